This design comes from an exercise in tuning for small area, a short achievable clock period and few clock cycles on the open sky130 flow, not from production work. At most, simulation tests tie the RTL to the original design; equivalence was not proved. The runs stand in the order in which they began. Some may have run side by side, so a run need not build on the results above it, and the first need not be the original design. Not every run is shown, and edits may drop behaviour that the tests do not exercise. For runs 5, 13 and 14, only the layout was checked, not whether the RTL still works.

[flow/config.mk]
export PLATFORM = sky130hd
export DESIGN_NAME = calculator
export DESIGN_NICKNAME = calculator
export VERILOG_FILES = /design/flow/design.v
export SDC_FILE = /design/flow/constraint.sdc
export NUM_CORES = 4
export LEC_CHECK = 0
export CAP_MARGIN = 20
export CORE_MARGIN = 2
export CORE_UTILIZATION = 40
export SLEW_MARGIN = 20
[flow/run.sh]
#!/bin/bash
# synth_recipe.tcl (not shown) runs the flow's synth.tcl, then flattens the netlist and writes it again
# the make line also repeats each setting of config.mk as NAME=value (left out here)
make -C /OpenROAD-flow-scripts/flow DESIGN_CONFIG=/design/flow/config.mk WORK_HOME=/design/flow/orfs CLKGATE_MAP_FILE= SYNTH_SCRIPT=/design/flow/synth_recipe.tcl finish
[flow/design.v]
module LIFO
	#(parameter AWF=3,   
	  parameter DW=8    
	)
(
	input wire clk,
	input wire rst,
	input wire en,
	input wire wr,
	input wire [DW-1:0] dat_i,
	output wire [DW-1:0] dat_o,
	output reg [AWF:0] counter,
	output reg [1:0] error,
	output reg empty,
	output reg full
);
	reg [DW-1:0] stack_mem[1:2**AWF];
	reg [AWF:0] SP;
	always @(posedge clk) begin
		if(rst) begin
			SP <= 2**AWF;
			error <= 0;
		end 
		else if(en) begin
			error <= 0;
			if(wr==1) begin
				if(full==1) begin
					error <= 1;
				end else begin
					stack_mem[SP] <= dat_i;
					SP <= SP - 1;
				end
			end else begin
				if(empty==1) begin
					error <= 2;
				end else begin
				 	SP <= SP + 1;
				end
			end
		end
	end
	assign dat_o = stack_mem[SP+1];
	always @(*) begin
		if(SP==2**AWF) begin
			empty=1;
			full=0;
			counter=0;
		end 
		else if(SP==0) begin
			empty=0;
			full=1;
			counter=2**AWF;
		end else begin
			empty=0;
			full=0;
			counter=2**AWF - SP;
		end
	end
endmodule
module calculator 
	#( parameter MDF=3  
		) 
	(
	input wire clk,
	input wire rst,
	output reg rdy,
	input wire req_valid,
	input wire [2:0] req_instr,
	input wire [31:0] req_operand,
	output wire result_valid,
	output wire [31:0] result,
	output reg [7:0] error
);
	parameter DATA_WIDTH=32; 
	reg en;
	reg wr;
	reg [DATA_WIDTH-1:0] dat_i;
	wire [MDF:0] counter;
	wire [DATA_WIDTH-1:0] dat_o;
	wire [1:0] st_err;
	wire empty;
	wire full;
	LIFO #(MDF,DATA_WIDTH) i_stack(
		.clk(clk),
		.rst(rst),
		.en(en),
		.wr(wr),
		.dat_i(dat_i),
		.dat_o(dat_o),
		.counter(counter),
		.error(st_err),
		.empty(empty),
		.full(full)
	);
	reg [3:0] op_cnt; 	 
	reg [31:0] operand1;  
	reg [31:0] operand2;  
	reg [1:0] st_ctl;  
	reg       st_release;  
	reg [3:0] st_state;  
	localparam st0=4'b0001;   
	localparam st1=4'b0010;   
	localparam st2=4'b0100;   
	localparam st3=4'b1000;   
	always @(posedge clk) begin
		if(rst) begin
			en <= 0;
			wr <= 0;
			op_cnt <= 0;
			st_state <= st0;
		end else begin
			en <= 0;
			wr <= 0;
			case(st_state)
				st0: begin 
					if(st_ctl==1) st_state<=st1; 
					else if(st_ctl==2) st_state<=st2;
				end
				st1: begin  
					en<=1; 
					wr<=1; 
					st_state<=st3; 
				end
				st2: begin  
					wr<=0; 
					operand1<=dat_o; 
					operand2<=operand1; 
					op_cnt <= op_cnt + 1; 
					if(op_cnt <= 1) begin 
						en<=1; 
					end else begin
						en<=0; 
						st_state <= st3; 
						op_cnt <= 0;
					end
				end
				st3: begin  
					if(st_release) st_state<=st0;
				end
				default: st_state<=st0; 
			endcase
		end
	end
	reg [31:0] alg_result; 
	reg [2:0] alg_ctl; 
	reg       alg_release; 
	reg [5:0] alg_state; 
	reg [4:0]  div_cnt;   
	reg [31:0] div_rem;   
	reg [31:0] div_quo;   
	wire [32:0] div_trial = {div_rem, div_quo[31]} - {1'b0, operand2};
	localparam alg0=6'b000001;  
	localparam alg1=6'b000010;  
	localparam alg2=6'b000100;  
	localparam alg3=6'b001000;  
	localparam alg4=6'b010000;  
	localparam alg5=6'b100000;  
	always @(posedge clk) begin
		if(rst) begin
			alg_state <= alg0;
		end else begin
			case(alg_state)
				alg0: begin 
					if(alg_ctl==1) alg_state<=alg1; 
					else if(alg_ctl==2) alg_state<=alg2;
					else if(alg_ctl==3) alg_state<=alg3;
					else if(alg_ctl==4) begin
						alg_state<=alg4;
						div_cnt<=0;
						div_rem<=0;
						div_quo<=operand1;
					end
				end
				alg1: begin
					alg_result <= operand1 + operand2;
					alg_state <= alg5;
				end
				alg2: begin
					alg_result <= operand1 - operand2;
					alg_state<=alg5;
				end
				alg3: begin 
					alg_result <= operand1 * operand2;
					alg_state<=alg5;
				end
				alg4: begin
					if(div_trial[32]) begin
						div_rem <= {div_rem[30:0], div_quo[31]};
						div_quo <= {div_quo[30:0], 1'b0};
					end else begin
						div_rem <= div_trial[31:0];
						div_quo <= {div_quo[30:0], 1'b1};
					end
					div_cnt <= div_cnt + 1;
					if(div_cnt==31) begin
						alg_result <= {div_quo[30:0], ~div_trial[32]};
						alg_state<=alg5;
					end
				end
				alg5: begin
					if(alg_release) alg_state<=alg0;
				end
				default: alg_state<= alg0;
			endcase
		end
	end
	reg [3:0] op_ctl;
	reg 			op_flag;  
	reg       op_release;
	reg [31:0] dat_tmp;
	always @(posedge clk) begin
		if(rst) begin
			op_ctl <= 0;  
			op_flag <= 0; 
			rdy<=1;
		end else begin
			op_flag <= 0;  						 
			if(op_ctl==1) op_ctl<= 0;  
			if(req_valid&&rdy&&(error==0)) begin  
				rdy<= 0;  							 
				op_ctl <= req_instr+1;   
				dat_tmp<= req_operand;   
				if(req_instr==1||req_instr==2||req_instr==3||req_instr==4) op_flag<= 1; 
			end else if(op_release==1) begin
				rdy<=1;
			end
		end
	end
	reg [2:0] op_state;
	localparam  OP0=3'b001;  
	localparam  OP1=3'b010;  
	localparam  OP2=3'b100;  
	always @(posedge clk) begin
		if(rst) begin
			op_state <= OP0;
			st_release<=0;
			st_ctl<=0;
			alg_release<=0;
			alg_ctl<=0;
			op_release<=0;
		end else begin
			st_release<=0;
			alg_release<=0;
			op_release<=0;
			case(op_state)
				OP0: begin  
					if(op_ctl==1) op_state <= OP1;  
					else if(op_flag==1) op_state <= OP2;  
				end
				OP1: begin   
					if(st_state==st0) begin   
						st_ctl<=1;
						dat_i<= dat_tmp;  
					end else begin
						if(st_state==st3) begin  
							st_ctl<=0;
							st_release<=1;
							op_release<=1;
							op_state<=OP0;
						end
					end
				end
				OP2: begin  
					if(st_state==st0 && alg_state==alg0) begin   
						st_ctl<=2;   
					end else begin
						if(st_state==st3 && alg_state==alg0) begin  
							st_release<=1;  
							st_ctl<=0;     
							if(op_ctl==2) alg_ctl<=1;    
							else if(op_ctl==3) alg_ctl<=2;    
							else if(op_ctl==4) alg_ctl<=3;    
							else if(op_ctl==5) alg_ctl<=4;    
						end else begin
							if(st_state==st0 && alg_state==alg5) begin  
								st_ctl<=1;      
								dat_i<= alg_result;  
							end else begin
								if(st_state==st3) begin
									st_ctl<=0;
									st_release<=1;
									alg_ctl<=0;
									alg_release<=1;
									op_release<=1;
									op_state<=OP0;
								end
							end
						end
					end
				end
				default: begin
					op_state <= OP0;
					st_ctl<=0;
					alg_ctl<=0;
				end
			endcase
		end
	end 
	assign result = dat_o;
	assign result_valid = (op_release | rdy )&(counter>0);
	always @(*) begin
		if(counter<2&&req_valid&&req_instr!=0) error = 1; 
		else if(full&&req_valid&&req_instr==0) error = 2; 
		else if(req_valid&&req_instr>4) error = 3; 
		else error=0;
	end
endmodule
[flow/constraint.sdc]
create_clock -name core_clock -period 9.0 [get_ports {clk}]
set_input_delay 1.8000 -clock core_clock [delete_from_list [all_inputs] [get_ports {clk}]]
set_output_delay 1.8000 -clock core_clock [all_outputs]
set_load 0.01 [all_outputs]
==> results of run 1 <==
[state kept, by name, summed over array words and instances (netlist names), 2 cells and up]
name and count:
op_state 3, st_state 4, div_cnt 5, alg_ctl 3
op_ctl 4, op_cnt 4, dat_tmp 32, div_quo 32
alg_result 32, operand1 32, i_stack.SP 4, operand2 32
st_ctl 2, div_rem 32, i_stack.stack_mem 256, alg_state 6
dat_i 32
[metrics by stage]
step / area (µm²) / util (%)
3_5_place_dp: 42200 / 42.9
3_3_place_gp: 42200 / 42.8
6_report: 44100 / 44.7
2_1_floorplan: 39900 / -
4_1_cts: 44100 / 44.7
5_1_grt: 44100 / 44.7
[layer usage]
layer  share of wire [%]  vias to the layer above  GRT usage [%]
met5                   0                        -              0
met4                 4.2                        0           8.05
met3                 6.2                      202           2.94
met2                  46                      832           35.0
met1                  44                    13300           30.6
li1                    -                    11700              -
[worst max-delay path by stage]
stage / startpoint / endpoint / slack, ns / depth (start not counted)
after detailed placement: operand2[6] / alg_result[31] / 0.91 / 24
after global placement: operand2[6] / alg_result[31] / 0.95 / 24
final: operand2[3] / alg_result[31] / 0.89 / 24
after CTS: operand2[6] / alg_result[31] / 0.87 / 24
after global routing: operand2[9] / alg_result[31] / 0.53 / 25
after floorplan: rst / dat_i[0] / 1.32 / 2
[cell type report]
cell class	instances	area (µm²)	share of cell area, %
well taps	1287	1610	3.65
inverters	441	1660	3.75
flip-flops and latches	522	15300	34.7
clock inverters	39	430	0.976
diodes	1	2.50	0.00567
clock buffers	64	1430	3.25
repair buffers	151	1330	3.01
multi-input cells	2370	22300	50.6
[worst min-delay path, delay by kind of cell (launching register included)]
| kind | cells | cell delay, ns |
|---|---|---|
| DFF | 1 | 0.34 |
| and+or+nand+nor | 2 | 0.11 |
[cell usage in the layout (no fill, tap or decap), types with 30 or more instances in the layout]
cell type / n
edfxtp_1: 485
nand2_1: 469
inv_1: 440
fa_1: 410
and2_1: 290
ha_1: 203
nor2_1: 137
xnor2_1: 126
a21oi_1: 98
buf_4: 77
clkdlybuf4s50_1: 73
o21ai_0: 68
mux4_2: 64
clkbuf_16: 56
xor2_1: 49
a21o_1: 40
mux2i_1: 37
dfxtp_1: 36
mux2_2: 33
nand2b_1: 30
[cell families (layout without fill, tap and decap cells)]
kind of cell | count (synthesis) | in the layout | synth area share [%]
mux | 134 | 134 | 5.47
other cells | 1 | 7 | 0.00940
buf+inv | 611 | 695 | 5.88
simple gates | 1068 | 1068 | 13.1
fa+ha+maj | 615 | 615 | 27.0
compound gates | 370 | 370 | 6.23
xor+xnor | 177 | 177 | 3.93
flops | 522 | 522 | 38.4
==> results.txt, run 1 <==
- Die area: 0.102 mm²
- Layout cell share with drive strength beyond 1: 8.59%
- Synthesized area per cell: 11.4 µm²
- Post-DP HPWL: 79700 µm
- Hold EP: alg_state[2]
- Worst R2R Setup Slack: 0.89 ns
- Clk buf depth: 3
- Worst Reg-to-Reg Cells: 24
- Crit. End Element: flop
- Total gr overflow: 0
- # IOs: 80
- Fin cells: 4875
- Layout area overhead: 10.6%
- Clk latency of the worst-skew pair: 0.64 ns
- Number of remaining DRC errors: 0
- Max cap viols: 0
- Critical Path Fanout Max: 30
- Initial antenna violation count: 3
- Synth Cell Area: 0.0399 mm²
- Sink Count: 522
- Fin crit share: 90.1%
- Clock Tree Root: clkbuf_16
- Nets: 4193
- Post-DR wirelength/cell: 22.6 µm
- Fill cells: 9064
- Largest net degree at the start of global routing: 70
- Post-cts sizing count: 0
- Number of synthesized flops with an enable pin: 485
- Seq cells post-synth: 522
- GR Util All Layers: 21.9%
- FF-to-FF End: alg_result[31]
- Rows: 115
- Top cell type's share of synthesized area: 36.5%
- Clock tree from TritonCTS: yes
- CP bufs+invs: 4
- DR vias: 26100
- Number of port buffers: 73
- Post-Place Setup Slack: 0.905 ns
- Chip width: 320 µm
- Vias in the first global route: 26900
- Status: finished clean
- Commonest cells in the synthesized netlist: edfxtp_1 (485), nand2_1 (470), inv_1 (440)
- Seq/Total Area, Yosys: 38.4%
- Synth top area cells: edfxtp_1 (37%), fa_1 (21%), ha_1 (6.4%)
- Synth warn: 2
- Crit Path Class: reg -> reg
- Synth area leader: edfxtp_1
- Num CTS Buffers: 55
- Via density: 5.35
- Cell count after synthesis: 3498
- Post-DRT Antenna Nets: 0
- H-tree lvl count: 2
- Core ar.: 0.0986 mm²
- # Post-CTS Setup Buffers: 0
- Worst Setup Start Kind: flop
- CP peak stage delay: 1.08 ns
- Min cycle time layout: 8.11 ns
- Top FF cell, synth: edfxtp_1
- RSZ-0062 raised after global routing: false
- Worst Clk Skew: 0.0263 ns
- Cells after DPL: 4771
- CP delay by family, top: adder cells
- # setup viols final: 0
- CTS hold repair buffers: 0
- Starting density of the core: 40.5%
- Slowest CP cell: edfxtp_1
- Slew Viols, Final: 0
- Worst slew margin: 21.7%
- Iter 0 DRT Violations: 2312
- Worst hold slack: 0.492 ns
- Hold Path Class: reg -> reg
- DRT Pass-1 Iters: 5
- Final Hold Viols: 0
- Sum Neg Setup Slack: 0 ns
- WHS Path Cells: 2
- Routability cong.: 0.930
- Count leader, synth: edfxtp_1
- Final WS setup: 0.892 ns
- Worst-path clk slew: 0.07 ns
- R2r startpoint: operand2[3]
- Worst-Margin Slew: 1.17 ns
- Global-route wire length before repair: 170000 µm
- Async set-reset flop share out of synthesis: 0%
- CP required: 9.38 ns
- FMAX: 123 MHz
- Arrival @ worst endpoint: 8.49 ns
- Most used cell, CP: fa_1
- Routed wire length: 110000 µm
- Synth unique cells: 87
- Worst-path cell chain: and2_1, fa_1, inv_1, fa_1, fa_1, fa_1, inv_1, fa_1, inv_1, fa_1, inv_1, fa_1, fa_1, ha_1, a21oi_1, o21ai_0, or3_1, o22ai_1, nor2_1, a41o_1, o31a_1, a31oi_1, xnor2_1, a211o_1
- Worst Hold Launch: alg_ctl[1]
- Die Span Y: 320 µm
Testbench counts, summed over its fixed seeds: cycles 46,876.
Power of run 1 is not shown: the default activity estimate is doubtful for this run.
==> run 2: changes to the inputs <==
==> flow/design.v (replaced) <==
module LIFO
	#(parameter N=6,    
	  parameter DW=32   
	)
(
	input wire clk,
	input wire push,            
	input wire [N+2:0] dep,     
	input wire [DW-1:0] dat_i,
	output reg [DW-1:0] dat_o   
);
	reg [DW-1:0] mem [0:N-1];
	genvar i;
	generate
		for (i = 0; i < N; i = i + 1) begin : g_ent
			always @(posedge clk)
				if (push && dep[i+2]) mem[i] <= dat_i;
		end
	endgenerate
	integer j;
	always @(*) begin
		dat_o = {DW{1'b0}};
		for (j = 0; j < N; j = j + 1)
			dat_o = dat_o | ({DW{dep[j+3]}} & mem[j]);
	end
endmodule
module calculator
	(
	input wire clk,
	input wire rst,
	output reg rdy,
	input wire req_valid,
	input wire [2:0] req_instr,
	input wire [31:0] req_operand,
	output reg result_valid,
	output wire [31:0] result,
	output reg [7:0] error
);
	reg [31:0] T;       
	reg [31:0] S;       
	reg [31:0] R;       
	reg [8:0]  dep;     
	reg        bmul;    
	reg        bdiv;    
	reg [4:0]  cnt;     
	wire lt2  = dep[0] | dep[1];
	wire full = dep[8];
	wire i_push = (req_instr == 3'd0);
	wire i_add  = (req_instr == 3'd1);
	wire i_sub  = (req_instr == 3'd2);
	wire i_mul  = (req_instr == 3'd3);
	wire i_div  = (req_instr == 3'd4);
	wire i_bad  = req_instr[2] & (req_instr[1] | req_instr[0]);
	always @(*) begin
		if (req_valid && !i_push && lt2) error = 8'd1;
		else if (req_valid && i_push && full) error = 8'd2;
		else if (req_valid && i_bad) error = 8'd3;
		else error = 8'd0;
	end
	wire ok  = i_push ? !full : (!lt2 && !i_bad);
	wire acc = rdy & req_valid & ok;
	wire [31:0] pop_val;
	LIFO #(6, 32) i_stack (
		.clk(clk),
		.push(acc & i_push),
		.dep(dep),
		.dat_i(S),
		.dat_o(pop_val)
	);
	wire [31:0] sub_b = rdy ? T : R;
	wire [32:0] diff  = {1'b0, S} - {1'b0, sub_b};
	wire        borrow = diff[32];
	wire [31:0] pp0 = {32{bmul ? R[0] : 1'b1}} & S;
	wire [31:0] pp1 = {32{bmul & R[1]}} & {S[30:0], 1'b0};
	wire [31:0] pp2 = {32{bmul & R[2]}} & {S[29:0], 2'b0};
	wire [31:0] pp3 = {32{bmul & R[3]}} & {S[28:0], 3'b0};
	wire [31:0] s1 = T ^ pp0 ^ pp1;
	wire [31:0] c1 = {((T & pp0) | (T & pp1) | (pp0 & pp1)), 1'b0};
	wire [31:0] s2 = pp2 ^ pp3 ^ s1;
	wire [31:0] c2 = {((pp2 & pp3) | (pp2 & s1) | (pp3 & s1)), 1'b0};
	wire [31:0] s3 = c1 ^ s2 ^ c2;
	wire [31:0] c3 = {((c1 & s2) | (c1 & c2) | (s2 & c2)), 1'b0};
	wire [31:0] sum = s3 + c3;
	function [5:0] clz;
		input [31:0] x;
		integer k;
		begin
			clz = 6'd32;
			for (k = 0; k < 32; k = k + 1)
				if (x[k]) clz = 6'd31 - k;
		end
	endfunction
	wire [5:0] zs = clz(S);
	wire [5:0] zt = clz(T);
	wire [5:0] dz = zt - zs;
	wire       div_now = (T == 32'd0) | (zt < zs);   
	wire [31:0] t_al = T << dz[4:0];
	wire mul_last = (R[31:4] == 28'd0);
	wire div_last = (cnt == 5'd0);
	wire done = (bmul & mul_last) | (bdiv & div_last);
	always @(posedge clk) begin
		if (rst) begin
			rdy <= 1'b1;
			result_valid <= 1'b0;
			dep <= 9'd1;
			bmul <= 1'b0;
			bdiv <= 1'b0;
		end else begin
			if (acc) begin
				if (i_push) begin
					dep <= {dep[7:0], 1'b0};
					result_valid <= 1'b1;
				end else if (i_add | i_sub | (i_div & div_now)) begin
					dep <= {1'b0, dep[8:1]};
				end else begin
					rdy <= 1'b0;
					result_valid <= 1'b0;
					bmul <= i_mul;
					bdiv <= i_div;
				end
			end
			if (done) begin
				rdy <= 1'b1;
				result_valid <= 1'b1;
				bmul <= 1'b0;
				bdiv <= 1'b0;
				dep <= {1'b0, dep[8:1]};
			end
		end
	end
	always @(posedge clk) begin
		if (acc) begin
			if (i_push) begin
				T <= req_operand;
				S <= T;
			end else if (i_add) begin
				T <= sum;
				S <= pop_val;
			end else if (i_sub) begin
				T <= diff[31:0];
				S <= pop_val;
			end else if (i_mul) begin
				T <= 32'd0;
				S <= borrow ? T : S;
				R <= borrow ? S : T;
			end else begin
				T <= (T == 32'd0) ? 32'hFFFFFFFF : 32'd0;
				if (div_now) S <= pop_val;
				R <= t_al;
				cnt <= dz[4:0];
			end
		end else if (bmul) begin
			T <= sum;
			S <= mul_last ? pop_val : {S[27:0], 4'b0};
			R <= {4'b0, R[31:4]};
		end else if (bdiv) begin
			T <= {T[30:0], ~borrow};
			if (div_last) S <= pop_val;
			else if (!borrow) S <= diff[31:0];
			R <= {1'b0, R[31:1]};
			cnt <= cnt - 5'd1;
		end
	end
	assign result = T;
endmodule
==> results.txt, run 2 <==
- Status: finished clean
- # Post-CTS Setup Buffers: 0 (unchanged)
- Chip width: 244 µm (-24%)
- N_diodes: 0 (-1)
- GRT Max-Usage Layer: met2
- Crit Path Class: reg -> reg
- Met1 GRT Util: 39.3% (+8.7 points)
- Most used cell, CP: fa_1
- DR vias: 20100 (-23%)
- Layout cell share with drive strength beyond 1: 7.13% (-1.5 points)
- # IOs: 80 (unchanged)
- DRT Pass-1 Iters: 6 (+1)
- CTS hold repair buffers: 0 (unchanged)
- Crit. End Element: flop
- Critical Path Fanout Max: 29 (-3.3%)
- Post-DRT Antenna Nets: 0 (unchanged)
- Post-cts sizing count: 0 (unchanged)
- Number of port buffers: 73 (unchanged)
- Arrival @ worst endpoint: 6.66 ns (-1.83 ns)
- Synthesized area per cell: 9.48 µm² (-17%)
- Worst-Margin Slew: 1.07 ns (-0.106 ns)
- Seq/Total Area, Yosys: 39.3% (+0.90 points)
- Synth Cell Area: 0.0231 mm² (-42%)
- Worst Clk Skew: 0.0216 ns (-0.00466 ns)
- # setup viols final: 0 (unchanged)
- Via density: 6.29 (+17%)
- Synth area leader: edfxtp_1
- Clock tree from TritonCTS: yes
- Async set-reset flop share out of synthesis: 0% (unchanged)
- Post-DP HPWL: 58900 µm (-26%)
- Core ar.: 0.0574 mm² (-42%)
- CP bufs+invs: 2 (-2)
- CP required: 9.30 ns (-0.08 ns)
- FMAX: 157 MHz (+27%)
- R2r startpoint: R[1]
- Fin util: 44.7% (about the same)
- Nets: 2598 (-38%)
- Largest net degree at the start of global routing: 100 (+43%)
- Worst R2R Setup Slack: 2.64 ns (+1.75 ns)
- Met2 Track Usage GR: 41.7% (+6.6 points)
- Sink Count: 306 (-41%)
- Cell count after synthesis: 2434 (-30%)
- Vias in the first global route: 19400 (-28%)
- Die Span Y: 244 µm (-24%)
- Post-DR wirelength/cell: 26.2 µm (+16%)
- Number of remaining DRC errors: 0 (unchanged)
- Slowest CP cell: o31ai_2
- Top FF cell, synth: edfxtp_1
- GR Layer Usage met3: 4.72% (+1.8 points)
- Initial antenna violation count: 1 (-2)
- CP peak stage delay: 0.65 ns (-0.43 ns)
- Starting density of the core: 40.2% (-0.26 points)
- Worst slew margin: 28.8% (+7.1 points)
- Global-route wire length before repair: 125000 µm (-27%)
- Synth top area cells: edfxtp_1 (38%), fa_1 (7.7%), nand2_1 (5.4%)
- Fin crit share: 70.7% (-19 points)
- Rows: 88 (-23%)
- Sum Neg Setup Slack: 0 ns (unchanged)
- Clk latency of the worst-skew pair: 0.56 ns (-0.08 ns)
- Routability cong.: 1.03 (+10%)
- Worst Reg-to-Reg Cells: 18 (-25%)
- Die area: 0.0596 mm² (-42%)
- Commonest non-fill, non-tap cells in the layout: nand2_1 (333), edfxtp_1 (293), o21ai_0 (175)
- Num CTS Buffers: 36 (-35%)
- Total gr overflow: 0 (unchanged)
- Leading cell type in the layout, fill and taps excluded: nand2_1
- Slew Viols, Final: 0 (unchanged)
- Max FFs per register: 192 (-25%)
- Routed wire length: 83600 µm (-24%)
- Max cap viols: 0 (unchanged)
- Synth warn: 3 (+1)
- Iter 0 DRT Violations: 2358 (+2.0%)
- GR Util All Layers: 27.7% (+5.7 points)
- Worst Hold Launch: dep[2]
- Hold EP: dep[3]
- Clock Tree Root: clkbuf_16
- Layout area overhead: 11.2%
- Worst Setup Start Kind: flop
- WHS Path Cells: 2 (unchanged)
- H-tree lvl count: 2 (unchanged)
- Final Hold Viols: 0 (unchanged)
- Clk buf depth: 3 (unchanged)
- Worst-path cell chain: and2_1, buf_4, nand2_1, fa_1, fa_1, inv_1, fa_1, ha_1, o211ai_1, a21boi_0, o211ai_2, o31ai_2, a2111oi_4, o31ai_1, a21oi_2, xnor2_1, o211a_1, a31oi_1
- Count leader, synth: nand2_1
- Worst-path clk slew: 0.07 ns (about the same)
- CP delay by family, top: compound AO/OA/AOI/OAI gates
- Hold Path Class: reg -> reg
- Min cycle time layout: 6.36 ns (-1.75 ns)
- RSZ-0062 raised after global routing: false
- Top reg by flops: i_stack.mem
- Commonest cells in the synthesized netlist: nand2_1 (333), edfxtp_1 (293), o21ai_0 (175)
- FF-to-FF End: T[31]
- Number of synthesized flops with an enable pin: 293 (-40%)
- Seq cells post-synth: 306 (-41%)
- Synth unique cells: 77 (-11%)
- Top cell type's share of synthesized area: 38.1% (+1.6 points)
==> run 2: cell type report <==
type	count	area [µm²]
Fill cell	5447	31700
Timing Repair Buffer	126	1160
Clock inverter	23	239
Inverter	148	556
Multi-Input combinational cell	1781	12700
Clock buffer	41	920
Sequential cell	306	9060
Tap cell	765	957
==> run 2: worst max-delay path by stage <==
stage | start | to | cells past startpoint
3_3_place_gp | R[1] | T[31] | 18
2_1_floorplan | req_instr[1] | S[0] | 10
5_1_grt | R[1] | T[31] | 18
6_report | R[1] | T[31] | 18
4_1_cts | R[1] | T[31] | 18
3_5_place_dp | R[1] | T[31] | 18
==> run 2: worst reg2reg max path, stage by stage (launching register included) <==
cell	delay, ns
edfxtp_1	0.59
and2_1	0.19
buf_4	0.32
nand2_1	0.14
fa_1	0.50
fa_1	0.55
inv_1	0.05
fa_1	0.47
ha_1	0.41
o211ai_1	0.15
a21boi_0	0.64
o211ai_2	0.30
o31ai_2	0.65
a2111oi_4	0.18
o31ai_1	0.41
a21oi_2	0.11
xnor2_1	0.24
o211a_1	0.17
a31oi_1	0.04
==> run 2: per-layer routing <==
| metal | vias to the layer above | part of all wire, % |
|---|---|---|
| met4 | 0 | 4.5 |
| met1 | 9915 | 42 |
| met2 | 1107 | 44 |
| li1 | 8831 | - |
| met5 | - | 0 |
| met3 | 197 | 9.4 |
==> run 2: kinds of logic after synthesis <==
family | after synthesis | synth area share [%]
compound gates | 720 | 20.7
simple gates | 689 | 12.9
buf+inv | 352 | 5.97
flops | 306 | 39.3
fa+ha+maj | 161 | 11.6
mux | 146 | 7.21
xor+xnor | 59 | 2.24
other cells | 1 | 0.0163
==> run 2: through the flow <==
stage | cells | hold WS [ns] | setup slack (ns) | instance area [µm²]
floorplan | 2439 | 0.481 | 1.45 | 23100
global placement | 3125 | 0.509 | 2.58 | 24500
detailed placement | 3125 | 0.511 | 2.65 | 24500
CTS | 3189 | 0.524 | 2.60 | 25600
global route | 3190 | 0.564 | 2.37 | 25600
finish | 3190 | 0.535 | 2.64 | 25600
Testbench counts for the RTL of run 2, summed over its fixed seeds: cycles 7,320.
Power of run 2 is not shown: the default activity estimate is doubtful for this run.
==> run 3: changes to the inputs <==
--- a/flow/config.mk
+++ b/flow/config.mk
@@ -5,7 +5,9 @@
 export SDC_FILE = /design/flow/constraint.sdc
 export NUM_CORES = 4
 export LEC_CHECK = 0
+export ABC_CLOCK_PERIOD_IN_PS = 4500
 export CAP_MARGIN = 20
 export CORE_MARGIN = 2
 export CORE_UTILIZATION = 40
+export SETUP_SLACK_MARGIN = 4.5
 export SLEW_MARGIN = 20
==> results.txt, run 3 <==
- Synth area leader: edfxtp_1
- Clock tree from TritonCTS: yes
- Count leader, synth: nand2_1
- Worst Hold Launch: dep[2]
- Clk latency of the worst-skew pair: 0.57 ns (about the same)
- Top reg by flops: i_stack.mem
- Leading cell type in the layout, fill and taps excluded: nand2_1
- Clk buf depth: 3 (unchanged)
- GR Util All Layers: 30.4% (+2.7 points)
- Critical Path Fanout Max: 9 (-69%)
- Number of synthesized flops with an enable pin: 293 (unchanged)
- Status: finished clean
- # IOs: 80 (unchanged)
- CP peak stage delay: 0.78 ns (+0.13 ns)
- Largest net degree at the start of global routing: 61 (-39%)
- Commonest non-fill, non-tap cells in the layout: nand2_1 (304), edfxtp_1 (293), buf_4 (213)
- Top FF cell, synth: edfxtp_1
- Layout area overhead: 27.8%
- Core ar.: 0.0574 mm² (unchanged)
- Post-DRT Antenna Nets: 0 (unchanged)
- Sum Neg Setup Slack: 0 ns (unchanged)
- Routability cong.: 0.991 (-3.6%)
- Rows: 88 (unchanged)
- Final Hold Viols: 0 (unchanged)
- Synthesized area per cell: 9.48 µm² (unchanged)
- FMAX: 190 MHz (+21%)
- Commonest cells in the synthesized netlist: nand2_1 (333), edfxtp_1 (293), o21ai_0 (175)
- Worst hold slack: 0.569 ns (+0.0340 ns)
- Via density: 6.39 (+1.6%)
- Seq cells post-synth: 306 (unchanged)
- Number of port buffers: 73 (unchanged)
- Die area: 0.0596 mm² (unchanged)
- Layout cell share with drive strength beyond 1: 24.2% (+17 points)
- DRT Pass-1 Iters: 8 (+2)
- CP required: 9.39 ns (+0.09 ns)
- Async set-reset flop share out of synthesis: 0% (unchanged)
- CP bufs+invs: 3 (+1)
- Final WS setup: 3.75 ns (+1.11 ns)
- RSZ-0062 raised after global routing: true
- Worst-Margin Slew: 1.31 ns (+0.246 ns)
- Slew Viols, Final: 0 (unchanged)
- Post-DR wirelength/cell: 27.3 µm (+4.3%)
- Top cell type's share of synthesized area: 38.1% (unchanged)
- WHS Path Cells: 2 (unchanged)
- FF-to-FF End: T[31]
- DP Area: 0.0246 mm² (+0.64%)
- Starting density of the core: 40.2% (unchanged)
- Number of remaining DRC errors: 0 (unchanged)
- Total gr overflow: 0 (unchanged)
- Fill cells: 4992 (-8.4%)
- Worst-path cell chain: inv_1, fa_1, fa_1, inv_1, fa_1, ha_1, a21oi_1, a2bb2oi_2, o31ai_4, buf_6, a2111oi_4, o31ai_2, a21oi_2, xnor2_2, o211a_1, a31oi_1
- Sink Count: 306 (unchanged)
- Worst slew margin: 12.4% (-16 points)
- Num CTS Buffers: 37 (+2.8%)
- Chip width: 244 µm (unchanged)
- Clock Tree Root: clkbuf_16
- Iter 0 DRT Violations: 2874 (+22%)
- Slowest CP cell: edfxtp_1
- H-tree lvl count: 2 (unchanged)
- Routed wire length: 93500 µm (+12%)
- Arrival @ worst endpoint: 5.64 ns (-1.02 ns)
- Synth top area cells: edfxtp_1 (38%), fa_1 (7.7%), nand2_1 (5.4%)
- Register area: 0.00906 mm² (unchanged)
- Cell count after synthesis: 2434 (unchanged)
- Worst Reg-to-Reg Cells: 16 (-2)
- Synth Cell Area: 0.0231 mm² (unchanged)
- Synth unique cells: 77 (unchanged)
- Max FFs per register: 192 (unchanged)
- DR vias: 21900 (+9.0%)
- Global-route wire length before repair: 136000 µm (+9.6%)
- R2r startpoint: T[15]
- Die Span Y: 244 µm (unchanged)
- Hold Path Class: reg -> reg
- Crit Path Class: reg -> reg
- Vias in the first global route: 20900 (+7.6%)
- # setup viols final: 0 (unchanged)
- Worst Clk Skew: 0.0360 ns (+0.0144 ns)
- Max cap viols: 0 (unchanged)
- Hold EP: dep[2]
- Initial antenna violation count: 1 (unchanged)
- CP delay by family, top: adder cells
- Nets: 2829 (+8.9%)
- Fin crit share: 58.4% (-12 points)
- Worst Setup Start Kind: flop
- Area of the multi-input gates: 0.0143 mm² (+12%)
- Min cycle time layout: 5.25 ns (-1.11 ns)
- Worst R2R Setup Slack: 3.75 ns (+1.11 ns)
- Worst-path clk slew: 0.06 ns (about the same)
- Seq/Total Area, Yosys: 39.3% (unchanged)
- Crit. End Element: flop
- Most used cell, CP: fa_1
- Post-Place Setup Slack: 2.82 ns (+0.173 ns)
- Post-DP HPWL: 59800 µm (+1.5%)
- Synth warn: 3 (unchanged)
- Final Instance Area: 0.0295 mm² (+15%)
-- run 3: cell counts after synthesis --
Identical to the previous run, type by type.
-- run 3: area by class of cell --
type | count | share of cell area (%)
antenna | 1 | 0.00849
clock buffer | 42 | 3.20
clock inverter | 23 | 0.704
inverter | 148 | 1.88
multi-input combinational | 1783 | 48.6
sequential | 306 | 30.7
tap | 765 | 3.25
timing repair buffer | 354 | 11.6
-- run 3: per-stage QoR --
step	std cells	util [%]
after global placement	3124	42.9
after global routing	3421	51.4
after CTS	3378	49.6
after floorplan	2439	-
final	3422	51.4
after detailed placement	3124	42.9
-- run 3: worst max-delay path by stage --
stage,slack (ns),to,cells after the start,startpoint
6_report,3.75,T[31],16,T[15]
5_1_grt,3.64,T[29],20,bmul
4_1_cts,3.85,T[31],20,bmul
3_5_place_dp,2.82,T[29],15,bmul
3_3_place_gp,2.77,T[29],15,bmul
2_1_floorplan,4.21,S[0],10,req_instr[1]
-- run 3: cells by family (layout without fill, tap and decap cells) --
family	count (synthesis)	count (layout)	share of synthesized area, %
muxes	146	146	7.21
buffers and inverters	352	567	5.97
xor gates and xnor gates	59	59	2.24
other	1	7	0.0163
and+or+nand+nor	689	691	12.9
adders and majority gates	161	161	11.6
AOI/OAI and AO/OA	720	720	20.7
DFF	306	306	39.3
-- run 3: what timing repair did --
action / 4_1_cts / 5_1_grt
endpoints found under the setup margin: 371 / 141
resized for setup: 268 / 164
buffers inserted: 177 / 42
hold buffers: 0 / 0
gates cloned: 12 / 0
pin swaps: 157 / 124
-- run 3: worst reg2reg max path: stages, from the launching register on --
cell	delay [ns]
edfxtp_1	0.78
inv_1	0.28
fa_1	0.57
fa_1	0.57
inv_1	0.06
fa_1	0.46
ha_1	0.42
a21oi_1	0.29
a2bb2oi_2	0.21
o31ai_4	0.09
buf_6	0.15
a2111oi_4	0.41
o31ai_2	0.10
a21oi_2	0.20
xnor2_2	0.10
o211a_1	0.22
a31oi_1	0.19
-- run 3: metal layers --
| metal | global-route usage, % | vias up | routed length [µm] |
|---|---|---|---|
| met5 | 0 | - | 12 |
| met4 | 12.8 | 2 | 5010 |
| met3 | 6.53 | 314 | 10400 |
| met2 | 46.5 | 1434 | 41200 |
| met1 | 41.6 | 10800 | 36900 |
| li1 | - | 9318 | - |
Power of run 3 is not shown: the default activity estimate is doubtful for this run.
==> run 4: changes to the inputs <==
--- a/flow/config.mk
+++ b/flow/config.mk
@@ -5,7 +5,6 @@
 export SDC_FILE = /design/flow/constraint.sdc
 export NUM_CORES = 4
 export LEC_CHECK = 0
-export ABC_CLOCK_PERIOD_IN_PS = 4500
 export CAP_MARGIN = 20
 export CORE_MARGIN = 2
 export CORE_UTILIZATION = 40
==> results.txt, run 4 <==
- Status: finished clean
- Synth Cell Area: 0.0231 mm² (unchanged)
- Sum Neg Setup Slack: 0 ns (unchanged)
- Initial antenna violation count: 1 (unchanged)
- Async set-reset flop share out of synthesis: 0% (unchanged)
- Arrival @ worst endpoint: 5.64 ns (about the same)
- Fill cells: 4992 (unchanged)
- Largest family of logic cells by synthesized area: compound AO/OA/AOI/OAI gates
- # setup viols final: 0 (unchanged)
- Chip width: 244 µm (unchanged)
- Via density: 6.39 (unchanged)
- Worst Clk Skew: 0.0360 ns (unchanged)
- Synth Area in Adders: 11.6% (unchanged)
- Number of remaining DRC errors: 0 (unchanged)
- Core ar.: 0.0574 mm² (unchanged)
- Most used cell, CP: fa_1
- CP required: 9.39 ns (about the same)
- Clk latency of the worst-skew pair: 0.57 ns (about the same)
- Final WS setup: 3.75 ns (unchanged)
- RSZ-0062 raised after global routing: true
- H-tree lvl count: 2 (unchanged)
- Post-synthesis mux area share: 7.21% (unchanged)
- Worst-path cell chain: inv_1, fa_1, fa_1, inv_1, fa_1, ha_1, a21oi_1, a2bb2oi_2, o31ai_4, buf_6, a2111oi_4, o31ai_2, a21oi_2, xnor2_2, o211a_1, a31oi_1
- Worst slew margin: 12.4% (unchanged)
- Die Span Y: 244 µm (unchanged)
- DRT Pass-1 Iters: 8 (unchanged)
- Post-DP HPWL: 59800 µm (unchanged)
- Cells after DPL: 3124 (unchanged)
- Layout area overhead: 27.8% (unchanged)
- Worst-path clk slew: 0.06 ns (about the same)
- Fin crit share: 58.4% (unchanged)
- Post-DRT Antenna Nets: 0 (unchanged)
- Synth area leader: edfxtp_1
- Global-route wire length before repair: 136000 µm (unchanged)
- Final Hold Viols: 0 (unchanged)
- Clk buf depth: 3 (unchanged)
- Count leader, synth: nand2_1
- Starting density of the core: 40.2% (unchanged)
- Seq cells post-synth: 306 (unchanged)
- # IOs: 80 (unchanged)
- FMAX: 190 MHz (unchanged)
- Worst Setup Start Kind: flop
- Number of synthesized flops with an enable pin: 293 (unchanged)
- Largest net degree at the start of global routing: 61 (unchanged)
- Routed wire length: 93500 µm (unchanged)
- Synth warn: 3 (unchanged)
- Sink Count: 306 (unchanged)
- CTS hold repair buffers: 0 (unchanged)
- Crit Path Class: reg -> reg
- Worst-Margin Slew: 1.31 ns (unchanged)
- Fin cells: 3422 (unchanged)
- Cell count after synthesis: 2434 (unchanged)
- Num CTS Buffers: 37 (unchanged)
- Commonest cells in the synthesized netlist: nand2_1 (333), edfxtp_1 (293), o21ai_0 (175)
- Top cell type's share of synthesized area: 38.1% (unchanged)
- Fin util: 51.4% (unchanged)
- Slowest CP cell: edfxtp_1
- DR vias: 21900 (unchanged)
- Commonest non-fill, non-tap cells in the layout: nand2_1 (304), edfxtp_1 (293), buf_4 (213)
- Top reg by flops: i_stack.mem
- Clock tree from TritonCTS: yes
- Routability cong.: 0.991 (unchanged)
- Synthesized area per cell: 9.48 µm² (unchanged)
- Seq/Total Area, Yosys: 39.3% (unchanged)
- Synth unique cells: 77 (unchanged)
- Synth Area in Simple Gates: 12.9% (unchanged)
- Leading cell type in the layout, fill and taps excluded: nand2_1
- Crit. End Element: flop
- Critical Path Fanout Max: 9 (unchanged)
- Vias in the first global route: 20900 (unchanged)
- CP peak stage delay: 0.78 ns (about the same)
- Max cap viols: 0 (unchanged)
- GR Util All Layers: 30.4% (unchanged)
- Min cycle time layout: 5.25 ns (unchanged)
- Total gr overflow: 0 (unchanged)
- Top FF cell, synth: edfxtp_1
- Hold Path Class: reg -> reg
- Nets: 2829 (unchanged)
- Synth Area in Compound Gates: 20.7% (unchanged)
- Die area: 0.0596 mm² (unchanged)
- Iter 0 DRT Violations: 2874 (unchanged)
- Slew Viols, Final: 0 (unchanged)
- Post-DR wirelength/cell: 27.3 µm (unchanged)
- Clock Tree Root: clkbuf_16
- Synth top area cells: edfxtp_1 (38%), fa_1 (7.7%), nand2_1 (5.4%)
- Post-synthesis xor/xnor area fraction: 2.24% (unchanged)
- Max FFs per register: 192 (unchanged)
- Number of port buffers: 73 (unchanged)
- Layout cell share with drive strength beyond 1: 24.2% (unchanged)
- Rows: 88 (unchanged)
- Post-Place Setup Slack: 2.82 ns (unchanged)
==> run 4: cell counts after synthesis <==
Identical to the previous run, type by type.
==> run 4: logic make-up after synthesis <==
logic type / after synthesis
compound gates: 720
buf+inv: 352
other cells: 1
flops: 306
xor+xnor: 59
fa+ha+maj: 161
simple gates: 689
mux: 146
==> run 4: area by class of cell <==
| class | count | area [µm²] | area share, % |
|---|---|---|---|
| Antenna cell | 1 | 2.50 | 0.00849 |
| Clock buffer | 42 | 945 | 3.20 |
| Clock inverter | 23 | 208 | 0.704 |
| Inverter | 148 | 556 | 1.88 |
| Multi-Input combinational cell | 1783 | 14300 | 48.6 |
| Sequential cell | 306 | 9060 | 30.7 |
| Tap cell | 765 | 957 | 3.25 |
| Timing Repair Buffer | 354 | 3420 | 11.6 |
==> run 4: timing repair <==
item | in CTS | in global routing
pin swaps | 157 | 124
resized for setup | 268 | 164
endpoints found under the hold margin | 0 | 0
gates cloned | 12 | 0
setup buffers | 177 | 42
endpoints found under the setup margin | 371 | 141
==> run 4: worst max-delay path, delay by kind of cell (launching register included) <==
family,cells,cell delay [ns]
adder cells (fa/ha/maj),4,2.02
flip-flops,1,0.78
XOR/XNOR,1,0.10
AO/OA/AOI/OAI,8,1.71
buffers and inverters,3,0.49
==> run 4: through the flow <==
step | cell area [µm²] | hold WS, ns
finish | 29500 | 0.569
global route | 29500 | 0.584
CTS | 28500 | 0.521
detailed placement | 24600 | 0.512
global placement | 24600 | 0.509
floorplan | 23400 | 0.481
==> run 4: final timing paths <==
path              endpoint   start  slack (ns)  depth (start not counted)
setup reg to reg     T[31]   T[15]        3.75                         16
setup / recovery     T[31]   T[15]        3.75                         16
hold / removal      dep[2]  dep[2]        0.57                          2
hold reg to reg     dep[2]  dep[2]        0.57                          2
==> run 4: per-layer routing <==
| metal | wire length, µm | track usage (%) | vias to the layer above |
|---|---|---|---|
| li1 | - | - | 9318 |
| met1 | 36900 | 41.6 | 10800 |
| met2 | 41200 | 46.5 | 1434 |
| met3 | 10400 | 6.53 | 314 |
| met4 | 5010 | 12.8 | 2 |
| met5 | 12 | 0 | - |
Power of run 4 is not shown: the default activity estimate is doubtful for this run.
==> run 5: changes to the inputs <==
--- a/flow/design.v
+++ b/flow/design.v
@@ -39,6 +39,7 @@
 	reg [31:0] T;       
 	reg [31:0] S;       
 	reg [31:0] R;       
+	reg        bm1;     
 	reg [8:0]  dep;     
 	reg        bmul;    
 	reg        bdiv;    
@@ -49,7 +50,6 @@
 	wire i_add  = (req_instr == 3'd1);
 	wire i_sub  = (req_instr == 3'd2);
 	wire i_mul  = (req_instr == 3'd3);
-	wire i_div  = (req_instr == 3'd4);
 	wire i_bad  = req_instr[2] & (req_instr[1] | req_instr[0]);
 	always @(*) begin
 		if (req_valid && !i_push && lt2) error = 8'd1;
@@ -67,20 +67,24 @@
 		.dat_i(S),
 		.dat_o(pop_val)
 	);
+	wire one0 = bmul ? (R[0] ^ bm1) : 1'b1;
+	wire two0 = bmul & ((R[1] & ~R[0] & ~bm1) | (~R[1] & R[0] & bm1));
+	wire neg0 = bmul & R[1];
+	wire one1 = bmul & (R[2] ^ R[1]);
+	wire two1 = bmul & ((R[3] & ~R[2] & ~R[1]) | (~R[3] & R[2] & R[1]));
+	wire neg1 = bmul & R[3];
+	wire [31:0] S2  = {S[30:0], 1'b0};
+	wire [31:0] m0  = ({32{one0}} & S) | ({32{two0}} & S2);
+	wire [31:0] m1  = ({32{one1}} & S) | ({32{two1}} & S2);
+	wire [31:0] pp0 = m0 ^ {32{neg0}};
+	wire [31:0] pp1 = {m1[29:0], 2'b00} ^ {32{neg1}};
+	wire [31:0] cs_s = T ^ pp0 ^ pp1;
+	wire [31:0] cs_c = {(T[30:0] & pp0[30:0]) | (T[30:0] & pp1[30:0]) | (pp0[30:0] & pp1[30:0]), neg0};
+	wire [32:0] sum33 = {cs_s, neg1} + {cs_c, neg1};
+	wire [31:0] sum = sum33[32:1];
 	wire [31:0] sub_b = rdy ? T : R;
-	wire [32:0] diff  = {1'b0, S} - {1'b0, sub_b};
-	wire        borrow = diff[32];
-	wire [31:0] pp0 = {32{bmul ? R[0] : 1'b1}} & S;
-	wire [31:0] pp1 = {32{bmul & R[1]}} & {S[30:0], 1'b0};
-	wire [31:0] pp2 = {32{bmul & R[2]}} & {S[29:0], 2'b0};
-	wire [31:0] pp3 = {32{bmul & R[3]}} & {S[28:0], 3'b0};
-	wire [31:0] s1 = T ^ pp0 ^ pp1;
-	wire [31:0] c1 = {((T & pp0) | (T & pp1) | (pp0 & pp1)), 1'b0};
-	wire [31:0] s2 = pp2 ^ pp3 ^ s1;
-	wire [31:0] c2 = {((pp2 & pp3) | (pp2 & s1) | (pp3 & s1)), 1'b0};
-	wire [31:0] s3 = c1 ^ s2 ^ c2;
-	wire [31:0] c3 = {((c1 & s2) | (c1 & c2) | (s2 & c2)), 1'b0};
-	wire [31:0] sum = s3 + c3;
+	wire [32:0] d1 = {1'b0, S} - {1'b0, sub_b};
+	wire        b1 = d1[32];
 	function [5:0] clz;
 		input [31:0] x;
 		integer k;
@@ -95,7 +99,7 @@
 	wire [5:0] dz = zt - zs;
 	wire       div_now = (T == 32'd0) | (zt < zs);   
 	wire [31:0] t_al = T << dz[4:0];
-	wire mul_last = (R[31:4] == 28'd0);
+	wire mul_last = (R[31:3] == 29'd0);
 	wire div_last = (cnt == 5'd0);
 	wire done = (bmul & mul_last) | (bdiv & div_last);
 	always @(posedge clk) begin
@@ -110,13 +114,13 @@
 				if (i_push) begin
 					dep <= {dep[7:0], 1'b0};
 					result_valid <= 1'b1;
-				end else if (i_add | i_sub | (i_div & div_now)) begin
+				end else if (!i_mul && !(req_instr[2] && !div_now)) begin
 					dep <= {1'b0, dep[8:1]};
 				end else begin
 					rdy <= 1'b0;
 					result_valid <= 1'b0;
 					bmul <= i_mul;
-					bdiv <= i_div;
+					bdiv <= !i_mul;
 				end
 			end
 			if (done) begin
@@ -137,12 +141,13 @@
 				T <= sum;
 				S <= pop_val;
 			end else if (i_sub) begin
-				T <= diff[31:0];
+				T <= d1[31:0];
 				S <= pop_val;
 			end else if (i_mul) begin
 				T <= 32'd0;
-				S <= borrow ? T : S;
-				R <= borrow ? S : T;
+				S <= b1 ? T : S;
+				R <= b1 ? S : T;
+				bm1 <= 1'b0;
 			end else begin
 				T <= (T == 32'd0) ? 32'hFFFFFFFF : 32'd0;
 				if (div_now) S <= pop_val;
@@ -153,10 +158,11 @@
 			T <= sum;
 			S <= mul_last ? pop_val : {S[27:0], 4'b0};
 			R <= {4'b0, R[31:4]};
+			bm1 <= R[3];
 		end else if (bdiv) begin
-			T <= {T[30:0], ~borrow};
+			T <= {T[30:0], ~b1};
 			if (div_last) S <= pop_val;
-			else if (!borrow) S <= diff[31:0];
+			else if (!b1) S <= d1[31:0];
 			R <= {1'b0, R[31:1]};
 			cnt <= cnt - 5'd1;
 		end
--- a/flow/config.mk
+++ b/flow/config.mk
@@ -5,6 +5,7 @@
 export SDC_FILE = /design/flow/constraint.sdc
 export NUM_CORES = 4
 export LEC_CHECK = 0
+export ABC_AREA = 1
 export CAP_MARGIN = 20
 export CORE_MARGIN = 2
 export CORE_UTILIZATION = 40
==> results.txt, run 5 <==
- Status: finished clean
- Post-DP HPWL: 57900 µm (-3.2%)
- Chip width: 239 µm (-2.0%)
- Post-DR wirelength/cell: 23.7 µm (-13%)
- Met1 Wirelength: 35200 µm (-4.8%)
- Post-DRT Antenna Nets: 0 (unchanged)
- Clk buf depth: 3 (unchanged)
- Top sig layer: met4
- Top FF cell, synth: edfxtp_1
- Clock Tree Root: clkbuf_16
- Post-Place Setup Slack: 2.56 ns (-0.260 ns)
- Clk latency of the worst-skew pair: 0.57 ns (about the same)
- Final WS setup: 3.93 ns (+0.183 ns)
- DR vias: 21500 (-1.8%)
- Worst slew margin: 29.1% (+17 points)
- H-tree lvl count: 2 (unchanged)
- Arrival @ worst endpoint: 5.50 ns (-0.14 ns)
- Crit. End Element: flop
- Layout area overhead: 22.3%
- Number of remaining DRC errors: 0 (unchanged)
- Largest net degree at the start of global routing: 66 (+8.2%)
- Vias in the first global route: 20000 (-4.0%)
- # setup viols final: 0 (unchanged)
- Worst R2R Setup Slack: 3.93 ns (+0.18 ns)
- Starting density of the core: 40.3% (+0.11 points)
- Synth Cell Area: 0.0221 mm² (-4.1%)
- Async set-reset flop share out of synthesis: 0% (unchanged)
- Leading cell type in the layout, fill and taps excluded: nand2_1
- Min cycle time layout: 5.07 ns (-0.183 ns)
- Rows: 86 (-2.3%)
- Worst-Margin Slew: 1.06 ns (-0.250 ns)
- Fin crit share: 56.3% (-2.0 points)
- Num CTS Buffers: 36 (-2.7%)
- Core ar.: 0.0549 mm² (-4.3%)
- Die Span Y: 239 µm (-2.0%)
- Synth warn: 3 (unchanged)
- Worst Setup Start Kind: flop
- RSZ-0062 raised after global routing: true
- Clock tree from TritonCTS: yes
- Routability cong.: 0.964 (-2.7%)
- Seq/Total Area, Yosys: 41.1% (+1.8 points)
- Number of port buffers: 73 (unchanged)
- Final Hold Viols: 0 (unchanged)
- Crit Path Class: reg -> reg
- CTS hold repair buffers: 0 (unchanged)
- Top cell type's share of synthesized area: 39.9% (+1.8 points)
- Worst-path clk slew: 0.06 ns (about the same)
- Worst hold slack: 0.548 ns (-0.0211 ns)
- Synth area leader: edfxtp_1
- Slew Viols, Final: 0 (unchanged)
- Global-route wire length before repair: 125000 µm (-8.5%)
- Met2 routed WL: 38500 µm (-6.5%)
- # IOs: 80 (unchanged)
- GR Util All Layers: 29.1% (-1.3 points)
- Commonest cells in the synthesized netlist: nand2_1 (635), inv_1 (319), edfxtp_1 (294)
- Count leader, synth: nand2_1
- Synth top area cells: edfxtp_1 (40%), nand2_1 (11%), o21ai_0 (6.2%)
- Worst Clk Skew: 0.0312 ns (-0.00474 ns)
- Layout cell share with drive strength beyond 1: 15.3% (-8.9 points)
- Critical Path Fanout Max: 6 (-3)
- N_diodes: 0 (-1)
- Iter 0 DRT Violations: 2467 (-14%)
- Routed wl met3: 7870 µm (-24%)
- Most used cell, CP: nand2_1
- Max cap viols: 0 (unchanged)
- Sum Neg Setup Slack: 0 ns (unchanged)
- Seq cells post-synth: 307 (+0.33%)
- Initial antenna violation count: 0 (-1)
- Via density: 5.95 (-6.9%)
- Max FFs per register: 192 (unchanged)
- Cell count after synthesis: 2740 (+13%)
- Top reg by flops: i_stack.mem
- Commonest non-fill, non-tap cells in the layout: nand2_1 (608), edfxtp_1 (294), inv_1 (293)
- FMAX: 197 MHz (+3.6%)
- Nets: 3022 (+6.8%)
- CP bufs+invs: 7 (+4)
- Die area: 0.0572 mm² (-4.0%)
- CP required: 9.43 ns (+0.04 ns)
- Routed wire length: 85700 µm (-8.3%)
- Synthesized area per cell: 8.08 µm² (-15%)
- Slowest CP cell: edfxtp_1
- Synth unique cells: 61 (-21%)
- Number of synthesized flops with an enable pin: 294 (+0.34%)
- Total gr overflow: 0 (unchanged)
- CP delay by family, top: simple AND/OR/NAND/NOR gates
- DRT Pass-1 Iters: 6 (-2)
- CP peak stage delay: 0.45 ns (-0.33 ns)
- Hold Path Class: reg -> reg
- Sink Count: 307 (+0.33%)
## run 5: cell types whose count changed after synthesis, sizes merged, moves of 62 or more
cell   previous run  this run
mux2i           119        17
a21oi           157       234
o21ai           180       290
xor2             16       101
nand2           333       638
inv             148       324
nand3            44       107
a22oi            90        28
## run 5: final timing paths
path | start | to | cells past startpoint
max reg2reg | S[1] | R[24] | 45
min reg2reg | dep[1] | dep[1] | 2
max | S[1] | R[24] | 45
min | dep[1] | dep[1] | 2
## run 5: kinds of logic (layout without fill, tap and decap cells)
family	Yosys count	count (layout)	synth area share (%)
AOI/OAI and AO/OA	765	765	20.3
xor gates and xnor gates	130	130	5.15
adders and majority gates	104	104	7.00
buffers and inverters	475	636	8.19
DFF	307	307	41.1
muxes	17	17	0.769
other	1	6	0.0169
and+or+nand+nor	941	941	17.5
## run 5: timing repair
action | in CTS | in global routing
endpoints found under the setup margin | 401 | 102
gates resized for setup | 194 | 133
pin swaps | 38 | 55
buffers inserted | 81 | 39
cloned | 12 | 4
## run 5: layer usage
| layer | vias up | GRT usage, % |
|---|---|---|
| li1 | 9766 | - |
| met1 | 10300 | 39.2 |
| met2 | 1162 | 46.4 |
| met3 | 248 | 5.00 |
| met4 | 0 | 12.1 |
| met5 | - | 0 |
## run 5: cell type report
class,count,area (µm²)
fillers,5179,27800
clock inverters,23,226
inverters,331,1340
well taps,704,881
repair buffers,233,2270
multi-input cells,1963,12300
clock buffers,41,920
flip-flops and latches,307,9100
repair inverters,8,57.6
## run 5: metrics by stage
step           area (µm²)  std cells  util [%]
6_report            27100       3610      49.3
5_1_grt             27100       3610      49.3
4_1_cts             26200       3567      47.7
3_5_place_dp        23600       3410      43.0
3_3_place_gp        23600       3410      43.0
2_1_floorplan       22200       2745         -
## run 5: worst reg2reg max path: cells and delay by family, from the launching register on
| family | cells | cell delay, ns |
|---|---|---|
| and+or+nand+nor | 31 | 2.07 |
| buffers and inverters | 7 | 0.93 |
| AOI/OAI and AO/OA | 4 | 0.73 |
| adders and majority gates | 2 | 0.57 |
| DFF | 1 | 0.45 |
| xor gates and xnor gates | 1 | 0.22 |
Power of run 5 is not shown: the default activity estimate is doubtful for this run.
==> run 6: changes to the inputs <==
--- a/flow/design.v
+++ b/flow/design.v
@@ -85,17 +85,9 @@
 	wire [31:0] sub_b = rdy ? T : R;
 	wire [32:0] d1 = {1'b0, S} - {1'b0, sub_b};
 	wire        b1 = d1[32];
-	function [5:0] clz;
-		input [31:0] x;
-		integer k;
-		begin
-			clz = 6'd32;
-			for (k = 0; k < 32; k = k + 1)
-				if (x[k]) clz = 6'd31 - k;
-		end
-	endfunction
-	wire [5:0] zs = clz(S);
-	wire [5:0] zt = clz(T);
+	wire [5:0] zs, zt;
+	calc_lzc i_lzs (.x(S), .z(zs));
+	calc_lzc i_lzt (.x(T), .z(zt));
 	wire [5:0] dz = zt - zs;
 	wire       div_now = (T == 32'd0) | (zt < zs);   
 	wire [31:0] t_al = T << dz[4:0];
@@ -169,3 +161,42 @@
 	end
 	assign result = T;
 endmodule
+module calc_lzc (
+	input wire [31:0] x,
+	output wire [5:0] z
+);
+	wire [15:0] v1;
+	wire [15:0] z1;
+	genvar i;
+	generate
+		for (i = 0; i < 16; i = i + 1) begin : g1
+			assign v1[i] = x[2*i+1] | x[2*i];
+			assign z1[i] = ~x[2*i+1];
+		end
+	endgenerate
+	wire [7:0] v2;
+	wire [15:0] z2;
+	generate
+		for (i = 0; i < 8; i = i + 1) begin : g2
+			assign v2[i] = v1[2*i+1] | v1[2*i];
+			assign z2[2*i+1:2*i] = v1[2*i+1] ? {1'b0, z1[2*i+1]} : {1'b1, z1[2*i]};
+		end
+	endgenerate
+	wire [3:0] v3;
+	wire [11:0] z3;
+	generate
+		for (i = 0; i < 4; i = i + 1) begin : g3
+			assign v3[i] = v2[2*i+1] | v2[2*i];
+			assign z3[3*i+2:3*i] = v2[2*i+1] ? {1'b0, z2[4*i+3:4*i+2]} : {1'b1, z2[4*i+1:4*i]};
+		end
+	endgenerate
+	wire [1:0] v4;
+	wire [7:0] z4;
+	generate
+		for (i = 0; i < 2; i = i + 1) begin : g4
+			assign v4[i] = v3[2*i+1] | v3[2*i];
+			assign z4[4*i+3:4*i] = v3[2*i+1] ? {1'b0, z3[6*i+5:6*i+3]} : {1'b1, z3[6*i+2:6*i]};
+		end
+	endgenerate
+	assign z = v4[1] ? {2'b00, z4[7:4]} : v4[0] ? {2'b01, z4[3:0]} : 6'd32;
+endmodule
--- a/flow/config.mk
+++ b/flow/config.mk
@@ -5,7 +5,6 @@
 export SDC_FILE = /design/flow/constraint.sdc
 export NUM_CORES = 4
 export LEC_CHECK = 0
-export ABC_AREA = 1
 export CAP_MARGIN = 20
 export CORE_MARGIN = 2
 export CORE_UTILIZATION = 40
==> results.txt, run 6 <==
- Status: finished clean
- N_diodes: 0 (unchanged)
- Sink Count: 307 (unchanged)
- Clock tree from TritonCTS: yes
- Initial antenna violation count: 4 (+4)
- Commonest cells in the synthesized netlist: edfxtp_1 (294), nand2_1 (206), nor2_1 (189)
- Cell count after synthesis: 2472 (-9.8%)
- GR Layer Usage met3: 8.09% (+3.1 points)
- GR Util All Layers: 35.5% (+6.4 points)
- Synth top area cells: edfxtp_1 (38%), mux2i_1 (5.7%), a22oi_1 (4.5%)
- Worst slew margin: 18.1% (-11 points)
- Arrival @ worst endpoint: 5.16 ns (-0.34 ns)
- Seq cells post-synth: 307 (unchanged)
- Post-DP HPWL: 72900 µm (+26%)
- Count leader, synth: edfxtp_1
- Seq/Total Area, Yosys: 38.9% (-2.2 points)
- CP required: 9.33 ns (-0.10 ns)
- Top cell type's share of synthesized area: 37.8% (-2.1 points)
- DR vias: 23200 (+7.9%)
- # setup viols final: 0 (unchanged)
- Number of remaining DRC errors: 0 (unchanged)
- CP peak stage delay: 0.80 ns (+0.35 ns)
- Starting density of the core: 40.5% (+0.18 points)
- Num CTS Buffers: 35 (-2.8%)
- Largest net degree at the start of global routing: 54 (-18%)
- Synth warn: 3 (unchanged)
- Clk buf depth: 3 (unchanged)
- CP delay by family, top: compound AO/OA/AOI/OAI gates
- Global-route wire length before repair: 155000 µm (+24%)
- Worst Setup Start Kind: flop
- Clock Tree Root: clkbuf_16
- Fill cells: 5193 (+0.27%)
- Commonest non-fill, non-tap cells in the layout: edfxtp_1 (294), buf_4 (198), nand2_1 (191)
- Total gr overflow: 0 (unchanged)
- Fin crit share: 53.6% (-2.8 points)
- RSZ-0062 raised after global routing: true
- Area of the multi-input gates: 0.0150 mm² (+23%)
- Worst-path clk slew: 0.08 ns (+0.02 ns)
- Top FF cell, synth: edfxtp_1
- Synth area leader: edfxtp_1
- Nets: 2777 (-8.1%)
- Register area: 0.00910 mm² (unchanged)
- CP bufs+invs: 3 (-4)
- Number of port buffers: 73 (unchanged)
- Fin cells: 3427 (-5.1%)
- FMAX: 207 MHz (+5.2%)
- Worst-Margin Slew: 1.23 ns (+0.164 ns)
- Cells after DPL: 3175 (-6.9%)
- Chip width: 246 µm (+2.7%)
- Synth Cell Area: 0.0234 mm² (+5.6%)
- Layout cell share with drive strength beyond 1: 25.5% (+10 points)
- Iter 0 DRT Violations: 3739 (+52%)
- Max FFs per register: 192 (unchanged)
- DRT Pass-1 Iters: 8 (+2)
- Synth unique cells: 81 (+33%)
- Number of synthesized flops with an enable pin: 294 (unchanged)
- Die area: 0.0604 mm² (+5.5%)
- Max cap viols: 0 (unchanged)
- Synthesized area per cell: 9.45 µm² (+17%)
- Met1 GRT Util: 49.6% (+10 points)
- Via density: 6.76 (+14%)
- Worst-path cell chain: or4_4, nor4b_4, nor3_1, o21ai_1, a31oi_2, o21a_1, ha_4, fa_4, buf_12, buf_4, mux4_2, buf_4, mux2i_4, a21oi_2, a222oi_1, o21ai_0
- # IOs: 80 (unchanged)
- Final Hold Viols: 0 (unchanged)
- Post-DRT Antenna Nets: 0 (unchanged)
- Core ar.: 0.0577 mm² (+5.1%)
- Die Span Y: 246 µm (+2.7%)
- Slowest CP cell: fa_4
- Top reg by flops: i_stack.mem
- Hold Path Class: reg -> reg
- GRT Max-Usage Layer: met2
- Most used cell, CP: buf_4
- Sum Neg Setup Slack: 0 ns (unchanged)
- Crit. End Element: flop
- Layout area overhead: 28.3%
- Slew Viols, Final: 0 (unchanged)
- Critical Path Fanout Max: 5 (-1)
- Fin util: 52.0% (+2.7 points)
- H-tree lvl count: 2 (unchanged)
- Routed wire length: 110000 µm (+29%)
- Met2 Track Usage GR: 52.0% (+5.7 points)
- Routability cong.: 1.07 (+11%)
- Crit Path Class: reg -> reg
- Vias in the first global route: 21600 (+7.6%)
- Post-DR wirelength/cell: 32.2 µm (+36%)
- Rows: 88 (+2.3%)
- Leading cell type in the layout, fill and taps excluded: edfxtp_1
- Min cycle time layout: 4.82 ns (-0.250 ns)
- Clk latency of the worst-skew pair: 0.61 ns (+0.04 ns)
- Worst Clk Skew: 0.0617 ns (+0.0305 ns)
- Async set-reset flop share out of synthesis: 0% (unchanged)
## run 6: cell types whose count changed after synthesis, sizes merged, moves of 71 or more
cell / delta
a22oi: +112
inv: -196
mux2i: +115
nand2: -432
nand3: -79
nor2: +71
o21ai: -132
xnor2: +71
xor2: -73
## run 6: layer usage
layer	part of all wire (%)	vias up	wire, µm
met4	6.3	6	6960
met1	40	11300	43600
met3	13	420	13900
met2	42	1799	45900
li1	-	9631	-
met5	0.038	-	42
## run 6: worst register-to-register path: stages (launching register included)
cell,delay [ns]
edfxtp_1,0.45
or4_4,0.53
nor4b_4,0.31
nor3_1,0.09
o21ai_1,0.15
a31oi_2,0.17
o21a_1,0.18
ha_4,0.18
fa_4,0.80
buf_12,0.15
buf_4,0.13
mux4_2,0.35
buf_4,0.17
mux2i_4,0.19
a21oi_2,0.14
a222oi_1,0.42
o21ai_0,0.14
## run 6: cells by family (layout without fill, tap and decap cells)
family / after synthesis / count (layout) / share of synthesized area, %
AO/OA/AOI/OAI: 786 / 786 / 22.5
buffers and inverters: 341 / 522 / 5.74
AND/OR/NAND/NOR: 623 / 626 / 12.4
adder cells (fa/ha/maj): 104 / 104 / 6.63
flip-flops: 307 / 307 / 38.9
other: 1 / 6 / 0.0160
XOR/XNOR: 128 / 129 / 4.80
multiplexers: 182 / 182 / 9.03
## run 6: final timing paths
| kind | from | cells past startpoint | slack [ns] | end |
|---|---|---|---|---|
| worst min-delay path | dep[2] | 2 | 0.54 | dep[2] |
| worst min register to register | dep[2] | 2 | 0.54 | dep[2] |
| worst max-delay path | S[5] | 16 | 4.18 | R[12] |
| worst max register to register | S[5] | 16 | 4.18 | R[12] |
## run 6: cell type report
cell class,count,area share (%)
Timing Repair Buffer,329,10.7
Clock inverter,23,1.04
Sequential cell,307,30.3
Inverter,129,1.64
Tap cell,765,3.19
Multi-Input combinational cell,1833,50.1
Clock buffer,41,3.00
## run 6: what timing repair did
action / CTS / global route
hold buffers: 0 / 0
endpoints found under the setup margin: 381 / 102
endpoints found under the hold margin: 0 / 0
setup buffers: 133 / 42
gates resized for setup: 314 / 155
pin swaps: 102 / 113
gates cloned: 9 / 3
## run 6: through the flow
stage / hold WS (ns) / setup slack [ns] / area (µm²)
finish: 0.544 / 4.18 / 30000
global route: 0.627 / 4.00 / 30000
CTS: 0.542 / 4.32 / 28800
detailed placement: 0.531 / 2.81 / 25000
global placement: 0.529 / 2.88 / 25000
floorplan: 0.489 / 4.47 / 23600
Testbench counts for the RTL of run 6, summed over its fixed seeds: cycles 7,484.
Power of run 6 is not shown: the default activity estimate is doubtful for this run.
==> run 7: changes to the inputs <==
--- a/flow/config.mk
+++ b/flow/config.mk
@@ -5,6 +5,7 @@
 export SDC_FILE = /design/flow/constraint.sdc
 export NUM_CORES = 4
 export LEC_CHECK = 0
+export ABC_AREA = 1
 export CAP_MARGIN = 20
 export CORE_MARGIN = 2
 export CORE_UTILIZATION = 40
==> results.txt, run 7 <==
- Commonest cells in the synthesized netlist: nand2_1 (942), inv_1 (397), edfxtp_1 (294)
- Post-synthesis mux area share: 0.539% (-8.5 points)
- Critical Path Fanout Max: 4 (-1)
- Max FFs per register: 192 (unchanged)
- Chip width: 250 µm (+1.6%)
- CP delay by family, top: buffers and inverters
- Crit. End Element: primary output
- Synth unique cells: 61 (-25%)
- FMAX: 219 MHz (+5.5%)
- Top FF cell, synth: edfxtp_1
- Layout cell share with drive strength beyond 1: 9.17% (-16 points)
- Worst Setup Start Kind: input port
- Worst Clk Skew: 0.0474 ns (-0.0143 ns)
- Worst-path cell chain: buf_8, nor2_4, buf_12, nand2_8, o21ai_4, nand2_2, a21oi_4, buf_6
- Min cycle time layout: 4.57 ns (-0.250 ns)
- Arrival @ worst endpoint: 2.77 ns (-2.39 ns)
- CP bufs+invs: 3 (unchanged)
- Clock tree from TritonCTS: yes
- Synth Area in Adders: 6.41% (-0.21 points)
- Seq/Total Area, Yosys: 37.6% (-1.3 points)
- Via density: 5.82 (-14%)
- Seq cells post-synth: 307 (unchanged)
- Count leader, synth: nand2_1
- Synth Area in Compound Gates: 17.0% (-5.5 points)
- Hold Path Class: reg -> reg
- Hold EP: bdiv
- Async set-reset flop share out of synthesis: 0% (unchanged)
- Clk buf depth: 3 (unchanged)
- Layout area overhead: 14.5%
- Status: finished clean
- Routability cong.: 1.02 (-4.7%)
- DR vias: 24300 (+5.1%)
- WHS Path Cells: 2 (unchanged)
- R2r startpoint: S[2]
- Global-route wire length before repair: 143000 µm (-7.7%)
- Synthesized area per cell: 7.34 µm² (-22%)
- H-tree lvl count: 2 (unchanged)
- # setup viols final: 0 (unchanged)
- CTS hold repair buffers: 0 (unchanged)
- RSZ-0062 raised after global routing: true
- CP peak stage delay: 0.21 ns (-0.59 ns)
- # IOs: 80 (unchanged)
- Worst path depth: 8 (-8)
- Final Hold Viols: 0 (unchanged)
- Fin crit share: 50.8% (-2.8 points)
- Worst-path clk slew: 0.06 ns (-0.02 ns)
- Commonest non-fill, non-tap cells in the layout: nand2_1 (936), inv_1 (377), edfxtp_1 (294)
- Iter 0 DRT Violations: 3077 (-18%)
- Sum Neg Setup Slack: 0 ns (unchanged)
- Post-DR wirelength/cell: 23.5 µm (-27%)
- Top reg by flops: i_stack.mem
- Synth Area in Simple Gates: 25.5% (+13 points)
- Leading cell type in the layout, fill and taps excluded: nand2_1
- Largest family of logic cells by synthesized area: simple AND/OR/NAND/NOR gates
- N_diodes: 0 (unchanged)
- Slowest CP cell: a21oi_4
- Nets: 3521 (+27%)
- Number of synthesized flops with an enable pin: 294 (unchanged)
- Clk latency of the worst-skew pair: 0.57 ns (-0.04 ns)
- Starting density of the core: 40.2% (-0.27 points)
- FF-to-FF End: R[27]
- Worst Hold Launch: bdiv
- Initial antenna violation count: 0 (-4)
- Rows: 90 (+2.3%)
- Worst-Margin Slew: 1.16 ns (-0.0662 ns)
- Synth warn: 3 (unchanged)
- Total gr overflow: 0 (unchanged)
- Worst R2R Setup Slack: 4.53 ns (+0.35 ns)
- Sink Count: 307 (unchanged)
- Synth Cell Area: 0.0242 mm² (+3.3%)
- Routed wire length: 98300 µm (-11%)
- Num CTS Buffers: 35 (unchanged)
- Worst slew margin: 22.5% (+4.4 points)
- CP required: 7.20 ns (-2.13 ns)
- Crit Path Class: in -> out
- Slew Viols, Final: 0 (unchanged)
- DRT Pass-1 Iters: 8 (unchanged)
- Vias in the first global route: 22600 (+4.6%)
- Post-DP HPWL: 70100 µm (-3.8%)
- Cell count after synthesis: 3289 (+33%)
- Max cap viols: 0 (unchanged)
- Number of port buffers: 73 (unchanged)
- Die area: 0.0624 mm² (+3.3%)
- Largest net degree at the start of global routing: 67 (+24%)
- Core ar.: 0.0600 mm² (+4.0%)
- Number of remaining DRC errors: 0 (unchanged)
- Synth top area cells: edfxtp_1 (37%), nand2_1 (15%), inv_1 (6.2%)
- Die Span Y: 250 µm (+1.6%)
- Top cell type's share of synthesized area: 36.6% (-1.2 points)
- GR Util All Layers: 30.7% (-4.8 points)
- Synth area leader: edfxtp_1
- Crit path from: req_instr[0]
- Worst Reg-to-Reg Cells: 16 (unchanged)
- Clock Tree Root: clkbuf_16
- Post-DRT Antenna Nets: 0 (unchanged)
- Post-synthesis xor/xnor area fraction: 3.37% (-1.4 points)
run 7: cell families (layout without fill, tap and decap cells):
logic type / Yosys count / count (layout)
flops: 307 / 307
compound gates: 718 / 718
other cells: 1 / 6
fa+ha+maj: 104 / 104
xor+xnor: 93 / 93
buf+inv: 570 / 675
mux: 13 / 13
simple gates: 1483 / 1486
run 7: layout make-up:
cell class / count / area [µm²]
Multi-Input combinational cell: 2420 / 13100
Clock buffer: 38 / 908
Clock inverter: 22 / 213
Timing Repair inverter: 3 / 22.5
Timing Repair Buffer: 189 / 1710
Fill cell: 6048 / 32400
Sequential cell: 307 / 9090
Inverter: 423 / 1660
Tap cell: 782 / 978
run 7: how the worst max path moves through the flow:
stage / endpoint / slack, ns
6_report: error[1] / 4.43
2_1_floorplan: S[0] / 4.37
3_3_place_gp: S[3] / 3.07
5_1_grt: error[1] / 4.43
3_5_place_dp: S[6] / 2.92
4_1_cts: error[1] / 4.43
run 7: timing repair:
item                       CTS  global route
pin swaps                   10             6
setup endpoints to repair  189            97
buffers inserted            53            22
gates resized for setup     86            40
cloned                       5             2
run 7: per-layer routing:
metal / GRT usage, % / vias to the layer above / wire length, µm
li1: - / 11200 / -
met4: 13.9 / 0 / 5210
met1: 40.8 / 11500 / 39400
met2: 46.9 / 1348 / 42500
met3: 8.05 / 302 / 11200
met5: 0 / - / 0
run 7: per-stage QoR:
step                      setup slack (ns)  hold slack, ns  utilization, %  std cells  area [µm²]
after global routing                  4.43           0.532            46.1       4184       27600
after global placement                3.07           0.473            42.6       4042       25600
after CTS                             4.43           0.483            45.5       4160       27300
after floorplan                       4.37           0.450               -       3294       24200
final                                 4.43           0.495            46.1       4184       27600
after detailed placement              2.92           0.474            42.6       4042       25600
run 7: tightest hold or removal path, stage by stage (launching register included):
cell     delay (ns)
dfxtp_1        0.32
nand2_1        0.07
a21oi_1        0.05
Power of run 7 is not shown: the default activity estimate is doubtful for this run.
==> run 8: changes to the inputs <==
--- a/flow/design.v
+++ b/flow/design.v
@@ -82,14 +82,14 @@
 	wire [31:0] cs_c = {(T[30:0] & pp0[30:0]) | (T[30:0] & pp1[30:0]) | (pp0[30:0] & pp1[30:0]), neg0};
 	wire [32:0] sum33 = {cs_s, neg1} + {cs_c, neg1};
 	wire [31:0] sum = sum33[32:1];
-	wire [31:0] sub_b = rdy ? T : R;
-	wire [32:0] d1 = {1'b0, S} - {1'b0, sub_b};
+	wire [32:0] d1 = {1'b0, S} - {1'b0, R};
 	wire        b1 = d1[32];
 	wire [5:0] zs, zt;
 	calc_lzc i_lzs (.x(S), .z(zs));
 	calc_lzc i_lzt (.x(T), .z(zt));
-	wire [5:0] dz = zt - zs;
-	wire       div_now = (T == 32'd0) | (zt < zs);   
+	wire [6:0] dz = {1'b0, zt} - {1'b0, zs};
+	wire       t_zero = zt[5];                         
+	wire       div_now = t_zero | dz[6];               
 	wire [31:0] t_al = T << dz[4:0];
 	wire mul_last = (R[31:3] == 29'd0);
 	wire div_last = (cnt == 5'd0);
@@ -124,40 +124,43 @@
 			end
 		end
 	end
+	wire a_push = acc & i_push;
+	wire a_add  = acc & i_add;
+	wire a_sub  = acc & i_sub;
+	wire a_mul  = acc & i_mul;
+	wire a_div  = acc & req_instr[2];
+	wire sT_op   = a_push;
+	wire sT_sum  = a_add | bmul;
+	wire sT_sub  = a_sub;
+	wire sT_q    = bdiv;
+	wire sT_ones = a_div & t_zero;
+	wire enT     = acc | bmul | bdiv;
+	wire [31:0] T_d = ({32{sT_op}} & req_operand) | ({32{sT_sum}} & sum)
+	                | ({32{sT_sub}} & d1[31:0]) | ({32{sT_q}} & {T[30:0], ~b1})
+	                | {32{sT_ones}};
+	wire sS_T   = a_push | (a_mul & b1);
+	wire sS_pop = a_add | a_sub | (a_div & div_now) | (bmul & mul_last) | (bdiv & div_last);
+	wire sS_sh  = bmul & ~mul_last;
+	wire sS_d   = bdiv & ~div_last & ~b1;
+	wire enS    = sS_T | sS_pop | sS_sh | sS_d;
+	wire [31:0] S_d = ({32{sS_T}} & T) | ({32{sS_pop}} & pop_val)
+	                | ({32{sS_sh}} & {S[27:0], 4'b0}) | ({32{sS_d}} & d1[31:0]);
+	wire sR_S  = a_mul & b1;
+	wire sR_al = a_div & ~div_now;
+	wire sR_4  = bmul & ~mul_last;
+	wire sR_1  = bdiv & ~div_last;
+	wire sR_T  = (acc & ~i_mul & ~(req_instr[2] & ~div_now)) | done;
+	wire enR   = sR_S | sR_al | sR_4 | sR_1 | sR_T;
+	wire [31:0] R_d = ({32{sR_S}} & S) | ({32{sR_al}} & t_al) | ({32{sR_T}} & T_d)
+	                | ({32{sR_4}} & {4'b0, R[31:4]}) | ({32{sR_1}} & {1'b0, R[31:1]});
 	always @(posedge clk) begin
-		if (acc) begin
-			if (i_push) begin
-				T <= req_operand;
-				S <= T;
-			end else if (i_add) begin
-				T <= sum;
-				S <= pop_val;
-			end else if (i_sub) begin
-				T <= d1[31:0];
-				S <= pop_val;
-			end else if (i_mul) begin
-				T <= 32'd0;
-				S <= b1 ? T : S;
-				R <= b1 ? S : T;
-				bm1 <= 1'b0;
-			end else begin
-				T <= (T == 32'd0) ? 32'hFFFFFFFF : 32'd0;
-				if (div_now) S <= pop_val;
-				R <= t_al;
-				cnt <= dz[4:0];
-			end
-		end else if (bmul) begin
-			T <= sum;
-			S <= mul_last ? pop_val : {S[27:0], 4'b0};
-			R <= {4'b0, R[31:4]};
-			bm1 <= R[3];
-		end else if (bdiv) begin
-			T <= {T[30:0], ~b1};
-			if (div_last) S <= pop_val;
-			else if (!b1) S <= d1[31:0];
-			R <= {1'b0, R[31:1]};
-			cnt <= cnt - 5'd1;
-		end
+		if (enT) T <= T_d;
+		if (enS) S <= S_d;
+		if (enR) R <= R_d;
+		if (a_mul) bm1 <= 1'b0;
+		else if (bmul) bm1 <= R[3];
+		if (a_div) cnt <= dz[4:0];
+		else if (bdiv) cnt <= cnt - 5'd1;
 	end
 	assign result = T;
 endmodule
==> results.txt, run 8 <==
- Synth unique cells: 63 (+3.3%)
- Worst Setup Start Kind: flop
- Starting density of the core: 40.5% (+0.22 points)
- Synth warn: 3 (unchanged)
- Number of port buffers: 73 (unchanged)
- CP required: 9.29 ns (+2.09 ns)
- Clk latency of the worst-skew pair: 0.55 ns (-0.02 ns)
- Top FF cell, synth: edfxtp_1
- Number of synthesized flops with an enable pin: 293 (-0.34%)
- # IOs: 80 (unchanged)
- Post-DP HPWL: 69900 µm (-0.35%)
- Sink Count: 307 (unchanged)
- FMAX: 223 MHz (+2.1%)
- Area of the multi-input gates: 0.0119 mm² (-8.9%)
- Largest net degree at the start of global routing: 59 (-12%)
- Synth Area in Compound Gates: 14.2% (-2.9 points)
- Status: finished clean
- Sum Neg Setup Slack: 0 ns (unchanged)
- Rows: 86 (-4.4%)
- Worst-Margin Slew: 1.11 ns (-0.0497 ns)
- Min cycle time layout: 4.48 ns (-0.0944 ns)
- Cell count after synthesis: 2849 (-13%)
- Commonest cells in the synthesized netlist: nand2_1 (754), inv_1 (306), edfxtp_1 (293)
- Crit Path Class: reg -> reg
- Commonest non-fill, non-tap cells in the layout: nand2_1 (747), edfxtp_1 (293), inv_1 (292)
- Post-DR wirelength/cell: 24.9 µm (+6.1%)
- Synth Area in Adders: 6.94% (+0.52 points)
- Fin crit share: 49.7% (-1.0 points)
- Fill cells: 5512 (-8.9%)
- Worst-path clk slew: 0.06 ns (about the same)
- Clk buf depth: 3 (unchanged)
- Slew Viols, Final: 0 (unchanged)
- Final Instance Area: 0.0261 mm² (-5.5%)
- Synth Area in Simple Gates: 26.6% (+1.1 points)
- Clock tree from TritonCTS: yes
- Nets: 3115 (-12%)
- Post-synthesis mux area share: 0.269% (-0.27 points)
- H-tree lvl count: 2 (unchanged)
- Count leader, synth: nand2_1
- Worst Clk Skew: 0.0260 ns (-0.0214 ns)
- Synthesized area per cell: 7.84 µm² (+6.8%)
- Core ar.: 0.0552 mm² (-8.0%)
- Synth Cell Area: 0.0223 mm² (-7.5%)
- Synth area leader: edfxtp_1
- Global-route wire length before repair: 134000 µm (-6.2%)
- Top cell type's share of synthesized area: 39.4% (+2.8 points)
- Largest family of logic cells by synthesized area: simple AND/OR/NAND/NOR gates
- DP Area: 0.0237 mm² (-7.4%)
- Layout cell share with drive strength beyond 1: 10.6% (+1.5 points)
- Synth top area cells: edfxtp_1 (39%), nand2_1 (13%), nand3_1 (6.0%)
- Hold Path Class: reg -> reg
- Seq/Total Area, Yosys: 40.6% (+3.0 points)
- Max cap viols: 0 (unchanged)
- GR Util All Layers: 31.9% (+1.1 points)
- Clock Tree Root: clkbuf_16
- Layout area overhead: 17.0%
- Crit. End Element: flop
- Post-synthesis xor/xnor area fraction: 3.25% (-0.12 points)
- Initial antenna violation count: 0 (unchanged)
- Routability cong.: 1.03 (+1.0%)
- Worst slew margin: 25.9% (+3.4 points)
- Number of remaining DRC errors: 0 (unchanged)
- Die Span Y: 240 µm (-3.8%)
- Routed wire length: 93400 µm (-5.0%)
- Fin util: 47.4% (+1.3 points)
- Worst R2R Setup Slack: 4.52 ns (about the same)
- Async set-reset flop share out of synthesis: 0% (unchanged)
- Max FFs per register: 192 (unchanged)
- Post-DRT Antenna Nets: 0 (unchanged)
- Iter 0 DRT Violations: 2544 (-17%)
- Critical Path Fanout Max: 15 (+11)
- Leading cell type in the layout, fill and taps excluded: nand2_1
- Final Hold Viols: 0 (unchanged)
- Arrival @ worst endpoint: 4.77 ns (+2.00 ns)
- Seq cells post-synth: 307 (unchanged)
- RSZ-0062 raised after global routing: true
- Vias in the first global route: 20600 (-8.5%)
- DR vias: 21800 (-10%)
- Num CTS Buffers: 35 (unchanged)
- # setup viols final: 0 (unchanged)
- Register area: 0.00908 mm² (-0.12%)
- DRT Pass-1 Iters: 7 (-1)
- Top reg by flops: i_stack.mem
- Chip width: 240 µm (-3.8%)
- Die area: 0.0577 mm² (-7.4%)
- Total gr overflow: 0 (unchanged)
- Via density: 5.82 (about the same)
==> run 8: changes by cell type after synthesis, sizes merged, moves of 14 or more <==
| cell | delta |
|---|---|
| inv | -98 |
| o211ai | -25 |
| clkbuf | -24 |
| nor2 | -32 |
| a221oi | -14 |
| nand4 | +17 |
| nand3 | +104 |
| a21oi | -58 |
| a22o | +28 |
| nand2 | -181 |
| o21ai | -129 |
==> run 8: cell families (layout without fill, tap and decap cells) <==
family / after synthesis / in the layout
and+or+nand+nor: 1383 / 1386
AOI/OAI and AO/OA: 529 / 529
buffers and inverters: 437 / 579
DFF: 307 / 307
adders and majority gates: 104 / 104
xor gates and xnor gates: 82 / 82
muxes: 6 / 6
other: 1 / 7
==> run 8: metal layers <==
| layer | routed length [µm] | global-route usage (%) | vias up |
|---|---|---|---|
| met5 | 0 | 0 | - |
| met2 | 41400 | 49.9 | 1152 |
| li1 | - | - | 10000 |
| met3 | 7600 | 4.10 | 234 |
| met1 | 38600 | 43.1 | 10400 |
| met4 | 5880 | 16.7 | 0 |
==> run 8: area by class of cell <==
cell class | instances | area share [%]
multi-input combinational | 2113 | 45.5
sequential | 307 | 34.7
timing repair buffer | 189 | 6.70
inverter | 323 | 4.95
tap | 748 | 3.58
clock buffer | 38 | 3.48
clock inverter | 25 | 0.929
timing repair inverter | 4 | 0.101
antenna | 1 | 0.00957
==> run 8: final timing paths <==
| path | from | end | cells past startpoint |
|---|---|---|---|
| max | R[1] | R[21] | 22 |
| min | rdy | rdy | 2 |
| max reg2reg | R[1] | R[21] | 22 |
| min reg2reg | rdy | rdy | 2 |
==> run 8: timing repair <==
action                                  CTS  global route
gates resized for setup                  82            83
endpoints found under the setup margin  178           117
buffers inserted                         24            65
hold buffers                              0             0
hold endpoints to repair                  0             0
cloned                                    5             4
pin swaps                                 5            11
==> run 8: critical path: stages (launching register included) <==
cell and delay [ns]:
edfxtp_1 0.50, nand2_1 0.11, inv_1 0.06, nor2_4 0.25, nand2_2 0.33, o22ai_1 0.30, xor2_1 0.11, fa_1 0.51
inv_1 0.05, ha_1 0.32, nand2_1 0.12, nor2_1 0.21, nand2_1 0.08, nand2_1 0.15, nand3_1 0.11, nand2_1 0.25
nand2_1 0.13, nand2_1 0.09, nand2_1 0.05, nand3_1 0.09, nand3_1 0.24, nand2_1 0.12, nand2_1 0.06
==> run 8: metrics by stage <==
step | worst slack [ns] | instances | hold WS, ns
after detailed placement | 3.12 | 3586 | 0.483
after floorplan | 4.67 | 2854 | 0.444
after global routing | 4.45 | 3747 | 0.504
after global placement | 3.16 | 3585 | 0.482
after CTS | 4.50 | 3678 | 0.492
final | 4.52 | 3748 | 0.490
Testbench counts for the RTL of run 8, summed over its fixed seeds: cycles 7,484.
Power of run 8 is not shown: the default activity estimate is doubtful for this run.
==> run 9: changes to the inputs <==
--- a/flow/config.mk
+++ b/flow/config.mk
@@ -11,3 +11,4 @@
 export CORE_UTILIZATION = 40
 export SETUP_SLACK_MARGIN = 4.5
 export SLEW_MARGIN = 20
+export TNS_END_PERCENT = 0
==> results.txt, run 9 <==
- Status: finished clean
- Cell count after synthesis: 2849 (unchanged)
- H-tree lvl count: 2 (unchanged)
- Post-DRT Antenna Nets: 0 (unchanged)
- GR Util All Layers: 31.4% (-0.44 points)
- Core ar.: 0.0552 mm² (unchanged)
- Max FFs per register: 192 (unchanged)
- Min cycle time layout: 4.52 ns (+0.0461 ns)
- Seq cells post-synth: 307 (unchanged)
- Vias in the first global route: 20500 (-0.47%)
- CP required: 9.39 ns (+0.10 ns)
- Area of the multi-input gates: 0.0118 mm² (-0.65%)
- Hold Path Class: reg -> reg
- RSZ-0062 raised after global routing: true
- Count leader, synth: nand2_1
- Routed wire length: 92800 µm (-0.66%)
- Top reg by flops: i_stack.mem
- Max cap viols: 0 (unchanged)
- Final WS setup: 4.48 ns (-0.0461 ns)
- Total gr overflow: 0 (unchanged)
- Die Span Y: 240 µm (unchanged)
- Crit Path Class: reg -> reg
- Iter 0 DRT Violations: 2529 (-0.59%)
- # setup viols final: 0 (unchanged)
- Arrival @ worst endpoint: 4.92 ns (+0.15 ns)
- Initial antenna violation count: 0 (unchanged)
- Routability cong.: 1.03 (unchanged)
- Clock Tree Root: clkbuf_16
- Top FF cell, synth: edfxtp_1
- Nets: 3118 (+0.096%)
- Final Hold Viols: 0 (unchanged)
- Die area: 0.0577 mm² (unchanged)
- Clock tree from TritonCTS: yes
- Sum Neg Setup Slack: 0 ns (unchanged)
- Worst-Margin Slew: 1.12 ns (+0.00896 ns)
- Layout cell share with drive strength beyond 1: 10.3% (-0.34 points)
- Worst slew margin: 25.3% (-0.60 points)
- Synth unique cells: 63 (unchanged)
- Num CTS Buffers: 35 (unchanged)
- Worst Setup Start Kind: flop
- Synth warn: 3 (unchanged)
- Starting density of the core: 40.5% (unchanged)
- FMAX: 221 MHz (-1.0%)
- Number of synthesized flops with an enable pin: 293 (unchanged)
- Commonest non-fill, non-tap cells in the layout: nand2_1 (748), inv_1 (294), edfxtp_1 (293)
- Worst-path clk slew: 0.06 ns (about the same)
- Post-DP HPWL: 69900 µm (unchanged)
- Worst Clk Skew: 0.0261 ns (+0.0000919 ns)
- Top cell type's share of synthesized area: 39.4% (unchanged)
- Clk buf depth: 3 (unchanged)
- Leading cell type in the layout, fill and taps excluded: nand2_1
- Layout area overhead: 16.7%
- Fill cells: 5544 (+0.58%)
- Fin crit share: 50.2% (+0.51 points)
- Chip width: 240 µm (unchanged)
- Slew Viols, Final: 0 (unchanged)
- Async set-reset flop share out of synthesis: 0% (unchanged)
- Post-Place Setup Slack: 3.12 ns (unchanged)
- Register area: 0.00908 mm² (unchanged)
- Largest net degree at the start of global routing: 59 (unchanged)
- Via density: 5.84 (+0.44%)
- Rows: 86 (unchanged)
- Synth top area cells: edfxtp_1 (39%), nand2_1 (13%), nand3_1 (6.0%)
- Clk latency of the worst-skew pair: 0.54 ns (about the same)
- # IOs: 80 (unchanged)
- Seq/Total Area, Yosys: 40.6% (unchanged)
- Critical Path Fanout Max: 22 (+7)
- Commonest cells in the synthesized netlist: nand2_1 (754), inv_1 (306), edfxtp_1 (293)
- Post-DR wirelength/cell: 24.7 µm (-0.74%)
- DR vias: 21900 (+0.52%)
- Crit. End Element: flop
- Synth area leader: edfxtp_1
- Synth Cell Area: 0.0223 mm² (unchanged)
- Global-route wire length before repair: 133000 µm (-1.2%)
- Synthesized area per cell: 7.84 µm² (unchanged)
- DRT Pass-1 Iters: 6 (-1)
- Number of remaining DRC errors: 0 (unchanged)
- Sink Count: 307 (unchanged)
- Number of port buffers: 73 (unchanged)
[run 9: changes by cell type in the layout (fill, tap and decap cells not counted), moves of 2 or more]
cell,change
nand2_4,+3
buf_4,+5
inv_1,+2
nor2_1,+3
nand2_8,-2
inv_4,-3
nor2_2,-3
nand2_2,-2
[run 9: logic make-up after synthesis]
| group | count (synthesis) | share of synthesized area, % |
|---|---|---|
| xor+xnor | 82 | 3.25 |
| buf+inv | 437 | 8.08 |
| simple gates | 1383 | 26.6 |
| flops | 307 | 40.6 |
| fa+ha+maj | 104 | 6.94 |
| other cells | 1 | 0.0168 |
| mux | 6 | 0.269 |
| compound gates | 529 | 14.2 |
[run 9: layout make-up]
| type | instances | share of cell area (%) |
|---|---|---|
| clock inverters | 25 | 0.931 |
| multi-input cells | 2113 | 45.3 |
| well taps | 748 | 3.59 |
| repair inverters | 3 | 0.0816 |
| repair buffers | 193 | 6.75 |
| inverters | 323 | 4.95 |
| flip-flops and latches | 307 | 34.8 |
| diodes | 1 | 0.00960 |
| clock buffers | 38 | 3.49 |
[run 9: final timing paths]
path,from,end,slack [ns],cells past startpoint
setup / recovery,S[0],R[23],4.48,15
hold / removal,dep[0],dep[0],0.49,2
setup reg to reg,S[0],R[23],4.48,15
hold reg to reg,dep[0],dep[0],0.49,2
[run 9: worst max-delay path, stage by stage (launching register included)]
cell	delay (ns)
edfxtp_1	0.49
inv_1	0.32
ha_1	0.22
inv_1	0.12
fa_1	0.49
nand3_1	0.11
nand3_1	0.22
nand2_1	0.13
nand2_1	0.13
nand2_1	0.10
nand2_1	0.07
nand3b_1	0.25
nand3_2	0.45
inv_1	0.86
a21oi_1	0.23
nand3_1	0.14
[run 9: per-layer routing]
| metal | wire (µm) | track usage [%] | vias to the layer above | share of wire, % |
|---|---|---|---|---|
| li1 | - | - | 10000 | - |
| met1 | 38400 | 42.5 | 10500 | 41 |
| met2 | 40800 | 49.1 | 1144 | 44 |
| met3 | 7620 | 4.09 | 242 | 8.2 |
| met4 | 6070 | 16.7 | 0 | 6.5 |
| met5 | 0 | 0 | - | 0 |
[run 9: through the flow]
stage	hold WS, ns	cells	utilization [%]	area (µm²)
after floorplan	0.444	2854	-	22400
after CTS	0.492	3667	45.5	25100
after global routing	0.506	3750	47.2	26100
final	0.494	3751	47.2	26100
after global placement	0.482	3585	42.9	23700
after detailed placement	0.483	3586	42.9	23700
[run 9: what timing repair did]
action                                 4_1_cts  5_1_grt
hold buffers                                 0        0
gates resized for setup                     58       87
setup endpoints to repair                  178      122
cloned                                       2        5
setup buffers                               16       78
endpoints found under the hold margin        0        0
pin swaps                                    3       13
Power of run 9 is not shown: the default activity estimate is doubtful for this run.
==> run 10: changes to the inputs <==
--- a/flow/config.mk
+++ b/flow/config.mk
@@ -9,6 +9,6 @@
 export CAP_MARGIN = 20
 export CORE_MARGIN = 2
 export CORE_UTILIZATION = 40
+export CTS_BUF_LIST = sky130_fd_sc_hd__clkbuf_4 sky130_fd_sc_hd__clkbuf_8
 export SETUP_SLACK_MARGIN = 4.5
 export SLEW_MARGIN = 20
-export TNS_END_PERCENT = 0
==> results.txt, run 10 <==
- Synth Cell Area: 0.0223 mm² (unchanged)
- Vias in the first global route: 20900 (+1.7%)
- Iter 0 DRT Violations: 2395 (-5.3%)
- Async set-reset flop share out of synthesis: 0% (unchanged)
- Global-route wire length before repair: 134000 µm (+1.4%)
- Clock tree from TritonCTS: yes
- Sum Neg Setup Slack: 0 ns (unchanged)
- CP required: 7.20 ns (-2.19 ns)
- Post-DRT Antenna Nets: 0 (unchanged)
- Critical Path Fanout Max: 5 (-77%)
- Number of remaining DRC errors: 0 (unchanged)
- Number of synthesized flops with an enable pin: 293 (unchanged)
- Layout cell share with drive strength beyond 1: 11.4% (+1.1 points)
- Arrival @ worst endpoint: 2.67 ns (-2.25 ns)
- Leading cell type in the layout, fill and taps excluded: nand2_1
- Total gr overflow: 0 (unchanged)
- GR Util All Layers: 32.0% (+0.55 points)
- Count leader, synth: nand2_1
- Top FF cell, synth: edfxtp_1
- Worst-path cell chain: clkbuf_4, nor2_4, nand2_8, inv_6, nand2_8, a21oi_4, buf_6
- RSZ-0062 raised after global routing: true
- Synth top area cells: edfxtp_1 (39%), nand2_1 (13%), nand3_1 (6.0%)
- Worst hold slack: 0.490 ns (-0.00384 ns)
- Post-synthesis xor/xnor area fraction: 3.25% (unchanged)
- Worst Clk Skew: 0.0472 ns (+0.0211 ns)
- Clk buf depth: 3 (unchanged)
- Status: finished clean
- Clock Tree Root: clkbuf_8
- Num CTS Buffers: 52 (+49%)
- Synth Area in Adders: 6.94% (unchanged)
- Max cap viols: 0 (unchanged)
- Sink Count: 307 (unchanged)
- Final Hold Viols: 0 (unchanged)
- Hold Path Class: reg -> reg
- Synthesized area per cell: 7.84 µm² (unchanged)
- Clk latency of the worst-skew pair: 0.66 ns (+0.12 ns)
- Nets: 3131 (+0.42%)
- Worst-Margin Slew: 1.15 ns (+0.0335 ns)
- Post-Place Setup Slack: 3.12 ns (unchanged)
- Rows: 86 (unchanged)
- Slew Viols, Final: 0 (unchanged)
- Slowest CP cell: nor2_4
- CP bufs+invs: 3 (unchanged)
- Top reg by flops: i_stack.mem
- Synth unique cells: 63 (unchanged)
- Layout area overhead: 16.2%
- Synth area leader: edfxtp_1
- Largest family of logic cells by synthesized area: simple AND/OR/NAND/NOR gates
- Synth Area in Simple Gates: 26.6% (unchanged)
- Min cycle time layout: 4.47 ns (-0.0528 ns)
- # setup viols final: 0 (unchanged)
- Commonest non-fill, non-tap cells in the layout: nand2_1 (746), inv_1 (294), edfxtp_1 (293)
- Routed wire length: 93900 µm (+1.2%)
- Number of port buffers: 73 (unchanged)
- Synth Area in Compound Gates: 14.2% (unchanged)
- Final WS setup: 4.53 ns (+0.0528 ns)
- Worst-path clk slew: 0.06 ns (about the same)
- CP peak stage delay: 0.19 ns (-0.67 ns)
- Fill cells: 5546 (+0.036%)
- Die Span Y: 240 µm (unchanged)
- DR vias: 22000 (+0.40%)
- Commonest cells in the synthesized netlist: nand2_1 (754), inv_1 (306), edfxtp_1 (293)
- DP Area: 0.0237 mm² (unchanged)
- CP delay by family, top: buffers and inverters
- Seq cells post-synth: 307 (unchanged)
- Top cell type's share of synthesized area: 39.4% (unchanged)
- Via density: 5.82 (-0.40%)
- Starting density of the core: 40.5% (unchanged)
- Routability cong.: 1.03 (unchanged)
- Post-synthesis mux area share: 0.269% (unchanged)
- FMAX: 224 MHz (+1.2%)
- Register area: 0.00908 mm² (unchanged)
- Core ar.: 0.0552 mm² (unchanged)
- # IOs: 80 (unchanged)
- Most used cell, CP: nand2_8
- Seq/Total Area, Yosys: 40.6% (unchanged)
- Synth warn: 3 (unchanged)
- Area of the multi-input gates: 0.0119 mm² (+0.47%)
- Final Instance Area: 0.0260 mm² (-0.41%)
- DRT Pass-1 Iters: 5 (-1)
- Cell count after synthesis: 2849 (unchanged)
- Crit. End Element: primary output
- Max FFs per register: 192 (unchanged)
- Chip width: 240 µm (unchanged)
- Post-DR wirelength/cell: 24.8 µm (+0.41%)
- H-tree lvl count: 2 (unchanged)
- Die area: 0.0577 mm² (unchanged)
- Post-DP HPWL: 69900 µm (unchanged)
- Worst Setup Start Kind: input port
- Initial antenna violation count: 1 (+1)
- Worst slew margin: 23.0% (-2.2 points)
- Largest net degree at the start of global routing: 59 (unchanged)
- Fin crit share: 49.7% (-0.59 points)
- Crit Path Class: in -> out
run 10: repair_timing:
action	in CTS	in global routing
hold buffers	0	0
buffers inserted	29	59
gates resized for setup	83	80
pin swaps	6	10
cloned	5	4
hold endpoints to repair	0	0
endpoints found under the setup margin	169	116
run 10: path summary, 6_finish.rpt:
kind,slack (ns),end,from,cells after the start
setup reg to reg,4.55,S[31],S[0],16
hold reg to reg,0.49,rdy,rdy,2
setup / recovery,4.53,error[1],req_instr[0],7
hold / removal,0.49,rdy,rdy,2
run 10: cell families after synthesis:
logic type	Yosys count
buffers and inverters	437
AO/OA/AOI/OAI	529
multiplexers	6
AND/OR/NAND/NOR	1383
flip-flops	307
other	1
XOR/XNOR	82
adder cells (fa/ha/maj)	104
run 10: routing by layer:
metal  wire length, µm  GRT usage, %
met1             39000          42.8
met2             41500          49.9
met3              7640          4.85
met4              5880          17.2
met5                 0             0
run 10: metrics by stage:
step,utilization (%),cells
global placement,42.9,3585
floorplan,-,2854
global route,47.0,3778
detailed placement,42.9,3586
CTS,45.7,3715
finish,47.0,3781
run 10: layout make-up:
cell class                      count  share of cell area (%)
Inverter                          323                    4.97
Timing Repair Buffer              188                    6.59
Clock buffer                       67                    3.22
Antenna cell                        3                  0.0289
Timing Repair inverter              4                   0.101
Multi-Input combinational cell   2113                    45.7
Clock inverter                     28                   0.742
Sequential cell                   307                    35.0
Tap cell                          748                    3.61
run 10: worst reg2reg max path, cell delays in order (launching register included):
cell and delay, ns:
edfxtp_1 0.48, inv_1 0.33, ha_1 0.23, inv_1 0.11, fa_1 0.49, nand3_1 0.11, nand3_1 0.21, nand2_1 0.13
nand2_1 0.13, nand2_1 0.11, nand2_1 0.08, nand3b_1 0.26, nand3_2 0.47, nand2_4 0.52, nor2_1 0.15, nand3_4 0.10
buf_6 0.21
Power of run 10 is not shown: the default activity estimate is doubtful for this run.
==> run 11: changes to the inputs <==
--- a/flow/config.mk
+++ b/flow/config.mk
@@ -6,9 +6,9 @@
 export NUM_CORES = 4
 export LEC_CHECK = 0
 export ABC_AREA = 1
-export CAP_MARGIN = 20
+export CAP_MARGIN = 0
 export CORE_MARGIN = 2
-export CORE_UTILIZATION = 40
+export CORE_UTILIZATION = 50
 export CTS_BUF_LIST = sky130_fd_sc_hd__clkbuf_4 sky130_fd_sc_hd__clkbuf_8
 export SETUP_SLACK_MARGIN = 4.5
-export SLEW_MARGIN = 20
+export SLEW_MARGIN = 0
==> results.txt, run 11 <==
- Leading cell type in the layout, fill and taps excluded: nand2_1
- Worst-path clk slew: 0.06 ns (about the same)
- Synth warn: 3 (unchanged)
- Hold Path Class: reg -> reg
- Cell count after synthesis: 2849 (unchanged)
- Routed wire length: 90300 µm (-3.9%)
- Crit Path Class: reg -> reg
- Post-DR wirelength/cell: 25.1 µm (+0.92%)
- Worst Setup Start Kind: flop
- Chip width: 215 µm (-10%)
- # IOs: 80 (unchanged)
- Global-route wire length before repair: 131000 µm (-2.9%)
- Max FFs per register: 192 (unchanged)
- RSZ-0062 raised after global routing: true
- Total gr overflow: 0 (unchanged)
- Synthesized area per cell: 7.84 µm² (unchanged)
- Fill cells: 4239 (-24%)
- Via density: 6.13 (+5.3%)
- Synth unique cells: 63 (unchanged)
- Commonest non-fill, non-tap cells in the layout: nand2_1 (745), edfxtp_1 (293), inv_1 (292)
- Post-DRT Antenna Nets: 0 (unchanged)
- GR Util All Layers: 37.9% (+5.9 points)
- Rows: 77 (-10%)
- H-tree lvl count: 2 (unchanged)
- Worst Hold Launch: rdy
- Clk latency of the worst-skew pair: 0.63 ns (-0.03 ns)
- Clock Tree Root: clkbuf_8
- Layout area overhead: 14.2%
- Max cap viols: 0 (unchanged)
- Largest net degree at the start of global routing: 59 (unchanged)
- Critical Path Fanout Max: 28 (+23)
- Synth Cell Area: 0.0223 mm² (unchanged)
- Synth area leader: edfxtp_1
- Top FF cell, synth: edfxtp_1
- Register area: 0.00908 mm² (unchanged)
- Seq/Total Area, Yosys: 40.6% (unchanged)
- Core ar.: 0.0441 mm² (-20%)
- Worst slew margin: 35.7% (+13 points)
- Slew Viols, Final: 0 (unchanged)
- Min cycle time layout: 4.45 ns (-0.0242 ns)
- Commonest cells in the synthesized netlist: nand2_1 (754), inv_1 (306), edfxtp_1 (293)
- Sink Count: 307 (unchanged)
- R2r startpoint: R[0]
- # setup viols final: 0 (unchanged)
- Layout cell share with drive strength beyond 1: 11.0% (-0.31 points)
- CP required: 9.37 ns (+2.17 ns)
- Crit path from: R[0]
- Number of remaining DRC errors: 0 (unchanged)
- Vias in the first global route: 20500 (-1.9%)
- Status: finished clean
- Number of synthesized flops with an enable pin: 293 (unchanged)
- Iter 0 DRT Violations: 2790 (+16%)
- Die area: 0.0464 mm² (-20%)
- Fin crit share: 49.4% (-0.27 points)
- Number of port buffers: 73 (unchanged)
- Clock tree from TritonCTS: yes
- Num CTS Buffers: 48 (-7.7%)
- Async set-reset flop share out of synthesis: 0% (unchanged)
- Area of the multi-input gates: 0.0118 mm² (-0.46%)
- Crit. End Element: flop
- Top cell type's share of synthesized area: 39.4% (unchanged)
- Post-DP HPWL: 67000 µm (-4.1%)
- CTS hold repair buffers: 0 (unchanged)
- Synth top area cells: edfxtp_1 (39%), nand2_1 (13%), nand3_1 (6.0%)
- Sum Neg Setup Slack: 0 ns (unchanged)
- Routability cong.: 1.05 (+1.4%)
- Seq cells post-synth: 307 (unchanged)
- Worst-Margin Slew: 0.957 ns (-0.197 ns)
- Starting density of the core: 50.6% (+10 points)
- DRT Pass-1 Iters: 7 (+2)
- Top reg by flops: i_stack.mem
- Nets: 3114 (-0.54%)
- Count leader, synth: nand2_1
- Initial antenna violation count: 0 (-1)
- Arrival @ worst endpoint: 4.81 ns (+2.14 ns)
- Die Span Y: 215 µm (-10%)
- Final Hold Viols: 0 (unchanged)
- FMAX: 225 MHz (+0.54%)
- Clk buf depth: 3 (unchanged)
- Worst Clk Skew: 0.0497 ns (+0.00250 ns)
- DR vias: 22100 (+0.24%)
==> run 11: timing repair <==
item,CTS,global route
pin swaps,5,7
cloned,3,4
resized for setup,62,86
endpoints found under the setup margin,161,110
buffers inserted,22,51
==> run 11: final cells by class <==
| cell class | count | share of cell area (%) |
|---|---|---|
| diodes | 1 | 0.00981 |
| clock buffers | 76 | 3.46 |
| clock inverters | 9 | 0.231 |
| inverters | 323 | 4.97 |
| multi-input cells | 2112 | 46.3 |
| flip-flops and latches | 307 | 35.6 |
| well taps | 592 | 2.90 |
| repair buffers | 178 | 6.42 |
| repair inverters | 2 | 0.0540 |
==> run 11: final timing paths <==
| path | cells after the start | end | slack, ns |
|---|---|---|---|
| min reg2reg | 2 | rdy | 0.47 |
| max | 23 | R[27] | 4.55 |
| max reg2reg | 23 | R[27] | 4.55 |
| min | 2 | rdy | 0.47 |
==> run 11: per-stage QoR <==
stage,setup slack [ns],cells,area [µm²],hold WS [ns],util (%)
after global routing,4.39,3599,25500,0.487,57.8
after detailed placement,3.32,3434,23500,0.458,53.3
final,4.55,3600,25500,0.472,57.8
after CTS,4.44,3544,24800,0.470,56.2
after floorplan,4.67,2854,22400,0.444,-
after global placement,3.42,3434,23500,0.459,53.3
==> run 11: metal layers <==
| metal | up-vias | track usage, % | routed length [µm] |
|---|---|---|---|
| li1 | 10000 | - | - |
| met1 | 10400 | 50.7 | 34800 |
| met2 | 1336 | 59.5 | 40400 |
| met3 | 265 | 6.57 | 9420 |
| met4 | 0 | 18.6 | 5620 |
| met5 | - | 0 | 0 |
==> run 11: critical path: stages, from the launching register on <==
cell and delay [ns]:
edfxtp_1 0.45, inv_1 0.08, nand2_1 0.09, nand3_2 0.28, inv_2 0.18, buf_8 0.22, o22ai_1 0.12, xor2_1 0.16
fa_1 0.51, inv_1 0.06, ha_1 0.35, nand2_1 0.14, nor2_1 0.33, nand2_1 0.10, nand2_1 0.18, nand2_1 0.07
nand2_1 0.13, nand2_1 0.17, nand2_1 0.10, nand2_1 0.05, nand3_1 0.13, nand3_1 0.12, nand2_1 0.09, nand2_1 0.06
==> run 11: kinds of logic (layout without fill, tap and decap cells) <==
group | after synthesis | count (layout) | synth area share, %
and+or+nand+nor | 1383 | 1385 | 26.6
buffers and inverters | 437 | 588 | 8.08
DFF | 307 | 307 | 40.6
AOI/OAI and AO/OA | 529 | 529 | 14.2
muxes | 6 | 6 | 0.269
adders and majority gates | 104 | 104 | 6.94
other | 1 | 7 | 0.0168
xor gates and xnor gates | 82 | 82 | 3.25
Power of run 11 is not shown: the default activity estimate is doubtful for this run.
==> run 12: changes to the inputs <==
--- a/flow/config.mk
+++ b/flow/config.mk
@@ -10,5 +10,5 @@
 export CORE_MARGIN = 2
 export CORE_UTILIZATION = 50
 export CTS_BUF_LIST = sky130_fd_sc_hd__clkbuf_4 sky130_fd_sc_hd__clkbuf_8
-export SETUP_SLACK_MARGIN = 4.5
+export SETUP_SLACK_MARGIN = 4.7
 export SLEW_MARGIN = 0
==> results.txt, run 12 <==
- Number of port buffers: 73 (unchanged)
- Post-Place Setup Slack: 3.32 ns (+0.00430 ns)
- Crit. End Element: primary output
- GR Util All Layers: 39.2% (+1.4 points)
- DRT Pass-1 Iters: 7 (unchanged)
- Sink Count: 307 (unchanged)
- DP Area: 0.0235 mm² (about the same)
- Post-DRT Antenna Nets: 0 (unchanged)
- Die Span Y: 215 µm (unchanged)
- Final Instance Area: 0.0266 mm² (+4.1%)
- Sum Neg Setup Slack: 0 ns (unchanged)
- Max cap viols: 0 (unchanged)
- Clock Tree Root: clkbuf_8
- Largest net degree at the start of global routing: 59 (unchanged)
- # setup viols final: 0 (unchanged)
- Seq/Total Area, Yosys: 40.6% (unchanged)
- Routed wire length: 94700 µm (+4.9%)
- Post-DP HPWL: 67700 µm (+1.1%)
- Worst-path cell chain: buf_8, nor2_4, buf_6, nor2_4, a21oi_4, nor2_1, buf_2
- Synth unique cells: 63 (unchanged)
- Fin crit share: 48.4% (-0.96 points)
- FMAX: 229 MHz (+2.0%)
- Final Hold Viols: 0 (unchanged)
- Number of synthesized flops with an enable pin: 293 (unchanged)
- Rows: 77 (unchanged)
- Clk buf depth: 3 (unchanged)
- Crit Path Class: in -> out
- Num CTS Buffers: 48 (unchanged)
- Seq cells post-synth: 307 (unchanged)
- Vias in the first global route: 21400 (+4.4%)
- Slew Viols, Final: 0 (unchanged)
- DR vias: 22800 (+3.5%)
- H-tree lvl count: 2 (unchanged)
- Min cycle time layout: 4.36 ns (-0.0863 ns)
- Worst-path clk slew: 0.06 ns (about the same)
- CP required: 7.20 ns (-2.17 ns)
- Synth Cell Area: 0.0223 mm² (unchanged)
- RSZ-0062 raised after global routing: true
- CP peak stage delay: 0.18 ns (-0.33 ns)
- Arrival @ worst endpoint: 2.56 ns (-2.25 ns)
- Max FFs per register: 192 (unchanged)
- Clock tree from TritonCTS: yes
- Most used cell, CP: nor2_4
- Nets: 3184 (+2.2%)
- Routability cong.: 1.00 (-4.3%)
- Worst-Margin Slew: 1.08 ns (+0.126 ns)
- Worst hold slack: 0.510 ns (+0.0373 ns)
- Core ar.: 0.0441 mm² (unchanged)
- Commonest cells in the synthesized netlist: nand2_1 (754), inv_1 (306), edfxtp_1 (293)
- Worst slew margin: 27.6% (-8.1 points)
- Layout cell share with drive strength beyond 1: 15.3% (+4.3 points)
- Initial antenna violation count: 3 (+3)
- Total gr overflow: 0 (unchanged)
- Hold Path Class: reg -> reg
- Synthesized area per cell: 7.84 µm² (unchanged)
- Iter 0 DRT Violations: 3055 (+9.5%)
- Worst Clk Skew: 0.0555 ns (+0.00578 ns)
- Leading cell type in the layout, fill and taps excluded: nand2_1
- Top cell type's share of synthesized area: 39.4% (unchanged)
- Synth area leader: edfxtp_1
- Layout area overhead: 18.9%
- Fill cells: 4067 (-4.1%)
- Die area: 0.0464 mm² (unchanged)
- # IOs: 80 (unchanged)
- Post-DR wirelength/cell: 25.8 µm (+2.8%)
- Cell count after synthesis: 2849 (unchanged)
- Number of remaining DRC errors: 0 (unchanged)
- Count leader, synth: nand2_1
- Status: finished clean
- Async set-reset flop share out of synthesis: 0% (unchanged)
- Top reg by flops: i_stack.mem
- Global-route wire length before repair: 135000 µm (+3.1%)
- Final WS setup: 4.64 ns (+0.0863 ns)
- Worst Setup Start Kind: input port
- Synth warn: 3 (unchanged)
- Clk latency of the worst-skew pair: 0.63 ns (about the same)
- Starting density of the core: 50.6% (unchanged)
- Chip width: 215 µm (unchanged)
- Commonest non-fill, non-tap cells in the layout: nand2_1 (735), edfxtp_1 (293), inv_1 (283)
- Slowest CP cell: nor2_4
- Top FF cell, synth: edfxtp_1
- Critical Path Fanout Max: 5 (-82%)
- Via density: 6.21 (+1.4%)
- Synth top area cells: edfxtp_1 (39%), nand2_1 (13%), nand3_1 (6.0%)
-- run 12: cell counts after synthesis --
Identical to the previous run, type by type.
-- run 12: what timing repair did --
action,CTS,global route
resized for setup,130,134
gates cloned,8,3
buffers inserted,58,84
pin swaps,13,38
hold buffers,0,0
setup endpoints to repair,202,160
-- run 12: final timing paths --
| check | startpoint | to | slack [ns] | depth (start not counted) |
|---|---|---|---|---|
| max | req_instr[0] | error[0] | 4.64 | 7 |
| min reg2reg | dep[0] | dep[0] | 0.51 | 2 |
| max reg2reg | S[0] | S[2] | 4.66 | 16 |
| min | dep[0] | dep[0] | 0.51 | 2 |
-- run 12: critical path: cells and delay by family --
family,cells,cell delay (ns)
AOI/OAI and AO/OA,1,0.11
buffers and inverters,3,0.37
and+or+nand+nor,3,0.27
-- run 12: metal layers --
metal	part of all wire, %	vias up	GRT usage (%)	wire length [µm]
li1	-	10100	-	-
met1	38	10800	50.6	36200
met2	44	1492	60.9	41400
met3	10	356	8.22	9900
met4	7.6	0	23.5	7220
met5	0	-	0	0
-- run 12: cells by family (layout without fill, tap and decap cells) --
group / after synthesis / after routing / share of synthesized area [%]
and+or+nand+nor: 1383 / 1386 / 26.6
AOI/OAI and AO/OA: 529 / 529 / 14.2
buffers and inverters: 437 / 659 / 8.08
DFF: 307 / 307 / 40.6
adders and majority gates: 104 / 104 / 6.94
xor gates and xnor gates: 82 / 82 / 3.25
muxes: 6 / 6 / 0.269
other: 1 / 8 / 0.0168
-- run 12: stage by stage --
step | utilization, % | instances
finish | 60.2 | 3673
global route | 60.2 | 3672
CTS | 57.4 | 3584
detailed placement | 53.2 | 3431
global placement | 53.2 | 3431
floorplan | - | 2854
-- run 12: area by class of cell --
type | instances | area, µm² | area share, %
clock inverter | 16 | 85.1 | 0.320
inverter | 323 | 1290 | 4.87
timing repair buffer | 245 | 2220 | 8.37
tap | 592 | 741 | 2.79
sequential | 307 | 9080 | 34.2
multi-input combinational | 2113 | 12300 | 46.1
timing repair inverter | 4 | 26.3 | 0.0989
antenna | 2 | 5.00 | 0.0188
clock buffer | 71 | 846 | 3.18
Power of run 12 is not shown: the default activity estimate is doubtful for this run.
==> run 13: changes to the inputs <==
--- a/flow/design.v
+++ b/flow/design.v
@@ -80,9 +80,13 @@
 	wire [31:0] pp1 = {m1[29:0], 2'b00} ^ {32{neg1}};
 	wire [31:0] cs_s = T ^ pp0 ^ pp1;
 	wire [31:0] cs_c = {(T[30:0] & pp0[30:0]) | (T[30:0] & pp1[30:0]) | (pp0[30:0] & pp1[30:0]), neg0};
-	wire [32:0] sum33 = {cs_s, neg1} + {cs_c, neg1};
-	wire [31:0] sum = sum33[32:1];
-	wire [32:0] d1 = {1'b0, S} - {1'b0, R};
+	wire [31:0] sum;
+	wire        sum_co;
+	calc_add #(32) u_cpa (.a(cs_s), .b(cs_c), .ci(neg1), .s(sum), .co(sum_co));
+	wire [32:0] d1;
+	wire        d1_co;
+	calc_add #(32) u_sub (.a(S), .b(~R), .ci(1'b1), .s(d1[31:0]), .co(d1_co));
+	assign d1[32] = ~d1_co;
 	wire        b1 = d1[32];
 	wire [5:0] zs, zt;
 	calc_lzc i_lzs (.x(S), .z(zs));
@@ -203,3 +207,30 @@
 	endgenerate
 	assign z = v4[1] ? {2'b00, z4[7:4]} : v4[0] ? {2'b01, z4[3:0]} : 6'd32;
 endmodule
+module calc_add #(parameter W = 32) (
+	input wire [W-1:0] a,
+	input wire [W-1:0] b,
+	input wire ci,
+	output wire [W-1:0] s,
+	output wire co
+);
+	reg [W-1:0] g, p;
+	integer l, i;
+	always @(*) begin
+		g = a & b;
+		p = a ^ b;
+		g[0] = g[0] | (p[0] & ci);
+		for (l = 1; l < W; l = l * 2)
+			for (i = 2 * l - 1; i < W; i = i + 2 * l) begin
+				g[i] = g[i] | (p[i] & g[i-l]);
+				p[i] = p[i] & p[i-l];
+			end
+		for (l = W / 4; l >= 1; l = l / 2)
+			for (i = 3 * l - 1; i < W; i = i + 2 * l) begin
+				g[i] = g[i] | (p[i] & g[i-l]);
+				p[i] = p[i] & p[i-l];
+			end
+	end
+	assign s = (a ^ b) ^ {g[W-2:0], ci};
+	assign co = g[W-1];
+endmodule
--- a/flow/config.mk
+++ b/flow/config.mk
@@ -10,5 +10,5 @@
 export CORE_MARGIN = 2
 export CORE_UTILIZATION = 50
 export CTS_BUF_LIST = sky130_fd_sc_hd__clkbuf_4 sky130_fd_sc_hd__clkbuf_8
-export SETUP_SLACK_MARGIN = 4.7
+export SETUP_SLACK_MARGIN = 4.5
 export SLEW_MARGIN = 0
==> results.txt, run 13 <==
- Critical Path Fanout Max: 7 (+2)
- Met1 Wirelength: 31500 µm (-13%)
- Number of port buffers: 73 (unchanged)
- Crit Path Class: reg -> reg
- Slew Viols, Final: 0 (unchanged)
- CP delay by family, top: adder cells
- Top sig layer: met4
- Clk latency of the worst-skew pair: 0.70 ns (+0.07 ns)
- GR Util All Layers: 35.7% (-3.6 points)
- R2r startpoint: bm1
- Number of remaining DRC errors: 0 (unchanged)
- Clk buf depth: 3 (unchanged)
- Cells after DPL: 2976 (-13%)
- Synth area leader: edfxtp_1
- Layout area overhead: 18.5%
- Post-DRT Antenna Nets: 0 (unchanged)
- Commonest non-fill, non-tap cells in the layout: nand2_1 (706), nand3_1 (299), edfxtp_1 (293)
- Post-DR wirelength/cell: 24.6 µm (-4.6%)
- # IOs: 80 (unchanged)
- Sink Count: 307 (unchanged)
- Synth top area cells: edfxtp_1 (42%), nand2_1 (13%), nand3_1 (7.3%)
- Slowest CP cell: fa_2
- Routed wl met3: 8270 µm (-16%)
- H-tree lvl count: 2 (unchanged)
- Worst Setup Start Kind: flop
- Status: finished clean
- Worst Clk Skew: 0.0728 ns (+0.0173 ns)
- Worst-path clk slew: 0.06 ns (about the same)
- Hold Path Class: reg -> reg
- Worst slew margin: 25.2% (-2.5 points)
- Top reg by flops: i_stack.mem
- Max FFs per register: 192 (unchanged)
- Iter 0 DRT Violations: 2523 (-17%)
- Async set-reset flop share out of synthesis: 0% (unchanged)
- Rows: 74 (-3.9%)
- DRT Pass-1 Iters: 6 (-1)
- Leading cell type in the layout, fill and taps excluded: nand2_1
- Seq/Total Area, Yosys: 43.6% (+2.9 points)
- DR vias: 19300 (-15%)
- Die Span Y: 208 µm (-3.3%)
- Sum Neg Setup Slack: 0 ns (unchanged)
- FF-to-FF End: R[22]
- Initial antenna violation count: 0 (-3)
- Global-route wire length before repair: 116000 µm (-14%)
- Worst R2R Setup Slack: 4.08 ns (-0.58 ns)
- WHS Path Cells: 2 (unchanged)
- Top FF cell, synth: edfxtp_1
- Count leader, synth: nand2_1
- Worst Hold Launch: rdy
- RSZ-0062 raised after global routing: true
- Clock tree from TritonCTS: yes
- Top cell type's share of synthesized area: 42.2% (+2.8 points)
- Min cycle time layout: 4.92 ns (+0.559 ns)
- Synthesized area per cell: 8.51 µm² (+8.5%)
- CP required: 9.38 ns (+2.18 ns)
- Synth unique cells: 47 (-25%)
- Worst-Margin Slew: 1.12 ns (+0.0386 ns)
- Arrival @ worst endpoint: 5.30 ns (+2.74 ns)
- Final Hold Viols: 0 (unchanged)
- Crit. End Element: flop
- FMAX: 203 MHz (-11%)
- Final Instance Area: 0.0247 mm² (-7.0%)
- Fin crit share: 54.6% (+6.2 points)
- Starting density of the core: 50.8% (+0.20 points)
- Largest net degree at the start of global routing: 38 (-36%)
- DP Area: 0.0221 mm² (-5.9%)
- Met2 routed WL: 33200 µm (-20%)
- Fin cells: 3173 (-14%)
- Die area: 0.0433 mm² (-6.6%)
- Total gr overflow: 0 (unchanged)
- Nets: 2767 (-13%)
- Num CTS Buffers: 53 (+10%)
- Chip width: 208 µm (-3.3%)
- Commonest cells in the synthesized netlist: nand2_1 (720), nand3_1 (302), edfxtp_1 (293)
- Clock Tree Root: clkbuf_8
- Synth Cell Area: 0.0208 mm² (-6.7%)
- Seq cells post-synth: 307 (unchanged)
- Routed wire length: 78000 µm (-18%)
- Layout cell share with drive strength beyond 1: 14.7% (-0.64 points)
- Post-DP HPWL: 52500 µm (-22%)
- Cell count after synthesis: 2450 (-14%)
- Vias in the first global route: 18400 (-14%)
- Number of synthesized flops with an enable pin: 293 (unchanged)
- # setup viols final: 0 (unchanged)
- Worst Reg-to-Reg Cells: 25 (+9)
- Max cap viols: 0 (unchanged)
- Routability cong.: 1.02 (+2.3%)
- Most used cell, CP: nand2_1
- CP bufs+invs: 7 (+4)
- N_diodes: 0 (-2)
- Hold EP: rdy
- Core ar.: 0.0410 mm² (-7.0%)
- CP peak stage delay: 0.58 ns (+0.40 ns)
- Via density: 6.10 (-1.9%)
- Synth warn: 4 (+1)
run 13: what timing repair did:
action | in CTS | in global routing
pin swaps | 21 | 47
cloned | 11 | 0
endpoints found under the setup margin | 139 | 112
hold buffers | 0 | 0
gates resized for setup | 114 | 55
setup buffers | 47 | 41
run 13: worst max path at each step:
stage                     cells past startpoint  start     to
after floorplan                              15  S[31]   R[0]
after global placement                       32   bmul  R[31]
after detailed placement                     32   bmul  R[31]
after CTS                                    29   R[0]  R[31]
after global routing                         32   R[0]  R[31]
final                                        25    bm1  R[22]
run 13: layout make-up:
class                           count  area [µm²]
Timing Repair inverter              8        57.6
Sequential cell                   307        9080
Tap cell                          532         666
Timing Repair Buffer              207        1870
Clock inverter                     22         179
Inverter                          233         935
Fill cell                        3674       16300
Multi-Input combinational cell   1788       11000
Clock buffer                       76         902
run 13: routing by layer:
metal  GRT usage [%]  up-vias
met1            49.6     9224
met4            20.2        0
li1                -     8702
met2            52.0     1181
met3            7.34      241
met5               0        -
run 13: logic make-up (layout without fill, tap and decap cells):
family,after synthesis,count (layout),synth area share [%]
AO/OA/AOI/OAI,285,285,8.76
other,1,6,0.0180
AND/OR/NAND/NOR,1268,1268,26.4
buffers and inverters,360,546,6.94
flip-flops,307,307,43.6
XOR/XNOR,98,98,4.12
adder cells (fa/ha/maj),131,131,10.2
run 13: tightest hold or removal path, stage by stage, from the launching register on:
cell and delay, ns:
dfxtp_1 0.33, nand2_1 0.07, nand2_1 0.04
run 13: metrics by stage:
step / utilization (%) / hold slack [ns] / worst slack (ns)
final: 60.2 / 0.490 / 4.08
after global routing: 60.2 / 0.495 / 3.95
after CTS: 58.8 / 0.487 / 4.40
after detailed placement: 53.9 / 0.468 / 3.10
after global placement: 53.9 / 0.455 / 3.16
after floorplan: - / 0.444 / 4.50
Power of run 13 is not shown: the default activity estimate is doubtful for this run.
==> run 14: changes to the inputs <==
--- a/flow/config.mk
+++ b/flow/config.mk
@@ -10,5 +10,5 @@
 export CORE_MARGIN = 2
 export CORE_UTILIZATION = 50
 export CTS_BUF_LIST = sky130_fd_sc_hd__clkbuf_4 sky130_fd_sc_hd__clkbuf_8
-export SETUP_SLACK_MARGIN = 4.5
+export SETUP_SLACK_MARGIN = 4.3
 export SLEW_MARGIN = 0
==> results.txt, run 14 <==
- Die Span Y: 208 µm (unchanged)
- Top cell type's share of synthesized area: 42.2% (unchanged)
- Worst R2R Setup Slack: 4.24 ns (+0.16 ns)
- Sum Neg Setup Slack: 0 ns (unchanged)
- Slowest CP cell: fa_1
- Core ar.: 0.0410 mm² (unchanged)
- Worst-Margin Slew: 1.20 ns (+0.0827 ns)
- Clk buf depth: 3 (unchanged)
- Status: finished clean
- Synth top area cells: edfxtp_1 (42%), nand2_1 (13%), nand3_1 (7.3%)
- GR Util All Layers: 35.0% (-0.63 points)
- Routability cong.: 1.02 (-0.71%)
- N_diodes: 0 (unchanged)
- Num CTS Buffers: 52 (-1.9%)
- Worst Clk Skew: 0.0481 ns (-0.0247 ns)
- Worst slew margin: 19.7% (-5.4 points)
- Synth area leader: edfxtp_1
- Critical Path Fanout Max: 8 (+1)
- Synth Cell Area: 0.0208 mm² (unchanged)
- Arrival @ worst endpoint: 5.15 ns (-0.15 ns)
- Seq cells post-synth: 307 (unchanged)
- CP peak stage delay: 0.54 ns (-0.04 ns)
- Synth warn: 4 (unchanged)
- Commonest cells in the synthesized netlist: nand2_1 (720), nand3_1 (302), edfxtp_1 (293)
- Min cycle time layout: 4.76 ns (-0.162 ns)
- Post-DRT Antenna Nets: 0 (unchanged)
- Leading cell type in the layout, fill and taps excluded: nand2_1
- Commonest non-fill, non-tap cells in the layout: nand2_1 (706), nand3_1 (298), edfxtp_1 (293)
- Total gr overflow: 0 (unchanged)
- Post-DR wirelength/cell: 24.7 µm (+0.37%)
- Most used cell, CP: nand2_1
- Count leader, synth: nand2_1
- Async set-reset flop share out of synthesis: 0% (unchanged)
- Cell count after synthesis: 2450 (unchanged)
- Rows: 74 (unchanged)
- Sink Count: 307 (unchanged)
- Final Hold Viols: 0 (unchanged)
- Crit Path Class: reg -> reg
- Top reg by flops: i_stack.mem
- Slew Viols, Final: 0 (unchanged)
- Clk latency of the worst-skew pair: 0.66 ns (-0.04 ns)
- Chip width: 208 µm (unchanged)
- Seq/Total Area, Yosys: 43.6% (unchanged)
- Layout area overhead: 17.6%
- CP required: 9.39 ns (about the same)
- H-tree lvl count: 2 (unchanged)
- Worst-path clk slew: 0.08 ns (+0.02 ns)
- Number of port buffers: 73 (unchanged)
- Fill cells: 3736 (+1.7%)
- Layout cell share with drive strength beyond 1: 13.5% (-1.1 points)
- # IOs: 80 (unchanged)
- Fin crit share: 52.8% (-1.8 points)
- DRT Pass-1 Iters: 7 (+1)
- FMAX: 210 MHz (+3.4%)
- Via density: 6.08 (-0.33%)
- Max cap viols: 0 (unchanged)
- Top FF cell, synth: edfxtp_1
- Crit. End Element: flop
- Max FFs per register: 192 (unchanged)
- Initial antenna violation count: 0 (unchanged)
- Global-route wire length before repair: 113000 µm (-1.8%)
- Synthesized area per cell: 8.51 µm² (unchanged)
- Clock tree from TritonCTS: yes
- Largest net degree at the start of global routing: 38 (unchanged)
- Nets: 2763 (-0.14%)
- Iter 0 DRT Violations: 2224 (-12%)
- Number of remaining DRC errors: 0 (unchanged)
- Vias in the first global route: 17800 (-3.1%)
- Worst Setup Start Kind: flop
- CTS hold repair buffers: 0 (unchanged)
- # setup viols final: 0 (unchanged)
- Routed wire length: 78100 µm (about the same)
- Post-DP HPWL: 54000 µm (+2.9%)
- Number of synthesized flops with an enable pin: 293 (unchanged)
- RSZ-0062 raised after global routing: true
- Hold Path Class: reg -> reg
- Die area: 0.0433 mm² (unchanged)
- DR vias: 19200 (-0.65%)
- Synth unique cells: 47 (unchanged)
- Starting density of the core: 50.8% (unchanged)
- Clock Tree Root: clkbuf_8
==> run 14: final timing paths <==
path	cells past startpoint	startpoint	to
max	30	R[0]	R[31]
max reg2reg	30	R[0]	R[31]
min reg2reg	2	dep[0]	dep[0]
min	2	dep[0]	dep[0]
==> run 14: layout make-up <==
cell class | instances | area (µm²) | share of cell area (%)
inverters | 233 | 931 | 3.80
clock inverters | 22 | 170 | 0.694
multi-input cells | 1788 | 10900 | 44.4
clock buffers | 69 | 881 | 3.59
repair inverters | 6 | 42.5 | 0.174
repair buffers | 206 | 1850 | 7.54
well taps | 532 | 666 | 2.72
flip-flops and latches | 307 | 9080 | 37.1
==> run 14: routing by layer <==
| layer | GRT usage [%] | wire length, µm | share of wire (%) |
|---|---|---|---|
| met1 | 49.9 | 32000 | 41 |
| met2 | 51.9 | 33700 | 43 |
| met3 | 6.07 | 8190 | 10 |
| met4 | 17.0 | 4160 | 5.3 |
| met5 | 0 | 0 | 0 |
==> run 14: worst max-delay path: cells and delay by family (launching register included) <==
kind	cells	cell delay, ns
AOI/OAI and AO/OA	4	0.55
xor gates and xnor gates	2	0.33
adders and majority gates	3	1.25
buffers and inverters	4	0.44
DFF	1	0.46
and+or+nand+nor	17	1.44
==> run 14: logic make-up (layout without fill, tap and decap cells) <==
group | after synthesis | in the layout | share of synthesized area [%]
buffers and inverters | 360 | 536 | 6.94
AOI/OAI and AO/OA | 285 | 285 | 8.76
DFF | 307 | 307 | 43.6
xor gates and xnor gates | 98 | 98 | 4.12
and+or+nand+nor | 1268 | 1268 | 26.4
other | 1 | 6 | 0.0180
adders and majority gates | 131 | 131 | 10.2
==> run 14: per-stage QoR <==
step / hold slack, ns / std cells / cell area [µm²] / util (%) / setup slack (ns)
after floorplan: 0.444 / 2455 / 20900 / - / 4.39
after CTS: 0.486 / 3091 / 23500 / 57.3 / 4.24
after global routing: 0.535 / 3163 / 24500 / 59.8 / 4.03
final: 0.485 / 3163 / 24500 / 59.8 / 4.24
after detailed placement: 0.476 / 2982 / 22100 / 54.0 / 2.97
after global placement: 0.459 / 2982 / 22100 / 54.0 / 3.13
==> run 14: repair_timing <==
| item | 4_1_cts | 5_1_grt |
|---|---|---|
| endpoints found under the setup margin | 124 | 100 |
| gates resized for setup | 65 | 79 |
| pin swaps | 6 | 39 |
| setup buffers | 13 | 68 |
| endpoints found under the hold margin | 0 | 0 |
| cloned | 5 | 4 |
Power of run 14 is not shown: the default activity estimate is doubtful for this run.
==> run 15: changes to the inputs <==
--- a/flow/design.v
+++ b/flow/design.v
@@ -82,7 +82,7 @@
 	wire [31:0] cs_c = {(T[30:0] & pp0[30:0]) | (T[30:0] & pp1[30:0]) | (pp0[30:0] & pp1[30:0]), neg0};
 	wire [31:0] sum;
 	wire        sum_co;
-	calc_add #(32) u_cpa (.a(cs_s), .b(cs_c), .ci(neg1), .s(sum), .co(sum_co));
+	calc_add_fast #(32) u_cpa (.a(cs_s), .b(cs_c), .ci(neg1), .s(sum), .co(sum_co));
 	wire [32:0] d1;
 	wire        d1_co;
 	calc_add #(32) u_sub (.a(S), .b(~R), .ci(1'b1), .s(d1[31:0]), .co(d1_co));
@@ -153,9 +153,10 @@
 	wire sR_al = a_div & ~div_now;
 	wire sR_4  = bmul & ~mul_last;
 	wire sR_1  = bdiv & ~div_last;
-	wire sR_T  = (acc & ~i_mul & ~(req_instr[2] & ~div_now)) | done;
-	wire enR   = sR_S | sR_al | sR_4 | sR_1 | sR_T;
-	wire [31:0] R_d = ({32{sR_S}} & S) | ({32{sR_al}} & t_al) | ({32{sR_T}} & T_d)
+	wire sR_T  = (acc & ~i_mul & ~(req_instr[2] & ~div_now)) | (bdiv & div_last);
+	wire sR_p  = bmul & mul_last;   
+	wire enR   = sR_S | sR_al | sR_4 | sR_1 | sR_T | sR_p;
+	wire [31:0] R_d = ({32{sR_S}} & S) | ({32{sR_al}} & t_al) | ({32{sR_T}} & T_d) | ({32{sR_p}} & sum)
 	                | ({32{sR_4}} & {4'b0, R[31:4]}) | ({32{sR_1}} & {1'b0, R[31:1]});
 	always @(posedge clk) begin
 		if (enT) T <= T_d;
@@ -234,3 +235,27 @@
 	assign s = (a ^ b) ^ {g[W-2:0], ci};
 	assign co = g[W-1];
 endmodule
+module calc_add_fast #(parameter W = 32) (
+	input wire [W-1:0] a,
+	input wire [W-1:0] b,
+	input wire ci,
+	output wire [W-1:0] s,
+	output wire co
+);
+	reg [W-1:0] g, p;
+	integer l, i, j;
+	always @(*) begin
+		g = a & b;
+		p = a ^ b;
+		g[0] = g[0] | (p[0] & ci);
+		for (l = 1; l < W; l = l * 2)
+			for (i = W - 1; i >= 0; i = i - 1)
+				if (i & l) begin
+					j = (i & ~(l - 1)) - 1;
+					g[i] = g[i] | (p[i] & g[j]);
+					p[i] = p[i] & p[j];
+				end
+	end
+	assign s = (a ^ b) ^ {g[W-2:0], ci};
+	assign co = g[W-1];
+endmodule
==> results.txt, run 15 <==
- H-tree lvl count: 2 (unchanged)
- Initial antenna violation count: 1 (+1)
- Largest net degree at the start of global routing: 38 (unchanged)
- Status: finished clean
- FMAX: 215 MHz (+2.1%)
- Synth top area cells: edfxtp_1 (41%), nand2_1 (13%), nand3_1 (8.8%)
- Crit Path Class: in -> out
- # setup viols final: 0 (unchanged)
- Num CTS Buffers: 51 (-1.9%)
- Commonest non-fill, non-tap cells in the layout: nand2_1 (724), nand3_1 (374), edfxtp_1 (293)
- # IOs: 80 (unchanged)
- Rows: 75 (+1.4%)
- Chip width: 210 µm (+1.1%)
- Post-DP HPWL: 55700 µm (+3.2%)
- Global-route wire length before repair: 116000 µm (+2.2%)
- Worst Setup Start Kind: input port
- CP required: 7.20 ns (-2.19 ns)
- DR vias: 20400 (+6.1%)
- Total gr overflow: 0 (unchanged)
- Sink Count: 307 (unchanged)
- Layout cell share with drive strength beyond 1: 11.3% (-2.2 points)
- Commonest cells in the synthesized netlist: nand2_1 (731), nand3_1 (374), edfxtp_1 (293)
- Synth area leader: edfxtp_1
- Fin crit share: 51.7% (-1.1 points)
- Final Hold Viols: 0 (unchanged)
- Routed wire length: 79400 µm (+1.8%)
- Min cycle time layout: 4.66 ns (-0.100 ns)
- Number of port buffers: 73 (unchanged)
- Worst-path clk slew: 0.06 ns (-0.02 ns)
- Slew Viols, Final: 0 (unchanged)
- Routability cong.: 0.982 (-3.4%)
- Critical Path Fanout Max: 4 (-4)
- CTS hold repair buffers: 0 (unchanged)
- Fin cells: 3350 (+5.9%)
- Synth Cell Area: 0.0213 mm² (+2.2%)
- Cells after DPL: 3133 (+5.1%)
- Max cap viols: 0 (unchanged)
- Layout area overhead: 15.5%
- Clock tree from TritonCTS: yes
- Count leader, synth: nand2_1
- Worst-Margin Slew: 1.12 ns (-0.0832 ns)
- Worst R2R Setup Slack: 4.44 ns (+0.20 ns)
- GR Util All Layers: 35.3% (+0.29 points)
- Worst hold slack: 0.511 ns (+0.0265 ns)
- Worst slew margin: 25.1% (+5.4 points)
- Die area: 0.0443 mm² (+2.2%)
- Clock Tree Root: clkbuf_8
- Worst Clk Skew: 0.0661 ns (+0.0181 ns)
- Iter 0 DRT Violations: 2424 (+9.0%)
- Synth unique cells: 48 (+2.1%)
- Max FFs per register: 192 (unchanged)
- Fill cells: 3923 (+5.0%)
- Clk latency of the worst-skew pair: 0.65 ns (about the same)
- Seq/Total Area, Yosys: 42.6% (-0.94 points)
- RSZ-0062 raised after global routing: true
- Clk buf depth: 3 (unchanged)
- Synthesized area per cell: 8.17 µm² (-4.0%)
- Nets: 2932 (+6.1%)
- Vias in the first global route: 18400 (+3.5%)
- Arrival @ worst endpoint: 2.86 ns (-2.29 ns)
- Leading cell type in the layout, fill and taps excluded: nand2_1
- DRT Pass-1 Iters: 9 (+2)
- Top cell type's share of synthesized area: 41.3% (-0.91 points)
- Starting density of the core: 50.7% (-0.14 points)
- Hold Path Class: reg -> reg
- Via density: 6.09 (+0.15%)
- Post-DR wirelength/cell: 23.7 µm (-3.9%)
- Cell count after synthesis: 2609 (+6.5%)
- Die Span Y: 210 µm (+1.1%)
- Number of remaining DRC errors: 0 (unchanged)
- Top FF cell, synth: edfxtp_1
- Core ar.: 0.0420 mm² (+2.5%)
- Sum Neg Setup Slack: 0 ns (unchanged)
- Crit. End Element: primary output
- Synth warn: 5 (+1)
- Area of the multi-input gates: 0.0110 mm² (+0.82%)
- Seq cells post-synth: 307 (unchanged)
- Number of synthesized flops with an enable pin: 293 (unchanged)
- Register area: 0.00908 mm² (about the same)
- Async set-reset flop share out of synthesis: 0% (unchanged)
- Top reg by flops: i_stack.mem
- Post-DRT Antenna Nets: 0 (unchanged)
==> run 15: routing by layer <==
layer	vias up	routed length [µm]	track usage, %
li1	9243	-	-
met1	9806	34600	53.2
met2	1192	33600	51.8
met3	150	8670	6.09
met4	0	2550	11.2
met5	-	0	0
==> run 15: logic make-up (layout without fill, tap and decap cells) <==
group,count (synthesis),after routing,synth area share [%]
AO/OA/AOI/OAI,330,330,9.80
XOR/XNOR,89,89,3.66
adder cells (fa/ha/maj),121,121,8.97
buffers and inverters,354,547,6.72
flip-flops,307,307,42.6
other,1,7,0.0176
AND/OR/NAND/NOR,1407,1410,28.2
==> run 15: area by class of cell <==
type	count	area share, %
repair inverters	1	0.0305
flip-flops and latches	307	36.9
inverters	231	3.85
diodes	1	0.0102
clock buffers	68	3.50
well taps	539	2.74
repair buffers	225	7.67
clock inverters	22	0.696
multi-input cells	1956	44.6
==> run 15: worst paths after layout <==
kind                                 from  endpoint  cells past startpoint
worst max-delay path            req_valid  error[0]                      4
worst min-delay path               dep[0]    dep[0]                      2
worst max register to register      S[12]     R[20]                     21
worst min register to register     dep[0]    dep[0]                      2
==> run 15: worst max-delay path: stages <==
cell	delay [ns]
clkdlybuf4s50_1	0.55
inv_1	0.05
o21ai_0	0.16
dlygate4sd2_1	0.29
==> run 15: through the flow <==
| step | utilization [%] | setup WS, ns | cell area [µm²] |
|---|---|---|---|
| 2_1_floorplan | - | 4.52 | 21300 |
| 3_3_place_gp | 53.4 | 2.54 | 22500 |
| 3_5_place_dp | 53.4 | 2.44 | 22500 |
| 4_1_cts | 56.3 | 4.31 | 23700 |
| 5_1_grt | 58.6 | 4.29 | 24600 |
| 6_report | 58.6 | 4.34 | 24600 |
==> run 15: what timing repair did <==
action | CTS | global route
setup endpoints to repair | 338 | 120
cloned | 4 | 0
buffers inserted | 12 | 110
gates resized for setup | 26 | 39
pin swaps | 7 | 3
Testbench counts for the RTL of run 15, summed over its fixed seeds: cycles 7,484.
Power of run 15 is not shown: the default activity estimate is doubtful for this run.
==> run 16: changes to the inputs <==
--- a/flow/config.mk
+++ b/flow/config.mk
@@ -10,5 +10,5 @@
 export CORE_MARGIN = 2
 export CORE_UTILIZATION = 50
 export CTS_BUF_LIST = sky130_fd_sc_hd__clkbuf_4 sky130_fd_sc_hd__clkbuf_8
-export SETUP_SLACK_MARGIN = 4.3
+export SETUP_SLACK_MARGIN = 4.5
 export SLEW_MARGIN = 0
==> results.txt, run 16 <==
- Core ar.: 0.0420 mm² (unchanged)
- DRT Pass-1 Iters: 6 (-3)
- CP delay by family, top: simple AND/OR/NAND/NOR gates
- CP required: 7.20 ns (about the same)
- Worst Hold Launch: dep[0]
- Most used cell, CP: buf_2
- CP bufs+invs: 3 (unchanged)
- Hold Path Class: reg -> reg
- # IOs: 80 (unchanged)
- Worst-path cell chain: buf_2, nor2_4, nand2_4, inv_2, nand2_2, o21ai_4, and3_1, buf_2
- Commonest non-fill, non-tap cells in the layout: nand2_1 (720), nand3_1 (374), edfxtp_1 (293)
- Synthesized area per cell: 8.17 µm² (unchanged)
- Worst Clk Skew: 0.0606 ns (-0.00555 ns)
- Final Hold Viols: 0 (unchanged)
- Worst slew margin: 24.9% (-0.16 points)
- FF-to-FF End: R[8]
- Total gr overflow: 0 (unchanged)
- Clock Tree Root: clkbuf_8
- Seq cells post-synth: 307 (unchanged)
- Worst Reg-to-Reg Cells: 20 (-4.8%)
- Async set-reset flop share out of synthesis: 0% (unchanged)
- Synth Cell Area: 0.0213 mm² (unchanged)
- Worst path depth: 8 (+4)
- Die Span Y: 210 µm (unchanged)
- H-tree lvl count: 2 (unchanged)
- Num CTS Buffers: 51 (unchanged)
- Via density: 6.09 (+0.12%)
- Starting density of the core: 50.7% (unchanged)
- Critical Path Fanout Max: 3 (-1)
- Count leader, synth: nand2_1
- Die area: 0.0443 mm² (unchanged)
- CTS hold repair buffers: 0 (unchanged)
- Status: finished clean
- Synth warn: 5 (unchanged)
- Largest net degree at the start of global routing: 38 (unchanged)
- Fin crit share: 48.7% (-3.0 points)
- Rows: 75 (unchanged)
- Number of remaining DRC errors: 0 (unchanged)
- Layout area overhead: 16.3%
- Sum Neg Setup Slack: 0 ns (unchanged)
- Synth unique cells: 48 (unchanged)
- Fill cells: 3890 (-0.84%)
- Synth top area cells: edfxtp_1 (41%), nand2_1 (13%), nand3_1 (8.8%)
- Max cap viols: 0 (unchanged)
- Top cell type's share of synthesized area: 41.3% (unchanged)
- Commonest cells in the synthesized netlist: nand2_1 (731), nand3_1 (374), edfxtp_1 (293)
- Global-route wire length before repair: 116000 µm (+0.18%)
- WHS Path Cells: 2 (unchanged)
- Post-DP HPWL: 55700 µm (unchanged)
- Slew Viols, Final: 0 (unchanged)
- Hold EP: dep[0]
- R2r startpoint: R[1]
- Cell count after synthesis: 2609 (unchanged)
- Chip width: 210 µm (unchanged)
- RSZ-0062 raised after global routing: true
- Slowest CP cell: and3_1
- Top reg by flops: i_stack.mem
- CP peak stage delay: 0.16 ns (-0.39 ns)
- Number of port buffers: 73 (unchanged)
- Seq/Total Area, Yosys: 42.6% (unchanged)
- GR Util All Layers: 35.4% (+0.068 points)
- Vias in the first global route: 18400 (-0.25%)
- Arrival @ worst endpoint: 2.59 ns (-0.27 ns)
- Worst-path clk slew: 0.06 ns (about the same)
- Clk buf depth: 3 (unchanged)
- Min cycle time layout: 4.39 ns (-0.269 ns)
- DR vias: 20500 (+0.36%)
- Worst Setup Start Kind: input port
- Crit Path Class: in -> out
- # setup viols final: 0 (unchanged)
- Clk latency of the worst-skew pair: 0.65 ns (about the same)
- Sink Count: 307 (unchanged)
- FMAX: 228 MHz (+6.1%)
- Leading cell type in the layout, fill and taps excluded: nand2_1
- Nets: 2939 (+0.24%)
- Max FFs per register: 192 (unchanged)
- Top FF cell, synth: edfxtp_1
- Layout cell share with drive strength beyond 1: 12.1% (+0.79 points)
- Initial antenna violation count: 1 (unchanged)
- Worst-Margin Slew: 1.12 ns (+0.00245 ns)
- Number of synthesized flops with an enable pin: 293 (unchanged)
- Post-DR wirelength/cell: 23.9 µm (+0.64%)
- Worst R2R Setup Slack: 4.64 ns (+0.20 ns)
- Routability cong.: 0.982 (unchanged)
- Routed wire length: 80100 µm (+0.88%)
- Iter 0 DRT Violations: 2579 (+6.4%)
- Crit. End Element: primary output
- Clock tree from TritonCTS: yes
- Post-DRT Antenna Nets: 0 (unchanged)
- Synth area leader: edfxtp_1
-- run 16: cell counts after synthesis --
No cell type changed its count.
-- run 16: worst max path at each step --
stage / endpoint / start / slack [ns]
final: error[1] / req_instr[0] / 4.61
after global routing: R[9] / R[1] / 4.33
after CTS: T[16] / bmul / 4.50
after detailed placement: S[7] / req_instr[2] / 2.44
after global placement: S[27] / req_instr[2] / 2.54
after floorplan: i_stack.mem[5][0] / req_instr[0] / 4.52
-- run 16: cells by family after synthesis --
logic type	share of synthesized area [%]
and+or+nand+nor	28.2
buffers and inverters	6.72
AOI/OAI and AO/OA	9.80
DFF	42.6
adders and majority gates	8.97
xor gates and xnor gates	3.66
other	0.0176
-- run 16: repair_timing --
| action | 4_1_cts | 5_1_grt |
|---|---|---|
| hold endpoints to repair | 0 | 0 |
| gates resized for setup | 49 | 54 |
| pin swaps | 7 | 14 |
| gates cloned | 4 | 3 |
| endpoints found under the setup margin | 342 | 149 |
| buffers inserted | 17 | 109 |
-- run 16: area by class of cell --
type | count | area, µm² | share of cell area [%]
timing repair inverter | 4 | 32.5 | 0.131
tap | 539 | 674 | 2.72
sequential | 307 | 9080 | 36.7
clock buffer | 68 | 861 | 3.47
multi-input combinational | 1956 | 11100 | 44.8
inverter | 231 | 945 | 3.81
antenna | 2 | 5.00 | 0.0202
timing repair buffer | 229 | 1920 | 7.73
clock inverter | 22 | 171 | 0.692
-- run 16: layer usage --
layer	share of wire, %	global-route usage, %
met1	43	53.4
met2	42	51.8
met3	12	5.99
met4	3.3	11.2
met5	0	0
-- run 16: stage by stage --
step	util [%]	instances	hold WS [ns]	setup slack [ns]	area, µm²
detailed placement	53.4	3133	0.482	2.44	22500
CTS	56.5	3244	0.499	4.50	23700
global placement	53.4	3133	0.460	2.54	22500
global route	58.9	3357	0.536	4.33	24800
finish	58.9	3358	0.499	4.61	24800
floorplan	-	2614	0.443	4.52	21300
-- run 16: worst register-to-register path, cell delays in order (launching register included) --
cell and delay, ns:
edfxtp_1 0.50, nand2_1 0.12, inv_1 0.13, nand2_1 0.12
nand2_4 0.15, bufinv_16 0.22, o22ai_1 0.20, xor2_1 0.11
fa_1 0.52, inv_1 0.04, ha_1 0.31, nand2_1 0.08
nor2_1 0.10, nand3_1 0.10, nand2_2 0.13, buf_4 0.12
inv_1 0.04, fa_1 0.60, o21ai_0 0.11, nor3_1 0.26
nand3_1 0.13
Power of run 16 is not shown: the default activity estimate is doubtful for this run.
==> run 17: changes to the inputs <==
--- a/flow/config.mk
+++ b/flow/config.mk
@@ -10,5 +10,5 @@
 export CORE_MARGIN = 2
 export CORE_UTILIZATION = 50
 export CTS_BUF_LIST = sky130_fd_sc_hd__clkbuf_4 sky130_fd_sc_hd__clkbuf_8
-export SETUP_SLACK_MARGIN = 4.5
+export SETUP_SLACK_MARGIN = 4.7
 export SLEW_MARGIN = 0
==> results.txt, run 17 <==
- Total gr overflow: 0 (unchanged)
- Synth Area in Adders: 8.97% (unchanged)
- Commonest cells in the synthesized netlist: nand2_1 (731), nand3_1 (374), edfxtp_1 (293)
- Iter 0 DRT Violations: 2947 (+14%)
- Clock tree from TritonCTS: yes
- Global-route wire length before repair: 119000 µm (+2.3%)
- Largest family of logic cells by synthesized area: simple AND/OR/NAND/NOR gates
- Synth top area cells: edfxtp_1 (41%), nand2_1 (13%), nand3_1 (8.8%)
- Synth area leader: edfxtp_1
- Crit Path Class: in -> out
- Post-synthesis xor/xnor area fraction: 3.66% (unchanged)
- Number of remaining DRC errors: 0 (unchanged)
- Routed wire length: 83100 µm (+3.7%)
- H-tree lvl count: 2 (unchanged)
- Via density: 6.17 (+1.2%)
- Largest net degree at the start of global routing: 37 (-2.6%)
- Crit. End Element: primary output
- Chip width: 210 µm (unchanged)
- Worst-Margin Slew: 1.20 ns (+0.0813 ns)
- Cells after DPL: 3130 (-0.096%)
- FF-to-FF End: R[17]
- Clk latency of the worst-skew pair: 0.61 ns (-0.04 ns)
- Fill cells: 3787 (-2.6%)
- # IOs: 80 (unchanged)
- # setup viols final: 0 (unchanged)
- Top reg by flops: i_stack.mem
- Num CTS Buffers: 48 (-5.9%)
- Fin crit share: 48.1% (-0.66 points)
- Post-DR wirelength/cell: 24.6 µm (+3.3%)
- Post-DP HPWL: 56300 µm (+0.94%)
- Leading cell type in the layout, fill and taps excluded: nand2_1
- Hold EP: dep[0]
- Post-DRT Antenna Nets: 0 (unchanged)
- Number of synthesized flops with an enable pin: 293 (unchanged)
- FMAX: 231 MHz (+1.4%)
- Synth unique cells: 48 (unchanged)
- Hold Path Class: reg -> reg
- Post-synthesis mux area share: 0% (unchanged)
- Layout cell share with drive strength beyond 1: 14.9% (+2.8 points)
- Synth Cell Area: 0.0213 mm² (unchanged)
- Arrival @ worst endpoint: 2.53 ns (-0.06 ns)
- Die area: 0.0443 mm² (unchanged)
- Synth warn: 5 (unchanged)
- CP required: 7.20 ns (about the same)
- Worst Hold Launch: dep[0]
- Worst Clk Skew: 0.0310 ns (-0.0296 ns)
- Fin util: 60.5% (+1.5 points)
- Starting density of the core: 50.7% (unchanged)
- Routability cong.: 0.983 (+0.12%)
- Slew Viols, Final: 0 (unchanged)
- Final Hold Viols: 0 (unchanged)
- Layout area overhead: 19.4%
- Top FF cell, synth: edfxtp_1
- Worst-path clk slew: 0.07 ns (about the same)
- Max cap viols: 0 (unchanged)
- Worst slew margin: 19.6% (-5.4 points)
- RSZ-0062 raised after global routing: true
- Commonest non-fill, non-tap cells in the layout: nand2_1 (712), nand3_1 (372), edfxtp_1 (293)
- Nets: 2953 (+0.48%)
- Async set-reset flop share out of synthesis: 0% (unchanged)
- Critical Path Fanout Max: 3 (unchanged)
- WHS Path Cells: 2 (unchanged)
- Status: finished clean
- Count leader, synth: nand2_1
- Max FFs per register: 192 (unchanged)
- Die Span Y: 210 µm (unchanged)
- Worst Reg-to-Reg Cells: 20 (unchanged)
- Sum Neg Setup Slack: 0 ns (unchanged)
- Clk buf depth: 3 (unchanged)
- GR Util All Layers: 36.3% (+0.90 points)
- Worst R2R Setup Slack: 4.75 ns (+0.11 ns)
- Synth Area in Compound Gates: 9.80% (unchanged)
- Worst hold slack: 0.501 ns (+0.00217 ns)
- Vias in the first global route: 18900 (+2.6%)
- Synth Area in Simple Gates: 28.2% (unchanged)
- Synthesized area per cell: 8.17 µm² (unchanged)
- Number of port buffers: 73 (unchanged)
- Worst Setup Start Kind: input port
- Initial antenna violation count: 1 (unchanged)
- DRT Pass-1 Iters: 6 (unchanged)
- Clock Tree Root: clkbuf_8
- Seq/Total Area, Yosys: 42.6% (unchanged)
- Fin cells: 3371 (+0.39%)
- Rows: 75 (unchanged)
- Min cycle time layout: 4.33 ns (-0.0595 ns)
- Seq cells post-synth: 307 (unchanged)
- Top cell type's share of synthesized area: 41.3% (unchanged)
- R2r startpoint: R[0]
- DR vias: 20800 (+1.6%)
- Cell count after synthesis: 2609 (unchanged)
- N_diodes: 0 (-2)
- Sink Count: 307 (unchanged)
- Core ar.: 0.0420 mm² (unchanged)
==> run 17: cell counts after synthesis <==
No cell type changed its count.
==> run 17: stage by stage <==
stage	worst slack, ns	cell area, µm²
floorplan	4.54	21300
global placement	3.00	22400
detailed placement	2.87	22400
CTS	4.66	24100
global route	4.59	25400
finish	4.67	25400
==> run 17: layout make-up <==
type                            count  area [µm²]  share of cell area [%]
Clock inverter                     19         173                   0.679
Multi-Input combinational cell   1956       11400                    45.0
Clock buffer                       69         831                    3.27
Tap cell                          539         674                    2.65
Sequential cell                   307        9080                    35.7
Timing Repair Buffer              243        2170                    8.55
Inverter                          231         995                    3.91
Timing Repair inverter              7        53.8                   0.212
==> run 17: worst max-delay path, cell delays in order <==
cell     delay (ns)
buf_8          0.10
nor2_4         0.12
nand2_4        0.07
inv_2          0.05
nand2_2        0.04
o21ai_2        0.06
and3_1         0.16
buf_2          0.13
==> run 17: worst max-delay path by stage <==
stage                 startpoint                end  slack, ns
floorplan           req_instr[0]  i_stack.mem[0][0]       4.54
finish              req_instr[0]           error[1]       4.67
detailed placement          bmul              R[17]       2.87
global route                R[1]              R[17]       4.59
global placement            bmul              R[17]       3.00
CTS                         R[0]              R[17]       4.66
==> run 17: cell families (layout without fill, tap and decap cells) <==
kind of cell,Yosys count,after routing
AOI/OAI and AO/OA,330,330
buffers and inverters,354,569
and+or+nand+nor,1407,1410
xor gates and xnor gates,89,89
DFF,307,307
other,1,6
adders and majority gates,121,121
==> run 17: timing repair <==
item                                    CTS  global route
gates cloned                              5             8
pin swaps                                10            43
buffers inserted                         57            83
endpoints found under the setup margin  353           146
resized for setup                        78           120
endpoints found under the hold margin     0             0
hold buffers                              0             0
==> run 17: layer usage <==
layer	up-vias	global-route usage, %	share of wire (%)
li1	9282	-	-
met5	-	0	0.016
met1	9869	52.8	41
met2	1377	53.6	42
met4	2	13.9	4.7
met3	268	7.17	12
Power of run 17 is not shown: the default activity estimate is doubtful for this run.
==> run 18: changes to the inputs <==
--- a/flow/config.mk
+++ b/flow/config.mk
@@ -8,7 +8,7 @@
 export ABC_AREA = 1
 export CAP_MARGIN = 0
 export CORE_MARGIN = 2
-export CORE_UTILIZATION = 50
+export CORE_UTILIZATION = 58
 export CTS_BUF_LIST = sky130_fd_sc_hd__clkbuf_4 sky130_fd_sc_hd__clkbuf_8
-export SETUP_SLACK_MARGIN = 4.7
+export SETUP_SLACK_MARGIN = 4.5
 export SLEW_MARGIN = 0
==> results.txt, run 18 <==
- Routability cong.: 1.04 (+5.8%)
- Largest net degree at the start of global routing: 39 (+5.4%)
- Synth unique cells: 48 (unchanged)
- GR Util All Layers: 38.9% (+2.6 points)
- Chip width: 196 µm (-7.0%)
- CP bufs+invs: 3 (unchanged)
- Most used cell, CP: buf_2
- Final WS setup: 4.58 ns (-0.0914 ns)
- Crit Path Class: in -> out
- Area of the multi-input gates: 0.0111 mm² (-2.9%)
- Number of synthesized flops with an enable pin: 293 (unchanged)
- Top reg by flops: i_stack.mem
- Worst-Margin Slew: 1.23 ns (+0.0289 ns)
- Top FF cell, synth: edfxtp_1
- Count leader, synth: nand2_1
- Worst-path cell chain: buf_2, nor2_4, nand2_4, inv_2, nand2_1, o21ai_2, and3_1, buf_2
- Slew Viols, Final: 0 (unchanged)
- CTS hold repair buffers: 0 (unchanged)
- Synth area leader: edfxtp_1
- Vias in the first global route: 18700 (-0.98%)
- Synth warn: 5 (unchanged)
- Total gr overflow: 0 (unchanged)
- Worst Setup Start Kind: input port
- Clk latency of the worst-skew pair: 0.62 ns (about the same)
- Rows: 70 (-6.7%)
- Max cap viols: 0 (unchanged)
- CP delay by family, top: simple AND/OR/NAND/NOR gates
- Nets: 2916 (-1.3%)
- Worst slew margin: 17.6% (-2.0 points)
- Core ar.: 0.0363 mm² (-14%)
- Post-DRT Antenna Nets: 0 (unchanged)
- Post-Place Setup Slack: 3.28 ns (+0.417 ns)
- Via density: 6.32 (+2.5%)
- Worst R2R Setup Slack: 4.59 ns (-0.16 ns)
- DRT Pass-1 Iters: 6 (unchanged)
- Hold EP: dep[0]
- Clk buf depth: 3 (unchanged)
- R2r startpoint: R[1]
- Critical Path Fanout Max: 3 (unchanged)
- Top cell type's share of synthesized area: 41.3% (unchanged)
- CP required: 7.20 ns (about the same)
- Number of remaining DRC errors: 0 (unchanged)
- FMAX: 226 MHz (-2.1%)
- WHS Path Cells: 2 (unchanged)
- Routed wire length: 77300 µm (-7.0%)
- Post-DP HPWL: 53700 µm (-4.5%)
- Layout area overhead: 14.8%
- Layout cell share with drive strength beyond 1: 11.3% (-3.6 points)
- # IOs: 80 (unchanged)
- Fin util: 67.3% (+6.8 points)
- FF-to-FF End: R[17]
- Commonest cells in the synthesized netlist: nand2_1 (731), nand3_1 (374), edfxtp_1 (293)
- Post-DR wirelength/cell: 23.7 µm (-3.9%)
- Cell count after synthesis: 2609 (unchanged)
- # setup viols final: 0 (unchanged)
- Worst Hold Launch: dep[0]
- Hold Path Class: reg -> reg
- Synth Cell Area: 0.0213 mm² (unchanged)
- CP peak stage delay: 0.17 ns (about the same)
- Async set-reset flop share out of synthesis: 0% (unchanged)
- Leading cell type in the layout, fill and taps excluded: nand2_1
- Clock tree from TritonCTS: yes
- Final Hold Viols: 0 (unchanged)
- N_diodes: 0 (unchanged)
- H-tree lvl count: 2 (unchanged)
- Die area: 0.0383 mm² (-14%)
- Worst Clk Skew: 0.0534 ns (+0.0224 ns)
- Clock Tree Root: clkbuf_8
- Global-route wire length before repair: 111000 µm (-6.3%)
- Iter 0 DRT Violations: 3025 (+2.6%)
- Initial antenna violation count: 1 (unchanged)
- Status: finished clean
- Min cycle time layout: 4.42 ns (+0.0914 ns)
- Synth top area cells: edfxtp_1 (41%), nand2_1 (13%), nand3_1 (8.8%)
- Max FFs per register: 192 (unchanged)
- Sink Count: 307 (unchanged)
- Seq cells post-synth: 307 (unchanged)
- Fin crit share: 49.1% (+1.0 points)
- Num CTS Buffers: 48 (unchanged)
- DR vias: 20600 (-0.80%)
- Crit. End Element: primary output
- Register area: 0.00908 mm² (unchanged)
- Worst Reg-to-Reg Cells: 21 (+5.0%)
- Sum Neg Setup Slack: 0 ns (unchanged)
- Slowest CP cell: and3_1
- Arrival @ worst endpoint: 2.62 ns (+0.09 ns)
- Number of port buffers: 73 (unchanged)
- Seq/Total Area, Yosys: 42.6% (unchanged)
- Synthesized area per cell: 8.17 µm² (unchanged)
- Die Span Y: 196 µm (-7.0%)
- Starting density of the core: 58.6% (+7.9 points)
- RSZ-0062 raised after global routing: true
- Commonest non-fill, non-tap cells in the layout: nand2_1 (723), nand3_1 (374), edfxtp_1 (293)
- Fill cells: 3113 (-18%)
- Worst-path clk slew: 0.06 ns (about the same)
-- run 18: cell count changes in the layout (fill, tap and decap cells not counted), sizes merged, moves of 2 or more --
cell      before  now
buf          172  137
bufinv         4    2
clkbuf        72   67
clkinv        15   21
clkinvlp      19    8
inv          219  227
-- run 18: how the worst max path moves through the flow --
| stage | start | endpoint | slack [ns] | cells after the start |
|---|---|---|---|---|
| 2_1_floorplan | req_instr[0] | i_stack.mem[5][0] | 4.52 | 9 |
| 3_3_place_gp | req_instr[2] | S[26] | 3.44 | 14 |
| 3_5_place_dp | req_instr[2] | S[7] | 3.28 | 14 |
| 4_1_cts | R[1] | R[17] | 4.52 | 23 |
| 5_1_grt | R[1] | R[17] | 4.39 | 21 |
| 6_report | req_instr[1] | error[1] | 4.58 | 8 |
-- run 18: cells by family after synthesis --
family,Yosys count,synth area share [%]
other,1,0.0176
and+or+nand+nor,1407,28.2
DFF,307,42.6
xor gates and xnor gates,89,3.66
AOI/OAI and AO/OA,330,9.80
buffers and inverters,354,6.72
adders and majority gates,121,8.97
-- run 18: through the flow --
step	hold WS (ns)	area, µm²	instances
after floorplan	0.443	21300	2614
after global placement	0.466	22300	3058
after detailed placement	0.470	22300	3058
after CTS	0.502	23500	3162
after global routing	0.534	24500	3263
final	0.505	24500	3263
-- run 18: worst min-delay path: cells and delay by family (launching register included) --
family	cells	cell delay, ns
flops	1	0.34
simple gates	2	0.13
-- run 18: metal layers --
layer	GRT usage [%]	vias up	wire (µm)
li1	-	9211	-
met1	55.3	9661	30600
met2	56.5	1508	32600
met3	10.3	251	10400
met4	16.7	0	3770
met5	0	-	0
-- run 18: area by class of cell --
type,count,area share [%]
tap,468,2.39
timing repair inverter,5,0.153
multi-input combinational,1957,45.4
timing repair buffer,207,7.25
clock inverter,22,0.552
sequential,307,37.1
clock buffer,66,3.28
inverter,231,3.82
-- run 18: repair_timing --
item                                    CTS  global route
resized for setup                        46            46
pin swaps                                 5            11
buffers inserted                         14            93
endpoints found under the setup margin  308           285
cloned                                    2             8
Power of run 18 is not shown: the default activity estimate is doubtful for this run.
==> run 19: changes to the inputs <==
--- a/flow/config.mk
+++ b/flow/config.mk
@@ -8,7 +8,7 @@
 export ABC_AREA = 1
 export CAP_MARGIN = 0
 export CORE_MARGIN = 2
-export CORE_UTILIZATION = 58
-export CTS_BUF_LIST = sky130_fd_sc_hd__clkbuf_4 sky130_fd_sc_hd__clkbuf_8
+export CORE_UTILIZATION = 50
+export CTS_BUF_LIST = sky130_fd_sc_hd__clkbuf_4
 export SETUP_SLACK_MARGIN = 4.5
 export SLEW_MARGIN = 0
==> results.txt, run 19 <==
- Status: finished clean
- Worst Clk Skew: 0.0742 ns (+0.0208 ns)
- Worst R2R Setup Slack: 4.62 ns (+0.03 ns)
- Commonest cells in the synthesized netlist: nand2_1 (731), nand3_1 (374), edfxtp_1 (293)
- Die Span Y: 210 µm (+7.5%)
- Clk latency of the worst-skew pair: 0.83 ns (+0.21 ns)
- Clock Tree Root: clkbuf_4
- Sink Count: 307 (unchanged)
- Post-DR wirelength/cell: 23.7 µm (+0.13%)
- Commonest non-fill, non-tap cells in the layout: nand2_1 (720), nand3_1 (374), edfxtp_1 (293)
- Area of the multi-input gates: 0.0111 mm² (-0.19%)
- CTS hold repair buffers: 0 (unchanged)
- Seq cells post-synth: 307 (unchanged)
- Count leader, synth: nand2_1
- Clk buf depth: 3 (unchanged)
- Routability cong.: 0.982 (-5.6%)
- CP required: 7.20 ns (about the same)
- Die area: 0.0443 mm² (+16%)
- # setup viols final: 0 (unchanged)
- Critical Path Fanout Max: 3 (unchanged)
- Chip width: 210 µm (+7.5%)
- Min cycle time layout: 4.40 ns (-0.0150 ns)
- Crit path capture: error[0]
- Post-DRT Antenna Nets: 0 (unchanged)
- Synth unique cells: 48 (unchanged)
- Slew Viols, Final: 0 (unchanged)
- Crit path from: req_instr[0]
- Layout area overhead: 16.3%
- Num CTS Buffers: 83 (+73%)
- Final Hold Viols: 0 (unchanged)
- Synth Cell Area: 0.0213 mm² (unchanged)
- Worst Setup Start Kind: input port
- Synth area leader: edfxtp_1
- DRT Pass-1 Iters: 6 (unchanged)
- Nets: 2967 (+1.7%)
- Worst Reg-to-Reg Cells: 18 (-14%)
- Post-Place Setup Slack: 2.44 ns (-0.846 ns)
- Max cap viols: 0 (unchanged)
- Cell count after synthesis: 2609 (unchanged)
- Number of remaining DRC errors: 0 (unchanged)
- Crit. End Element: primary output
- Seq/Total Area, Yosys: 42.6% (unchanged)
- Crit Path Class: in -> out
- R2r startpoint: S[7]
- Post-DP HPWL: 55700 µm (+3.8%)
- Sum Neg Setup Slack: 0 ns (unchanged)
- DR vias: 20500 (-0.43%)
- Layout cell share with drive strength beyond 1: 13.3% (+2.0 points)
- Worst-Margin Slew: 1.11 ns (-0.121 ns)
- Largest net degree at the start of global routing: 38 (-2.6%)
- Total gr overflow: 0 (unchanged)
- Max FFs per register: 192 (unchanged)
- GR Util All Layers: 35.8% (-3.1 points)
- Final WS setup: 4.60 ns (+0.0150 ns)
- Async set-reset flop share out of synthesis: 0% (unchanged)
- Worst-path clk slew: 0.07 ns (about the same)
- Top cell type's share of synthesized area: 41.3% (unchanged)
- Via density: 6.03 (-4.6%)
- Hold Path Class: reg -> reg
- Fill cells: 3937 (+26%)
- FF-to-FF End: R[29]
- Synthesized area per cell: 8.17 µm² (unchanged)
- Number of synthesized flops with an enable pin: 293 (unchanged)
- Routed wire length: 80700 µm (+4.5%)
- Synth warn: 5 (unchanged)
- Starting density of the core: 50.7% (-7.9 points)
- Initial antenna violation count: 3 (+2)
- Clock tree from TritonCTS: yes
- Register area: 0.00908 mm² (unchanged)
- Fin util: 58.9% (-8.4 points)
- Worst slew margin: 25.7% (+8.2 points)
- Arrival @ worst endpoint: 2.60 ns (-0.02 ns)
- # IOs: 80 (unchanged)
- H-tree lvl count: 3 (+1)
- Core ar.: 0.0420 mm² (+16%)
- Top FF cell, synth: edfxtp_1
- Synth top area cells: edfxtp_1 (41%), nand2_1 (13%), nand3_1 (8.8%)
- Number of port buffers: 73 (unchanged)
- Global-route wire length before repair: 117000 µm (+5.0%)
- Iter 0 DRT Violations: 2641 (-13%)
- RSZ-0062 raised after global routing: true
- Leading cell type in the layout, fill and taps excluded: nand2_1
- Rows: 75 (+7.1%)
- Vias in the first global route: 18800 (+0.45%)
- FMAX: 227 MHz (+0.34%)
- Fin crit share: 48.9% (-0.17 points)
- Top reg by flops: i_stack.mem
run 19: changes by cell type in the layout (fill, tap and decap cells not counted), moves of 5 or more:
cell,before,now
buf_4,128,146
clkbuf_4,17,117
clkbuf_8,49,0
clkinv_1,10,17
clkinv_2,10,1
nand2_2,7,12
run 19: what timing repair did:
| item | 4_1_cts | 5_1_grt |
|---|---|---|
| gates cloned | 4 | 4 |
| setup buffers | 23 | 98 |
| endpoints found under the hold margin | 0 | 0 |
| endpoints found under the setup margin | 342 | 244 |
| gates resized for setup | 54 | 49 |
| pin swaps | 7 | 13 |
run 19: worst min-delay path by stage:
stage,start,end,slack [ns],cells past startpoint
after floorplan,dep[0],dep[0],0.44,2
after global placement,dep[0],dep[0],0.46,2
after detailed placement,dep[0],dep[0],0.48,2
after CTS,dep[0],dep[0],0.50,2
after global routing,dep[0],dep[0],0.54,2
final,dep[0],dep[0],0.50,2
run 19: final cells by class:
type,count,area share (%)
diodes,2,0.0202
flip-flops and latches,307,36.7
multi-input cells,1956,44.8
clock buffers,117,3.55
repair buffers,225,7.72
clock inverters,23,0.596
inverters,231,3.82
well taps,539,2.72
repair inverters,4,0.116
run 19: routing by layer:
| metal | global-route usage [%] | wire (µm) | vias to the layer above |
|---|---|---|---|
| li1 | - | - | 9341 |
| met1 | 52.9 | 35100 | 9863 |
| met2 | 51.8 | 34000 | 1171 |
| met3 | 6.87 | 8790 | 168 |
| met4 | 14.2 | 2810 | 0 |
| met5 | 0 | 0 | - |
run 19: cell families after synthesis:
logic type	after synthesis	share of synthesized area [%]
flops	307	42.6
buf+inv	354	6.72
fa+ha+maj	121	8.97
compound gates	330	9.80
simple gates	1407	28.2
other cells	1	0.0176
xor+xnor	89	3.66
run 19: worst max-delay path: stages:
cell and delay (ns):
buf_2 0.13, nor2_4 0.14, buf_4 0.14, nor2_1 0.04
nand2_1 0.04, o21ai_0 0.08, clkdlybuf4s15_2 0.23
run 19: per-stage QoR:
step	hold slack (ns)	cells	cell area (µm²)
after global placement	0.460	3133	22500
after detailed placement	0.482	3133	22500
after global routing	0.541	3404	24800
after CTS	0.500	3300	23800
after floorplan	0.443	2614	21300
final	0.499	3404	24800
Power of run 19 is not shown: the default activity estimate is doubtful for this run.
==> run 20: changes to the inputs <==
--- a/flow/config.mk
+++ b/flow/config.mk
@@ -5,10 +5,9 @@
 export SDC_FILE = /design/flow/constraint.sdc
 export NUM_CORES = 4
 export LEC_CHECK = 0
-export ABC_AREA = 1
 export CAP_MARGIN = 0
 export CORE_MARGIN = 2
 export CORE_UTILIZATION = 50
-export CTS_BUF_LIST = sky130_fd_sc_hd__clkbuf_4
+export CTS_BUF_LIST = sky130_fd_sc_hd__clkbuf_4 sky130_fd_sc_hd__clkbuf_8
 export SETUP_SLACK_MARGIN = 4.5
 export SLEW_MARGIN = 0
==> results.txt, run 20 <==
- Iter 0 DRT Violations: 2617 (-0.91%)
- Critical Path Fanout Max: 6 (+3)
- Worst Setup Start Kind: flop
- Count leader, synth: edfxtp_1
- Num CTS Buffers: 54 (-35%)
- Chip width: 206 µm (-2.0%)
- Commonest cells in the synthesized netlist: edfxtp_1 (293), nand2_1 (175), a22oi_1 (157)
- Number of synthesized flops with an enable pin: 293 (unchanged)
- Die Span Y: 206 µm (-2.0%)
- Leading cell type in the layout, fill and taps excluded: edfxtp_1
- GR Util All Layers: 36.3% (+0.48 points)
- Synth Area in Adders: 9.39% (+0.42 points)
- GRT Max-Usage Layer: met2
- Starting density of the core: 50.3% (-0.33 points)
- H-tree lvl count: 2 (-1)
- Seq cells post-synth: 307 (unchanged)
- Most used cell, CP: o21ai_1
- Number of remaining DRC errors: 0 (unchanged)
- Crit. End Element: flop
- Vias in the first global route: 17200 (-8.4%)
- CP required: 9.38 ns (+2.18 ns)
- Max cap viols: 0 (unchanged)
- Top FF cell, synth: edfxtp_1
- Post-DP HPWL: 49700 µm (-11%)
- Synth Cell Area: 0.0205 mm² (-4.0%)
- CP peak stage delay: 0.60 ns (+0.37 ns)
- Slew Viols, Final: 0 (unchanged)
- Via density: 6.86 (+14%)
- Post-synthesis xor/xnor area fraction: 4.83% (+1.2 points)
- Final Instance Area: 0.0254 mm² (+2.7%)
- Largest net degree at the start of global routing: 42 (+11%)
- Total gr overflow: 0 (unchanged)
- DRT Pass-1 Iters: 8 (+2)
- Synth top area cells: edfxtp_1 (43%), a22oi_1 (5.8%), fa_1 (5.2%)
- Routability cong.: 0.961 (-2.1%)
- Worst-Margin Slew: 1.05 ns (-0.0668 ns)
- FMAX: 213 MHz (-6.0%)
- Worst-path clk slew: 0.06 ns (about the same)
- Post-DRT Antenna Nets: 0 (unchanged)
- Final Hold Viols: 0 (unchanged)
- Worst slew margin: 29.7% (+4.0 points)
- Rows: 74 (-1.3%)
- # setup viols final: 0 (unchanged)
- Layout cell share with drive strength beyond 1: 25.4% (+12 points)
- # IOs: 80 (unchanged)
- Synth warn: 5 (unchanged)
- Worst-path cell chain: inv_1, o21ai_1, a221oi_2, a31oi_1, o21ai_1, o21ai_1, ha_2, inv_2, fa_2, buf_12, buf_16, mux4_2, nor2_1, a21o_1, mux2_4, o22ai_1, a222oi_1, o2111ai_1
- N_diodes: 0 (-2)
- Sink Count: 307 (unchanged)
- Async set-reset flop share out of synthesis: 0% (unchanged)
- Largest family of logic cells by synthesized area: compound AO/OA/AOI/OAI gates
- Crit Path Class: reg -> reg
- DP Area: 0.0216 mm² (-3.6%)
- Arrival @ worst endpoint: 5.07 ns (+2.47 ns)
- Top reg by flops: i_stack.mem
- Synth Area in Compound Gates: 21.5% (+12 points)
- Commonest non-fill, non-tap cells in the layout: edfxtp_1 (293), buf_4 (193), nand2_1 (165)
- Layout area overhead: 24.3%
- Worst Clk Skew: 0.0435 ns (-0.0307 ns)
- Core ar.: 0.0406 mm² (-3.3%)
- Seq/Total Area, Yosys: 44.4% (+1.8 points)
- Clk latency of the worst-skew pair: 0.67 ns (-0.16 ns)
- Met1 GRT Util: 50.3% (-2.6 points)
- Hold Path Class: reg -> reg
- Clock tree from TritonCTS: yes
- Clock Tree Root: clkbuf_8
- GR Layer Usage met3: 8.85% (+2.0 points)
- Synth area leader: edfxtp_1
- RSZ-0062 raised after global routing: true
- Post-DR wirelength/cell: 29.7 µm (+25%)
- Top cell type's share of synthesized area: 43.0% (+1.7 points)
- Sum Neg Setup Slack: 0 ns (unchanged)
- Nets: 2248 (-24%)
- Met2 Track Usage GR: 54.5% (+2.7 points)
- DR vias: 18300 (-11%)
- Status: finished clean
- Synth Area in Simple Gates: 9.62% (-19 points)
- Global-route wire length before repair: 112000 µm (-3.8%)
- Die area: 0.0426 mm² (-3.9%)
- Synth unique cells: 86 (+79%)
- Max FFs per register: 192 (unchanged)
- Number of port buffers: 73 (unchanged)
- Post-synthesis mux area share: 5.30% (+5.3 points)
- Slowest CP cell: fa_2
- Fin crit share: 52.0% (+3.1 points)
- Initial antenna violation count: 0 (-3)
- Min cycle time layout: 4.68 ns (+0.280 ns)
- Clk buf depth: 3 (unchanged)
- Routed wire length: 79000 µm (-2.2%)
- Synthesized area per cell: 10.8 µm² (+33%)
- Cell count after synthesis: 1889 (-28%)
==> run 20: cell types whose count changed after synthesis, moves of 28 or more <==
cell,delta
xnor2_1,+50
a22o_1,-30
clkbuf_1,+28
a221o_1,+38
a21oi_1,-31
a22oi_1,+154
mux2i_1,+52
nand3_1,-352
xor2_1,-28
inv_1,-127
nor2_1,-134
a31oi_1,+28
o22ai_1,-41
nand2_1,-556
==> run 20: area by class of cell <==
class | instances | area [µm²]
clock inverters | 25 | 183
repair buffers | 296 | 2690
clock buffers | 73 | 911
multi-input cells | 1338 | 11600
flip-flops and latches | 307 | 9080
fillers | 3265 | 15200
well taps | 532 | 666
inverters | 92 | 354
==> run 20: logic make-up (layout without fill, tap and decap cells) <==
logic type      Yosys count  in the layout
compound gates          600            601
xor+xnor                112            112
fa+ha+maj               122            122
buf+inv                 250            486
flops                   307            307
mux                      83             83
other cells               1              6
simple gates            414            414
==> run 20: metrics by stage <==
step	utilization (%)	std cells	hold WS [ns]	setup slack, ns
after CTS	59.8	2612	0.521	4.50
after global placement	53.2	2384	0.510	3.30
after detailed placement	53.2	2384	0.508	3.28
final	62.6	2663	0.533	4.32
after global routing	62.6	2663	0.536	4.26
after floorplan	-	1894	0.466	4.48
==> run 20: path summary, 6_finish.rpt <==
kind | startpoint | end | slack (ns) | depth (start not counted)
hold / removal | rdy | rdy | 0.53 | 1
setup reg to reg | T[1] | R[22] | 4.32 | 18
hold reg to reg | rdy | rdy | 0.53 | 1
setup / recovery | T[1] | R[22] | 4.32 | 18
==> run 20: what timing repair did <==
action | in CTS | in global routing
hold buffers | 0 | 0
pin swaps | 31 | 67
endpoints found under the setup margin | 181 | 82
setup buffers | 126 | 48
gates resized for setup | 134 | 142
cloned | 4 | 3
==> run 20: routing by layer <==
layer,share of wire (%),vias to the layer above
met2,44,1338
met3,12,271
met1,39,8972
met4,5.4,0
li1,-,7692
met5,0,-
==> run 20: critical path, delay by kind of cell, from the launching register on <==
| kind | cells | cell delay, ns |
|---|---|---|
| and+or+nand+nor | 1 | 0.11 |
| adders and majority gates | 2 | 0.81 |
| DFF | 1 | 0.41 |
| buffers and inverters | 4 | 0.40 |
| AOI/OAI and AO/OA | 9 | 1.98 |
| muxes | 2 | 0.67 |
Power of run 20 is not shown: the default activity estimate is doubtful for this run.
==> run 21: changes to the inputs <==
--- a/flow/config.mk
+++ b/flow/config.mk
@@ -5,9 +5,10 @@
 export SDC_FILE = /design/flow/constraint.sdc
 export NUM_CORES = 4
 export LEC_CHECK = 0
+export ABC_AREA = 1
 export CAP_MARGIN = 0
 export CORE_MARGIN = 2
-export CORE_UTILIZATION = 50
+export CORE_UTILIZATION = 55
 export CTS_BUF_LIST = sky130_fd_sc_hd__clkbuf_4 sky130_fd_sc_hd__clkbuf_8
-export SETUP_SLACK_MARGIN = 4.5
+export SETUP_SLACK_MARGIN = 4.6
 export SLEW_MARGIN = 0
==> results.txt, run 21 <==
- Status: finished clean
- DRT Pass-1 Iters: 9 (+1)
- Met2 Track Usage GR: 55.0% (+0.49 points)
- RSZ-0062 raised after global routing: true
- Layout area overhead: 18.3%
- Max FFs per register: 192 (unchanged)
- Leading cell type in the layout, fill and taps excluded: nand2_1
- Routed wire length: 79600 µm (+0.79%)
- Seq/Total Area, Yosys: 42.6% (-1.8 points)
- Num CTS Buffers: 48 (-11%)
- CTS hold repair buffers: 0 (unchanged)
- Post-DP HPWL: 54000 µm (+8.6%)
- Top FF cell, synth: edfxtp_1
- # IOs: 80 (unchanged)
- N_diodes: 0 (unchanged)
- Seq cells post-synth: 307 (unchanged)
- Layout cell share with drive strength beyond 1: 13.9% (-12 points)
- Sum Neg Setup Slack: 0 ns (unchanged)
- Initial antenna violation count: 0 (unchanged)
- Number of port buffers: 73 (unchanged)
- Critical Path Fanout Max: 5 (-1)
- Total gr overflow: 0 (unchanged)
- Number of synthesized flops with an enable pin: 293 (unchanged)
- Top cell type's share of synthesized area: 41.3% (-1.7 points)
- # setup viols final: 0 (unchanged)
- Core ar.: 0.0385 mm² (-5.4%)
- Final Hold Viols: 0 (unchanged)
- Commonest non-fill, non-tap cells in the layout: nand2_1 (713), nand3_1 (373), edfxtp_1 (293)
- Worst Clk Skew: 0.0578 ns (+0.0143 ns)
- Die area: 0.0403 mm² (-5.2%)
- Max cap viols: 0 (unchanged)
- Min cycle time layout: 4.35 ns (-0.334 ns)
- GR Layer Usage met3: 10.2% (+1.3 points)
- Starting density of the core: 55.4% (+5.0 points)
- Clk buf depth: 3 (unchanged)
- Crit. End Element: primary output
- Async set-reset flop share out of synthesis: 0% (unchanged)
- Global-route wire length before repair: 115000 µm (+2.4%)
- Arrival @ worst endpoint: 2.55 ns (-2.52 ns)
- Sink Count: 307 (unchanged)
- Worst-path clk slew: 0.06 ns (about the same)
- Via density: 6.19 (-9.8%)
- CP required: 7.20 ns (-2.18 ns)
- Clk latency of the worst-skew pair: 0.63 ns (-0.04 ns)
- Largest net degree at the start of global routing: 37 (-12%)
- DR vias: 20700 (+14%)
- GRT Max-Usage Layer: met2
- Vias in the first global route: 18600 (+8.1%)
- Post-DR wirelength/cell: 23.7 µm (-20%)
- Clock tree from TritonCTS: yes
- Synth unique cells: 48 (-44%)
- Synth warn: 5 (unchanged)
- Clock Tree Root: clkbuf_8
- Synthesized area per cell: 8.17 µm² (-25%)
- Iter 0 DRT Violations: 3030 (+16%)
- GR Util All Layers: 37.9% (+1.7 points)
- Fill cells: 3340 (+2.3%)
- Rows: 72 (-2.7%)
- Met1 GRT Util: 54.2% (+3.9 points)
- Hold Path Class: reg -> reg
- FMAX: 230 MHz (+7.7%)
- Worst slew margin: 23.3% (-6.4 points)
- H-tree lvl count: 2 (unchanged)
- Synth Cell Area: 0.0213 mm² (+4.1%)
- Cell count after synthesis: 2609 (+38%)
- Worst Setup Start Kind: input port
- Slew Viols, Final: 0 (unchanged)
- Synth top area cells: edfxtp_1 (41%), nand2_1 (13%), nand3_1 (8.8%)
- Number of remaining DRC errors: 0 (unchanged)
- Crit Path Class: in -> out
- Fin crit share: 48.3% (-3.7 points)
- Die Span Y: 201 µm (-2.7%)
- Chip width: 201 µm (-2.7%)
- Synth area leader: edfxtp_1
- Count leader, synth: nand2_1
- Commonest cells in the synthesized netlist: nand2_1 (731), nand3_1 (374), edfxtp_1 (293)
- Post-DRT Antenna Nets: 0 (unchanged)
- Worst-Margin Slew: 1.15 ns (+0.101 ns)
- Top reg by flops: i_stack.mem
- Routability cong.: 1.00 (+4.4%)
- Nets: 2956 (+31%)
-- run 21: cell count changes in the layout (fill, tap and decap cells not counted), moves of 38 or more --
cell / before / now
xnor2_1: 58 / 10
nand3_1: 20 / 373
mux2i_1: 41 / 0
a21oi_1: 49 / 96
nor2_1: 75 / 200
a22oi_1: 145 / 2
nand2_1: 165 / 713
inv_1: 86 / 201
a221o_1: 38 / 0
-- run 21: layout make-up --
type                       count  area [µm²]  share of cell area [%]
clock inverter                28         269                    1.07
inverter                     231         976                    3.87
timing repair buffer         250        2170                    8.60
sequential                   307        9080                    36.0
timing repair inverter         4        35.0                   0.139
clock buffer                  60         782                    3.10
tap                          518         648                    2.57
multi-input combinational   1955       11200                    44.6
-- run 21: worst paths after layout --
check / cells after the start / from / to / slack (ns)
setup / recovery: 8 / req_instr[2] / error[1] / 4.65
hold / removal: 2 / dep[0] / dep[0] / 0.50
setup reg to reg: 19 / R[1] / T[16] / 4.68
hold reg to reg: 2 / dep[0] / dep[0] / 0.50
-- run 21: logic make-up (layout without fill, tap and decap cells) --
| logic type | after synthesis | count (layout) | synth area share, % |
|---|---|---|---|
| and+or+nand+nor | 1407 | 1409 | 28.2 |
| buffers and inverters | 354 | 573 | 6.72 |
| AOI/OAI and AO/OA | 330 | 330 | 9.80 |
| DFF | 307 | 307 | 42.6 |
| adders and majority gates | 121 | 121 | 8.97 |
| xor gates and xnor gates | 89 | 89 | 3.66 |
| other | 1 | 6 | 0.0176 |
-- run 21: worst max-delay path: stages --
cell	delay (ns)
clkbuf_4	0.15
inv_4	0.09
nand2_4	0.06
inv_2	0.05
nand2_2	0.05
o21ai_2	0.06
and3_1	0.16
buf_2	0.12
-- run 21: metal layers --
layer  up-vias  part of all wire (%)
li1       9284                     -
met1      9778                    40
met2      1405                    42
met3       275                    13
met4         0                   5.1
met5         -                     0
-- run 21: through the flow --
| step | util, % | worst slack (ns) | instances | hold slack (ns) | instance area, µm² |
|---|---|---|---|---|---|
| after floorplan | - | 4.54 | 2614 | 0.443 | 21300 |
| after global placement | 58.3 | 3.40 | 3109 | 0.463 | 22400 |
| after detailed placement | 58.3 | 3.26 | 3109 | 0.476 | 22400 |
| after CTS | 61.7 | 4.59 | 3219 | 0.492 | 23700 |
| after global routing | 65.5 | 4.51 | 3353 | 0.534 | 25200 |
| final | 65.5 | 4.65 | 3353 | 0.497 | 25200 |
-- run 21: repair_timing --
action / in CTS / in global routing
cloned: 3 / 5
gates resized for setup: 60 / 89
setup endpoints to repair: 312 / 134
buffers inserted: 19 / 129
pin swaps: 6 / 27
Power of run 21 is not shown: the default activity estimate is doubtful for this run.
==> run 22: changes to the inputs <==
==> flow/flow/run.sh (new file) <==
#!/bin/bash
# The standard layout (standard.sh, all steps), with the ports
# buffered by the smallest buffer cell instead of ORFS's default choice.
set -e
export BUFFER_PORTS_ARGS="-buffer_cell sky130_fd_sc_hd__buf_1"
bash standard.sh > standard.log 2>&1
==> flow/standard.sh (new file) <==
#!/bin/bash
# synth_recipe.tcl (not shown) runs the flow's synth.tcl, then flattens the netlist and writes it again
# the make line also repeats each setting of config.mk as NAME=value (left out here)
make -C /OpenROAD-flow-scripts/flow DESIGN_CONFIG=/design/flow/config.mk WORK_HOME=/design/flow/orfs CLKGATE_MAP_FILE= SYNTH_SCRIPT=/design/flow/synth_recipe.tcl "${@:-finish}"
--- a/flow/config.mk
+++ b/flow/config.mk
@@ -8,7 +8,7 @@
 export ABC_AREA = 1
 export CAP_MARGIN = 0
 export CORE_MARGIN = 2
-export CORE_UTILIZATION = 55
+export CORE_UTILIZATION = 50
 export CTS_BUF_LIST = sky130_fd_sc_hd__clkbuf_4 sky130_fd_sc_hd__clkbuf_8
-export SETUP_SLACK_MARGIN = 4.6
+export SETUP_SLACK_MARGIN = 4.5
 export SLEW_MARGIN = 0
removed: flow/run.sh
==> results.txt, run 22 <==
- Total gr overflow: 0 (unchanged)
- Synth unique cells: 48 (unchanged)
- Status: finished clean
- Nets: 2970 (+0.47%)
- Num CTS Buffers: 52 (+8.3%)
- Arrival @ worst endpoint: 2.68 ns (+0.13 ns)
- Clk buf depth: 3 (unchanged)
- Clock Tree Root: clkbuf_8
- Synth Cell Area: 0.0213 mm² (unchanged)
- Number of remaining DRC errors: 0 (unchanged)
- GRT Max-Usage Layer: met2
- Crit. End Element: primary output
- Synth top area cells: edfxtp_1 (41%), nand2_1 (13%), nand3_1 (8.8%)
- Seq/Total Area, Yosys: 42.6% (unchanged)
- Starting density of the core: 50.7% (-4.7 points)
- Post-DP HPWL: 55600 µm (+3.0%)
- CP peak stage delay: 0.21 ns (+0.05 ns)
- DP Area: 0.0220 mm² (-1.9%)
- Worst-path clk slew: 0.06 ns (about the same)
- Final Instance Area: 0.0249 mm² (-1.4%)
- Async set-reset flop share out of synthesis: 0% (unchanged)
- Rows: 75 (+4.2%)
- Worst Clk Skew: 0.0753 ns (+0.0176 ns)
- Slew Viols, Final: 0 (unchanged)
- Crit path from: req_instr[0]
- Post-DR wirelength/cell: 24.4 µm (+2.6%)
- Crit Path Class: in -> out
- Top FF cell, synth: edfxtp_1
- Largest net degree at the start of global routing: 39 (+5.4%)
- Final Hold Viols: 0 (unchanged)
- Vias in the first global route: 18900 (+1.7%)
- Met1 GRT Util: 51.7% (-2.5 points)
- Count leader, synth: nand2_1
- DRT Pass-1 Iters: 6 (-3)
- Routed wire length: 82700 µm (+3.9%)
- Worst path depth: 8 (unchanged)
- Worst Setup Start Kind: input port
- Max cap viols: 0 (unchanged)
- Worst-Margin Slew: 1.14 ns (-0.00801 ns)
- Worst Hold Launch: dep[0]
- Worst R2R Setup Slack: 4.52 ns (-0.16 ns)
- Leading cell type in the layout, fill and taps excluded: nand2_1
- Top reg by flops: i_stack.mem
- Fin util: 59.1% (-6.4 points)
- Synth warn: 5 (unchanged)
- Commonest non-fill, non-tap cells in the layout: nand2_1 (716), nand3_1 (371), edfxtp_1 (293)
- Slowest CP cell: and3_4
- CP bufs+invs: 3 (-1)
- Worst Reg-to-Reg Cells: 17 (-2)
- Chip width: 210 µm (+4.8%)
- Sink Count: 307 (unchanged)
- Top cell type's share of synthesized area: 41.3% (unchanged)
- Die area: 0.0443 mm² (+9.8%)
- Die Span Y: 210 µm (+4.8%)
- Via density: 6.10 (-1.4%)
- FMAX: 223 MHz (-3.0%)
- GR Util All Layers: 35.7% (-2.2 points)
- Synth area leader: edfxtp_1
- Clock tree from TritonCTS: yes
- Sum Neg Setup Slack: 0 ns (unchanged)
- Cell count after synthesis: 2609 (unchanged)
- Clk latency of the worst-skew pair: 0.69 ns (+0.06 ns)
- Initial antenna violation count: 0 (unchanged)
- R2r startpoint: S[28]
- Final WS setup: 4.52 ns (-0.134 ns)
- H-tree lvl count: 2 (unchanged)
- N_diodes: 0 (unchanged)
- Seq cells post-synth: 307 (unchanged)
- Iter 0 DRT Violations: 2974 (-1.8%)
- Worst slew margin: 23.8% (+0.54 points)
- Hold Path Class: reg -> reg
- CP required: 7.20 ns (about the same)
- Layout area overhead: 16.7%
- Core ar.: 0.0420 mm² (+9.3%)
- Fin crit share: 49.8% (+1.5 points)
- Synthesized area per cell: 8.17 µm² (unchanged)
- Number of synthesized flops with an enable pin: 293 (unchanged)
- Global-route wire length before repair: 117000 µm (+2.1%)
- CP delay by family, top: simple AND/OR/NAND/NOR gates
- Commonest cells in the synthesized netlist: nand2_1 (731), nand3_1 (374), edfxtp_1 (293)
- WHS Path Cells: 2 (unchanged)
- Max FFs per register: 192 (unchanged)
- Post-DRT Antenna Nets: 0 (unchanged)
- DR vias: 20700 (-0.21%)
- # IOs: 80 (unchanged)
- Met2 Track Usage GR: 52.1% (-2.9 points)
- # setup viols final: 0 (unchanged)
- Worst-path cell chain: buf_4, nor2_4, nand2_4, inv_2, nand2_2, o21ai_4, and3_4, buf_6
- Min cycle time layout: 4.48 ns (+0.134 ns)
- Critical Path Fanout Max: 6 (+1)
- Post-Place Setup Slack: 3.24 ns (-0.0230 ns)
- CTS hold repair buffers: 0 (unchanged)
- GR Layer Usage met3: 7.46% (-2.7 points)
- RSZ-0062 raised after global routing: false
- Routability cong.: 1.03 (+2.5%)
- Number of port buffers: 73 (unchanged)
- Layout cell share with drive strength beyond 1: 13.8% (-0.027 points)
run 22: area by class of cell:
| type | instances | area (µm²) |
|---|---|---|
| clock buffers | 70 | 876 |
| clock inverters | 28 | 270 |
| fillers | 3893 | 17200 |
| inverters | 231 | 942 |
| multi-input cells | 1956 | 11200 |
| flip-flops and latches | 307 | 9080 |
| well taps | 539 | 674 |
| repair buffers | 257 | 1760 |
| repair inverters | 6 | 46.3 |
run 22: cell families after synthesis:
family	share of synthesized area (%)
xor+xnor	3.66
buf+inv	6.72
flops	42.6
fa+ha+maj	8.97
simple gates	28.2
other cells	0.0176
compound gates	9.80
run 22: path summary, 6_finish.rpt:
path,to
worst max-delay path,error[1]
worst min register to register,dep[0]
worst max register to register,R[30]
worst min-delay path,dep[0]
run 22: through the flow:
step	hold slack, ns	cells
global route	0.499	3394
floorplan	0.443	2614
global placement	0.463	3131
finish	0.487	3394
detailed placement	0.471	3131
CTS	0.485	3248
run 22: timing repair:
| item | CTS | global route |
|---|---|---|
| setup buffers | 15 | 140 |
| pin swaps | 3 | 21 |
| hold endpoints to repair | 0 | 0 |
| cloned | 4 | 6 |
| setup endpoints to repair | 119 | 265 |
| resized for setup | 31 | 74 |
run 22: worst min-delay path: cells and delay by family (launching register included):
family / cells / cell delay [ns]
flops: 1 / 0.32
simple gates: 2 / 0.11
run 22: layer usage:
layer,vias to the layer above,wire length [µm]
li1,9326,-
met1,9735,33800
met2,1378,34500
met3,259,10200
met4,0,4170
met5,-,0
Power of run 22 is not shown: the default activity estimate is doubtful for this run.

-- re-timing with driven ports --
How much do the figures lean on ideal ports? The routed layouts below were timed once more, with nothing changed but the port constraints.
Step 1: set_driving_cell puts a clkbuf_16 on clk and a buf_2 on each other input, an assumption about the parent block.
Step 2 times the ports against the registers' clock, not the clock port: input delays grow and output delays shrink by t, the midpoint of the rising clock arrivals with the driver on.
a / b / c = ideal / step 1 / step 2; a / b = the first two.
run | t (ns) | setup slack, ns | latest minus earliest clock arrival (ns) | worst data-port slew with drivers (ns) | cell pins on the clock port's net
run 1 | 0.691 | 0.892 / 0.892 / 0.892 | 0.028 / 0.029 | 0.04 | 1
run 2 | 0.607 | 2.640 / 2.640 / 2.640 | 0.022 / 0.023 | 0.04 | 1
run 3 | 0.613 | 3.746 / 3.746 / 3.746 | 0.036 / 0.037 | 0.07 | 1
run 4 | 0.613 | 3.746 / 3.746 / 3.746 | 0.036 / 0.037 | 0.07 | 1
run 5 | 0.615 | 3.929 / 3.929 / 3.929 | 0.034 / 0.035 | 0.06 | 1
run 6 | 0.640 | 4.179 / 4.179 / 3.787 | 0.062 / 0.062 | 0.09 | 1
run 7 | 0.608 | 4.429 / 4.391 / 4.017 | 0.048 / 0.048 | 0.07 | 1
run 8 | 0.587 | 4.524 / 4.510 / 4.390 | 0.028 / 0.028 | 0.06 | 1
run 9 | 0.590 | 4.478 / 4.468 / 4.270 | 0.028 / 0.028 | 0.06 | 1
run 10 | 0.689 | 4.530 / 4.509 / 4.292 | 0.051 / 0.051 | 0.06 | 1
run 11 | 0.653 | 4.555 / 4.552 / 4.364 | 0.054 / 0.054 | 0.08 | 1
run 12 | 0.657 | 4.641 / 4.600 / 4.175 | 0.055 / 0.055 | 0.05 | 1
run 13 | 0.706 | 4.082 / 4.082 / 4.040 | 0.073 / 0.073 | 0.06 | 1
run 14 | 0.678 | 4.244 / 4.244 / 3.912 | 0.049 / 0.049 | 0.07 | 1
run 15 | 0.668 | 4.344 / 4.317 / 4.085 | 0.068 / 0.067 | 0.04 | 1
run 16 | 0.677 | 4.613 / 4.592 / 4.288 | 0.063 / 0.062 | 0.04 | 1
run 17 | 0.653 | 4.673 / 4.628 / 4.238 | 0.036 / 0.035 | 0.06 | 1
run 18 | 0.659 | 4.581 / 4.561 / 4.186 | 0.054 / 0.054 | 0.04 | 1
run 19 | 0.848 | 4.596 / 4.575 / 3.792 | 0.074 / 0.074 | 0.04 | 1
run 20 | 0.702 | 4.316 / 4.316 / 3.963 | 0.045 / 0.045 | 0.04 | 1
run 21 | 0.651 | 4.650 / 4.612 / 4.237 | 0.060 / 0.060 | 0.05 | 1
run 22 | 0.708 | 4.516 / 4.492 / 4.039 | 0.077 / 0.077 | 0.04 | 1
After both steps setup and hold are still met in every run listed. For run 19, which loses most, drivers alone change the setup slack by -0.021 ns; drivers and shift together by -0.804 ns.
